Source: an optimization exercise on an open RTL-to-GDS flow (aim: small area and a short achievable clock period). Production flows keep margins and buffers that such runs may drop. Where RTL was checked, it was by simulation tests only, not by an equivalence proof against the original. The runs stand in the order in which they began. Some may have run side by side, so a run need not build on the results above it, and the first need not be the original design. Some runs may be left out. An edit can pass the tests and still lose a function that they never use. No functional check of the RTL was part of runs 8 and 10. Power figures rest on the tool's default switching activity, not on a simulated workload.

[flow/config.mk]
export PLATFORM = sky130hd
export DESIGN_NAME = LDL_rr_pri_v1
export DESIGN_NICKNAME = LDL_rr_pri_v1
export VERILOG_FILES = /design/flow/design.v
export SDC_FILE = /design/flow/constraint.sdc
export NUM_CORES = 4
export LEC_CHECK = 0
export CAP_MARGIN = 20
export CORE_AREA = 5 5 185 185
export DIE_AREA = 0 0 190 190
export SLEW_MARGIN = 20
[flow/constraint.sdc]
create_clock -name core_clock -period 60.0 [get_ports {clk}]
set_input_delay 12.0000 -clock core_clock [delete_from_list [all_inputs] [get_ports {clk}]]
set_output_delay 12.0000 -clock core_clock [all_outputs]
set_load 0.01 [all_outputs]
[flow/design.v]
module  LDL_hot2bin_pri_v1
#(parameter
    BIN_WIDTH =  4
   ,HOT_WIDTH = (1 << BIN_WIDTH)
)(
     input       [HOT_WIDTH -1:0]  x
   ,output reg   [BIN_WIDTH -1:0]  y
   ,output                         valid
);
always @* begin
    y = {BIN_WIDTH{1'b0}};
    for (int j=HOT_WIDTH -1; j>=0; j--)  
        if (x[j]) begin
            y = j[BIN_WIDTH -1:0];
        end
end
assign  valid =  |x;
endmodule  
module  LDL_bin2hot_v1
#(parameter
    BIN_WIDTH =  8
   ,HOT_WIDTH = (1<<BIN_WIDTH)
)(
     input                         en
   , input       [BIN_WIDTH -1:0]  x
   ,output reg   [HOT_WIDTH -1:0]  y
);
always @* begin
    y = {HOT_WIDTH{1'b0}};
    if (en) y[x] = 1'b1;
end
endmodule  
module  LDL_rr_v1
#(parameter
    BIN_WIDTH  =  3
   ,USER_WIDTH =  1
   ,REQ_WIDTH  = (1 << BIN_WIDTH)
)(
     input                          clk
   , input                          rst
   , input       [REQ_WIDTH -1:0]   req
   , input       [REQ_WIDTH -1:0][USER_WIDTH -1:0]  iuser
   , input                          ready
   ,output reg                      valid
   ,output       [REQ_WIDTH -1:0]   ack
   ,output reg   [BIN_WIDTH -1:0]   bin
   ,output reg   [USER_WIDTH -1:0]  ouser
);
reg  [REQ_WIDTH -1:0]  msb_mask;
always @* begin
    msb_mask = {REQ_WIDTH{1'b1}};
    msb_mask =  msb_mask << (bin + 1'b1);
end
reg  [REQ_WIDTH -1:0]  lsb_mask;
always @* begin
    lsb_mask = ~msb_mask;
    lsb_mask[bin] =  ~valid;  
end
wire [BIN_WIDTH -1:0]  msb_bin, lsb_bin, nx;
wire                   msb_vld, lsb_vld;
LDL_hot2bin_pri_v1 #(
        .BIN_WIDTH              ( BIN_WIDTH              )
    )
    msb_pri (
        .x                      ( req & msb_mask         ),  
        .y                      ( msb_bin                ),  
        .valid                  ( msb_vld                )   
    );
LDL_hot2bin_pri_v1 #(
        .BIN_WIDTH              ( BIN_WIDTH              )
    )
    lsb_pri (
        .x                      ( req & lsb_mask         ),  
        .y                      ( lsb_bin                ),  
        .valid                  ( lsb_vld                )   
    );
wire  vld = msb_vld | lsb_vld;
assign nx = msb_vld ? msb_bin : lsb_bin;
    always @(posedge clk, posedge rst)
begin
    if (rst) begin
        valid <=  1'b0;
        bin   <= { BIN_WIDTH{1'b0}};
        ouser <= {USER_WIDTH{1'b0}};
    end
    else if (~valid || ready) begin
        valid <= vld;
        if (vld) begin  
            bin <= nx;
            ouser <= iuser[nx];
        end
    end
end
LDL_bin2hot_v1 #(
        .BIN_WIDTH              ( BIN_WIDTH              ) 
    )
    bin2hot (
        .en                     ( valid                  ),  
        .x                      ( bin                    ),  
        .y                      ( ack                    )   
    );
endmodule  
module  LDL_rr_pri_v1
#(parameter
    BIN_WIDTH  =  5
   ,COS_WIDTH  =  3
   ,USER_WIDTH =  8
   ,REQ_WIDTH  = (1 << BIN_WIDTH)
)(
     input                          clk
   , input                          rst
   , input       [REQ_WIDTH -1:0]   req
   , input       [REQ_WIDTH*COS_WIDTH -1:0]  icos   
   , input       [REQ_WIDTH*USER_WIDTH -1:0]  iuser
   , input                          ready
   ,output       [REQ_WIDTH -1:0]   ack
   ,output       [BIN_WIDTH -1:0]   bin
   ,output                          valid
   ,output reg   [USER_WIDTH -1:0]  ouser
   ,output reg   [ COS_WIDTH -1:0]  ocos
);
reg  [COS_WIDTH -1:0]  max_cos;
reg  [REQ_WIDTH -1:0]  max_req;
reg  [REQ_WIDTH -1:0][USER_WIDTH + COS_WIDTH -1:0]  iuser_t;
always @* begin
    max_cos = {COS_WIDTH{1'b0}};
    for(int i=0; i<REQ_WIDTH; i++) begin
        if (req[i] && (icos[i*COS_WIDTH +: COS_WIDTH]>max_cos) )
            max_cos = icos[i*COS_WIDTH +: COS_WIDTH];
    end
    for(int i=0; i<REQ_WIDTH; i++) begin
        max_req[i] = req[i];
        if (icos[i*COS_WIDTH +: COS_WIDTH]<max_cos)
            max_req[i] = 1'b0;
    end
    for(int i=0; i<REQ_WIDTH; i++) begin
        iuser_t[i] = {icos[i*COS_WIDTH +: COS_WIDTH], iuser[i*USER_WIDTH +: USER_WIDTH]};
    end
end
wire  [USER_WIDTH + COS_WIDTH -1:0]  ouser_t;
LDL_rr_v1 #(
        .BIN_WIDTH              ( BIN_WIDTH              ),
        .USER_WIDTH             ( USER_WIDTH + COS_WIDTH )
    )
    round (
        .clk                    ( clk                    ),  
        .rst                    ( rst                    ),  
        .req                    ( max_req                ),  
        .iuser                  ( iuser_t                ),  
        .ready                  ( ready                  ),  
        .ack                    ( ack                    ),  
        .bin                    ( bin                    ),  
        .ouser                  ( ouser_t                ),  
        .valid                  ( valid                  )   
    );
assign  {ocos, ouser} = ouser_t;
endmodule  
[flow/run.sh]
#!/bin/bash
# synth_recipe.tcl (not shown) runs the flow's synth.tcl, then flattens the netlist and writes it again
# the make line also repeats each setting of config.mk as NAME=value (left out here)
make -C /OpenROAD-flow-scripts/flow DESIGN_CONFIG=/design/flow/config.mk WORK_HOME=/design/flow/orfs CLKGATE_MAP_FILE= SYNTH_SCRIPT=/design/flow/synth_recipe.tcl finish
==> metrics.log, run 1 <==
[metrics] final net count: 2841
[metrics] initial antenna violation count: 6
[metrics] number of hold violations in the final report: 0
[metrics] clk sink count: 17
[metrics] internal cell power: 398 µW
[metrics] upper clock frequency limit: 17.7 MHz
[metrics] worst-case headroom to the max-slew limit: 28.8%
[metrics] worst reg2reg setup slack: 53.50 ns
[metrics] Critical Path End Type: register
[metrics] min Tclk post-route: 56.52 ns
[metrics] required time of the critical path: 60.11 ns
[metrics] starting density of the core: 39.3%
[metrics] number of buffers added by the clock tree synthesis step: 3
[metrics] remaining global-route overflow: 0
[metrics] First-pass DRT Iterations: 8
[metrics] First DRT Iteration DRCs: 2401
[metrics] clock-pin slew on the worst setup and hold paths: 0.06 ns
[metrics] core area: 32300 µm²
[metrics] count of flip-flops with a built-in enable after synthesis: 0
[metrics] switching power share of the total: 67.0%
[metrics] first-pass GRT wire length: 108000 µm
[metrics] Final setup viols: 0
[metrics] portion of total power attributed to the clock network: 1.2%
[metrics] Crit path top cell by count: nor2_1
[metrics] Flop pwr share: 2.4%
[metrics] synthesized netlist cell count: 2094
[metrics] async set-reset flop share out of synthesis: 100%
[metrics] post-synthesis sequential element count: 17
[metrics] vias post-DR: 19084
[metrics] die extent in x: 190 µm
[metrics] peak ir drop on the vdd network: 91.0 µV
[metrics] sequential-to-total area share from yosys stat: 3.35%
[metrics] number of buffers and inverters on the critical path: 7
[metrics] mean cell area of the mapped netlist: 6.06 µm²
[metrics] final worst-path cycle share: 94.2%
[metrics] number of hold-repair buffers added at the cts stage: 0
[metrics] routed wire length: 74700 µm
[metrics] Yosys warning total: 4
[metrics] Total GRT Usage: 37.9%
[metrics] CTS H-Tree Depth: 1
[metrics] Die Y: 190 µm
[metrics] Cell Area, Placed: 17200 µm²
[metrics] unique cell type count in the Yosys netlist: 105
[metrics] cell class contributing the biggest share of worst-path delay: compound AO/OA/AOI/OAI gates
[metrics] number of buffers inserted by port buffering: 435
[metrics] top_reg_cell synth: dfrtp_1
[metrics] Worst-Margin Slew: 1.06 ns
[metrics] via count of the first global-routing pass: 17713
[metrics] DP Wirelength: 57500 µm
[metrics] ratio of cells with drive above 1 in the final layout: 5.14%
[metrics] share of total power in combinational logic: 96.4%
[metrics] start point of the worst min-delay path: round.ouser[4]
[metrics] CTS Buffer Depth: 2
[metrics] clock latency (worst-skew pair): 0.26 ns
[metrics] number of vias per cell after detailed routing: 6.67
[metrics] post-synthesis instance area: 12700 µm²
[metrics] slowest stage cell on the critical path: clkdlybuf4s50_1
[metrics] capture endpoint of the worst hold path: round.ouser[4]
[metrics] clock tree from TritonCTS: yes
[metrics] Synthesized Nets: 2521
[metrics] cell depth of the worst min-delay path: 3
[metrics] area of all placed cells without fillers: 17500 µm²
[metrics] signal arrival time at the worst endpoint: 56.63 ns
[metrics] count of max-cap constraint violations: 0
[metrics] type of element launching the critical path: input port
[metrics] Fin Setup TNS: 0 ns
[metrics] final max-slew violation count: 0
[metrics] site row count: 66
[metrics] leakage power of the design: 6.68 nW
[metrics] endpoint of the lowest-slack register-to-register path: round.ouser[5]
[metrics] detail-routed net length per standard cell: 26.1 µm
[metrics] peak fanout along the critical path: 51
[metrics] Net Sw Power: 809 µW
[metrics] # DRC: 0
[metrics] Total Die Area: 36100 µm²
[metrics] largest net degree at the start of global routing: 93
[metrics] number of placed I/O pins: 436
[metrics] reg2reg start: round.bin[0]
[metrics] clk_skew: 0.00385 ns
[metrics] remaining antenna violation count: 0
[metrics] Worst Setup Path Type: input port to register
[metrics] clock root buffer master: clkbuf_16
[metrics] weighted congestion at the end of routability-driven global placement: 1.04
[metrics] run status: finished clean
[metrics] P per Cell Area: 68.8 nW/µm²
[metrics] count of cells along the worst register-to-register path: 18
[metrics] worst min-delay path category: register to register
[metrics] maximum single-stage delay on the critical path: 0.67 ns
[metrics] layout overhead on the synthesized area: 38.2%
power by group through the flow:
stage	clock [mW]	combinational, mW	sequential [mW]
after global placement	0	1.07	0.0285
after floorplan	0	0.726	0.0264
after global routing	0.0148	1.22	0.0299
final	0.0145	1.16	0.0291
after detailed placement	0	1.08	0.0288
after CTS	0.0143	1.08	0.0286
logic make-up after synthesis:
logic type	after synthesis	synth area share [%]
AND/OR/NAND/NOR	892	32.7
AO/OA/AOI/OAI	824	46.5
buffers and inverters	254	8.04
adder cells (fa/ha/maj)	50	4.73
multiplexers	49	4.12
flip-flops	17	3.35
XOR/XNOR	8	0.552
layout by cell type, fill, tap and decap left out, types with 21 or more instances in the layout:
master / count
o211ai_1: 41
nor2_1: 183
o22ai_1: 21
mux2i_1: 40
nor2b_1: 24
a31oi_1: 65
ha_1: 40
a21oi_1: 98
a21o_1: 22
o21ai_0: 135
and3_1: 21
a211oi_1: 141
nand4_1: 23
and2_1: 25
inv_1: 102
nand3_1: 118
buf_4: 23
nor3_1: 44
clkdlybuf4s50_1: 435
nand2_1: 346
o21a_1: 26
worst max path at each step:
stage            start               to  slack [ns]  depth (start not counted)
3_3_place_gp    req[0]   round.ouser[2]        4.52                        224
4_1_cts         req[0]  round.ouser[10]        2.89                        226
3_5_place_dp    req[0]  round.ouser[10]        2.79                        226
5_1_grt         req[0]   round.ouser[0]       -0.15                        231
6_report        req[0]  round.ouser[10]        3.48                        227
2_1_floorplan  icos[1]   round.ouser[3]       10.39                        227
what timing repair did:
| item | 4_1_cts | 5_1_grt |
|---|---|---|
| setup buffers | 0 | 6 |
| resized for setup | 0 | 46 |
| endpoints found under the setup margin | 0 | 16 |
tightest hold or removal path: cells and delay by family (launching register included):
| family | cells | cell delay (ns) |
|---|---|---|
| DFF | 1 | 0.33 |
| and+or+nand+nor | 1 | 0.12 |
| AOI/OAI and AO/OA | 2 | 0.12 |
sequential cells by signal, summed over array words and instances (netlist names):
signal       cells
round.bin        5
round.ouser     11
round.valid      1
routing by layer:
layer / wire (µm) / track usage, %
met5: 0 / 0
met3: 8010 / 7.45
met1: 28400 / 46.8
met2: 34500 / 64.1
met4: 3770 / 16.4
layout make-up:
class / instances / area (µm²)
diodes: 6 / 15.0
clock buffers: 4 / 78.8
inverters: 103 / 387
well taps: 442 / 553
multi-input cells: 1825 / 11500
fillers: 3217 / 14700
flip-flops and latches: 17 / 425
repair buffers: 464 / 4620
through the flow:
stage	hold WS [ns]	power, mW	cells	setup slack, ns	util, %
after floorplan	0.635	0.752	2094	10.39	-
after global placement	0.595	1.10	2843	4.52	53.3
after detailed placement	0.600	1.10	2843	2.79	53.3
after CTS	0.619	1.13	2847	2.89	53.6
after global routing	0.666	1.26	2861	-0.147	54.3
final	0.618	1.21	2861	3.48	54.3
synth_stat cells (7+ instances only):
| library cell | number | area (µm²) |
|---|---|---|
| a221o_1 | 9 | 90.1 |
| dfrtp_1 | 17 | 425 |
| nor3_1 | 45 | 225 |
| o22ai_1 | 21 | 131 |
| buf_2 | 36 | 180 |
| o21a_1 | 27 | 203 |
| o211ai_1 | 41 | 308 |
| a31oi_1 | 66 | 413 |
| nand2b_1 | 18 | 113 |
| a22oi_1 | 20 | 150 |
| a31o_2 | 7 | 61.3 |
| a211oi_1 | 142 | 1070 |
| clkbuf_1 | 106 | 398 |
| o2111ai_1 | 18 | 158 |
| or3_1 | 15 | 93.8 |
| a311oi_1 | 15 | 131 |
| nand2_1 | 347 | 1300 |
| a2111oi_0 | 9 | 78.8 |
| ha_1 | 40 | 500 |
| a21o_1 | 23 | 173 |
| o31ai_1 | 17 | 128 |
| a41oi_1 | 7 | 61.3 |
| nor2b_1 | 24 | 150 |
| nand4_1 | 23 | 144 |
| and3_1 | 22 | 138 |
| nand3_1 | 120 | 601 |
| o21ai_0 | 138 | 691 |
| and2_1 | 25 | 156 |
| a21boi_0 | 7 | 52.6 |
| a221oi_1 | 18 | 158 |
| mux2i_1 | 41 | 410 |
| o31a_1 | 15 | 131 |
| maj3_1 | 10 | 100 |
| a211o_1 | 19 | 166 |
| inv_1 | 102 | 383 |
| nor4_1 | 13 | 81.3 |
| o211a_1 | 7 | 70.1 |
| o221ai_1 | 13 | 114 |
| a21oi_1 | 101 | 505 |
| or2_2 | 10 | 62.6 |
| nor2_1 | 185 | 694 |
==> run 2, diff against run 1 <==
--- a/flow/design.v
+++ b/flow/design.v
@@ -116,4 +116,4 @@
    ,output       [REQ_WIDTH -1:0]   ack
-   ,output       [BIN_WIDTH -1:0]   bin
-   ,output                          valid
+   ,output reg   [BIN_WIDTH -1:0]   bin
+   ,output reg                      valid
    ,output reg   [USER_WIDTH -1:0]  ouser
@@ -122,36 +122,61 @@
 reg  [COS_WIDTH -1:0]  max_cos;
-reg  [REQ_WIDTH -1:0]  max_req;
-reg  [REQ_WIDTH -1:0][USER_WIDTH + COS_WIDTH -1:0]  iuser_t;
+reg  [REQ_WIDTH -1:0]  run;
 always @* begin
-    max_cos = {COS_WIDTH{1'b0}};
-    for(int i=0; i<REQ_WIDTH; i++) begin
-        if (req[i] && (icos[i*COS_WIDTH +: COS_WIDTH]>max_cos) )
-            max_cos = icos[i*COS_WIDTH +: COS_WIDTH];
-    end
-    for(int i=0; i<REQ_WIDTH; i++) begin
-        max_req[i] = req[i];
-        if (icos[i*COS_WIDTH +: COS_WIDTH]<max_cos)
-            max_req[i] = 1'b0;
-    end
-    for(int i=0; i<REQ_WIDTH; i++) begin
-        iuser_t[i] = {icos[i*COS_WIDTH +: COS_WIDTH], iuser[i*USER_WIDTH +: USER_WIDTH]};
+    run = req;
+    for (int b=COS_WIDTH-1; b>=0; b--) begin
+        max_cos[b] = 1'b0;
+        for (int i=0; i<REQ_WIDTH; i++)
+            max_cos[b] = max_cos[b] | (run[i] & icos[i*COS_WIDTH + b]);
+        for (int i=0; i<REQ_WIDTH; i++)
+            run[i] = run[i] & (icos[i*COS_WIDTH + b] | ~max_cos[b]);
     end
 end
-wire  [USER_WIDTH + COS_WIDTH -1:0]  ouser_t;
-LDL_rr_v1 #(
-        .BIN_WIDTH              ( BIN_WIDTH              ),
-        .USER_WIDTH             ( USER_WIDTH + COS_WIDTH )
-    )
-    round (
-        .clk                    ( clk                    ),  
-        .rst                    ( rst                    ),  
-        .req                    ( max_req                ),  
-        .iuser                  ( iuser_t                ),  
-        .ready                  ( ready                  ),  
-        .ack                    ( ack                    ),  
-        .bin                    ( bin                    ),  
-        .ouser                  ( ouser_t                ),  
-        .valid                  ( valid                  )   
-    );
-assign  {ocos, ouser} = ouser_t;
+wire [REQ_WIDTH -1:0]  cand = run & ~{1'b0, ack[REQ_WIDTH-2:0]};
+reg  [REQ_WIDTH -1:0]  upper;
+always @* begin
+    for (int i=0; i<REQ_WIDTH; i++)
+        upper[i] = (i > bin) || (bin == REQ_WIDTH-1);
+end
+wire [REQ_WIDTH -1:0]  cu = cand & upper;
+wire                   any_u = |cu;
+wire                   any   = |cand;
+reg  [REQ_WIDTH -1:0]  pre_u, pre_a, gnt;
+always @* begin
+    pre_u[0] = 1'b0;
+    pre_a[0] = 1'b0;
+    for (int i=1; i<REQ_WIDTH; i++) begin
+        pre_u[i] = pre_u[i-1] | cu[i-1];
+        pre_a[i] = pre_a[i-1] | cand[i-1];
+    end
+    for (int i=0; i<REQ_WIDTH; i++)
+        gnt[i] = any_u ? (cu[i] & ~pre_u[i]) : (cand[i] & ~pre_a[i]);
+end
+reg  [BIN_WIDTH -1:0]  nx_bin;
+reg  [USER_WIDTH -1:0] nx_user;
+always @* begin
+    nx_bin  = {BIN_WIDTH{1'b0}};
+    nx_user = {USER_WIDTH{1'b0}};
+    for (int i=0; i<REQ_WIDTH; i++) begin
+        nx_bin  = nx_bin  | ({BIN_WIDTH{gnt[i]}} & i[BIN_WIDTH-1:0]);
+        nx_user = nx_user | ({USER_WIDTH{gnt[i]}} & iuser[i*USER_WIDTH +: USER_WIDTH]);
+    end
+end
+    always @(posedge clk, posedge rst)
+begin
+    if (rst) begin
+        valid <= 1'b0;
+        bin   <= {BIN_WIDTH{1'b0}};
+        ocos  <= {COS_WIDTH{1'b0}};
+        ouser <= {USER_WIDTH{1'b0}};
+    end
+    else if (~valid || ready) begin
+        valid <= any;
+        if (any) begin
+            bin   <= nx_bin;
+            ocos  <= max_cos;
+            ouser <= nx_user;
+        end
+    end
+end
+assign  ack = valid ? ({{(REQ_WIDTH-1){1'b0}}, 1'b1} << bin) : {REQ_WIDTH{1'b0}};
 endmodule  
--- a/flow/config.mk
+++ b/flow/config.mk
@@ -7,2 +7,3 @@
 export LEC_CHECK = 0
+export ABC_AREA = 1
 export CAP_MARGIN = 20
==> run 2 against run 1 <==
- sequential share of layout area grew 1.2 points
- largest power group unchanged
- count of clock-buffer cells in the layout fell by 1
- via count is 41% lower
- sequential power decreased by 23%
- non-clock buffer count down 28
- core utilization fell by 18 points
- final cell count fell by 16%
- still clean on timing, DRC and antenna
- highest routed layer unchanged
- first-iteration DRC count shrank 67%
- clock skew is 0.00094 ns lower
- cell area is 32% lower
- clock power decreased by 7%
==> metrics.log, run 2 <==
[metrics] run status: finished clean
[metrics] register with the most flip-flops: ouser
[metrics] share of total power in combinational logic: 87.2%
[metrics] Final setup viols: 0
[metrics] met2 GRT Util: 41.0%
[metrics] internal cell power: 109 µW
[metrics] number of hold-repair buffers added at the cts stage: 0
[metrics] sequential-to-total area share from yosys stat: 6.01%
[metrics] Fin Setup TNS: 0 ns
[metrics] worst min-delay path category: register to register
[metrics] remaining antenna violation count: 0
[metrics] cell type with the largest total area after synthesis: nand2_1
[metrics] clock root buffer master: clkbuf_16
[metrics] clk_skew: 0.00290 ns
[metrics] Total GRT Usage: 23.0%
[metrics] starting density of the core: 21.9%
[metrics] count of cells along the worst register-to-register path: 24
[metrics] clock latency (worst-skew pair): 0.25 ns
[metrics] async set-reset flop share out of synthesis: 100%
[metrics] post-CTS setup repair buffer count: 0
[metrics] setup repair after global routing missed its margin: false
[metrics] final worst-path cycle share: 31.6%
[metrics] area of all placed cells without fillers: 11900 µm²
[metrics] type of element launching the critical path: input port
[metrics] endpoint of the lowest-slack register-to-register path: ouser[7]
[metrics] maximum single-stage delay on the critical path: 0.78 ns
[metrics] first-pass GRT wire length: 64800 µm
[metrics] switching power share of the total: 61.3%
[metrics] start point of the worst min-delay path: ocos[0]
[metrics] share of Yosys cell area claimed by the top area cell type: 34.3%
[metrics] First DRT Iteration DRCs: 782
[metrics] Worst Setup Path Type: input port to register
[metrics] DP Wirelength: 38900 µm
[metrics] leakage power of the design: 6.32 nW
[metrics] via count of the first global-routing pass: 10913
[metrics] Critical Path End Type: register
[metrics] post-synthesis instance area: 7070 µm²
[metrics] final cell count without fillers: 2413
[metrics] count of flip-flops with a built-in enable after synthesis: 0
[metrics] CTS H-Tree Depth: 1
[metrics] required time of the critical path: 60.19 ns
[metrics] post-cts repair resize count: 0
[metrics] synthesized netlist cell count: 1557
[metrics] cell depth of the worst min-delay path: 2
[metrics] top cells by instance count after synthesis: 647 x nand2_1, 236 x nand3_1, 234 x inv_1
[metrics] peak ir drop on the vdd network: 14.9 µV
[metrics] detail-routed net length per standard cell: 18.4 µm
[metrics] layout overhead on the synthesized area: 68.0%
[metrics] ratio of cells with drive above 1 in the final layout: 3.25%
[metrics] # DRC: 0
[metrics] vias post-DR: 11279
[metrics] clock tree from TritonCTS: yes
[metrics] number of hold violations in the final report: 0
[metrics] mean cell area of the mapped netlist: 4.54 µm²
[metrics] Crit path top cell by count: nand2_1
[metrics] top_reg_cell synth: dfrtp_1
[metrics] most frequent cells in the layout: 647 x nand2_1, 435 x clkdlybuf4s50_1, 236 x nand3_1
[metrics] antenna fix cells: 0
[metrics] final net count: 2359
[metrics] most instantiated library cell after synthesis: nand2_1
[metrics] largest net degree at the start of global routing: 34
[metrics] routed wire length: 44500 µm
[metrics] die extent in x: 190 µm
[metrics] largest registers: ouser (8), bin (5), ocos (3)
[metrics] signal arrival time at the worst endpoint: 19.14 ns
[metrics] initial antenna violation count: 0
[metrics] remaining global-route overflow: 0
[metrics] portion of total power attributed to the clock network: 4.8%
[metrics] weighted congestion at the end of routability-driven global placement: 0.956
[metrics] site row count: 66
[metrics] slowest stage cell on the critical path: o21ai_1
[metrics] met1 layer usage reported by global route: 29.4%
[metrics] Fill cells: 3668
[metrics] worst-case headroom to the max-slew limit: 28.2%
[metrics] P per Cell Area: 23.6 nW/µm²
[metrics] Synthesized Nets: 1944
[metrics] Yosys warning total: 1
[metrics] worst reg2reg setup slack: 54.76 ns
[metrics] clk sink count: 17
[metrics] number of buffers inserted by port buffering: 435
[metrics] Total Die Area: 36100 µm²
[metrics] clock-pin slew on the worst setup and hold paths: 0.05 ns
[metrics] Net Sw Power: 172 µW
[metrics] met3 usage in global routing: 3.36%
[metrics] post-synthesis sequential element count: 17
[metrics] max reg flops: 8
[metrics] Worst-Margin Slew: 1.07 ns
[metrics] GRT busiest layer: met2
[metrics] core area: 32300 µm²
[metrics] number of placed I/O pins: 436
[metrics] unique cell type count in the Yosys netlist: 40
[metrics] count of max-cap constraint violations: 0
[metrics] peak fanout along the critical path: 33
[metrics] Cell Area, Placed: 11800 µm²
[metrics] number of buffers added by the clock tree synthesis step: 3
[metrics] cells taking the most area after synthesis: nand2_1 34%, nand3_1 17%, inv_1 12%
[metrics] upper clock frequency limit: 52.8 MHz
[metrics] overall power after layout: 281 µW
[metrics] reg2reg start: bin[0]
[metrics] placed cells: 2409
[metrics] Die Y: 190 µm
[metrics] number of vias per cell after detailed routing: 4.67
[metrics] Flop pwr share: 8.0%
[metrics] final max-slew violation count: 0
[metrics] most common cell after layout, fill and taps aside: nand2_1
[metrics] First-pass DRT Iterations: 6
[metrics] capture endpoint of the worst hold path: ocos[0]
[metrics] min Tclk post-route: 18.95 ns
[metrics] CTS Buffer Depth: 2
[run 2: final cells by class]
cell class | instances | area, µm² | area share, %
tap | 442 | 553 | 4.65
sequential | 17 | 425 | 3.58
inverter | 247 | 927 | 7.80
clock inverter | 1 | 5.00 | 0.0421
clock buffer | 3 | 75.1 | 0.632
timing repair buffer | 436 | 4360 | 36.7
multi-input combinational | 1267 | 5530 | 46.6
[run 2: per-layer routing]
metal | share of wire (%) | vias to the layer above
li1 | - | 5684
met1 | 42 | 5114
met2 | 49 | 420
met3 | 6.7 | 61
met4 | 2.6 | 0
met5 | 0 | -
[run 2: cells by family after synthesis]
kind of cell	count (synthesis)	share of synthesized area, %
AOI/OAI and AO/OA	68	5.89
buffers and inverters	273	15.7
DFF	17	6.01
and+or+nand+nor	1199	72.4
[run 2: worst max path at each step]
stage / from / to / slack, ns / cells past startpoint
6_report: req[29] / ouser[7] / 41.05 / 41
5_1_grt: req[29] / ouser[4] / 40.40 / 42
4_1_cts: req[29] / ouser[7] / 41.13 / 41
3_5_place_dp: req[29] / ouser[7] / 40.89 / 41
3_3_place_gp: req[29] / ouser[7] / 41.00 / 41
2_1_floorplan: req[29] / bin[3] / 44.27 / 41
[run 2: critical path: cells and delay by family]
family          cells  cell delay (ns)
simple gates       35             5.00
compound gates      2             1.11
buf+inv             4             0.97
[run 2: metrics by stage]
step	utilization, %	setup WS (ns)	hold slack (ns)
6_report	36.8	41.05	0.481
5_1_grt	36.8	40.40	0.525
3_5_place_dp	36.5	40.89	0.468
3_3_place_gp	36.5	41.00	0.464
2_1_floorplan	-	44.27	0.509
4_1_cts	36.8	41.13	0.485
[run 2: power by group through the flow]
stage	registers, mW	logic (mW)	clock network [mW]
after CTS	0.0224	0.245	0.0139
final	0.0223	0.245	0.0135
after detailed placement	0.0225	0.244	0
after floorplan	0.0196	0.146	0
after global routing	0.0229	0.274	0.0146
after global placement	0.0224	0.244	0
==> run 3, diff against run 2 <==
==> flow/flow/run.sh (new file) <==
#!/bin/bash
# Standard ORFS layout, but the port buffers use the smallest plain buffer.
set -euo pipefail
bash standard.sh "BUFFER_PORTS_ARGS=-buffer_cell sky130_fd_sc_hd__buf_1" finish > standard.log 2>&1
==> flow/standard.sh (new file) <==
#!/bin/bash
# synth_recipe.tcl (not shown) runs the flow's synth.tcl, then flattens the netlist and writes it again
# the make line also repeats each setting of config.mk as NAME=value (left out here)
make -C /OpenROAD-flow-scripts/flow DESIGN_CONFIG=/design/flow/config.mk WORK_HOME=/design/flow/orfs CLKGATE_MAP_FILE= SYNTH_SCRIPT=/design/flow/synth_recipe.tcl "${@:-finish}"
removed: flow/run.sh
==> run 3 against run 2 <==
- still clean
- synthesized area is the same
- register-to-register slack is essentially flat
- combinational power shrank 8%
- via count grew 2.5%
- cell area shrank 23%
- non-clock buffer count grew 4
- maximum frequency grew 2.7%
- count of clock-buffer cells in the layout grew 1
- clock power grew 3%
- flip-flop and latch count is the same
- critical path type unchanged
- largest power group unchanged
==> metrics.log, run 3 <==
[metrics] run status: finished clean
[metrics] peak ir drop on the vdd network: 18.5 µV
[metrics] signal arrival time at the worst endpoint: 18.64 ns
[metrics] Fin Setup TNS: 0 ns
[metrics] Synthesized Nets: 1944
[metrics] starting density of the core: 21.9%
[metrics] most frequent cells in the layout: 647 x nand2_1, 435 x buf_1, 236 x nand3_1
[metrics] overall power after layout: 263 µW
[metrics] most common cell after layout, fill and taps aside: nand2_1
[metrics] Critical Path End Type: register
[metrics] # DRC: 0
[metrics] largest net degree at the start of global routing: 34
[metrics] P per Cell Area: 28.6 nW/µm²
[metrics] count of cells along the worst register-to-register path: 22
[metrics] number of hold-repair buffers added at the cts stage: 0
[metrics] Die Y: 190 µm
[metrics] weighted congestion at the end of routability-driven global placement: 1.01
[metrics] detail-routed net length per standard cell: 17.8 µm
[metrics] First DRT Iteration DRCs: 954
[metrics] count of max-cap constraint violations: 0
[metrics] unique cell type count in the Yosys netlist: 40
[metrics] routed wire length: 43000 µm
[metrics] Fill cells: 3915
[metrics] CTS Buffer Depth: 2
[metrics] Final setup viols: 0
[metrics] worst min-delay path category: register to register
[metrics] switching power share of the total: 66.8%
[metrics] core area: 32300 µm²
[metrics] DP Wirelength: 37600 µm
[metrics] mean cell area of the mapped netlist: 4.54 µm²
[metrics] async set-reset flop share out of synthesis: 100%
[metrics] largest registers: ouser (8), bin (5), ocos (3)
[metrics] die extent in x: 190 µm
[metrics] final worst-path cycle share: 30.7%
[metrics] top_reg_cell synth: dfrtp_1
[metrics] smallest hold slack: 0.478 ns
[metrics] count of flip-flops with a built-in enable after synthesis: 0
[metrics] number of vias per cell after detailed routing: 4.78
[metrics] Yosys warning total: 1
[metrics] clock root buffer master: clkbuf_16
[metrics] sequential-to-total area share from yosys stat: 6.01%
[metrics] cells taking the most area after synthesis: nand2_1 34%, nand3_1 17%, inv_1 12%
[metrics] clk_skew: 0.00140 ns
[metrics] vias post-DR: 11561
[metrics] worst reg2reg setup slack: 54.77 ns
[metrics] site row count: 66
[metrics] worst-case headroom to the max-slew limit: 27.5%
[metrics] final cell count without fillers: 2417
[metrics] First-pass DRT Iterations: 6
[metrics] core utilization of the finished layout: 28.5%
[metrics] remaining global-route overflow: 0
[metrics] required time of the critical path: 60.19 ns
[metrics] setup repair after global routing missed its margin: false
[metrics] remaining antenna violation count: 0
[metrics] clock-pin slew on the worst setup and hold paths: 0.06 ns
[metrics] clock tree from TritonCTS: yes
[metrics] register with the most flip-flops: ouser
[metrics] number of buffers inserted by port buffering: 435
[metrics] min Tclk post-route: 18.45 ns
[metrics] cell class contributing the biggest share of worst-path delay: simple AND/OR/NAND/NOR gates
[metrics] critical path endpoint: ouser[5]
[metrics] type of element launching the critical path: input port
[metrics] upper clock frequency limit: 54.2 MHz
[metrics] Worst-Margin Slew: 1.08 ns
[metrics] Worst Setup Path Type: input port to register
[metrics] post-cts repair resize count: 0
[metrics] Net Sw Power: 175 µW
[metrics] number of buffers added by the clock tree synthesis step: 3
[metrics] internal cell power: 87.2 µW
[metrics] reg2reg start: bin[0]
[metrics] number of placed I/O pins: 436
[metrics] post-CTS setup repair buffer count: 0
[metrics] number of hold violations in the final report: 0
[metrics] share of total power in combinational logic: 86.2%
[metrics] layout overhead on the synthesized area: 30.0%
[metrics] portion of total power attributed to the clock network: 5.3%
[metrics] Crit path top cell by count: nand2_1
[metrics] peak fanout along the critical path: 33
[metrics] first-pass GRT wire length: 63300 µm
[metrics] final max-slew violation count: 0
[metrics] max reg flops: 8
[metrics] number of buffers and inverters on the critical path: 3
[metrics] slowest stage cell on the critical path: o21ai_1
[metrics] maximum single-stage delay on the critical path: 0.85 ns
[metrics] post-synthesis instance area: 7070 µm²
[metrics] via count of the first global-routing pass: 11085
[metrics] Total GRT Usage: 22.2%
[metrics] CTS H-Tree Depth: 1
[metrics] share of Yosys cell area claimed by the top area cell type: 34.3%
[metrics] placed cells: 2413
[metrics] top cells by instance count after synthesis: 647 x nand2_1, 236 x nand3_1, 234 x inv_1
[metrics] clock latency (worst-skew pair): 0.25 ns
[metrics] synthesized netlist cell count: 1557
[metrics] initial antenna violation count: 0
[metrics] Total Die Area: 36100 µm²
[metrics] leakage power of the design: 5.17 nW
[metrics] ratio of cells with drive above 1 in the final layout: 3.49%
[metrics] final net count: 2363
[metrics] Flop pwr share: 8.5%
[metrics] Worst Setup SP: req[1]
[metrics] antenna fix cells: 0
[metrics] clk sink count: 17
[metrics] cell type with the largest total area after synthesis: nand2_1
[metrics] post-synthesis sequential element count: 17
[metrics] endpoint of the lowest-slack register-to-register path: ouser[5]
[metrics] logic depth of the worst setup path including buffers: 39
[metrics] most instantiated library cell after synthesis: nand2_1
run 3: routing by layer:
| metal | vias up | part of all wire, % | global-route usage, % |
|---|---|---|---|
| li1 | 5691 | - | - |
| met1 | 5295 | 42 | 29.0 |
| met2 | 514 | 48 | 39.1 |
| met3 | 61 | 7.5 | 3.23 |
| met4 | 0 | 2.4 | 4.62 |
| met5 | - | 0 | 0 |
run 3: area by class of cell:
type                    instances  area, µm²  area share (%)
repair buffers                440       1670            18.2
flip-flops and latches         17        425            4.63
well taps                     442        553            6.01
multi-input cells            1267       5540            60.3
inverters                     247        927            10.1
clock buffers                   4       78.8           0.857
run 3: stage by stage:
step | setup slack [ns] | cell area (µm²)
2_1_floorplan | 44.27 | 7070
6_report | 41.55 | 9200
3_3_place_gp | 41.45 | 9110
4_1_cts | 41.65 | 9190
3_5_place_dp | 41.41 | 9110
5_1_grt | 40.77 | 9200
run 3: power groups by stage:
stage | clock network, mW | logic [mW] | registers (mW)
floorplan | 0 | 0.146 | 0.0196
finish | 0.0139 | 0.226 | 0.0225
CTS | 0.0142 | 0.226 | 0.0224
global route | 0.0147 | 0.255 | 0.0227
detailed placement | 0 | 0.225 | 0.0226
global placement | 0 | 0.224 | 0.0224
run 3: worst reg2reg max path, cell delays in order, from the launching register on:
cell and delay (ns):
dfrtp_1 0.58, nand2_1 0.27, nor2_1 0.28, inv_1 0.14, nor4_1 0.65, nor2_1 0.21, nand3_1 0.18, nand2_1 0.06
nor2_1 0.13, nand2_1 0.12, nor2_4 0.24, nand2_4 0.22, inv_2 0.30, nand4_1 0.13, o21ai_1 0.85, nand2_1 0.22
nand3_1 0.19, a21oi_1 0.06, nand4_1 0.14, nor2_1 0.06, nand3_1 0.07, nand2_1 0.05, inv_1 0.04
run 3: cell families (layout without fill, tap and decap cells):
family                 after synthesis  count (layout)  share of synthesized area [%]
and+or+nand+nor                   1199            1199                           72.4
buffers and inverters              273             691                           15.7
AOI/OAI and AO/OA                   68              68                           5.89
DFF                                 17              17                           6.01
run 3: worst min-delay path by stage:
stage | start | to | slack, ns | depth (start not counted)
final | ocos[1] | ocos[1] | 0.48 | 2
after floorplan | ocos[0] | ocos[0] | 0.51 | 2
after CTS | ocos[1] | ocos[1] | 0.48 | 2
after detailed placement | ocos[1] | ocos[1] | 0.47 | 2
after global routing | ocos[1] | ocos[1] | 0.50 | 2
after global placement | ocos[1] | ocos[1] | 0.46 | 2
==> run 4, diff against run 3 <==
--- a/flow/design.v
+++ b/flow/design.v
@@ -140,15 +140,15 @@
 wire [REQ_WIDTH -1:0]  cu = cand & upper;
+function automatic [REQ_WIDTH -1:0] pre_or(input [REQ_WIDTH -1:0] x);
+    reg [REQ_WIDTH -1:0] p;
+    p = x;
+    for (int l=0; l<BIN_WIDTH; l++)
+        for (int i=0; i<REQ_WIDTH; i++)
+            if (i[l]) p[i] = p[i] | p[((i >> l) << l) - 1];
+    pre_or = {p[REQ_WIDTH-2:0], 1'b0};
+endfunction
+wire [REQ_WIDTH -1:0]  pre_u = pre_or(cu);
+wire [REQ_WIDTH -1:0]  pre_a = pre_or(cand);
 wire                   any_u = |cu;
 wire                   any   = |cand;
-reg  [REQ_WIDTH -1:0]  pre_u, pre_a, gnt;
-always @* begin
-    pre_u[0] = 1'b0;
-    pre_a[0] = 1'b0;
-    for (int i=1; i<REQ_WIDTH; i++) begin
-        pre_u[i] = pre_u[i-1] | cu[i-1];
-        pre_a[i] = pre_a[i-1] | cand[i-1];
-    end
-    for (int i=0; i<REQ_WIDTH; i++)
-        gnt[i] = any_u ? (cu[i] & ~pre_u[i]) : (cand[i] & ~pre_a[i]);
-end
+wire [REQ_WIDTH -1:0]  gnt   = any_u ? (cu & ~pre_u) : (cand & ~pre_a);
 reg  [BIN_WIDTH -1:0]  nx_bin;
==> flow/flow/run.sh (replaced) <==
#!/bin/bash
# Layout flow: the standard ORFS flow (standard.sh) with three changes:
#  - synthesis maps the logic with flow/area.abc (an area-oriented ABC script) instead of
#    ORFS's abc script; everything else in synthesis is the standard flow's own script, unchanged;
#  - the port buffers are the smallest plain buffer (buf_1);
#  - extra make settings from flow/knobs.txt, one NAME=value per line.
set -euo pipefail
W=$PWD
# The standard flow's synthesis script as standard.sh names it
ORIG=$(grep -o 'SYNTH_SCRIPT=[^ ]*' standard.sh | head -1 | cut -d= -f2- | tr -d "'")
cat > "$W/my_synth.tcl" <<EOT
proc abc {args} {
  set i [lsearch -exact \$args -script]
  if {\$i >= 0} { lset args [expr {\$i + 1}] {$W/flow/area.abc} }
  yosys abc {*}\$args
}
source {$ORIG}
EOT
KNOBS=()
if [[ -f flow/knobs.txt ]]; then
  while IFS= read -r l; do [[ -n "$l" ]] && KNOBS+=("$l"); done < flow/knobs.txt
fi
bash standard.sh "SYNTH_SCRIPT=$W/my_synth.tcl" \
  "BUFFER_PORTS_ARGS=-buffer_cell sky130_fd_sc_hd__buf_1" "${KNOBS[@]}" finish > standard.log 2>&1
==> flow/flow/area.abc (new file) <==
strash
dc2
dch -f
amap
topo
buffer -c
upsize -c
dnsize -c
--- a/flow/config.mk
+++ b/flow/config.mk
@@ -7,3 +7,2 @@
 export LEC_CHECK = 0
-export ABC_AREA = 1
 export CAP_MARGIN = 20
==> run 4 against run 3 <==
- still clean on timing, DRC and antenna
- clock power barely moved
- count of clock-buffer cells in the layout is 1 lower
- first-iteration DRC count shrank 2.9%
- sequential share of layout area increased by 1.2 points
- wire length up 2.9%
- worst hold slack improved by 0.024 ns
- via count shrank 25%
- critical path type unchanged
- critical endpoint unchanged
==> metrics.log, run 4 <==
[metrics] run status: finished clean
[metrics] die extent in x: 190 µm
[metrics] Fin Setup TNS: 0 ns
[metrics] largest net degree at the start of global routing: 33
[metrics] site row count: 66
[metrics] Total Die Area: 36100 µm²
[metrics] placed cells: 1656
[metrics] GRT busiest layer: met2
[metrics] share of Yosys cell area claimed by the top area cell type: 8.91%
[metrics] top cells by instance count after synthesis: 104 x nor2_1, 73 x nand2_1, 70 x inv_1
[metrics] vias post-DR: 8693
[metrics] unique cell type count in the Yosys netlist: 57
[metrics] clock-pin slew on the worst setup and hold paths: 0.06 ns
[metrics] met1 layer usage reported by global route: 27.3%
[metrics] Critical Path End Type: register
[metrics] first-pass GRT wire length: 60600 µm
[metrics] async set-reset flop share out of synthesis: 100%
[metrics] pre-CTS setup slack: 36.76 ns
[metrics] DP Wirelength: 38300 µm
[metrics] number of buffers inserted by port buffering: 435
[metrics] most instantiated library cell after synthesis: nor2_1
[metrics] count of max-cap constraint violations: 0
[metrics] clk_skew: 0.00856 ns
[metrics] peak fanout along the critical path: 32
[metrics] detail-routed net length per standard cell: 26.6 µm
[metrics] signal arrival time at the worst endpoint: 23.37 ns
[metrics] CTS H-Tree Depth: 1
[metrics] Yosys warning total: 1
[metrics] sequential-to-total area share from yosys stat: 8.70%
[metrics] overall power after layout: 217 µW
[metrics] # DRC: 0
[metrics] type of element launching the critical path: input port
[metrics] max reg flops: 8
[metrics] Worst Setup Path Type: input port to register
[metrics] remaining global-route overflow: 0
[metrics] First DRT Iteration DRCs: 926
[metrics] P per Cell Area: 29.7 nW/µm²
[metrics] clock latency (worst-skew pair): 0.25 ns
[metrics] synthesized netlist cell count: 782
[metrics] post-CTS setup repair buffer count: 0
[metrics] Synthesized Nets: 1169
[metrics] mean cell area of the mapped netlist: 6.25 µm²
[metrics] number of placed I/O pins: 436
[metrics] clock root buffer master: clkbuf_16
[metrics] count of flip-flops with a built-in enable after synthesis: 0
[metrics] worst min-delay path category: register to register
[metrics] final max-slew violation count: 0
[metrics] final cell count without fillers: 1661
[metrics] layout overhead on the synthesized area: 49.0%
[metrics] Die Y: 190 µm
[metrics] Total GRT Usage: 22.7%
[metrics] slowest stage cell on the critical path: a2111oi_0
[metrics] Crit path top cell by count: nand2b_1
[metrics] maximum single-stage delay on the critical path: 0.79 ns
[metrics] most frequent cells in the layout: 435 x buf_1, 104 x nor2_1, 73 x nand2_1
[metrics] most common cell after layout, fill and taps aside: buf_1
[metrics] leakage power of the design: 2.55 nW
[metrics] register with the most flip-flops: ouser
[metrics] remaining antenna violation count: 0
[metrics] number of buffers added by the clock tree synthesis step: 3
[metrics] required time of the critical path: 60.14 ns
[metrics] starting density of the core: 15.1%
[metrics] peak ir drop on the vdd network: 12.1 µV
[metrics] min Tclk post-route: 23.23 ns
[metrics] setup repair after global routing missed its margin: false
[metrics] via count of the first global-routing pass: 8807
[metrics] clock tree from TritonCTS: yes
[metrics] clk sink count: 17
[metrics] final worst-path cycle share: 38.7%
[metrics] post-cts repair resize count: 0
[metrics] post-synthesis sequential element count: 17
[metrics] Worst-Margin Slew: 1.06 ns
[metrics] worst-case headroom to the max-slew limit: 28.9%
[metrics] ratio of cells with drive above 1 in the final layout: 5.83%
[metrics] weighted congestion at the end of routability-driven global placement: 0.970
[metrics] cell type with the largest total area after synthesis: a22oi_1
[metrics] met2 GRT Util: 42.4%
[metrics] core area: 32300 µm²
[metrics] met3 usage in global routing: 2.24%
[metrics] top_reg_cell synth: dfrtp_1
[metrics] cells taking the most area after synthesis: a22oi_1 8.9%, dfrtp_1 8.7%, nor2_1 8.0%
[metrics] number of vias per cell after detailed routing: 5.23
[metrics] post-route worst setup slack: 36.77 ns
[metrics] number of hold-repair buffers added at the cts stage: 0
[metrics] routed wire length: 44200 µm
[metrics] CTS Buffer Depth: 2
[metrics] largest registers: ouser (8), bin (5), ocos (3)
[metrics] upper clock frequency limit: 43.0 MHz
[metrics] final net count: 1606
[metrics] initial antenna violation count: 3
[metrics] number of hold violations in the final report: 0
[metrics] post-synthesis instance area: 4890 µm²
[metrics] Final setup viols: 0
[metrics] First-pass DRT Iterations: 7
==> run 4: cell count changes after synthesis, sizes merged, moves of 33 or more <==
cell   before  now
nand3     241   19
o21a        1   34
o21ai      34   80
a22oi       0   58
nand2     654   73
inv       245   79
nor2      228  105
==> run 4: critical path, delay by kind of cell <==
kind	cells	cell delay, ns
compound gates	13	5.25
simple gates	33	4.78
buf+inv	5	1.33
==> run 4: layout make-up <==
type | instances | area (µm²)
fill | 3792 | 25000
multi-input combinational | 657 | 4110
timing repair buffer | 456 | 1790
tap | 442 | 553
sequential | 17 | 425
inverter | 84 | 315
clock buffer | 3 | 75.1
clock inverter | 1 | 7.51
antenna | 1 | 2.50
==> run 4: worst paths after layout <==
kind | start | slack [ns] | cells after the start | end
setup reg to reg | bin[1] | 50.97 | 36 | ouser[3]
max in group asynchronous | rst | 47.68 | 2 | ocos[2]
min in group asynchronous | rst | 11.84 | 2 | ouser[0]
setup / recovery | icos[74] | 36.77 | 51 | ouser[5]
hold reg to reg | ocos[0] | 0.50 | 2 | ocos[0]
hold / removal | ocos[0] | 0.50 | 2 | ocos[0]
==> run 4: kinds of logic (layout without fill, tap and decap cells) <==
| logic type | after synthesis | after routing | synth area share [%] |
|---|---|---|---|
| flip-flops | 17 | 17 | 8.70 |
| AO/OA/AOI/OAI | 320 | 320 | 47.4 |
| buffers and inverters | 108 | 544 | 9.29 |
| AND/OR/NAND/NOR | 337 | 337 | 34.6 |
| other | 0 | 1 | 0 |
==> run 4: power by group <==
| group | switching (mW) | internal (mW) | leakage [nW] |
|---|---|---|---|
| clock | 0.00496 | 0.00900 | 0.0371 |
| sequential | 0.00756 | 0.0166 | 0.187 |
| combinational | 0.123 | 0.0559 | 2.33 |
| total | 0.135 | 0.0815 | 2.55 |
==> run 4: per-layer routing <==
metal	share of wire [%]	wire [µm]
met1	38	16800
met2	50	22100
met3	8.4	3700
met4	3.7	1620
met5	0	0
==> run 4: per-stage QoR <==
stage	cell area, µm²	utilization (%)	hold WS, ns
2_1_floorplan	4890	-	0.521
3_3_place_gp	7190	22.3	0.479
3_5_place_dp	7190	22.3	0.491
4_1_cts	7280	22.5	0.507
5_1_grt	7280	22.5	0.540
6_report	7280	22.5	0.502
==> run 5, diff against run 4 <==
==> flow/flow/knobs.txt (new file) <==
SETUP_SLACK_MARGIN=43
==> run 5 against run 4 <==
- still clean on timing, DRC and antenna
- count of clock-buffer cells in the layout is the same
- via count rose by 5.8%
- sequential power rose by 3%
- flip-flop and latch count stayed put
- core utilization up 5.6 points
- clock skew about the same
- critical path depth unchanged
- critical endpoint is now bin[0]
- highest routed layer is now met5
==> metrics.log, run 5 <==
[metrics] CTS H-Tree Depth: 1
[metrics] cell type with the largest total area after synthesis: a22oi_1
[metrics] run status: finished clean
[metrics] number of hold violations in the final report: 0
[metrics] worst reg2reg setup slack: 52.57 ns
[metrics] most common cell after layout, fill and taps aside: buf_1
[metrics] remaining global-route overflow: 0
[metrics] mean cell area of the mapped netlist: 6.25 µm²
[metrics] Worst-Margin Slew: 1.13 ns
[metrics] worst-case headroom to the max-slew limit: 24.5%
[metrics] min Tclk post-route: 20.48 ns
[metrics] upper clock frequency limit: 48.8 MHz
[metrics] number of buffers inserted by port buffering: 435
[metrics] synthesized netlist cell count: 782
[metrics] Synthesized Nets: 1169
[metrics] clk sink count: 17
[metrics] reg2reg start: bin[1]
[metrics] mux contribution to synthesized area: 0%
[metrics] most instantiated library cell after synthesis: nor2_1
[metrics] post-route worst setup slack: 39.52 ns
[metrics] remaining antenna violation count: 0
[metrics] Total GRT Usage: 23.5%
[metrics] maximum single-stage delay on the critical path: 0.53 ns
[metrics] clock-pin slew on the worst setup and hold paths: 0.06 ns
[metrics] DP Wirelength: 38400 µm
[metrics] first-pass GRT wire length: 63000 µm
[metrics] pre-CTS setup slack: 37.75 ns
[metrics] ratio of cells with drive above 1 in the final layout: 23.7%
[metrics] cells taking the most area after synthesis: a22oi_1 8.9%, dfrtp_1 8.7%, nor2_1 8.0%
[metrics] cell depth of the worst min-delay path: 1
[metrics] type of element launching the critical path: input port
[metrics] start point of the worst min-delay path: ouser[0]
[metrics] Final setup viols: 0
[metrics] capture endpoint of the worst hold path: ouser[0]
[metrics] via count of the first global-routing pass: 9379
[metrics] count of cells along the worst register-to-register path: 37
[metrics] slowest stage cell on the critical path: a222oi_1
[metrics] signal arrival time at the worst endpoint: 20.60 ns
[metrics] Worst Setup Path Type: input port to register
[metrics] area fraction in compound gates after synthesis: 47.4%
[metrics] setup repair after global routing missed its margin: true
[metrics] P per Cell Area: 29.1 nW/µm²
[metrics] top cells by instance count after synthesis: 104 x nor2_1, 73 x nand2_1, 70 x inv_1
[metrics] final max-slew violation count: 0
[metrics] share of Yosys cell area claimed by the top area cell type: 8.91%
[metrics] vias post-DR: 9200
[metrics] share of total power in combinational logic: 85.1%
[metrics] most frequent cells in the layout: 415 x buf_1, 94 x nor2_1, 92 x buf_4
[metrics] CTS Buffer Depth: 2
[metrics] site row count: 66
[metrics] detail-routed net length per standard cell: 26.4 µm
[metrics] max reg flops: 8
[metrics] switching power share of the total: 57.6%
[metrics] unique cell type count in the Yosys netlist: 57
[metrics] clock root buffer master: clkbuf_16
[metrics] clock tree from TritonCTS: yes
[metrics] simple-gate area share of the yosys netlist: 34.6%
[metrics] Fin Setup TNS: 0 ns
[metrics] count of flip-flops with a built-in enable after synthesis: 0
[metrics] clock latency (worst-skew pair): 0.26 ns
[metrics] largest net degree at the start of global routing: 27
[metrics] post-synthesis instance area: 4890 µm²
[metrics] post-synthesis sequential element count: 17
[metrics] layout overhead on the synthesized area: 85.8%
[metrics] adder and majority gate portion of the synthesized area: 0%
[metrics] worst min-delay path category: register to register
[metrics] final net count: 1706
[metrics] portion of total power attributed to the clock network: 5.5%
[metrics] peak fanout along the critical path: 8
[metrics] Crit path top cell by count: nand2b_4
[metrics] peak ir drop on the vdd network: 15.2 µV
[metrics] sequential-to-total area share from yosys stat: 8.70%
[metrics] number of vias per cell after detailed routing: 5.22
[metrics] top_reg_cell synth: dfrtp_1
[metrics] routed wire length: 46500 µm
[metrics] number of hold-repair buffers added at the cts stage: 0
[metrics] register with the most flip-flops: ouser
[metrics] count of max-cap constraint violations: 0
[metrics] internal cell power: 112 µW
[metrics] # DRC: 0
[metrics] die extent in x: 190 µm
[metrics] synthesized-area fraction occupied by xor and xnor cells: 0%
[metrics] number of buffers added by the clock tree synthesis step: 3
[metrics] endpoint of the lowest-slack register-to-register path: bin[0]
[metrics] weighted congestion at the end of routability-driven global placement: 1.06
[metrics] initial antenna violation count: 6
[metrics] Die Y: 190 µm
[metrics] required time of the critical path: 60.12 ns
[metrics] Total Die Area: 36100 µm²
[metrics] Net Sw Power: 152 µW
[metrics] clk_skew: 0.00840 ns
[metrics] Yosys warning total: 1
[metrics] core area: 32300 µm²
[metrics] async set-reset flop share out of synthesis: 100%
[metrics] final worst-path cycle share: 34.1%
[metrics] Critical Path End Type: register
[metrics] main combinational cell family by area after synthesis: compound AO/OA/AOI/OAI gates
[metrics] leakage power of the design: 3.38 nW
[metrics] largest registers: ouser (8), bin (5), ocos (3)
[metrics] starting density of the core: 15.1%
[metrics] First DRT Iteration DRCs: 1007
[metrics] Flop pwr share: 9.4%
[metrics] First-pass DRT Iterations: 5
[metrics] number of placed I/O pins: 436
==> run 5: cell count changes in the layout (fill, tap and decap cells not counted), sizes merged, moves of 2 or more <==
cell and change:
o21ai +2, buf +90, diode +3, clkbuf +3, nor2 +3
==> run 5: worst max path at each step <==
stage | endpoint | cells past startpoint | slack [ns] | start
2_1_floorplan | ouser[1] | 49 | 40.99 | req[8]
3_3_place_gp | ouser[3] | 48 | 37.81 | req[13]
3_5_place_dp | ouser[3] | 48 | 37.75 | req[13]
4_1_cts | ouser[3] | 49 | 39.70 | icos[95]
5_1_grt | bin[1] | 51 | 39.21 | icos[26]
6_report | bin[0] | 51 | 39.52 | req[2]
==> run 5: cells by family after synthesis <==
| kind of cell | after synthesis |
|---|---|
| buffers and inverters | 108 |
| AND/OR/NAND/NOR | 337 |
| AO/OA/AOI/OAI | 320 |
| flip-flops | 17 |
==> run 5: layout make-up <==
| class | instances | area (µm²) |
|---|---|---|
| Inverter | 84 | 360 |
| Fill cell | 3608 | 23200 |
| Clock inverter | 1 | 7.51 |
| Timing Repair Buffer | 549 | 2700 |
| Timing Repair inverter | 1 | 8.76 |
| Tap cell | 442 | 553 |
| Sequential cell | 17 | 425 |
| Antenna cell | 4 | 10.0 |
| Multi-Input combinational cell | 663 | 4940 |
| Clock buffer | 3 | 75.1 |
==> run 5: layer usage <==
metal  global-route usage (%)  vias up  wire [µm]
li1                         -     4110          -
met1                     27.2     4427      17600
met2                     44.8      579      23800
met3                     3.43       80       3480
met4                     6.59        4       1560
met5                        0        -         21
==> run 5: timing repair <==
action,in CTS,in global routing
cloned,6,2
endpoints found under the setup margin,17,17
pin swaps,46,54
resized for setup,122,73
buffers inserted,56,38
==> run 5: through the flow <==
| stage | util (%) | cells | cell area [µm²] | hold WS (ns) | power [mW] |
|---|---|---|---|---|---|
| after floorplan | - | 782 | 5070 | 0.516 | 0.126 |
| after global placement | 22.8 | 1654 | 7350 | 0.471 | 0.202 |
| after detailed placement | 22.8 | 1654 | 7350 | 0.478 | 0.203 |
| after CTS | 26.2 | 1720 | 8460 | 0.497 | 0.245 |
| after global routing | 28.1 | 1763 | 9080 | 0.519 | 0.280 |
| final | 28.1 | 1764 | 9080 | 0.490 | 0.264 |
==> run 5: power groups by stage <==
stage | registers (mW) | logic [mW] | clock network, mW
CTS | 0.0244 | 0.206 | 0.0149
finish | 0.0248 | 0.225 | 0.0144
global route | 0.0259 | 0.239 | 0.0154
floorplan | 0.0220 | 0.104 | 0
detailed placement | 0.0242 | 0.178 | 0
global placement | 0.0243 | 0.178 | 0
==> run 5: critical path, delay by kind of cell <==
family	cells	cell delay, ns
compound gates	11	1.79
buf+inv	7	1.05
simple gates	33	5.73
==> run 6, diff against run 5 <==
--- a/flow/config.mk
+++ b/flow/config.mk
@@ -8,4 +8,4 @@
 export CAP_MARGIN = 20
-export CORE_AREA = 5 5 185 185
-export DIE_AREA = 0 0 190 190
+export CORE_AREA = 2 2 108 108
+export DIE_AREA = 0 0 110 110
 export SLEW_MARGIN = 20
removed: flow/flow/knobs.txt
==> run 6 against run 5 <==
- the flow now stops in I/O pin placement (3_2_place_iop)
- synthesized area is the same
- synthesized cell count is the same
==> metrics.log, run 6 <==
[metrics] run status: did not finish
[metrics] Halt Stage: I/O pin placement (3_2_place_iop)
[metrics] Run Error: [ERROR PPL-0024] Number of IO pins (436) exceeds maximum number of available positions (390). Increase the die perimeter from 440.00um to 592.96um.
[metrics] post-synthesis sequential element count: 17
[metrics] site row count: 38
[metrics] die extent in x: 110 µm
[metrics] unique cell type count in the Yosys netlist: 57
[metrics] cell type with the largest total area after synthesis: a22oi_1
[metrics] starting density of the core: 44.9%
[metrics] async set-reset flop share out of synthesis: 100%
[metrics] Yosys warning total: 1
[metrics] mean cell area of the mapped netlist: 6.25 µm²
[metrics] post-synthesis instance area: 4890 µm²
[metrics] cells taking the most area after synthesis: a22oi_1 8.9%, dfrtp_1 8.7%, nor2_1 8.0%
[metrics] share of Yosys cell area claimed by the top area cell type: 8.91%
[metrics] top cells by instance count after synthesis: 104 x nor2_1, 73 x nand2_1, 70 x inv_1
[metrics] most instantiated library cell after synthesis: nor2_1
[metrics] top_reg_cell synth: dfrtp_1
[metrics] Die Y: 110 µm
[metrics] sequential-to-total area share from yosys stat: 8.70%
[metrics] count of flip-flops with a built-in enable after synthesis: 0
[metrics] Synthesized Nets: 1169
[metrics] synthesized netlist cell count: 782
[run 6: cell counts after synthesis]
Identical to the previous run, type by type.
[run 6: cell families after synthesis]
group	share of synthesized area, %
simple gates	34.6
compound gates	47.4
buf+inv	9.29
flops	8.70
==> run 7, diff against run 6 <==
--- a/flow/config.mk
+++ b/flow/config.mk
@@ -8,4 +8,4 @@
 export CAP_MARGIN = 20
-export CORE_AREA = 2 2 108 108
-export DIE_AREA = 0 0 110 110
+export CORE_AREA = 2 2 148 148
+export DIE_AREA = 0 0 150 150
 export SLEW_MARGIN = 20
==> run 7 against run 6 <==
- now clean on timing, DRC and antenna
- synthesized area unchanged
- synthesized cell count stayed put
==> metrics.log, run 7 <==
[metrics] run status: finished clean
[metrics] worst min-delay path category: register to register
[metrics] register with the most flip-flops: ouser
[metrics] area of all placed cells without fillers: 7040 µm²
[metrics] unique cell type count in the Yosys netlist: 57
[metrics] most frequent cells in the layout: 435 x buf_1, 104 x nor2_1, 73 x nand2_1
[metrics] slowest stage cell on the critical path: nor2b_1
[metrics] capture endpoint of the worst hold path: ouser[0]
[metrics] DP Wirelength: 32200 µm
[metrics] share of Yosys cell area claimed by the top area cell type: 8.91%
[metrics] layout overhead on the synthesized area: 44.0%
[metrics] number of placed I/O pins: 436
[metrics] largest registers: ouser (8), bin (5), ocos (3)
[metrics] worst reg2reg setup slack: 51.50 ns
[metrics] routed wire length: 37900 µm
[metrics] site row count: 53
[metrics] top_reg_cell synth: dfrtp_1
[metrics] # DRC: 0
[metrics] Met3 Wirelength: 3740 µm
[metrics] Crit path top cell by count: nor2_1
[metrics] met2 WL post-DR: 18300 µm
[metrics] Cell Area, Placed: 6950 µm²
[metrics] cell depth of the worst min-delay path: 1
[metrics] sequential-to-total area share from yosys stat: 8.70%
[metrics] clock root buffer master: clkbuf_16
[metrics] upper clock frequency limit: 44.2 MHz
[metrics] number of hold-repair buffers added at the cts stage: 0
[metrics] Worst Setup Path Type: input port to register
[metrics] Critical Path End Type: register
[metrics] initial antenna violation count: 6
[metrics] setup repair after global routing missed its margin: false
[metrics] detail-routed net length per standard cell: 25.4 µm
[metrics] number of buffers added by the clock tree synthesis step: 3
[metrics] peak ir drop on the vdd network: 16.6 µV
[metrics] Yosys warning total: 1
[metrics] clock latency (worst-skew pair): 0.25 ns
[metrics] remaining global-route overflow: 0
[metrics] Synthesized Nets: 1169
[metrics] peak fanout along the critical path: 32
[metrics] CTS H-Tree Depth: 1
[metrics] mean cell area of the mapped netlist: 6.25 µm²
[metrics] pre-CTS setup slack: 37.27 ns
[metrics] P per Cell Area: 29.0 nW/µm²
[metrics] final net count: 1602
[metrics] cell type with the largest total area after synthesis: a22oi_1
[metrics] async set-reset flop share out of synthesis: 100%
[metrics] number of vias per cell after detailed routing: 5.73
[metrics] Worst-Margin Slew: 1.16 ns
[metrics] reg2reg start: bin[4]
[metrics] core area: 21000 µm²
[metrics] remaining antenna violation count: 0
[metrics] post-route worst setup slack: 37.38 ns
[metrics] vias post-DR: 8547
[metrics] synthesized netlist cell count: 782
[metrics] clk_skew: 0.00519 ns
[metrics] most common cell after layout, fill and taps aside: buf_1
[metrics] largest net degree at the start of global routing: 33
[metrics] post-cts repair resize count: 0
[metrics] number of hold violations in the final report: 0
[metrics] endpoint of the lowest-slack register-to-register path: ouser[3]
[metrics] final max-slew violation count: 0
[metrics] final worst-path cycle share: 37.7%
[metrics] start point of the worst min-delay path: ouser[0]
[metrics] Total GRT Usage: 31.3%
[metrics] most instantiated library cell after synthesis: nor2_1
[metrics] Die Y: 150 µm
[metrics] max reg flops: 8
[metrics] leakage power of the design: 2.53 nW
[metrics] maximum single-stage delay on the critical path: 0.56 ns
[metrics] First DRT Iteration DRCs: 1132
[metrics] cells taking the most area after synthesis: a22oi_1 8.9%, dfrtp_1 8.7%, nor2_1 8.0%
[metrics] smallest hold slack: 0.486 ns
[metrics] First-pass DRT Iterations: 7
[metrics] required time of the critical path: 60.14 ns
[metrics] ratio of cells with drive above 1 in the final layout: 5.44%
[metrics] Total Die Area: 22500 µm²
[metrics] post-synthesis instance area: 4890 µm²
[metrics] weighted congestion at the end of routability-driven global placement: 1.06
[metrics] top cells by instance count after synthesis: 104 x nor2_1, 73 x nand2_1, 70 x inv_1
[metrics] count of flip-flops with a built-in enable after synthesis: 0
[metrics] CTS Buffer Depth: 2
[metrics] overall power after layout: 204 µW
[metrics] post-CTS setup repair buffer count: 0
[metrics] top routing layer used: met5
[metrics] worst-case headroom to the max-slew limit: 22.8%
[metrics] type of element launching the critical path: input port
[metrics] WL met1: 14100 µm
[metrics] starting density of the core: 23.3%
[metrics] clock tree from TritonCTS: yes
[metrics] first-pass GRT wire length: 51800 µm
[metrics] min Tclk post-route: 22.62 ns
[metrics] Fin Setup TNS: 0 ns
[metrics] count of cells along the worst register-to-register path: 34
[metrics] via count of the first global-routing pass: 8200
[metrics] number of buffers inserted by port buffering: 435
[metrics] Final setup viols: 0
[metrics] clock-pin slew on the worst setup and hold paths: 0.06 ns
[metrics] post-synthesis sequential element count: 17
[metrics] signal arrival time at the worst endpoint: 22.76 ns
[metrics] count of max-cap constraint violations: 0
[metrics] clk sink count: 17
[metrics] die extent in x: 150 µm
==> run 7: cell counts after synthesis <==
Identical to the previous run, type by type.
==> run 7: power by group <==
| part | switching [mW] | leakage (nW) | internal, mW | total (mW) |
|---|---|---|---|---|
| combinational | 0.111 | 2.30 | 0.0551 | 0.166 |
| clock | 0.00466 | 0.0371 | 0.00899 | 0.0136 |
| sequential | 0.00772 | 0.187 | 0.0166 | 0.0243 |
| total | 0.123 | 2.53 | 0.0806 | 0.204 |
==> run 7: worst max-delay path, delay by kind of cell <==
family	cells	cell delay [ns]
and+or+nand+nor	24	4.90
AOI/OAI and AO/OA	18	4.38
buffers and inverters	7	1.43
==> run 7: kinds of logic (layout without fill, tap and decap cells) <==
family | Yosys count | in the layout | share of synthesized area, %
flip-flops | 17 | 17 | 8.70
AND/OR/NAND/NOR | 337 | 337 | 34.6
buffers and inverters | 108 | 540 | 9.29
AO/OA/AOI/OAI | 320 | 320 | 47.4
other | 0 | 3 | 0
==> run 7: worst max path at each step <==
| stage | to | cells after the start | start | slack [ns] |
|---|---|---|---|---|
| 6_report | ouser[3] | 49 | icos[95] | 37.38 |
| 5_1_grt | ouser[3] | 49 | icos[74] | 36.57 |
| 4_1_cts | ouser[3] | 49 | icos[74] | 37.49 |
| 3_5_place_dp | ouser[3] | 49 | icos[74] | 37.27 |
| 3_3_place_gp | ouser[3] | 49 | icos[74] | 37.24 |
| 2_1_floorplan | bin[1] | 49 | req[6] | 40.72 |
==> run 7: area by class of cell <==
class | instances | area [µm²]
multi-input cells | 657 | 4100
flip-flops and latches | 17 | 425
inverters | 84 | 315
repair buffers | 452 | 1760
diodes | 3 | 7.51
fillers | 2459 | 13900
clock buffers | 3 | 75.1
clock inverters | 1 | 7.51
well taps | 275 | 344
==> run 7: stage by stage <==
| step | util [%] | cells |
|---|---|---|
| global route | 33.6 | 1492 |
| finish | 33.6 | 1492 |
| global placement | 33.2 | 1485 |
| floorplan | - | 782 |
| detailed placement | 33.2 | 1485 |
| CTS | 33.6 | 1489 |
==> run 7: layer usage <==
layer / track usage, % / up-vias
li1: - / 3891
met1: 36.9 / 3923
met2: 56.0 / 631
met3: 6.13 / 96
met4: 11.1 / 6
met5: 0 / -
==> run 8, diff against run 7 <==
--- a/flow/design.v
+++ b/flow/design.v
@@ -133,3 +133,4 @@
 end
-wire [REQ_WIDTH -1:0]  cand = run & ~{1'b0, ack[REQ_WIDTH-2:0]};
+wire  load = ~valid | ready;
+wire [REQ_WIDTH -1:0]  cand = run & ~{1'b0, ack[REQ_WIDTH-2:0]} & {REQ_WIDTH{load}};
 reg  [REQ_WIDTH -1:0]  upper;
@@ -139,3 +140,5 @@
 end
-wire [REQ_WIDTH -1:0]  cu = cand & upper;
+wire                   any_u = |(cand & upper);
+wire                   any   = |cand;
+wire [REQ_WIDTH -1:0]  pick  = cand & (upper | {REQ_WIDTH{~any_u}});
 function automatic [REQ_WIDTH -1:0] pre_or(input [REQ_WIDTH -1:0] x);
@@ -148,7 +151,3 @@
 endfunction
-wire [REQ_WIDTH -1:0]  pre_u = pre_or(cu);
-wire [REQ_WIDTH -1:0]  pre_a = pre_or(cand);
-wire                   any_u = |cu;
-wire                   any   = |cand;
-wire [REQ_WIDTH -1:0]  gnt   = any_u ? (cu & ~pre_u) : (cand & ~pre_a);
+wire [REQ_WIDTH -1:0]  gnt = pick & ~pre_or(pick);
 reg  [BIN_WIDTH -1:0]  nx_bin;
@@ -156,4 +155,4 @@
 always @* begin
-    nx_bin  = {BIN_WIDTH{1'b0}};
-    nx_user = {USER_WIDTH{1'b0}};
+    nx_bin  = bin   & {BIN_WIDTH{~any}};
+    nx_user = ouser & {USER_WIDTH{~any}};
     for (int i=0; i<REQ_WIDTH; i++) begin
@@ -171,9 +170,7 @@
     end
-    else if (~valid || ready) begin
-        valid <= any;
-        if (any) begin
-            bin   <= nx_bin;
-            ocos  <= max_cos;
-            ouser <= nx_user;
-        end
+    else begin
+        valid <= any | ~load;
+        bin   <= nx_bin;
+        ocos  <= any ? max_cos : ocos;
+        ouser <= nx_user;
     end
==> flow/flow/area.abc (replaced) <==
strash
dc2
dch -f
map -D 5000
topo
stime -c
buffer -c
upsize -c -D 5000
dnsize -c -D 5000
==> run 8 against run 7 <==
- still clean
- worst hold slack better by 0.028 ns
- non-clock buffer count down 10
- critical path depth down 7
- sequential share of layout area down 0.37 points
- register-to-register slack better by 0.92 ns
- clock power about the same
==> metrics.log, run 8 <==
[metrics] run status: finished clean
[metrics] clk sink count: 17
[metrics] post-CTS setup repair buffer count: 0
[metrics] initial antenna violation count: 5
[metrics] min Tclk post-route: 21.58 ns
[metrics] post-cts repair resize count: 0
[metrics] largest registers: ouser (8), bin (5), ocos (3)
[metrics] first-pass GRT wire length: 53200 µm
[metrics] Fin Setup TNS: 0 ns
[metrics] number of buffers inserted by port buffering: 435
[metrics] most common cell after layout, fill and taps aside: buf_1
[metrics] routed wire length: 37800 µm
[metrics] post-synthesis instance area: 5480 µm²
[metrics] number of placed I/O pins: 436
[metrics] upper clock frequency limit: 46.3 MHz
[metrics] simple-gate area share of the yosys netlist: 40.4%
[metrics] worst min-delay path category: register to register
[metrics] starting density of the core: 26.1%
[metrics] final cell count without fillers: 1703
[metrics] weighted congestion at the end of routability-driven global placement: 1.04
[metrics] site row count: 53
[metrics] Fill cells: 2549
[metrics] peak ir drop on the vdd network: 9.92 µV
[metrics] First-pass DRT Iterations: 6
[metrics] main combinational cell family by area after synthesis: simple AND/OR/NAND/NOR gates
[metrics] maximum single-stage delay on the critical path: 0.74 ns
[metrics] via count of the first global-routing pass: 8885
[metrics] largest net degree at the start of global routing: 23
[metrics] top_reg_cell synth: dfrtp_1
[metrics] clock root buffer master: clkbuf_16
[metrics] die extent in x: 150 µm
[metrics] Critical Path End Type: register
[metrics] clock-pin slew on the worst setup and hold paths: 0.05 ns
[metrics] # DRC: 0
[metrics] Final setup viols: 0
[metrics] smallest hold slack: 0.515 ns
[metrics] Die Y: 150 µm
[metrics] final worst-path cycle share: 36.0%
[metrics] Synthesized Nets: 1387
[metrics] vias post-DR: 9307
[metrics] synthesized netlist cell count: 1000
[metrics] top cells by instance count after synthesis: 207 x nand2_1, 179 x inv_1, 106 x nor2_1
[metrics] Crit path top cell by count: nand2_1
[metrics] sequential-to-total area share from yosys stat: 7.77%
[metrics] clock tree from TritonCTS: yes
[metrics] cell class contributing the biggest share of worst-path delay: simple AND/OR/NAND/NOR gates
[metrics] placed cells: 1694
[metrics] remaining global-route overflow: 0
[metrics] async set-reset flop share out of synthesis: 100%
[metrics] slowest stage cell on the critical path: nor2_1
[metrics] final max-slew violation count: 0
[metrics] count of max-cap constraint violations: 0
[metrics] register with the most flip-flops: ouser
[metrics] remaining antenna violation count: 0
[metrics] pre-CTS setup slack: 38.34 ns
[metrics] First DRT Iteration DRCs: 793
[metrics] most frequent cells in the layout: 435 x buf_1, 207 x nand2_1, 179 x inv_1
[metrics] number of vias per cell after detailed routing: 5.47
[metrics] synthesized-area fraction occupied by xor and xnor cells: 0%
[metrics] unique cell type count in the Yosys netlist: 52
[metrics] ratio of cells with drive above 1 in the final layout: 3.51%
[metrics] core area: 21000 µm²
[metrics] DP Wirelength: 32900 µm
[metrics] Total GRT Usage: 31.6%
[metrics] Total Die Area: 22500 µm²
[metrics] area fraction in compound gates after synthesis: 35.8%
[metrics] number of hold-repair buffers added at the cts stage: 0
[metrics] signal arrival time at the worst endpoint: 21.76 ns
[metrics] count of flip-flops with a built-in enable after synthesis: 0
[metrics] CTS H-Tree Depth: 1
[metrics] CTS Buffer Depth: 2
[metrics] layout overhead on the synthesized area: 36.8%
[metrics] Yosys warning total: 1
[metrics] number of hold violations in the final report: 0
[metrics] mean cell area of the mapped netlist: 5.48 µm²
[metrics] cell type with the largest total area after synthesis: nand2_1
[metrics] type of element launching the critical path: input port
[metrics] worst-case headroom to the max-slew limit: 33.2%
[metrics] overall power after layout: 173 µW
[metrics] Worst Setup Path Type: input port to register
[metrics] share of Yosys cell area claimed by the top area cell type: 14.2%
[metrics] Worst-Margin Slew: 1.00 ns
[metrics] peak fanout along the critical path: 22
[metrics] most instantiated library cell after synthesis: nand2_1
[metrics] clock latency (worst-skew pair): 0.25 ns
[metrics] max reg flops: 8
[metrics] detail-routed net length per standard cell: 22.2 µm
[metrics] P per Cell Area: 23.1 nW/µm²
[metrics] number of buffers added by the clock tree synthesis step: 3
[metrics] required time of the critical path: 60.18 ns
[metrics] leakage power of the design: 3.10 nW
[metrics] mux contribution to synthesized area: 0%
[metrics] number of buffers and inverters on the critical path: 2
[metrics] adder and majority gate portion of the synthesized area: 0%
[metrics] post-synthesis sequential element count: 17
[metrics] cells taking the most area after synthesis: nand2_1 14%, inv_1 12%, dfrtp_1 7.8%
[metrics] final net count: 1811
[metrics] post-route worst setup slack: 38.42 ns
[metrics] clk_skew: 0.000705 ns
[metrics] setup repair after global routing missed its margin: false
run 8: cell types whose count changed after synthesis, sizes merged, moves of 24 or more:
cell | previous run | this run
a21oi | 24 | 70
a222oi | 28 | 0
nand2 | 73 | 208
inv | 79 | 185
a22oi | 58 | 34
o21ai | 80 | 49
nand3 | 19 | 49
run 8: worst paths after layout:
check	from	endpoint	slack, ns	cells past startpoint
setup / recovery	icos[50]	ouser[0]	38.42	42
setup reg to reg	bin[2]	ouser[3]	52.42	25
max in group asynchronous	rst	ouser[1]	47.74	2
hold / removal	ocos[1]	ocos[1]	0.51	2
min in group asynchronous	rst	ouser[3]	11.82	2
hold reg to reg	ocos[1]	ocos[1]	0.51	2
run 8: per-stage QoR:
step / area (µm²) / util (%)
after global routing: 7490 / 35.7
after floorplan: 5480 / -
final: 7490 / 35.7
after global placement: 7380 / 35.2
after CTS: 7460 / 35.6
after detailed placement: 7380 / 35.2
run 8: where the power goes:
group / internal [mW] / switching (mW)
logic: 0.0401 / 0.0940
clock network: 0.00903 / 0.00458
registers: 0.0167 / 0.00871
run 8: cell families (layout without fill, tap and decap cells):
family,Yosys count,after routing
other,0,5
flip-flops,17,17
AND/OR/NAND/NOR,473,473
buffers and inverters,220,643
AO/OA/AOI/OAI,290,290
run 8: worst min-delay path: cells and delay by family, from the launching register on:
family,cells,cell delay (ns)
simple gates,1,0.06
flops,1,0.35
compound gates,1,0.07
run 8: cell type report:
type | instances | area, µm² | share of cell area (%)
diodes | 5 | 12.5 | 0.167
clock buffers | 4 | 78.8 | 1.05
inverters | 197 | 739 | 9.87
multi-input cells | 763 | 4210 | 56.1
flip-flops and latches | 17 | 425 | 5.68
well taps | 275 | 344 | 4.59
repair buffers | 442 | 1690 | 22.5
run 8: per-layer routing:
| metal | global-route usage [%] | vias up | share of wire [%] | wire, µm |
|---|---|---|---|---|
| met4 | 11.1 | 0 | 4.0 | 1530 |
| met1 | 37.7 | 4244 | 37 | 14200 |
| met5 | 0 | - | 0 | 0 |
| met3 | 6.22 | 89 | 10 | 3850 |
| li1 | - | 4356 | - | - |
| met2 | 56.0 | 618 | 48 | 18300 |
==> run 9, diff against run 8 <==
--- a/flow/design.v
+++ b/flow/design.v
@@ -133,4 +133,3 @@
 end
-wire  load = ~valid | ready;
-wire [REQ_WIDTH -1:0]  cand = run & ~{1'b0, ack[REQ_WIDTH-2:0]} & {REQ_WIDTH{load}};
+wire [REQ_WIDTH -1:0]  cand = run & ~{1'b0, ack[REQ_WIDTH-2:0]};
 reg  [REQ_WIDTH -1:0]  upper;
@@ -140,5 +139,3 @@
 end
-wire                   any_u = |(cand & upper);
-wire                   any   = |cand;
-wire [REQ_WIDTH -1:0]  pick  = cand & (upper | {REQ_WIDTH{~any_u}});
+wire [REQ_WIDTH -1:0]  cu = cand & upper;
 function automatic [REQ_WIDTH -1:0] pre_or(input [REQ_WIDTH -1:0] x);
@@ -151,3 +148,7 @@
 endfunction
-wire [REQ_WIDTH -1:0]  gnt = pick & ~pre_or(pick);
+wire [REQ_WIDTH -1:0]  pre_u = pre_or(cu);
+wire [REQ_WIDTH -1:0]  pre_a = pre_or(cand);
+wire                   any_u = |cu;
+wire                   any   = |cand;
+wire [REQ_WIDTH -1:0]  gnt   = any_u ? (cu & ~pre_u) : (cand & ~pre_a);
 reg  [BIN_WIDTH -1:0]  nx_bin;
@@ -155,4 +156,4 @@
 always @* begin
-    nx_bin  = bin   & {BIN_WIDTH{~any}};
-    nx_user = ouser & {USER_WIDTH{~any}};
+    nx_bin  = {BIN_WIDTH{1'b0}};
+    nx_user = {USER_WIDTH{1'b0}};
     for (int i=0; i<REQ_WIDTH; i++) begin
@@ -170,7 +171,9 @@
     end
-    else begin
-        valid <= any | ~load;
-        bin   <= nx_bin;
-        ocos  <= any ? max_cos : ocos;
-        ouser <= nx_user;
+    else if (~valid || ready) begin
+        valid <= any;
+        if (any) begin
+            bin   <= nx_bin;
+            ocos  <= max_cos;
+            ouser <= nx_user;
+        end
     end
==> flow/flow/area.abc (replaced) <==
strash
dc2
dch -f
amap
topo
buffer -c
upsize -c
dnsize -c
==> flow/flow/knobs.txt (new file) <==
PLACE_PINS_ARGS=-min_distance 1 -min_distance_in_tracks
--- a/flow/config.mk
+++ b/flow/config.mk
@@ -8,4 +8,4 @@
 export CAP_MARGIN = 20
-export CORE_AREA = 2 2 148 148
-export DIE_AREA = 0 0 150 150
+export CORE_AREA = 2 2 108 108
+export DIE_AREA = 0 0 110 110
 export SLEW_MARGIN = 20
==> run 9 against run 8 <==
- final cell count decreased by 20%
- setup slack got worse by 0.064 ns
- synthesized area decreased by 11%
- power is 11% higher
==> metrics.log, run 9 <==
[metrics] final net count: 1601
[metrics] count of flip-flops with a built-in enable after synthesis: 0
[metrics] peak ir drop on the vdd network: 23.3 µV
[metrics] maximum single-stage delay on the critical path: 0.60 ns
[metrics] routed wire length: 28900 µm
[metrics] reg2reg start: bin[3]
[metrics] initial antenna violation count: 0
[metrics] simple-gate area share of the yosys netlist: 34.6%
[metrics] largest registers: ouser (8), bin (5), ocos (3)
[metrics] Net Sw Power: 116 µW
[metrics] Worst-Margin Slew: 1.04 ns
[metrics] number of vias per cell after detailed routing: 6.44
[metrics] CTS H-Tree Depth: 1
[metrics] CTS Buffer Depth: 2
[metrics] synthesized netlist cell count: 782
[metrics] largest net degree at the start of global routing: 33
[metrics] final worst-path cycle share: 36.1%
[metrics] min Tclk post-route: 21.65 ns
[metrics] clk_skew: 0.00599 ns
[metrics] critical path endpoint: ouser[1]
[metrics] portion of total power attributed to the clock network: 4.4%
[metrics] required time of the critical path: 60.14 ns
[metrics] Flop pwr share: 13.0%
[metrics] worst-case headroom to the max-slew limit: 30.8%
[metrics] ratio of cells with drive above 1 in the final layout: 4.53%
[metrics] # DRC: 0
[metrics] starting density of the core: 44.9%
[metrics] Crit path top cell by count: nor2_1
[metrics] register with the most flip-flops: ouser
[metrics] peak fanout along the critical path: 32
[metrics] adder and majority gate portion of the synthesized area: 0%
[metrics] sequential-to-total area share from yosys stat: 8.70%
[metrics] switching power share of the total: 60.7%
[metrics] number of placed I/O pins: 436
[metrics] post-CTS setup repair buffer count: 0
[metrics] remaining global-route overflow: 0
[metrics] post-cts repair resize count: 0
[metrics] number of hold-repair buffers added at the cts stage: 0
[metrics] worst reg2reg setup slack: 52.10 ns
[metrics] slowest stage cell on the critical path: nor2b_1
[metrics] setup repair after global routing missed its margin: false
[metrics] P per Cell Area: 28.4 nW/µm²
[metrics] type of element launching the critical path: input port
[metrics] clock root buffer master: clkbuf_8
[metrics] async set-reset flop share out of synthesis: 100%
[metrics] area fraction in compound gates after synthesis: 47.4%
[metrics] share of total power in combinational logic: 82.7%
[metrics] Final setup viols: 0
[metrics] first-pass GRT wire length: 41500 µm
[metrics] max reg flops: 8
[metrics] main combinational cell family by area after synthesis: compound AO/OA/AOI/OAI gates
[metrics] share of Yosys cell area claimed by the top area cell type: 8.91%
[metrics] top_reg_cell synth: dfrtp_1
[metrics] count of cells along the worst register-to-register path: 37
[metrics] number of buffers added by the clock tree synthesis step: 3
[metrics] unique cell type count in the Yosys netlist: 57
[metrics] die extent in x: 110 µm
[metrics] number of buffers inserted by port buffering: 435
[metrics] mux contribution to synthesized area: 0%
[metrics] signal arrival time at the worst endpoint: 21.79 ns
[metrics] site row count: 38
[metrics] clock-pin slew on the worst setup and hold paths: 0.06 ns
[metrics] remaining antenna violation count: 0
[metrics] endpoint of the lowest-slack register-to-register path: ouser[1]
[metrics] post-synthesis instance area: 4890 µm²
[metrics] synthesized-area fraction occupied by xor and xnor cells: 0%
[metrics] Die Y: 110 µm
[metrics] DP Wirelength: 24500 µm
[metrics] post-synthesis sequential element count: 17
[metrics] clk sink count: 17
[metrics] vias post-DR: 8720
[metrics] internal cell power: 75.3 µW
[metrics] run status: finished clean
[metrics] upper clock frequency limit: 46.2 MHz
[metrics] core area: 10900 µm²
[metrics] Fin Setup TNS: 0 ns
[metrics] Worst Setup SP: req[5]
[metrics] top cells by instance count after synthesis: 104 x nor2_1, 73 x nand2_1, 70 x inv_1
[metrics] Worst Setup Path Type: input port to register
[metrics] mean cell area of the mapped netlist: 6.25 µm²
[metrics] Yosys warning total: 1
[metrics] layout overhead on the synthesized area: 38.2%
[metrics] most common cell after layout, fill and taps aside: buf_1
[metrics] most frequent cells in the layout: 435 x buf_1, 104 x nor2_1, 73 x nand2_1
[metrics] clock latency (worst-skew pair): 0.25 ns
[metrics] Total GRT Usage: 44.3%
[metrics] count of max-cap constraint violations: 0
[metrics] weighted congestion at the end of routability-driven global placement: 1.10
[metrics] Total Die Area: 12100 µm²
[metrics] cells taking the most area after synthesis: a22oi_1 8.9%, dfrtp_1 8.7%, nor2_1 8.0%
[metrics] worst min-delay path category: register to register
[metrics] leakage power of the design: 2.49 nW
[metrics] Synthesized Nets: 1169
[metrics] First-pass DRT Iterations: 9
[metrics] Critical Path End Type: register
[metrics] clock tree from TritonCTS: yes
[metrics] number of hold violations in the final report: 0
[metrics] First DRT Iteration DRCs: 1201
[metrics] most instantiated library cell after synthesis: nor2_1
[metrics] final max-slew violation count: 0
[metrics] pre-CTS setup slack: 38.39 ns
[metrics] post-route worst setup slack: 38.35 ns
[metrics] cell type with the largest total area after synthesis: a22oi_1
[metrics] via count of the first global-routing pass: 8020
[metrics] detail-routed net length per standard cell: 21.3 µm
## run 9: cell count changes in the layout (fill, tap and decap cells not counted), moves of 24 or more
cell / before / now
nand3_1: 46 / 19
inv_1: 179 / 70
a22oi_1: 34 / 58
nand2_1: 207 / 73
a21oi_1: 68 / 24
a222oi_1: 0 / 28
## run 9: area by class of cell
type | count | area (µm²)
antenna | 1 | 2.50
clock inverter | 1 | 5.00
multi-input combinational | 657 | 4040
clock buffer | 3 | 41.3
timing repair buffer | 451 | 1750
sequential | 17 | 425
tap | 140 | 175
inverter | 84 | 315
fill | 1073 | 4130
## run 9: through the flow
step	total power [mW]	area (µm²)	hold WS [ns]	cells	util, %
2_1_floorplan	0.122	4890	0.521	782	-
3_3_place_gp	0.177	6710	0.472	1349	61.6
3_5_place_dp	0.178	6710	0.482	1349	61.6
4_1_cts	0.186	6750	0.496	1353	62.0
5_1_grt	0.205	6750	0.524	1353	62.0
6_report	0.192	6760	0.497	1354	62.0
## run 9: logic make-up (layout without fill, tap and decap cells)
kind of cell    Yosys count  count (layout)
other cells               0               1
flops                    17              17
simple gates            337             337
buf+inv                 108             539
compound gates          320             320
## run 9: how the worst min path moves through the flow
stage / start / cells after the start / slack [ns] / endpoint
2_1_floorplan: ocos[0] / 2 / 0.52 / ocos[0]
3_3_place_gp: ocos[0] / 2 / 0.47 / ocos[0]
3_5_place_dp: ouser[1] / 1 / 0.48 / ouser[1]
4_1_cts: ouser[1] / 1 / 0.50 / ouser[1]
5_1_grt: ouser[1] / 1 / 0.52 / ouser[1]
6_report: ouser[1] / 1 / 0.50 / ouser[1]
## run 9: per-layer routing
metal / vias to the layer above / wire (µm) / part of all wire [%] / GRT usage (%)
li1: 3895 / - / - / -
met1: 3838 / 10700 / 37 / 54.8
met2: 821 / 12200 / 42 / 70.0
met3: 166 / 4110 / 14 / 11.2
met4: 0 / 1880 / 6.5 / 24.0
met5: - / 0 / 0 / 0
## run 9: worst max-delay path: cells and delay by family
| family | cells | cell delay (ns) |
|---|---|---|
| compound gates | 18 | 3.72 |
| buf+inv | 6 | 0.97 |
| simple gates | 25 | 5.09 |
## run 9: power by group through the flow
stage | clock network, mW | logic (mW) | registers, mW
floorplan | 0 | 0.100 | 0.0220
global placement | 0 | 0.153 | 0.0241
detailed placement | 0 | 0.153 | 0.0243
CTS | 0.00853 | 0.154 | 0.0244
global route | 0.00910 | 0.171 | 0.0252
finish | 0.00834 | 0.159 | 0.0249
==> run 10, diff against run 9 <==
--- a/flow/design.v
+++ b/flow/design.v
@@ -133,3 +133,4 @@
 end
-wire [REQ_WIDTH -1:0]  cand = run & ~{1'b0, ack[REQ_WIDTH-2:0]};
+wire  load = ~valid | ready;
+wire [REQ_WIDTH -1:0]  cand = run & ~{1'b0, ack[REQ_WIDTH-2:0]} & {REQ_WIDTH{load}};
 reg  [REQ_WIDTH -1:0]  upper;
@@ -139,3 +140,5 @@
 end
-wire [REQ_WIDTH -1:0]  cu = cand & upper;
+wire                   any_u = |(cand & upper);
+wire                   any   = |cand;
+wire [REQ_WIDTH -1:0]  pick  = cand & (upper | {REQ_WIDTH{~any_u}});
 function automatic [REQ_WIDTH -1:0] pre_or(input [REQ_WIDTH -1:0] x);
@@ -148,7 +151,3 @@
 endfunction
-wire [REQ_WIDTH -1:0]  pre_u = pre_or(cu);
-wire [REQ_WIDTH -1:0]  pre_a = pre_or(cand);
-wire                   any_u = |cu;
-wire                   any   = |cand;
-wire [REQ_WIDTH -1:0]  gnt   = any_u ? (cu & ~pre_u) : (cand & ~pre_a);
+wire [REQ_WIDTH -1:0]  gnt = pick & ~pre_or(pick);
 reg  [BIN_WIDTH -1:0]  nx_bin;
@@ -156,4 +155,4 @@
 always @* begin
-    nx_bin  = {BIN_WIDTH{1'b0}};
-    nx_user = {USER_WIDTH{1'b0}};
+    nx_bin  = bin   & {BIN_WIDTH{~any}};
+    nx_user = ouser & {USER_WIDTH{~any}};
     for (int i=0; i<REQ_WIDTH; i++) begin
@@ -171,9 +170,7 @@
     end
-    else if (~valid || ready) begin
-        valid <= any;
-        if (any) begin
-            bin   <= nx_bin;
-            ocos  <= max_cos;
-            ouser <= nx_user;
-        end
+    else begin
+        valid <= any | ~load;
+        bin   <= nx_bin;
+        ocos  <= any ? max_cos : ocos;
+        ouser <= nx_user;
     end
==> flow/flow/area.abc (replaced) <==
strash
dc2
&get -n
&st
&dch -f
&nf -R 100
&put
topo
buffer -c
upsize -c
dnsize -c
==> run 10 against run 9 <==
- sequential power increased by 2%
- final cell count is 7.6% lower
- synthesized area decreased by 4.1%
- die area did not move
- critical endpoint is now ouser[0]
- worst hold slack improved by 0.018 ns
- synthesized cell count is 11% lower
- via count decreased by 2.7%
- sequential share of layout area rose by 0.26 points
- critical path type unchanged
- flip-flop and latch count unchanged
- highest routed layer unchanged
- first-iteration DRC count increased by 51%
- global-route usage is 2.1 points lower
- maximum frequency shrank 0.97%
==> metrics.log, run 10 <==
[metrics] mean cell area of the mapped netlist: 6.77 µm²
[metrics] cell depth of the worst min-delay path: 2
[metrics] number of hold violations in the final report: 0
[metrics] most frequent cells in the layout: 435 x buf_1, 101 x nor2_1, 70 x nand2_1
[metrics] post-synthesis instance area: 4690 µm²
[metrics] layout overhead on the synthesized area: 38.3%
[metrics] clock root buffer master: clkbuf_8
[metrics] count of max-cap constraint violations: 0
[metrics] share of total power in combinational logic: 78.8%
[metrics] Crit path top cell by count: nand2b_1
[metrics] endpoint of the lowest-slack register-to-register path: ouser[4]
[metrics] number of placed I/O pins: 436
[metrics] P per Cell Area: 24.4 nW/µm²
[metrics] post-CTS setup repair buffer count: 0
[metrics] number of buffers added by the clock tree synthesis step: 3
[metrics] cell type with the largest total area after synthesis: a221o_1
[metrics] First DRT Iteration DRCs: 1809
[metrics] start point of the worst min-delay path: ocos[2]
[metrics] sequential-to-total area share from yosys stat: 9.07%
[metrics] clk_skew: 0.00604 ns
[metrics] area fraction in compound gates after synthesis: 49.5%
[metrics] cell class contributing the biggest share of worst-path delay: simple AND/OR/NAND/NOR gates
[metrics] Synthesized Nets: 1080
[metrics] peak ir drop on the vdd network: 27.1 µV
[metrics] count of cells along the worst register-to-register path: 28
[metrics] First-pass DRT Iterations: 10
[metrics] number of hold-repair buffers added at the cts stage: 0
[metrics] synthesized netlist cell count: 693
[metrics] Yosys warning total: 1
[metrics] mux contribution to synthesized area: 0%
[metrics] post-route worst setup slack: 38.14 ns
[metrics] vias post-DR: 8487
[metrics] Critical Path End Type: register
[metrics] largest registers: ouser (8), bin (5), ocos (3)
[metrics] final cell count without fillers: 1251
[metrics] overall power after layout: 158 µW
[metrics] detail-routed net length per standard cell: 22.7 µm
[metrics] max reg flops: 8
[metrics] clock tree from TritonCTS: yes
[metrics] initial antenna violation count: 0
[metrics] final net count: 1499
[metrics] Fin Setup TNS: 0 ns
[metrics] post-cts repair resize count: 0
[metrics] worst min-delay path category: register to register
[metrics] number of vias per cell after detailed routing: 6.78
[metrics] simple-gate area share of the yosys netlist: 35.7%
[metrics] core utilization of the finished layout: 59.5%
[metrics] site row count: 38
[metrics] weighted congestion at the end of routability-driven global placement: 1.07
[metrics] adder and majority gate portion of the synthesized area: 0%
[metrics] remaining global-route overflow: 0
[metrics] unique cell type count in the Yosys netlist: 54
[metrics] most common cell after layout, fill and taps aside: buf_1
[metrics] remaining antenna violation count: 0
[metrics] clock-pin slew on the worst setup and hold paths: 0.07 ns
[metrics] register with the most flip-flops: ouser
[metrics] Net Sw Power: 90.6 µW
[metrics] ratio of cells with drive above 1 in the final layout: 3.78%
[metrics] portion of total power attributed to the clock network: 5.3%
[metrics] die extent in x: 110 µm
[metrics] area of all placed cells without fillers: 6480 µm²
[metrics] reg2reg start: bin[0]
[metrics] Total Die Area: 12100 µm²
[metrics] final worst-path cycle share: 36.4%
[metrics] Cell Area, Placed: 6440 µm²
[metrics] worst reg2reg setup slack: 52.43 ns
[metrics] starting density of the core: 43.1%
[metrics] number of buffers and inverters on the critical path: 4
[metrics] type of element launching the critical path: input port
[metrics] CTS H-Tree Depth: 1
[metrics] count of flip-flops with a built-in enable after synthesis: 0
[metrics] placed cells: 1247
[metrics] async set-reset flop share out of synthesis: 100%
[metrics] core area: 10900 µm²
[metrics] number of buffers inserted by port buffering: 435
[metrics] # DRC: 0
[metrics] Final setup viols: 0
[metrics] most instantiated library cell after synthesis: nor2_1
[metrics] CTS Buffer Depth: 2
[metrics] synthesized-area fraction occupied by xor and xnor cells: 0%
[metrics] smallest hold slack: 0.515 ns
[metrics] top_reg_cell synth: dfrtp_1
[metrics] top cells by instance count after synthesis: 101 x nor2_1, 70 x nand2_1, 64 x a221o_1
[metrics] internal cell power: 67.8 µW
[metrics] final max-slew violation count: 0
[metrics] peak fanout along the critical path: 39
[metrics] cells taking the most area after synthesis: a221o_1 14%, dfrtp_1 9.1%, nor2_1 8.1%
[metrics] slowest stage cell on the critical path: nor3_1
[metrics] clk sink count: 17
[metrics] min Tclk post-route: 21.86 ns
[metrics] via count of the first global-routing pass: 7477
[metrics] DP Wirelength: 24300 µm
[metrics] largest net degree at the start of global routing: 40
[metrics] upper clock frequency limit: 45.7 MHz
[metrics] Flop pwr share: 15.9%
[metrics] maximum single-stage delay on the critical path: 0.96 ns
[metrics] setup repair after global routing missed its margin: false
[metrics] required time of the critical path: 60.19 ns
[metrics] pre-CTS setup slack: 38.29 ns
[metrics] signal arrival time at the worst endpoint: 22.05 ns
[metrics] share of Yosys cell area claimed by the top area cell type: 13.7%
[metrics] Worst-Margin Slew: 1.14 ns
[metrics] first-pass GRT wire length: 39700 µm
[metrics] leakage power of the design: 2.33 nW
[metrics] Die Y: 110 µm
[metrics] post-synthesis sequential element count: 17
[metrics] clock latency (worst-skew pair): 0.25 ns
[metrics] antenna fix cells: 0
[metrics] routed wire length: 28400 µm
[metrics] capture endpoint of the worst hold path: ocos[2]
[metrics] worst-case headroom to the max-slew limit: 23.7%
[metrics] Worst Setup Path Type: input port to register
[metrics] Total GRT Usage: 42.2%
[metrics] main combinational cell family by area after synthesis: compound AO/OA/AOI/OAI gates
[metrics] switching power share of the total: 57.2%
[metrics] run status: finished clean
[run 10: area by class of cell]
type / count / area, µm²
clock inverter: 1 / 5.00
clock buffer: 3 / 41.3
tap: 140 / 175
timing repair buffer: 449 / 1750
fill: 1073 / 4410
sequential: 17 / 425
multi-input combinational: 618 / 4000
inverter: 23 / 86.3
[run 10: worst max-delay path by stage]
| stage | from | to | depth (start not counted) | slack [ns] |
|---|---|---|---|---|
| floorplan | req[27] | ouser[4] | 41 | 40.31 |
| global placement | req[19] | ouser[5] | 46 | 38.17 |
| detailed placement | req[19] | ouser[5] | 47 | 38.29 |
| CTS | req[19] | ouser[5] | 47 | 38.52 |
| global route | req[16] | ouser[5] | 47 | 37.27 |
| finish | req[16] | ouser[0] | 45 | 38.14 |
[run 10: kinds of logic (layout without fill, tap and decap cells)]
kind of cell,Yosys count,in the layout
AOI/OAI and AO/OA,294,294
DFF,17,17
and+or+nand+nor,324,324
buffers and inverters,58,476
[run 10: power by group through the flow]
stage / Sequential, mW / Clock, mW / Combinational, mW
3_3_place_gp: 0.0246 / 0 / 0.121
4_1_cts: 0.0244 / 0.00847 / 0.120
6_report: 0.0253 / 0.00833 / 0.125
2_1_floorplan: 0.0227 / 0 / 0.0773
3_5_place_dp: 0.0245 / 0 / 0.120
5_1_grt: 0.0252 / 0.00902 / 0.134
[run 10: worst min-delay path: cells and delay by family (launching register included)]
kind	cells	cell delay (ns)
compound gates	1	0.07
flops	1	0.36
simple gates	1	0.05
[run 10: metal layers]
| metal | global-route usage (%) | share of wire [%] | up-vias | wire [µm] |
|---|---|---|---|---|
| li1 | - | - | 3693 | - |
| met5 | 0 | 0 | - | 0 |
| met1 | 55.2 | 37 | 3714 | 10600 |
| met3 | 11.1 | 15 | 204 | 4170 |
| met4 | 18.3 | 5.8 | 0 | 1660 |
| met2 | 65.0 | 42 | 876 | 12000 |
==> run 11, diff against run 10 <==
--- a/flow/design.v
+++ b/flow/design.v
@@ -143,11 +143,4 @@
 wire [REQ_WIDTH -1:0]  pick  = cand & (upper | {REQ_WIDTH{~any_u}});
-function automatic [REQ_WIDTH -1:0] pre_or(input [REQ_WIDTH -1:0] x);
-    reg [REQ_WIDTH -1:0] p;
-    p = x;
-    for (int l=0; l<BIN_WIDTH; l++)
-        for (int i=0; i<REQ_WIDTH; i++)
-            if (i[l]) p[i] = p[i] | p[((i >> l) << l) - 1];
-    pre_or = {p[REQ_WIDTH-2:0], 1'b0};
-endfunction
-wire [REQ_WIDTH -1:0]  gnt = pick & ~pre_or(pick);
+wire [REQ_WIDTH -1:0]  gnt;
+LDL_rr_first32 first (.x(pick), .y(gnt));
 reg  [BIN_WIDTH -1:0]  nx_bin;
@@ -179 +172,14 @@
 endmodule  
+module  LDL_rr_first32 (
+     input       [31:0]  x
+   ,output       [31:0]  y
+);
+reg  [31:0]  p;
+always @* begin
+    p = x;
+    for (int l=0; l<5; l++)
+        for (int i=0; i<32; i++)
+            if (i[l]) p[i] = p[i] | p[((i >> l) << l) - 1];
+end
+assign  y = x & ~{p[30:0], 1'b0};
+endmodule  
==> flow/flow/run.sh (replaced) <==
#!/bin/bash
# Layout flow: the standard ORFS flow (standard.sh) with these changes:
#  - synthesis maps the logic with ABC scripts of our own: the modules named in
#    flow/fast_modules.txt with flow/fast.abc, then everything else with
#    flow/area.abc; the rest of synthesis is the standard flow's own script, unchanged;
#  - the port buffers are the smallest plain buffer (buf_1);
#  - extra make settings from flow/knobs.txt, one NAME=value per line.
set -euo pipefail
W=$PWD
# The standard flow's synthesis script as standard.sh names it
ORIG=$(grep -o 'SYNTH_SCRIPT=[^ ]*' standard.sh | head -1 | cut -d= -f2- | tr -d "'")
FAST=""
if [[ -f flow/fast_modules.txt ]]; then FAST=$(tr '\n' ' ' < flow/fast_modules.txt); fi
cat > "$W/my_synth.tcl" <<EOT
proc abc {args} {
  set i [lsearch -exact \$args -script]
  set fast \$args
  set area \$args
  if {\$i >= 0} {
    lset fast [expr {\$i + 1}] {$W/flow/fast.abc}
    lset area [expr {\$i + 1}] {$W/flow/area.abc}
  }
  foreach m {$FAST} { yosys abc {*}\$fast \$m }
  yosys abc {*}\$area
}
source {$ORIG}
EOT
KNOBS=()
if [[ -f flow/knobs.txt ]]; then
  while IFS= read -r l; do [[ -n "$l" ]] && KNOBS+=("$l"); done < flow/knobs.txt
fi
bash standard.sh "SYNTH_SCRIPT=$W/my_synth.tcl" \
  "BUFFER_PORTS_ARGS=-buffer_cell sky130_fd_sc_hd__buf_1" "${KNOBS[@]}" finish > standard.log 2>&1
==> flow/flow/fast.abc (new file) <==
strash
dch
map -B 0.9
topo
stime -c
buffer -c
upsize -c
dnsize -c
==> flow/flow/fast_modules.txt (new file) <==
LDL_rr_first32
--- a/flow/config.mk
+++ b/flow/config.mk
@@ -8,4 +8,5 @@
 export CAP_MARGIN = 20
-export CORE_AREA = 2 2 108 108
-export DIE_AREA = 0 0 110 110
+export CORE_AREA = 2 2 148 148
+export DIE_AREA = 0 0 150 150
 export SLEW_MARGIN = 20
+export SYNTH_HIERARCHICAL = 1
removed: flow/flow/knobs.txt
==> run 11 against run 10 <==
- setup slack better by 0.93 ns
- critical path depth decreased by 13
- cell area is 2.7% higher
- critical path type unchanged
- synthesized cell count rose by 7.8%
- non-clock buffer count down 4
==> metrics.log, run 11 <==
[metrics] run status: finished clean
[metrics] Seq. cell area: 425 µm²
[metrics] sequential-to-total area share from yosys stat: 8.94%
[metrics] First DRT Iteration DRCs: 1721
[metrics] Net Sw Power: 91.7 µW
[metrics] share of total power in combinational logic: 72.1%
[metrics] largest net degree at the start of global routing: 55
[metrics] post-CTS setup repair buffer count: 0
[metrics] share of Yosys cell area claimed by the top area cell type: 13.3%
[metrics] Yosys warning total: 8
[metrics] worst min-delay path category: register to register
[metrics] smallest hold slack: 0.510 ns
[metrics] internal cell power: 58.1 µW
[metrics] site row count: 53
[metrics] most frequent cells in the layout: 435 x buf_1, 89 x nor2_1, 67 x o21ai_0
[metrics] cells taking the most area after synthesis: a222oi_1 13%, dfrtp_1 8.9%, nor2_1 7.1%
[metrics] type of element launching the critical path: input port
[metrics] core area: 21000 µm²
[metrics] Worst-Margin Slew: 1.14 ns
[metrics] overall power after layout: 150 µW
[metrics] starting density of the core: 22.7%
[metrics] number of placed I/O pins: 436
[metrics] CTS H-Tree Depth: 1
[metrics] most common cell after layout, fill and taps aside: buf_1
[metrics] Fill cells: 2486
[metrics] setup repair after global routing missed its margin: false
[metrics] Cell Area, Placed: 6550 µm²
[metrics] top cells by instance count after synthesis: 90 x nor2_1, 67 x o21ai_0, 63 x a222oi_1
[metrics] core utilization of the finished layout: 31.8%
[metrics] unique cell type count in the Yosys netlist: 50
[metrics] antenna fix cells: 0
[metrics] Flop pwr share: 18.2%
[metrics] Total GRT Usage: 33.5%
[metrics] clock-pin slew on the worst setup and hold paths: 0.07 ns
[metrics] Synthesized Nets: 1134
[metrics] clock tree from TritonCTS: yes
[metrics] Final setup viols: 0
[metrics] upper clock frequency limit: 47.8 MHz
[metrics] post-cts repair resize count: 0
[metrics] post-synthesis instance area: 4760 µm²
[metrics] via count of the first global-routing pass: 8040
[metrics] Die Y: 150 µm
[metrics] DP Wirelength: 33600 µm
[metrics] number of vias per cell after detailed routing: 6.28
[metrics] maximum single-stage delay on the critical path: 1.17 ns
[metrics] First-pass DRT Iterations: 10
[metrics] number of hold-repair buffers added at the cts stage: 0
[metrics] area of all placed cells without fillers: 6660 µm²
[metrics] weighted congestion at the end of routability-driven global placement: 1.06
[metrics] required time of the critical path: 60.14 ns
[metrics] cell type with the largest total area after synthesis: a222oi_1
[metrics] vias post-DR: 8861
[metrics] die extent in x: 150 µm
[metrics] async set-reset flop share out of synthesis: 100%
[metrics] count of max-cap constraint violations: 0
[metrics] max reg flops: 8
[metrics] clock root buffer master: clkbuf_16
[metrics] Fin Setup TNS: 0 ns
[metrics] P per Cell Area: 22.5 nW/µm²
[metrics] first-pass GRT wire length: 55400 µm
[metrics] ratio of cells with drive above 1 in the final layout: 3.52%
[metrics] portion of total power attributed to the clock network: 9.7%
[metrics] peak ir drop on the vdd network: 9.58 µV
[metrics] final max-slew violation count: 0
[metrics] # DRC: 0
[metrics] number of buffers inserted by port buffering: 435
[metrics] clock latency (worst-skew pair): 0.26 ns
[metrics] largest registers: ouser (8), bin (5), ocos (3)
[metrics] signal arrival time at the worst endpoint: 21.07 ns
[metrics] switching power share of the total: 61.2%
[metrics] min Tclk post-route: 20.93 ns
[metrics] number of hold violations in the final report: 0
[metrics] synthesized netlist cell count: 747
[metrics] detail-routed net length per standard cell: 28.5 µm
[metrics] clk sink count: 17
[metrics] mean cell area of the mapped netlist: 6.37 µm²
[metrics] routed wire length: 40300 µm
[metrics] Worst Setup Path Type: input port to register
[metrics] count of flip-flops with a built-in enable after synthesis: 0
[metrics] remaining antenna violation count: 0
[metrics] leakage power of the design: 2.21 nW
[metrics] clk_skew: 0.0104 ns
[metrics] post-synthesis sequential element count: 17
[metrics] layout overhead on the synthesized area: 39.9%
[metrics] final worst-path cycle share: 34.9%
[metrics] initial antenna violation count: 1
[metrics] peak fanout along the critical path: 54
[metrics] area used by multi-input combinational logic: 3940 µm²
[metrics] top_reg_cell synth: dfrtp_1
[metrics] register with the most flip-flops: ouser
[metrics] slowest stage cell on the critical path: a21oi_1
[metrics] CTS Buffer Depth: 2
[metrics] worst-case headroom to the max-slew limit: 23.4%
[metrics] remaining global-route overflow: 0
[metrics] Total Die Area: 22500 µm²
[metrics] number of buffers added by the clock tree synthesis step: 3
[metrics] final net count: 1524
[metrics] Critical Path End Type: register
[metrics] most instantiated library cell after synthesis: nor2_1
## run 11: per-module statistics from Yosys (local to each module, per instance)
module / area [µm²] / flip-flops and latches / cells
LDL_rr_first32: 494 / 0 / 102
LDL_rr_pri_v1: 4260 / 17 / 645
## run 11: cell type report
type,instances,share of cell area [%]
clock buffers,3,1.13
clock inverters,1,0.0752
inverters,38,2.14
multi-input cells,632,59.2
flip-flops and latches,17,6.39
well taps,275,5.17
repair buffers,445,25.9
## run 11: kinds of logic after synthesis
family | count (synthesis) | synth area share [%]
buffers and inverters | 98 | 8.57
DFF | 17 | 8.94
and+or+nand+nor | 304 | 32.7
AOI/OAI and AO/OA | 328 | 49.8
## run 11: final timing paths
check | startpoint | endpoint | slack (ns) | cells past startpoint
min in group asynchronous | rst | ouser[1] | 11.86 | 2
worst max register to register | bin[4] | ouser[3] | 52.90 | 19
worst min register to register | ouser[7] | ouser[7] | 0.51 | 2
worst min-delay path | ouser[7] | ouser[7] | 0.51 | 2
worst max-delay path | icos[80] | ouser[3] | 39.07 | 32
max in group asynchronous | rst | bin[4] | 47.64 | 2
## run 11: routing by layer
metal | GRT usage [%] | wire length [µm]
met1 | 47.1 | 15800
met4 | 7.83 | 1250
met5 | 0.909 | 13
met2 | 48.5 | 17000
met3 | 12.1 | 6190
## run 11: critical path, delay by kind of cell
kind            cells  cell delay, ns
simple gates       16            3.58
compound gates     12            4.49
buf+inv             4            0.96
## run 11: metrics by stage
step	setup slack, ns	std cells
2_1_floorplan	42.50	747
3_3_place_gp	39.24	1406
3_5_place_dp	39.21	1406
4_1_cts	39.45	1410
5_1_grt	38.45	1411
6_report	39.07	1411
## run 11: power groups by stage
stage               clock (mW)  sequential (mW)  combinational, mW
floorplan                    0           0.0212             0.0662
global placement             0           0.0266              0.105
detailed placement           0           0.0269              0.104
CTS                     0.0145           0.0268              0.104
global route            0.0147           0.0282              0.115
finish                  0.0146           0.0272              0.108
==> run 12, diff against run 11 <==
--- a/flow/config.mk
+++ b/flow/config.mk
@@ -10,3 +10,3 @@
 export DIE_AREA = 0 0 150 150
-export SLEW_MARGIN = 20
+export SLEW_MARGIN = 70
 export SYNTH_HIERARCHICAL = 1
==> run 12 against run 11 <==
- synthesized cell count did not move
- first-iteration DRC count rose by 2.1%
- maximum frequency rose by 7.2%
- flip-flop and latch count did not move
- final cell count rose by 0.85%
==> metrics.log, run 12 <==
[metrics] ratio of cells with drive above 1 in the final layout: 7.67%
[metrics] worst min-delay path category: register to register
[metrics] smallest hold slack: 0.506 ns
[metrics] number of hold violations in the final report: 0
[metrics] top_reg_cell synth: dfrtp_1
[metrics] required time of the critical path: 60.14 ns
[metrics] detail-routed net length per standard cell: 28.2 µm
[metrics] upper clock frequency limit: 51.2 MHz
[metrics] run status: finished clean
[metrics] type of element launching the critical path: input port
[metrics] signal arrival time at the worst endpoint: 19.65 ns
[metrics] number of hold-repair buffers added at the cts stage: 0
[metrics] Crit path top cell by count: nand4_1
[metrics] clk_skew: 0.00941 ns
[metrics] largest net degree at the start of global routing: 55
[metrics] DP Wirelength: 33600 µm
[metrics] Worst-Margin Slew: 0.487 ns
[metrics] most frequent cells in the layout: 442 x buf_1, 72 x nor2_1, 63 x a222oi_1
[metrics] unique cell type count in the Yosys netlist: 50
[metrics] post-CTS setup repair buffer count: 0
[metrics] Fin Setup TNS: 0 ns
[metrics] largest registers: ouser (8), bin (5), ocos (3)
[metrics] clock tree from TritonCTS: yes
[metrics] maximum single-stage delay on the critical path: 0.48 ns
[metrics] mean cell area of the mapped netlist: 6.37 µm²
[metrics] clock-pin slew on the worst setup and hold paths: 0.06 ns
[metrics] cell type with the largest total area after synthesis: a222oi_1
[metrics] Worst Setup Path Type: input port to register
[metrics] final net count: 1536
[metrics] antenna fix cells: 0
[metrics] routed wire length: 40100 µm
[metrics] via count of the first global-routing pass: 8154
[metrics] First-pass DRT Iterations: 9
[metrics] min Tclk post-route: 19.51 ns
[metrics] max reg flops: 8
[metrics] CTS H-Tree Depth: 1
[metrics] Total Die Area: 22500 µm²
[metrics] area used by multi-input combinational logic: 4240 µm²
[metrics] most common cell after layout, fill and taps aside: buf_1
[metrics] site row count: 53
[metrics] cell class contributing the biggest share of worst-path delay: compound AO/OA/AOI/OAI gates
[metrics] post-synthesis sequential element count: 17
[metrics] count of max-cap constraint violations: 0
[metrics] number of buffers and inverters on the critical path: 6
[metrics] Yosys warning total: 8
[metrics] layout overhead on the synthesized area: 47.5%
[metrics] worst reg2reg setup slack: 54.31 ns
[metrics] top cells by instance count after synthesis: 90 x nor2_1, 67 x o21ai_0, 63 x a222oi_1
[metrics] die extent in x: 150 µm
[metrics] First DRT Iteration DRCs: 1757
[metrics] number of buffers added by the clock tree synthesis step: 3
[metrics] P per Cell Area: 22.7 nW/µm²
[metrics] remaining antenna violation count: 0
[metrics] final cell count without fillers: 1423
[metrics] Synthesized Nets: 1134
[metrics] clk sink count: 17
[metrics] first-pass GRT wire length: 54900 µm
[metrics] Seq. cell area: 434 µm²
[metrics] final worst-path cycle share: 32.5%
[metrics] initial antenna violation count: 2
[metrics] number of vias per cell after detailed routing: 6.33
[metrics] clock latency (worst-skew pair): 0.25 ns
[metrics] # DRC: 0
[metrics] post-cts repair resize count: 0
[metrics] number of placed I/O pins: 436
[metrics] cells taking the most area after synthesis: a222oi_1 13%, dfrtp_1 8.9%, nor2_1 7.1%
[metrics] sequential-to-total area share from yosys stat: 8.94%
[metrics] async set-reset flop share out of synthesis: 100%
[metrics] worst-case headroom to the max-slew limit: 67.3%
[metrics] placed cells: 1418
[metrics] synthesized netlist cell count: 747
[metrics] Total GRT Usage: 33.2%
[metrics] final max-slew violation count: 0
[metrics] CTS Buffer Depth: 2
[metrics] setup repair after global routing missed its margin: false
[metrics] clock root buffer master: clkbuf_16
[metrics] register with the most flip-flops: ouser
[metrics] starting density of the core: 22.7%
[metrics] vias post-DR: 9002
[metrics] peak fanout along the critical path: 54
[metrics] Die Y: 150 µm
[metrics] share of Yosys cell area claimed by the top area cell type: 13.3%
[metrics] Fill cells: 2425
[metrics] remaining global-route overflow: 0
[metrics] Critical Path End Type: register
[metrics] core area: 21000 µm²
[metrics] most instantiated library cell after synthesis: nor2_1
[metrics] count of flip-flops with a built-in enable after synthesis: 0
[metrics] post-synthesis instance area: 4760 µm²
[metrics] Final setup viols: 0
[metrics] slowest stage cell on the critical path: a21oi_4
[metrics] leakage power of the design: 2.26 nW
[metrics] number of buffers inserted by port buffering: 435
[metrics] peak ir drop on the vdd network: 12.5 µV
[metrics] weighted congestion at the end of routability-driven global placement: 1.06
-- run 12: cell count changes in the layout (fill, tap and decap cells not counted), moves of 5 or more --
cell and change:
nor2_4 +24, dfrtp_1 -5, nor4_1 -8, nor2_1 -17, o21ai_0 -32, o21ai_1 +28, nor3_1 -5, buf_1 +7
nor4_2 +8, nor2_2 -7
-- run 12: cell families (layout without fill, tap and decap cells) --
| group | Yosys count | in the layout | synth area share, % |
|---|---|---|---|
| buf+inv | 98 | 499 | 8.57 |
| flops | 17 | 17 | 8.94 |
| compound gates | 328 | 328 | 49.8 |
| simple gates | 304 | 304 | 32.7 |
-- run 12: worst register-to-register path, stage by stage (launching register included) --
cell and delay, ns:
dfrtp_2 0.53, inv_1 0.28, nand2_1 0.32, nor4_2 0.32
buf_1 0.22, nor3_1 0.06, o21ai_1 0.26, nor2_1 0.10
or4_1 0.49, nor4_2 0.24, nand3_4 0.36, a21oi_4 0.48
nor2_4 0.08, nand2_4 0.14, nor2_8 0.08, nand2_1 0.16
nor2_4 0.12, a22o_1 0.24, a221oi_1 0.30, nand4_1 0.32
a2111o_1 0.46
-- run 12: metal layers --
layer | vias up | GRT usage [%] | wire [µm]
met5 | - | 0 | 27
li1 | 3842 | - | -
met1 | 4234 | 46.5 | 15800
met3 | 124 | 11.9 | 6150
met4 | 4 | 9.95 | 1430
met2 | 798 | 47.3 | 16600
-- run 12: report_power, final --
group / internal [mW] / total (mW) / switching, mW
Sequential: 0.0165 / 0.0283 / 0.0118
Combinational: 0.0353 / 0.117 / 0.0818
Clock: 0.00894 / 0.0139 / 0.00498
Total: 0.0607 / 0.159 / 0.0986
-- run 12: final timing paths --
path / cells past startpoint / endpoint / startpoint
max in group asynchronous: 2 / bin[3] / rst
worst max-delay path: 34 / ouser[3] / icos[80]
worst max register to register: 20 / ouser[3] / bin[4]
worst min register to register: 1 / ouser[1] / ouser[1]
worst min-delay path: 1 / ouser[1] / ouser[1]
min in group asynchronous: 2 / bin[2] / rst
-- run 12: cell type report --
class,instances,share of cell area [%]
clock inverter,1,0.0713
multi-input combinational,632,60.5
tap,275,4.90
clock buffer,3,1.07
sequential,17,6.19
timing repair buffer,457,25.2
inverter,38,2.07
-- run 12: per-stage QoR --
step / power (mW) / setup slack, ns / cell area, µm² / util (%)
after floorplan: 0.0874 / 42.50 / 4760 / -
after CTS: 0.154 / 40.43 / 6950 / 33.2
final: 0.159 / 40.49 / 7020 / 33.5
after global placement: 0.132 / 39.24 / 6550 / 31.3
after detailed placement: 0.139 / 40.17 / 6870 / 32.8
after global routing: 0.168 / 39.99 / 7020 / 33.5
-- run 12: Yosys stat by module (local to each module, per instance) --
module / cell area, µm² / copies in the design / flip-flops and latches
LDL_rr_first32: 494 / 1 / 0
LDL_rr_pri_v1: 4260 / 1 / 17
==> run 13, diff against run 12 <==
--- a/flow/flow/run.sh
+++ b/flow/flow/run.sh
@@ -6,2 +6,4 @@
 #  - the port buffers are the smallest plain buffer (buf_1);
+#  - the cells in flow/area_dont_use.txt (one per line) are kept out of the
+#    flow/area.abc mapping;
 #  - extra make settings from flow/knobs.txt, one NAME=value per line.
@@ -11,2 +13,6 @@
 ORIG=$(grep -o 'SYNTH_SCRIPT=[^ ]*' standard.sh | head -1 | cut -d= -f2- | tr -d "'")
+AREA_DU=""
+if [[ -f flow/area_dont_use.txt ]]; then
+  while IFS= read -r c; do [[ -n "$c" ]] && AREA_DU+=" -dont_use $c"; done < flow/area_dont_use.txt
+fi
 FAST=""
@@ -23,3 +29,3 @@
   foreach m {$FAST} { yosys abc {*}\$fast \$m }
-  yosys abc {*}\$area
+  yosys abc {*}\$area$AREA_DU
 }
==> flow/flow/area_dont_use.txt (new file) <==
sky130_fd_sc_hd__nor4_1
sky130_fd_sc_hd__nor4b_1
sky130_fd_sc_hd__nor4bb_1
==> run 13 against run 12 <==
- via count is 1.1% higher
- maximum frequency is 1.1% lower
- cell area is 0.41% higher
- sequential power is 2% lower
- sequential share of layout area hardly changed
- synthesized cell count is 3.7% higher
- count of clock-buffer cells in the layout stayed put
- core utilization is 0.14 points higher
- non-clock buffer count is 3 lower
- largest power group unchanged
- flip-flop and latch count stayed put
- combinational power is 5% higher
==> metrics.log, run 13 <==
[metrics] final worst-path cycle share: 32.9%
[metrics] peak fanout along the critical path: 33
[metrics] ratio of cells with drive above 1 in the final layout: 7.51%
[metrics] critical path endpoint: ouser[5]
[metrics] weighted congestion at the end of routability-driven global placement: 1.05
[metrics] clock latency (worst-skew pair): 0.26 ns
[metrics] post-route worst setup slack: 40.26 ns
[metrics] Worst Setup Path Type: input port to register
[metrics] CTS Buffer Depth: 2
[metrics] First DRT Iteration DRCs: 1666
[metrics] signal arrival time at the worst endpoint: 19.85 ns
[metrics] post-synthesis sequential element count: 17
[metrics] Worst-Margin Slew: 0.459 ns
[metrics] final net count: 1560
[metrics] Yosys warning total: 8
[metrics] Fill cells: 2459
[metrics] most common cell after layout, fill and taps aside: buf_1
[metrics] clock-pin slew on the worst setup and hold paths: 0.07 ns
[metrics] Die Y: 150 µm
[metrics] CTS H-Tree Depth: 1
[metrics] via count of the first global-routing pass: 8585
[metrics] start point of the worst min-delay path: ouser[1]
[metrics] Synthesized Nets: 1162
[metrics] slowest stage cell on the critical path: or4_4
[metrics] count of cells along the worst register-to-register path: 21
[metrics] detail-routed net length per standard cell: 28.4 µm
[metrics] top cells by instance count after synthesis: 96 x nor2_1, 68 x nor3_1, 63 x a222oi_1
[metrics] Total GRT Usage: 34.1%
[metrics] count of flip-flops with a built-in enable after synthesis: 0
[metrics] cell depth of the worst min-delay path: 2
[metrics] clock root buffer master: clkbuf_16
[metrics] worst-case headroom to the max-slew limit: 69.4%
[metrics] required time of the critical path: 60.11 ns
[metrics] clk sink count: 17
[metrics] antenna fix cells: 0
[metrics] die extent in x: 150 µm
[metrics] layout overhead on the synthesized area: 46.3%
[metrics] async set-reset flop share out of synthesis: 100%
[metrics] Total Die Area: 22500 µm²
[metrics] share of Yosys cell area claimed by the top area cell type: 13.1%
[metrics] clock tree from TritonCTS: yes
[metrics] worst reg2reg setup slack: 53.88 ns
[metrics] endpoint of the lowest-slack register-to-register path: ouser[5]
[metrics] placed cells: 1442
[metrics] P per Cell Area: 23.3 nW/µm²
[metrics] site row count: 53
[metrics] clk_skew: 0.0133 ns
[metrics] number of hold-repair buffers added at the cts stage: 0
[metrics] post-CTS setup repair buffer count: 0
[metrics] number of placed I/O pins: 436
[metrics] initial antenna violation count: 1
[metrics] most instantiated library cell after synthesis: nor2_1
[metrics] Worst Setup SP: icos[14]
[metrics] Crit path top cell by count: nand4_1
[metrics] setup repair after global routing missed its margin: false
[metrics] final cell count without fillers: 1447
[metrics] number of buffers added by the clock tree synthesis step: 3
[metrics] count of max-cap constraint violations: 0
[metrics] maximum single-stage delay on the critical path: 0.61 ns
[metrics] Cell Area, Placed: 6940 µm²
[metrics] DP Wirelength: 35100 µm
[metrics] # DRC: 0
[metrics] leakage power of the design: 2.29 nW
[metrics] type of element launching the critical path: input port
[metrics] max reg flops: 8
[metrics] synthesized netlist cell count: 775
[metrics] worst min-delay path category: register to register
[metrics] core area: 21000 µm²
[metrics] top_reg_cell synth: dfrtp_1
[metrics] First-pass DRT Iterations: 10
[metrics] overall power after layout: 164 µW
[metrics] vias post-DR: 9104
[metrics] routed wire length: 41100 µm
[metrics] first-pass GRT wire length: 56600 µm
[metrics] remaining global-route overflow: 0
[metrics] remaining antenna violation count: 0
[metrics] cells taking the most area after synthesis: a222oi_1 13%, dfrtp_1 8.8%, nor2_1 7.5%
[metrics] peak ir drop on the vdd network: 12.7 µV
[metrics] reg2reg start: bin[4]
[metrics] register with the most flip-flops: ouser
[metrics] min Tclk post-route: 19.74 ns
[metrics] most frequent cells in the layout: 437 x buf_1, 74 x nor2_1, 63 x a222oi_1
[metrics] number of hold violations in the final report: 0
[metrics] run status: finished clean
[metrics] number of buffers inserted by port buffering: 435
[metrics] upper clock frequency limit: 50.7 MHz
[metrics] largest net degree at the start of global routing: 34
[metrics] Final setup viols: 0
[metrics] cell type with the largest total area after synthesis: a222oi_1
[metrics] mean cell area of the mapped netlist: 6.21 µm²
[metrics] number of vias per cell after detailed routing: 6.29
[metrics] smallest hold slack: 0.532 ns
[metrics] core utilization of the finished layout: 33.6%
[metrics] pre-CTS setup slack: 40.41 ns
[metrics] sequential-to-total area share from yosys stat: 8.83%
[metrics] starting density of the core: 23.0%
[metrics] post-synthesis instance area: 4820 µm²
[metrics] largest registers: ouser (8), bin (5), ocos (3)
[metrics] area of all placed cells without fillers: 7050 µm²
[metrics] final max-slew violation count: 0
[metrics] Critical Path End Type: register
[metrics] Fin Setup TNS: 0 ns
[metrics] post-cts repair resize count: 0
[metrics] unique cell type count in the Yosys netlist: 48
==> run 13: cell count changes after synthesis, moves of 4 or more <==
cell     change
o21ai_1     +31
o21ai_0     -24
nor3_1      +18
nor4_1      -15
inv_1       +11
a211o_1      -6
nor2_1       +6
nand3_1      +5
nand4_1      -4
==> run 13: power by group <==
| part | internal, mW | switching [mW] |
|---|---|---|
| clock network | 0.00894 | 0.00513 |
| registers | 0.0165 | 0.0110 |
| logic | 0.0359 | 0.0867 |
| total | 0.0614 | 0.103 |
==> run 13: layout make-up <==
class / instances / area [µm²] / share of cell area, %
clock inverters: 1 / 5.00 / 0.0710
flip-flops and latches: 17 / 433 / 6.14
inverters: 50 / 190 / 2.70
well taps: 275 / 344 / 4.88
repair buffers: 454 / 1760 / 25.0
multi-input cells: 647 / 4240 / 60.1
clock buffers: 3 / 75.1 / 1.07
==> run 13: worst min-delay path by stage <==
stage                     to  slack, ns
finish              ouser[1]       0.53
global placement     ocos[0]       0.52
detailed placement   ocos[0]       0.52
CTS                 ouser[1]       0.53
global route        ouser[1]       0.55
floorplan           ouser[1]       0.55
==> run 13: Yosys stat by module (local to each module, per instance) <==
module	flip-flops and latches	times used
LDL_rr_first32	0	1
LDL_rr_pri_v1	17	1
==> run 13: cells by family after synthesis <==
kind of cell	count (synthesis)	synth area share (%)
compound gates	326	48.5
simple gates	321	32.9
buf+inv	111	9.77
flops	17	8.83
==> run 13: critical path: cells and delay by family <==
family                 cells  cell delay (ns)
buffers and inverters      5             1.40
AO/OA/AOI/OAI             12             2.84
AND/OR/NAND/NOR           18             3.57
==> run 13: metal layers <==
metal / wire length, µm / GRT usage (%)
met2: 17200 / 49.4
met4: 1360 / 8.82
met5: 107 / 3.41
met3: 5980 / 11.9
met1: 16400 / 47.6
==> run 14, diff against run 13 <==
--- a/flow/flow/run.sh
+++ b/flow/flow/run.sh
@@ -6,4 +6,2 @@
 #  - the port buffers are the smallest plain buffer (buf_1);
-#  - the cells in flow/area_dont_use.txt (one per line) are kept out of the
-#    flow/area.abc mapping;
 #  - extra make settings from flow/knobs.txt, one NAME=value per line.
@@ -13,6 +11,2 @@
 ORIG=$(grep -o 'SYNTH_SCRIPT=[^ ]*' standard.sh | head -1 | cut -d= -f2- | tr -d "'")
-AREA_DU=""
-if [[ -f flow/area_dont_use.txt ]]; then
-  while IFS= read -r c; do [[ -n "$c" ]] && AREA_DU+=" -dont_use $c"; done < flow/area_dont_use.txt
-fi
 FAST=""
@@ -29,3 +23,3 @@
   foreach m {$FAST} { yosys abc {*}\$fast \$m }
-  yosys abc {*}\$area$AREA_DU
+  yosys abc {*}\$area
 }
==> flow/flow/area.abc (replaced) <==
strash
dc2
&get -n
&st
&dch -f
&nf -R 50
&put
topo
buffer -c
upsize -c
dnsize -c
removed: flow/flow/area_dont_use.txt
==> run 14 against run 13 <==
- clock skew down 0.0034 ns
- cell area up 0.60%
- combinational power about the same
- core utilization up 0.20 points
- flip-flop and latch count unchanged
- first-iteration DRC count up 3.7%
- wire length up 0.50%
- clock power about the same
- setup slack worse by 0.44 ns
- sequential share of layout area down 0.055 points
- synthesized cell count down 3.5%
- count of clock-buffer cells in the layout unchanged
- largest cell class unchanged
==> metrics.log, run 14 <==
[metrics] remaining antenna violation count: 0
[metrics] required time of the critical path: 60.14 ns
[metrics] top cells by instance count after synthesis: 92 x nor2_1, 63 x a222oi_1, 63 x o21ai_0
[metrics] cell class contributing the biggest share of worst-path delay: simple AND/OR/NAND/NOR gates
[metrics] starting density of the core: 22.9%
[metrics] Yosys warning total: 8
[metrics] Met3 Wirelength: 5680 µm
[metrics] portion of total power attributed to the clock network: 8.9%
[metrics] count of max-cap constraint violations: 0
[metrics] site row count: 53
[metrics] vias post-DR: 9029
[metrics] placed cells: 1420
[metrics] max reg flops: 8
[metrics] most instantiated library cell after synthesis: nor2_1
[metrics] weighted congestion at the end of routability-driven global placement: 1.07
[metrics] post-synthesis instance area: 4790 µm²
[metrics] core area: 21000 µm²
[metrics] Synthesized Nets: 1135
[metrics] Flop pwr share: 16.5%
[metrics] number of buffers added by the clock tree synthesis step: 3
[metrics] cells taking the most area after synthesis: a222oi_1 13%, dfrtp_1 8.9%, nor2_1 7.2%
[metrics] post-CTS setup repair buffer count: 0
[metrics] peak fanout along the critical path: 41
[metrics] clk sink count: 17
[metrics] final cell count without fillers: 1431
[metrics] final net count: 1543
[metrics] sequential-to-total area share from yosys stat: 8.88%
[metrics] upper clock frequency limit: 49.6 MHz
[metrics] # DRC: 0
[metrics] first-pass GRT wire length: 56400 µm
[metrics] most common cell after layout, fill and taps aside: buf_1
[metrics] mean cell area of the mapped netlist: 6.40 µm²
[metrics] leakage power of the design: 2.28 nW
[metrics] number of hold-repair buffers added at the cts stage: 0
[metrics] via count of the first global-routing pass: 8189
[metrics] signal arrival time at the worst endpoint: 20.32 ns
[metrics] initial antenna violation count: 4
[metrics] First DRT Iteration DRCs: 1728
[metrics] CTS H-Tree Depth: 1
[metrics] Die Y: 150 µm
[metrics] P per Cell Area: 22.9 nW/µm²
[metrics] largest registers: ouser (8), bin (5), ocos (3)
[metrics] Fin Setup TNS: 0 ns
[metrics] layout overhead on the synthesized area: 48.1%
[metrics] share of total power in combinational logic: 74.7%
[metrics] Worst Setup Path Type: input port to register
[metrics] post-cts repair resize count: 0
[metrics] peak ir drop on the vdd network: 14.2 µV
[metrics] post-synthesis sequential element count: 17
[metrics] overall power after layout: 162 µW
[metrics] internal cell power: 62.0 µW
[metrics] routed wire length: 41300 µm
[metrics] DP Wirelength: 34700 µm
[metrics] met2 WL post-DR: 17700 µm
[metrics] WL met1: 16900 µm
[metrics] clock tree from TritonCTS: yes
[metrics] CTS Buffer Depth: 2
[metrics] Total GRT Usage: 34.4%
[metrics] Net Sw Power: 100 µW
[metrics] register with the most flip-flops: ouser
[metrics] clock latency (worst-skew pair): 0.26 ns
[metrics] worst-case headroom to the max-slew limit: 67.6%
[metrics] clock root buffer master: clkbuf_16
[metrics] top_reg_cell synth: dfrtp_1
[metrics] number of vias per cell after detailed routing: 6.31
[metrics] detail-routed net length per standard cell: 28.9 µm
[metrics] most frequent cells in the layout: 439 x buf_1, 74 x nor2_1, 63 x a222oi_1
[metrics] die extent in x: 150 µm
[metrics] largest net degree at the start of global routing: 42
[metrics] Critical Path End Type: register
[metrics] run status: finished clean
[metrics] ratio of cells with drive above 1 in the final layout: 8.66%
[metrics] final max-slew violation count: 0
[metrics] share of Yosys cell area claimed by the top area cell type: 13.2%
[metrics] Total Die Area: 22500 µm²
[metrics] unique cell type count in the Yosys netlist: 53
[metrics] count of flip-flops with a built-in enable after synthesis: 0
[metrics] top routing layer used: met5
[metrics] type of element launching the critical path: input port
[metrics] clock-pin slew on the worst setup and hold paths: 0.06 ns
[metrics] number of buffers and inverters on the critical path: 9
[metrics] number of hold violations in the final report: 0
[metrics] final worst-path cycle share: 33.6%
[metrics] maximum single-stage delay on the critical path: 0.60 ns
[metrics] Final setup viols: 0
[metrics] switching power share of the total: 61.7%
[metrics] number of buffers inserted by port buffering: 435
[metrics] number of placed I/O pins: 436
[metrics] cell type with the largest total area after synthesis: a222oi_1
[metrics] async set-reset flop share out of synthesis: 100%
[metrics] slowest stage cell on the critical path: clkdlybuf4s50_1
[metrics] remaining global-route overflow: 0
[metrics] setup repair after global routing missed its margin: false
[metrics] synthesized netlist cell count: 748
[metrics] clk_skew: 0.00988 ns
[metrics] min Tclk post-route: 20.18 ns
[metrics] First-pass DRT Iterations: 10
[metrics] worst min-delay path category: register to register
[metrics] Worst-Margin Slew: 0.484 ns
==> run 14: power by group through the flow <==
stage / Combinational [mW] / Sequential, mW / Clock, mW
4_1_cts: 0.116 / 0.0260 / 0.0147
6_report: 0.121 / 0.0267 / 0.0144
3_5_place_dp: 0.115 / 0.0260 / 0
5_1_grt: 0.128 / 0.0273 / 0.0147
3_3_place_gp: 0.109 / 0.0255 / 0
2_1_floorplan: 0.0676 / 0.0211 / 0
==> run 14: modules after synthesis (local to each module, per instance) <==
module	flops+latches	copies in the design	cells
LDL_rr_first32	0	1	102
LDL_rr_pri_v1	17	1	646
==> run 14: stage by stage <==
| step | util, % | setup slack, ns | hold WS [ns] | instance area [µm²] |
|---|---|---|---|---|
| after floorplan | - | 42.50 | 0.505 | 4790 |
| after global routing | 33.8 | 39.50 | 0.520 | 7090 |
| final | 33.8 | 39.82 | 0.502 | 7090 |
| after CTS | 33.4 | 40.06 | 0.500 | 7000 |
| after detailed placement | 33.0 | 39.80 | 0.476 | 6920 |
| after global placement | 31.6 | 39.60 | 0.467 | 6610 |
==> run 14: cell type report <==
class / instances / area (µm²)
fillers: 2475 / 13900
clock inverters: 1 / 5.00
multi-input cells: 634 / 4250
flip-flops and latches: 17 / 432
well taps: 275 / 344
diodes: 1 / 2.50
repair buffers: 463 / 1840
clock buffers: 3 / 75.1
inverters: 37 / 141
==> run 14: cells by family (layout without fill, tap and decap cells) <==
family          count (synthesis)  after routing  synth area share (%)
compound gates                325            325                  49.3
buf+inv                        97            504                  8.41
flops                          17             17                  8.88
other cells                     0              1                     0
simple gates                  309            309                  33.4
==> run 14: layer usage <==
layer / vias to the layer above / global-route usage [%]
li1: 3848 / -
met1: 4343 / 49.1
met2: 740 / 50.1
met3: 92 / 11.1
met4: 6 / 7.59
met5: - / 0
==> run 14: worst reg2reg max path, cell delays in order, from the launching register on <==
cell	delay (ns)
dfrtp_2	0.52
inv_1	0.27
nand2_1	0.28
nor3_2	0.38
nor3_1	0.08
o21ai_1	0.20
nor2b_1	0.10
or4_1	0.52
nor4_1	0.28
nand4_1	0.32
buf_4	0.34
a21oi_4	0.42
nor2_4	0.08
nand2_4	0.16
nor2_8	0.08
nand3_4	0.21
nor2_4	0.12
buf_6	0.17
a222oi_1	0.28
clkdlybuf4s50_1	0.60
nand4_1	0.09
nor3_1	0.23
nand2_1	0.10
==> run 14: worst paths after layout <==
path                            slack (ns)       end      from  cells past startpoint
worst max-delay path                 39.82  ouser[2]  icos[59]                     35
worst min-delay path                  0.50  ouser[7]  ouser[7]                      2
worst max register to register       54.07  ouser[2]    bin[4]                     22
worst min register to register        0.50  ouser[7]  ouser[7]                      2
max in group asynchronous            48.09    bin[3]       rst                      2
min in group asynchronous            11.67    bin[2]       rst                      2
==> run 15, diff against run 14 <==
==> flow/flow/area.abc (replaced) <==
strash
dc2
&get -n
&st
&dch -f
&nf -R 100
&put
topo
buffer -c
upsize -c
dnsize -c
--- a/flow/config.mk
+++ b/flow/config.mk
@@ -10,3 +10,3 @@
 export DIE_AREA = 0 0 150 150
-export SLEW_MARGIN = 70
+export SLEW_MARGIN = 60
 export SYNTH_HIERARCHICAL = 1
==> run 15 against run 14 <==
- still clean
- via count is 1.5% lower
- maximum frequency is 0.24% lower
- synthesized area decreased by 0.63%
- register-to-register slack lost 0.07 ns
- synthesized cell count shrank 0.13%
- core utilization is 1.1 points lower
- worst hold slack improved by 0.020 ns
- flip-flop and latch count unchanged
- clock power barely moved
- die area is the same
- largest cell class unchanged
- largest power group unchanged
==> metrics.log, run 15 <==
[metrics] P per Cell Area: 22.7 nW/µm²
[metrics] largest net degree at the start of global routing: 55
[metrics] number of hold violations in the final report: 0
[metrics] mean cell area of the mapped netlist: 6.37 µm²
[metrics] most instantiated library cell after synthesis: nor2_1
[metrics] number of buffers inserted by port buffering: 435
[metrics] First DRT Iteration DRCs: 1798
[metrics] CTS H-Tree Depth: 1
[metrics] top cells by instance count after synthesis: 90 x nor2_1, 67 x o21ai_0, 63 x a222oi_1
[metrics] upper clock frequency limit: 49.4 MHz
[metrics] setup repair after global routing missed its margin: false
[metrics] required time of the critical path: 60.15 ns
[metrics] most common cell after layout, fill and taps aside: buf_1
[metrics] final worst-path cycle share: 33.7%
[metrics] reg2reg start: bin[2]
[metrics] share of Yosys cell area claimed by the top area cell type: 13.3%
[metrics] clock-pin slew on the worst setup and hold paths: 0.07 ns
[metrics] First-pass DRT Iterations: 11
[metrics] remaining antenna violation count: 0
[metrics] post-synthesis sequential element count: 17
[metrics] placed cells: 1410
[metrics] final max-slew violation count: 0
[metrics] cell class contributing the biggest share of worst-path delay: compound AO/OA/AOI/OAI gates
[metrics] async set-reset flop share out of synthesis: 100%
[metrics] ratio of cells with drive above 1 in the final layout: 5.88%
[metrics] clock latency (worst-skew pair): 0.27 ns
[metrics] Yosys warning total: 8
[metrics] Worst Setup Path Type: input port to register
[metrics] Total GRT Usage: 33.3%
[metrics] core area: 21000 µm²
[metrics] overall power after layout: 156 µW
[metrics] leakage power of the design: 2.22 nW
[metrics] DP Wirelength: 33600 µm
[metrics] clk sink count: 17
[metrics] synthesized netlist cell count: 747
[metrics] smallest hold slack: 0.522 ns
[metrics] maximum single-stage delay on the critical path: 0.55 ns
[metrics] met3 usage in global routing: 13.3%
[metrics] number of vias per cell after detailed routing: 6.28
[metrics] met2 GRT Util: 47.4%
[metrics] vias post-DR: 8893
[metrics] register with the most flip-flops: ouser
[metrics] start point of the worst min-delay path: ouser[7]
[metrics] weighted congestion at the end of routability-driven global placement: 1.06
[metrics] peak fanout along the critical path: 54
[metrics] final net count: 1528
[metrics] starting density of the core: 22.7%
[metrics] layout overhead on the synthesized area: 44.0%
[metrics] Critical Path End Type: register
[metrics] Worst-Margin Slew: 0.635 ns
[metrics] Fin Setup TNS: 0 ns
[metrics] die extent in x: 150 µm
[metrics] Worst Setup SP: req[26]
[metrics] type of element launching the critical path: input port
[metrics] post-cts repair resize count: 0
[metrics] Total Die Area: 22500 µm²
[metrics] met1 layer usage reported by global route: 45.7%
[metrics] Fill cells: 2444
[metrics] Final setup viols: 0
[metrics] min Tclk post-route: 20.23 ns
[metrics] first-pass GRT wire length: 54500 µm
[metrics] clock tree from TritonCTS: yes
[metrics] number of hold-repair buffers added at the cts stage: 0
[metrics] most frequent cells in the layout: 437 x buf_1, 73 x nor2_1, 63 x a222oi_1
[metrics] worst-case headroom to the max-slew limit: 57.2%
[metrics] slowest stage cell on the critical path: o21ai_0
[metrics] routed wire length: 40300 µm
[metrics] clock root buffer master: clkbuf_16
[metrics] max reg flops: 8
[metrics] site row count: 53
[metrics] CTS Buffer Depth: 2
[metrics] Synthesized Nets: 1134
[metrics] post-synthesis instance area: 4760 µm²
[metrics] worst min-delay path category: register to register
[metrics] post-CTS setup repair buffer count: 0
[metrics] signal arrival time at the worst endpoint: 20.38 ns
[metrics] largest registers: ouser (8), bin (5), ocos (3)
[metrics] top_reg_cell synth: dfrtp_1
[metrics] cells taking the most area after synthesis: a222oi_1 13%, dfrtp_1 8.9%, nor2_1 7.1%
[metrics] detail-routed net length per standard cell: 28.4 µm
[metrics] GRT busiest layer: met2
[metrics] count of flip-flops with a built-in enable after synthesis: 0
[metrics] number of buffers added by the clock tree synthesis step: 3
[metrics] remaining global-route overflow: 0
[metrics] sequential-to-total area share from yosys stat: 8.94%
[metrics] cell type with the largest total area after synthesis: a222oi_1
[metrics] peak ir drop on the vdd network: 9.46 µV
[metrics] final cell count without fillers: 1417
[metrics] number of placed I/O pins: 436
[metrics] Die Y: 150 µm
[metrics] number of buffers and inverters on the critical path: 5
[metrics] run status: finished clean
[metrics] via count of the first global-routing pass: 8078
[metrics] unique cell type count in the Yosys netlist: 50
[metrics] initial antenna violation count: 2
[metrics] count of max-cap constraint violations: 0
[metrics] # DRC: 0
[metrics] clk_skew: 0.0127 ns
-- run 15: cell count changes in the layout (fill, tap and decap cells not counted), moves of 4 or more --
cell,before,now
o21bai_1,5,1
a21oi_1,35,41
o21ai_1,24,15
nor2_4,23,19
o21ai_2,6,0
o21ai_0,39,55
-- run 15: report_power, final --
group / total, mW / internal [mW] / leakage [nW] / switching [mW]
registers: 0.0276 / 0.0161 / 0.196 / 0.0115
logic: 0.114 / 0.0342 / 1.99 / 0.0795
clock network: 0.0146 / 0.00898 / 0.0409 / 0.00560
total: 0.156 / 0.0592 / 2.22 / 0.0966
-- run 15: cell families after synthesis --
group,Yosys count,synth area share [%]
AO/OA/AOI/OAI,328,49.8
AND/OR/NAND/NOR,304,32.7
buffers and inverters,98,8.57
flip-flops,17,8.94
-- run 15: worst register-to-register path: stages (launching register included) --
cell and delay, ns:
dfrtp_1 0.58, or2_2 0.47, nor2_1 0.27, nand2_1 0.14, nor2_1 0.23, nor3_1 0.07, o21ai_1 0.28, nor2_1 0.09
or4_1 0.52, nor4_1 0.38, nand3_4 0.40, a21oi_1 0.50, nor2_1 0.14, nand2_2 0.15, nor2_8 0.07, nand2_1 0.13
nor2_2 0.15, a22o_1 0.25, a221oi_1 0.28, nand4_1 0.32, a2111o_1 0.46
-- run 15: layer usage --
| metal | part of all wire [%] | vias up |
|---|---|---|
| met4 | 3.1 | 2 |
| met3 | 16 | 94 |
| met5 | 0.20 | - |
| li1 | - | 3827 |
| met2 | 42 | 808 |
| met1 | 39 | 4162 |
-- run 15: final cells by class --
cell class	instances	area, µm²	area share, %
Multi-Input combinational cell	632	4120	60.1
Timing Repair Buffer	449	1730	25.3
Sequential cell	17	428	6.25
Tap cell	275	344	5.02
Inverter	38	143	2.08
Clock buffer	3	75.1	1.10
Clock inverter	1	5.00	0.0731
Antenna cell	2	5.00	0.0731
-- run 15: worst paths after layout --
check                           slack (ns)       end  cells past startpoint
worst max-delay path                 39.77  ouser[3]                     34
worst min register to register        0.52  ouser[7]                      2
worst min-delay path                  0.52  ouser[7]                      2
max in group asynchronous            47.94    bin[4]                      2
worst max register to register       54.00  ouser[3]                     20
min in group asynchronous            11.72  ouser[3]                      2
-- run 15: through the flow --
| stage | cell area, µm² | setup WS, ns | util (%) |
|---|---|---|---|
| 2_1_floorplan | 4760 | 42.50 | - |
| 3_3_place_gp | 6550 | 39.24 | 31.3 |
| 3_5_place_dp | 6720 | 39.82 | 32.1 |
| 4_1_cts | 6800 | 40.06 | 32.4 |
| 5_1_grt | 6850 | 39.24 | 32.7 |
| 6_report | 6850 | 39.77 | 32.7 |
-- run 15: per-module statistics from Yosys (local to each module, per instance) --
module / cells / copies in the design / flip-flops and latches / area, µm²
LDL_rr_first32: 102 / 1 / 0 / 494
LDL_rr_pri_v1: 645 / 1 / 17 / 4260

==> static timing again, ports no longer ideal <==
The results above use ideal ports. As a check the final layouts listed here were re-extracted and re-timed, cells and wires unchanged. Step 1 sets driving cells, clkbuf_16 on the clock port and buf_2 on the other inputs (assumed; they add their load-dependent delay and slew). Step 2, shift: input delay + t, output delay - t, t = (earliest + latest rising clock arrival at the registers) / 2. This alone moves slack from input paths to output paths. Three values: ideal, step 1, step 2; two values: the first two.
run	shift t [ns]	slack for setup (ns)	worst setup path at the end	latest minus earliest clock arrival (ns)	worst data-port slew with drivers (ns)
run 1	0.307	3.477 / 3.496 / 3.189	input to register	0.004 / 0.004	0.10
run 2	0.281	41.048 / 41.044 / 40.763	input to register	0.004 / 0.004	0.08
run 3	0.282	41.554 / 41.547 / 41.264	input to register	0.001 / 0.001	0.07
run 4	0.275	36.771 / 36.770 / 36.496	input to register	0.009 / 0.009	0.13
run 5	0.280	39.523 / 39.503 / 39.223	input to register	0.008 / 0.008	0.11
run 7	0.277	37.382 / 37.379 / 37.102	input to register	0.005 / 0.005	0.11
run 8	0.279	38.417 / 38.407 / 38.128	input to register	0.001 / 0.000	0.11
run 9	0.267	38.353 / 38.344 / 38.077	input to register	0.006 / 0.006	0.09
run 10	0.271	38.141 / 38.139 / 37.868	input to register	0.006 / 0.006	0.07
run 11	0.293	39.072 / 39.082 / 38.789	input to register	0.011 / 0.011	0.08
run 12	0.283	40.485 / 40.487 / 40.204	input to register	0.009 / 0.010	0.09
run 13	0.282	40.264 / 40.273 / 39.990	input to register	0.013 / 0.013	0.09
run 14	0.291	39.822 / 39.824 / 39.533	input to register	0.010 / 0.010	0.14
run 15	0.292	39.773 / 39.781 / 39.489	input to register	0.013 / 0.014	0.09
After both steps setup and hold are still met in every run listed. The setup slack of run 5, which loses most, moves by -0.020 ns with the drivers and by -0.300 ns with both steps.
